What follows belongs to an exercise in optimizing a design on an open flow for small area and a short achievable clock period; a production flow would make more cautious choices. RTL that was checked went through simulation tests only; none was proved equivalent to the original. Runs are listed by start time; runs that overlapped did not see each other's results, and the first one shown may already differ from the original design. Some runs may be left out. An edit can pass the tests and still lose a function that they never use. No functional check of the RTL was part of runs 5, 6, 16, 17, 19, 22 and 23. Power and IR drop assume default switching activity.

--- design/flow/design.v ---
`timescale 1ns / 1ps
module FIFO(clk, rst, wr_en, rd_en, buf_in, buf_out, buf_empty, buf_full, fifo_counter);
input clk, rst, wr_en, rd_en;
input [7:0] buf_in;
output [7:0] buf_out;
output buf_empty, buf_full;
output [6:0] fifo_counter;
reg [7:0] buf_out;
reg buf_empty, buf_full;
reg [6:0] fifo_counter;
reg [5:0] rd_ptr, wr_ptr;
reg [7:0] buf_mem[63:0];
always@ (fifo_counter) begin
    buf_empty = (fifo_counter == 0);  
    buf_full = (fifo_counter == 64);  
end
always @(posedge clk or posedge rst) begin
    if( rst )  
        fifo_counter <= 0;
    else if((!buf_full && wr_en) && (!buf_empty && rd_en))  
        fifo_counter <= fifo_counter;
    else if (!buf_full && wr_en)  
        fifo_counter <= fifo_counter + 1;
    else if (!buf_empty && rd_en)  
        fifo_counter <= fifo_counter - 1;
    else  
        fifo_counter <= fifo_counter;
end
always @(posedge clk or posedge rst) begin
    if (rst)  
        buf_out <= 0;
    else begin
        if (rd_en && !buf_empty)
            buf_out <= buf_mem[rd_ptr];
        else  
            buf_out <= buf_out;
    end
end
always @(posedge clk) begin
    if (!buf_full && wr_en)
        buf_mem[wr_ptr] <= buf_in;
    else
        buf_mem[wr_ptr] <= buf_mem[wr_ptr];
end
always @(posedge clk or posedge rst) begin
    if(rst) begin
        wr_ptr <= 0;
        rd_ptr <= 0;
    end
    else begin
        if (!buf_full && wr_en)  
            wr_ptr <= wr_ptr + 1;
        else  
            wr_ptr <= wr_ptr;
        if (!buf_empty && rd_en)  
            rd_ptr <= rd_ptr + 1;
        else  
            rd_ptr <= rd_ptr;               
    end
end
endmodule
--- design/flow/run.sh ---
#!/bin/bash
# synth_recipe.tcl (not shown) runs the flow's synth.tcl, then flattens the netlist and writes it again
# the make line also repeats each setting of config.mk as NAME=value (left out here)
make -C /OpenROAD-flow-scripts/flow DESIGN_CONFIG=/design/flow/config.mk WORK_HOME=/design/flow/orfs CLKGATE_MAP_FILE= SYNTH_SCRIPT=/design/flow/synth_recipe.tcl finish
--- design/flow/config.mk ---
export PLATFORM = sky130hd
export DESIGN_NAME = FIFO
export DESIGN_NICKNAME = FIFO
export VERILOG_FILES = /design/flow/design.v
export SDC_FILE = /design/flow/constraint.sdc
export NUM_CORES = 4
export LEC_CHECK = 0
export CAP_MARGIN = 20
export CORE_MARGIN = 2
export CORE_UTILIZATION = 40
export SLEW_MARGIN = 20
--- design/flow/constraint.sdc ---
create_clock -name core_clock -period 5.0 [get_ports {clk}]
set_input_delay 1.0000 -clock core_clock [delete_from_list [all_inputs] [get_ports {clk}]]
set_output_delay 1.0000 -clock core_clock [all_outputs]
set_load 0.01 [all_outputs]
==> results.txt, run 1 <==
Ports=29; Layout area overhead=12.7%; Slowest-stage cell, CP=clkdlybuf4s50_1; synth top area cells=edfxtp_1 72%, mux4_2 8.7%, mux2i_1 4.1%; chip width=235 um; Worst Path Required=4000 ps; die area=0.0553 mm2; Avg Vias per Cell=5.62; hold_buf cts=0; Seq/Total Area, Yosys=75.1%; clock-pin slew on the worst setup and hold paths=60 ps; overall via count from detail_route=10589; Fill cells=4386; Min Clock Period, post-route=3710 ps; leakage power=7.74 nW; met2 WL=24.1 mm; Post-synth top flop=edfxtp_1; total of max-cap violations=0; Buf+Inv Stages, Crit Path=1; GPL Wtd Cong=0.778; vias in the first global route=10965; CP top delay family=simple AND/OR/NAND/NOR gates; Resized Gates After CTS=0; root buffer cell=clkbuf_16; layout cells sized above 1=19.1%; port bufs=28; All-Layer GR Usage=17.8%; RR Startpoint=fifo_counter[0]; Power, Total=0.0130 W; final setup violation count=0; period utilisation layout=74.2%; FF/Latch Area=0.0161 mm2; Ant. Diodes=0; Placeable Area=0.0527 mm2; first-pass GRT wire length=72.9 mm; fmax=270 MHz; Synth async-reset ratio=5.01%; CTS Buf Count=54; top routing layer used=met4; # rows=84; final hold vios=0; Util after Layout=45.8%; Detail Route Antenna Nets=0; clock skew=19.9 ps; area share of the largest cell type after synthesis=71.9%; DRC=0; Synth area leader=edfxtp_1; DR pass1 iterations=5; Die Height=235 um; synthesized area per cell=19.2 um2; initial antenna violation count=0; CP Capture Type=output port; hpwl dp=29.1 mm; outcome=finished clean; Clock Sinks=539; multi-input gate area in the final layout=0.00499 mm2; pin count of the biggest net entering global routing=65; hold path startpoint=wr_ptr[2]; CTS tree=yes; Routed met1 length=20.9 mm; number of synthesized register bits=539; CP startpoint=fifo_counter[0]; starting DRC count in detailed routing=1077; H-tree levels=2; Gate Count Post-Synth=1111; pwr dens=540 mW/mm2; clock latency (worst-skew pair)=600 ps; Avg WL per Cell=26.2 um; library cells used by synthesis=55; HP Class=reg2reg; WP data arrival=2710 ps; Post-synth EDFFs=512; count of pins over their slew limit=0; gr ovfl total=0; Initial Util=40.6%; met3 wire len=2.67 mm; clk buf depth=3; Worst path max stage delay=650 ps; Startpoint Class=flip-flop; CP Max Fanout=5; Synth Warn #=1; Setup Crit Path Kind=reg2out; critical path, cell by cell=or4_4, nor4_1, clkdlybuf4s50_1; unrepaired setup endpoints after global routing=false; Worst-Margin Slew=940 ps; max_slew headroom=37.3%; # Post-CTS Setup Buffers=0; nets=1173; post-synthesis cell area=0.0214 mm2; worst vdd rail ir drop=0.000288 V; Total Negative Setup Slacks=0 ps; Routed WL=49.3 mm
placed cells by master (no fill, tap or decap), drive strengths merged, types with 10 or more instances in the layout:
master         instances
edfxtp               512
mux2i                 87
nor2                  84
mux4                  83
clkbuf                64
nand2                 37
mux2                  32
dfrtp                 27
buf                   25
o211ai                22
clkinv                21
clkdlybuf4s50         20
o22ai                 15
xnor2                 14
a211o                 13
nand3                 12
inv                   12
a21oi                 10
area by class of cell:
| cell class | instances | area share [%] |
|---|---|---|
| multi-input combinational | 501 | 20.7 |
| tap | 688 | 3.57 |
| clock inverter | 35 | 1.38 |
| sequential | 539 | 66.6 |
| timing repair buffer | 45 | 1.65 |
| inverter | 11 | 0.171 |
| clock buffer | 64 | 5.85 |
cells by family (layout without fill, tap and decap cells):
group | count (synthesis) | in the layout | share of synthesized area, %
AOI/OAI and AO/OA | 114 | 114 | 4.23
xor gates and xnor gates | 16 | 16 | 0.726
adders and majority gates | 9 | 9 | 0.562
buffers and inverters | 71 | 155 | 1.55
DFF | 539 | 539 | 75.1
muxes | 202 | 202 | 14.5
and+or+nand+nor | 160 | 160 | 3.33
state kept, by name, summed over array words and instances (netlist names):
register / flops
fifo_counter: 7
buf_mem: 512
wr_ptr: 6
buf_out: 8
rd_ptr: 6
per-stage QoR:
stage          setup WS [ps]  hold WS (ps)  area, um2  instances
4_1_cts                 1250           547      24100       1883
2_1_floorplan           2040           480      21400       1111
5_1_grt                 1190           574      24100       1883
3_5_place_dp            1080           532      22400       1784
6_report                1290           546      24100       1883
3_3_place_gp            1200           517      22400       1784
cells in the mapped netlist (10+ instances only):
| cell | number |
|---|---|
| edfxtp_1 | 512 |
| mux2i_1 | 87 |
| nor2_1 | 84 |
| mux4_2 | 83 |
| nand2_1 | 37 |
| mux2_2 | 32 |
| dfrtp_1 | 27 |
| buf_2 | 22 |
| o211ai_1 | 22 |
| clkbuf_1 | 19 |
| o22ai_1 | 15 |
| a211o_1 | 13 |
| nand3_1 | 12 |
| xnor2_1 | 12 |
| a21oi_1 | 10 |
| buf_1 | 10 |
| inv_1 | 10 |
final timing paths:
check	endpoint	slack (ps)	cells past startpoint
worst min register to register	wr_ptr[2]	550	1
worst min-delay path	wr_ptr[2]	550	1
worst max register to register	fifo_counter[5]	1770	9
max in group asynchronous	rd_ptr[1]	3880	3
min in group asynchronous	fifo_counter[1]	780	3
worst max-delay path	buf_full	1290	3
power breakdown:
part           leakage, nW  switching (W)  internal (W)
Clock                0.822        0.00169       0.00232
Sequential            4.92       0.000398       0.00521
Combinational         1.99        0.00186       0.00153
metal layers:
metal / up-vias / GRT usage [%]
met2: 353 / 29.1
met3: 98 / 3.24
met5: - / 0
li1: 4594 / -
met1: 5544 / 24.0
met4: 0 / 6.35
==> run 2, diff against run 1 <==
==> design/flow/design.v (replaced) <==
`timescale 1ns / 1ps
module FIFO(clk, rst, wr_en, rd_en, buf_in, buf_out, buf_empty, buf_full, fifo_counter);
input clk, rst, wr_en, rd_en;
input [7:0] buf_in;
output [7:0] buf_out;
output buf_empty, buf_full;
output [6:0] fifo_counter;
reg [7:0] buf_out;
reg buf_empty, buf_full;
reg [6:0] fifo_counter;
reg [7:0] mem [0:63];
wire do_wr = wr_en & ~buf_full;
wire do_rd = rd_en & ~buf_empty;
integer i;
always @(posedge clk) begin
    if (do_wr) begin
        mem[0] <= buf_in;
        for (i = 1; i < 64; i = i + 1)
            mem[i] <= mem[i-1];
    end
end
wire [7:0] rsel [0:63];
genvar g;
generate
    for (g = 0; g < 64; g = g + 1) begin : rs
        assign rsel[g] = mem[(g + 63) % 64];
    end
endgenerate
wire [7:0] rdata = rsel[fifo_counter[5:0]];
always @(posedge clk or posedge rst) begin
    if (rst)
        buf_out <= 8'd0;
    else if (do_rd)
        buf_out <= rdata;
end
wire inc = do_wr & ~do_rd;
wire dec = do_rd & ~do_wr;
always @(posedge clk or posedge rst) begin
    if (rst) begin
        fifo_counter <= 7'd0;
        buf_empty <= 1'b1;
        buf_full <= 1'b0;
    end else begin
        if (inc) begin
            fifo_counter <= fifo_counter + 7'd1;
            buf_empty <= 1'b0;
            buf_full <= (fifo_counter == 7'd63);
        end else if (dec) begin
            fifo_counter <= fifo_counter - 7'd1;
            buf_empty <= (fifo_counter == 7'd1);
            buf_full <= 1'b0;
        end
    end
end
endmodule
==> run 2 against run 1 <==
Still clean. Synthesized cell count rose by 5.3%. Core utilization rose by 0.92 points. Final area fell by 3.4%. Critical endpoint is now buf_out[2].
==> results.txt, run 2 <==
Placeable Area=0.0499 mm2; Clock Sinks=529; period utilisation layout=73.9%; clk buf depth=3; library cells used by synthesis=68; Synth async-reset ratio=3.21%; number of synthesized register bits=529; pwr dens=538 mW/mm2; die area=0.0520 mm2; Routed WL=66.9 mm; clock skew=13.2 ps; Seq/Total Area, Yosys=78.7%; GPL Wtd Cong=0.943; unrepaired setup endpoints after global routing=false; port bufs=28; Flop pwr share=44.8%; combinational fraction of design power=21.3%; Resized Gates After CTS=0; hpwl dp=43.1 mm; CP Max Fanout=37; commonest non-fill, non-tap cell in the layout=edfxtp_1; overall via count from detail_route=12906; NetSw=0.00393 W; clock latency (worst-skew pair)=600 ps; All-Layer GR Usage=25.2%; initial antenna violation count=0; Setup Crit Path Kind=reg2reg; most frequent cells in the layout=512 x edfxtp_1, 158 x a22oi_1, 57 x clkbuf_16; Synth area leader=edfxtp_1; Die Height=228 um; root buffer cell=clkbuf_16; DRC=0; Clock Power Share=33.9%; nets=1270; # rows=82; synth top area cells=edfxtp_1 77%, a22oi_1 5.9%, dfrtp_1 2.0%; chip width=228 um; flop2flop setup slack=1300 ps; RR Startpoint=fifo_counter[4]; total of max-cap violations=0; Layout area overhead=16.0%; vias in the first global route=12039; Hold EP=mem[19][1]; Worst Path Required=5520 ps; Synth Warn #=2; Post-synth top flop=edfxtp_1; count of pins over their slew limit=0; Avg WL per Cell=33.9 um; DR pass1 iterations=6; RR Endpoint=buf_out[2]; hold_buf cts=0; pre-CTS setup slack=1510 ps; Slowest-stage cell, CP=and3_1; Worst path max stage delay=940 ps; final setup margin=1300 ps; Min Clock Period, post-route=3700 ps; Post-synth EDFFs=512; first-pass GRT wire length=92.6 mm; Largest Register=mem; max reg flops=512; clock-pin slew on the worst setup and hold paths=70 ps; Int Power=0.00860 W; gr ovfl total=0; worst vdd rail ir drop=0.000256 V; CTS Buf Count=54; H-tree levels=2; Fill cells=4277; post-synthesis cell area=0.0201 mm2; dpl cells=1867; CP Capture Type=flip-flop; hold path startpoint=mem[18][1]; area share of the largest cell type after synthesis=76.6%; biggest registers after layout=mem: 512 flops, buf_out: 8 flops, fifo_counter: 7 flops; CTS tree=yes; top cells by count, synth=512 x edfxtp_1, 158 x a22oi_1, 63 x nor2_1; top-count cell post-synth=edfxtp_1; hold-critical path depth=0; HP Class=reg2reg; critical path, cell by cell=buf_4, nor2b_1, and3_1, a22oi_1, nand2_1, nor3_1, and4_1, o221ai_1; pin count of the biggest net entering global routing=158; Gate Count Post-Synth=1170; Initial Util=40.3%; cells on worst reg2reg path=8; layout cells sized above 1=12.6%; synthesized area per cell=17.2 um2; WP data arrival=4210 ps; non-filler instance count after layout=1970; Worst-Margin Slew=1240 ps; Sw Share=31.4%; # Post-CTS Setup Buffers=0; Avg Vias per Cell=6.55; final setup violation count=0; fmax=271 MHz; Startpoint Class=flip-flop; leakage power=7.84 nW; starting DRC count in detailed routing=2609; outcome=finished clean; max_slew headroom=17.0%; final hold vios=0; Ports=29; Detail Route Antenna Nets=0
[run 2: cell count changes after synthesis, moves of 11 or more]
cell and delta:
mux2i_1 -73, a22oi_1 +152, mux4_2 -83, nand4_1 +28
and3_1 +13, a32oi_1 +42, a22o_1 +15, nor2_1 -21
nor3_1 +11, nand2_1 +13, o211ai_1 -21, mux2_2 -31
dfrtp_1 -11, a211o_1 -13
[run 2: cells by family after synthesis]
family / Yosys count / share of synthesized area (%)
buffers and inverters: 61 / 1.48
adder cells (fa/ha/maj): 6 / 0.374
AO/OA/AOI/OAI: 296 / 11.6
AND/OR/NAND/NOR: 255 / 6.74
multiplexers: 16 / 0.810
flip-flops: 529 / 78.7
XOR/XNOR: 7 / 0.305
[run 2: worst max path at each step]
stage / start / to / slack [ps] / cells after the start
6_report: fifo_counter[4] / buf_out[2] / 1300 / 8
5_1_grt: fifo_counter[0] / buf_out[5] / 1230 / 10
4_1_cts: fifo_counter[0] / buf_out[5] / 1480 / 10
3_5_place_dp: fifo_counter[0] / buf_out[5] / 1510 / 10
3_3_place_gp: fifo_counter[0] / buf_out[2] / 1430 / 10
2_1_floorplan: wr_en / fifo_counter[6] / -5140 / 8
[run 2: worst max-delay path, delay by kind of cell, from the launching register on]
family	cells	cell delay [ps]
buffers and inverters	1	440
AND/OR/NAND/NOR	5	2120
AO/OA/AOI/OAI	2	400
flip-flops	1	640
[run 2: metrics by stage]
step | utilization [%] | hold WS [ps] | TNS, ps | power [W] | cell area [um2]
2_1_floorplan | - | 417 | -2141240 | 0.00707 | 20100
3_3_place_gp | 42.9 | 424 | 0 | 0.00821 | 21400
3_5_place_dp | 42.9 | 430 | 0 | 0.00822 | 21400
4_1_cts | 46.7 | 433 | 0 | 0.0124 | 23300
5_1_grt | 46.7 | 439 | 0 | 0.0128 | 23300
6_report | 46.7 | 444 | 0 | 0.0125 | 23300
[run 2: area by class of cell]
type / count / area, um2 / area share, %
multi-input combinational: 580 / 4020 / 17.3
timing repair buffer: 78 / 721 / 3.10
inverter: 9 / 33.8 / 0.145
antenna: 1 / 2.50 / 0.0107
tap: 672 / 841 / 3.61
clock inverter: 36 / 402 / 1.73
sequential: 529 / 15800 / 67.9
clock buffer: 65 / 1460 / 6.26
[run 2: per-layer routing]
metal  GRT usage (%)  vias up  share of wire, %
met5               0        -                 0
met4            13.2        0               6.6
met3            8.18      275                14
met2            35.9     1113                42
met1            34.6     6453                38
li1                -     5065                 -
[run 2: power by group through the flow]
stage                     registers, W  logic (W)  clock network, W
after global placement         0.00568    0.00253                 0
final                          0.00561    0.00267           0.00424
after global routing           0.00564    0.00272           0.00445
after detailed placement       0.00568    0.00254                 0
after CTS                      0.00560    0.00255           0.00429
after floorplan                0.00554    0.00154                 0
==> run 3, diff against run 2 <==
--- a/design/flow/config.mk
+++ b/design/flow/config.mk
@@ -6,6 +6,10 @@
 export NUM_CORES = 4
 export LEC_CHECK = 0
+export ABC_CLOCK_PERIOD_IN_PS = 2000
 export CAP_MARGIN = 20
 export CORE_MARGIN = 2
-export CORE_UTILIZATION = 40
+export CORE_UTILIZATION = 60
+export CTS_BUF_LIST = sky130_fd_sc_hd__clkbuf_8 sky130_fd_sc_hd__clkbuf_16
+export CTS_CLUSTER_SIZE = 40
+export SETUP_SLACK_MARGIN = 3.0
 export SLEW_MARGIN = 20
==> run 3 against run 2 <==
Still clean on timing, DRC and antenna. Critical path type unchanged. Critical endpoint is now buf_out[6]. Register-to-register slack better by 640 ps. Power increased by 15%. Highest routed layer is now met5. Final area rose by 12%. Maximum frequency is 21% higher. Synthesized cell count unchanged. Critical path depth up 2. Core utilization increased by 33 points.
==> results.txt, run 3 <==
critical path, cell by cell=buf_12, buf_2, buf_4, nor2_2, buf_6, a32o_1, nor4_2, or4b_4, nor4_4, o221ai_1; final hold vios=0; Power, Total=0.0145 W; Largest Register=mem; HP Class=reg2reg; Post-synth EDFFs=512; leakage power=9.23 nW; Worst Path Required=5470 ps; CP Capture Type=flip-flop; hold-critical path depth=0; library cells used by synthesis=68; top cells by count, synth=512 x edfxtp_1, 158 x a22oi_1, 63 x nor2_1; pin count of the biggest net entering global routing=56; synthesized area per cell=17.2 um2; Post-synth top flop=edfxtp_1; gr ovfl total=0; Detail Route Antenna Nets=0; Layout area overhead=29.4%; Startpoint Class=flip-flop; NetSw=0.00497 W; Worst-Margin Slew=1080 ps; All-Layer GR Usage=41.9%; Sw Share=34.4%; cells on worst reg2reg path=10; die area=0.0349 mm2; biggest registers after layout=mem: 512 flops, buf_out: 8 flops, fifo_counter: 7 flops; most frequent cells in the layout=512 x edfxtp_1, 171 x buf_4, 131 x a22oi_1; max_slew headroom=28.0%; total of max-cap violations=0; chip width=187 um; clock-pin slew on the worst setup and hold paths=70 ps; Fill cells=1759; Total Negative Setup Slacks=0 ps; Die Height=187 um; starting DRC count in detailed routing=3112; layout cells sized above 1=34.6%; non-filler instance count after layout=1935; top-count cell post-synth=edfxtp_1; clk buf depth=3; RR Startpoint=fifo_counter[2]; port bufs=28; clock skew=33.9 ps; Slowest-stage cell, CP=or4b_4; multi-input gate area in the final layout=0.00503 mm2; WP data arrival=3530 ps; period utilisation layout=61.1%; first-pass GRT wire length=101 mm; Hold EP=mem[36][0]; Placeable Area=0.0327 mm2; Int Power=0.00948 W; area share of the largest cell type after synthesis=76.6%; CP top delay family=simple AND/OR/NAND/NOR gates; max reg flops=512; Seq/Total Area, Yosys=78.7%; post-synthesis cell area=0.0201 mm2; Buf+Inv Stages, Crit Path=4; clock latency (worst-skew pair)=610 ps; dpl cells=1629; FF/Latch Area=0.0158 mm2; hold_buf cts=0; CP Max Fanout=8; Setup Crit Path Kind=reg2reg; Ports=29; Synth Warn #=2; DRC=0; flop2flop setup slack=1940 ps; RR Endpoint=buf_out[6]; combinational fraction of design power=35.3%; unrepaired setup endpoints after global routing=true; Synth area leader=edfxtp_1; hpwl dp=41.2 mm; CTS Buf Count=51; Avg Vias per Cell=7.64; count of pins over their slew limit=0; vias in the first global route=13318; number of synthesized register bits=529; outcome=finished clean; hold path startpoint=mem[35][0]; DR pass1 iterations=10; Clock Power Share=26.3%; Initial Util=61.4%; Synth async-reset ratio=3.21%; # rows=66; Placed Area=0.0212 mm2; commonest non-fill, non-tap cell in the layout=edfxtp_1; pwr dens=557 mW/mm2; worst vdd rail ir drop=0.000360 V; CTS tree=yes; overall via count from detail_route=14787; GPL Wtd Cong=0.948; Avg WL per Cell=39.9 um; Min Clock Period, post-route=3060 ps; root buffer cell=clkbuf_16; final setup violation count=0; fin area=0.0260 mm2; H-tree levels=2; Clock Sinks=529; Gate Count Post-Synth=1170; initial antenna violation count=2; Routed WL=77.2 mm; synth top area cells=edfxtp_1 77%, a22oi_1 5.9%, dfrtp_1 2.0%; fmax=327 MHz; Worst path max stage delay=520 ps; Flop pwr share=38.4%; nets=1469
run 3: cell count changes in the layout (fill, tap and decap cells not counted), moves of 19 or more:
cell,change
nor2_1,-32
buf_6,+38
buf_12,+21
clkdlybuf4s50_1,-19
a22oi_1,-27
buf_4,+127
a22oi_2,+27
nor2_4,+35
run 3: power groups by stage:
stage | clock [W] | sequential [W] | combinational [W]
after floorplan | 0 | 0.00555 | 0.00169
after global placement | 0 | 0.00567 | 0.00265
after detailed placement | 0 | 0.00567 | 0.00266
after CTS | 0.00378 | 0.00552 | 0.00419
after global routing | 0.00397 | 0.00555 | 0.00506
final | 0.00380 | 0.00554 | 0.00511
run 3: worst max path at each step:
stage	slack (ps)	to	from	cells past startpoint
floorplan	-5140	fifo_counter[6]	wr_en	8
global placement	1270	buf_out[5]	fifo_counter[3]	9
detailed placement	1170	buf_out[2]	fifo_counter[1]	10
CTS	2300	buf_out[4]	fifo_counter[5]	10
global route	1910	buf_out[3]	fifo_counter[0]	10
finish	1940	buf_out[6]	fifo_counter[2]	10
run 3: per-stage QoR:
step                hold WS (ps)  worst slack (ps)  util, %
floorplan                    417             -5140        -
global route                 449              1910     79.4
global placement             429              1270     64.8
CTS                          439              2300     76.6
finish                       419              1940     79.4
detailed placement           433              1170     64.8
run 3: area by class of cell:
type                    count  area share, %
inverters                   9          0.207
flip-flops and latches    529           60.9
clock buffers              53           5.11
well taps                 442           2.13
clock inverters            39           1.07
multi-input cells         580           19.4
repair buffers            280           11.2
diodes                      3         0.0289
run 3: routing by layer:
metal  vias to the layer above  global-route usage (%)  wire (um)
met1                      7126                    56.7      25200
met3                       506                    17.7      14300
met4                         4                    26.4       6580
met5                         -                    3.02         99
met2                      1664                    55.9      31000
li1                       5487                       -          -
run 3: cells by family (layout without fill, tap and decap cells):
logic type,Yosys count,count (layout),synth area share [%]
other cells,0,3,0
flops,529,529,78.7
xor+xnor,7,7,0.305
compound gates,296,296,11.6
mux,16,16,0.810
fa+ha+maj,6,6,0.374
simple gates,255,255,6.74
buf+inv,61,381,1.48
run 3: what timing repair did:
action | in CTS | in global routing
endpoints found under the setup margin | 541 | 296
cloned | 8 | 0
buffers inserted | 139 | 64
gates resized for setup | 265 | 84
pin swaps | 54 | 59
==> run 4, diff against run 3 <==
--- a/design/flow/config.mk
+++ b/design/flow/config.mk
@@ -10,6 +10,4 @@
 export CORE_MARGIN = 2
 export CORE_UTILIZATION = 60
-export CTS_BUF_LIST = sky130_fd_sc_hd__clkbuf_8 sky130_fd_sc_hd__clkbuf_16
-export CTS_CLUSTER_SIZE = 40
 export SETUP_SLACK_MARGIN = 3.0
 export SLEW_MARGIN = 20
==> run 4 against run 3 <==
Still clean on timing, DRC and antenna. Wire length fell by 2.2%. Power decreased by 0.88%. Core utilization decreased by 1.1 points. Hold slack better by 7.6 ps. Via count shrank 0.24%. First-iteration DRC count rose by 7.4%. Sequential power is essentially flat. Largest power group unchanged. Highest routed layer unchanged.
==> results.txt, run 4 <==
outcome=finished clean; M3 GR Usage=17.8%; gr ovfl total=0; CP Max Fanout=8; CTS tree=yes; root buffer cell=clkbuf_16; most frequent cells in the layout=512 x edfxtp_1, 161 x buf_4, 134 x a22oi_1; Gate Count Post-Synth=1170; CTS Buf Count=51; hold_buf cts=0; met1 GRT Util=56.7%; nets=1449; top cells by count, synth=512 x edfxtp_1, 158 x a22oi_1, 63 x nor2_1; CP Capture Type=flip-flop; max_slew headroom=33.2%; fin area=0.0256 mm2; hpwl dp=41.2 mm; Synth Warn #=2; Routed WL=75.5 mm; top-count cell post-synth=edfxtp_1; H-tree levels=2; Avg WL per Cell=39.4 um; clk buf depth=3; period utilisation layout=58.4%; Startpoint Class=flip-flop; NetSw=0.00487 W; synth top area cells=edfxtp_1 77%, a22oi_1 5.9%, dfrtp_1 2.0%; Flop pwr share=38.7%; Avg Vias per Cell=7.70; HP Class=reg2reg; Setup Crit Path Kind=reg2reg; Placed Area=0.0212 mm2; WHS=427 ps; worst vdd rail ir drop=0.000356 V; Die Height=187 um; total of max-cap violations=0; vias in the first global route=13272; Clock Power Share=26.2%; clock skew=28.9 ps; DRC=0; clock-pin slew on the worst setup and hold paths=70 ps; unrepaired setup endpoints after global routing=true; port bufs=28; leakage power=9.03 nW; fmax=342 MHz; non-filler instance count after layout=1917; Clock Sinks=529; library cells used by synthesis=68; Largest Register=mem; Ports=29; Post-synth EDFFs=512; max reg flops=512; die area=0.0349 mm2; overall via count from detail_route=14752; chip width=187 um; # rows=66; Util after Layout=78.3%; Post-synth top flop=edfxtp_1; commonest non-fill, non-tap cell in the layout=edfxtp_1; GR peak layer=met1; Sw Share=34.0%; area share of the largest cell type after synthesis=76.6%; WP data arrival=3380 ps; final hold vios=0; synthesized area per cell=17.2 um2; DR pass1 iterations=7; Layout area overhead=27.5%; Synth area leader=edfxtp_1; M2 GR Usage=55.6%; Seq/Total Area, Yosys=78.7%; pin count of the biggest net entering global routing=110; number of synthesized register bits=529; Initial Util=61.4%; Detail Route Antenna Nets=0; pwr dens=560 mW/mm2; GPL Wtd Cong=0.948; All-Layer GR Usage=41.6%; combinational fraction of design power=35.1%; post-synthesis cell area=0.0201 mm2; Min Clock Period, post-route=2920 ps; starting DRC count in detailed routing=3342; clock latency (worst-skew pair)=610 ps; Fill cells=1819; Int Power=0.00946 W; dpl cells=1629; count of pins over their slew limit=0; final setup violation count=0; Worst Path Required=5460 ps; biggest registers after layout=mem: 512 flops, buf_out: 8 flops, fifo_counter: 7 flops; initial antenna violation count=2; first-pass GRT wire length=100 mm; Total Negative Setup Slacks=0 ps; Worst-Margin Slew=1000 ps; Placeable Area=0.0327 mm2; layout cells sized above 1=33.3%; Synth async-reset ratio=3.21%
==> run 4: cell counts after synthesis <==
No cell type changed its count.
==> run 4: path summary, 6_finish.rpt <==
path / slack (ps) / start / endpoint / cells past startpoint
worst max-delay path: 2080 / fifo_counter[1] / buf_out[4] / 10
worst min-delay path: 430 / mem[35][0] / mem[36][0] / 0
worst max register to register: 2080 / fifo_counter[1] / buf_out[4] / 10
worst min register to register: 430 / mem[35][0] / mem[36][0] / 0
max in group asynchronous: 3320 / rst / fifo_counter[4] / 2
min in group asynchronous: 930 / rst / buf_out[5] / 2
==> run 4: per-layer routing <==
metal | up-vias | wire [um]
met5 | - | 12
met4 | 2 | 6590
met3 | 444 | 13000
met2 | 1648 | 30200
met1 | 7215 | 25600
li1 | 5443 | -
==> run 4: per-stage QoR <==
| stage | setup WS, ps | total power, W |
|---|---|---|
| 6_report | 2080 | 0.0143 |
| 3_5_place_dp | 1170 | 0.00833 |
| 2_1_floorplan | -5140 | 0.00724 |
| 4_1_cts | 2290 | 0.0134 |
| 3_3_place_gp | 1270 | 0.00832 |
| 5_1_grt | 2090 | 0.0145 |
==> run 4: cells by family after synthesis <==
family	Yosys count	synth area share [%]
AO/OA/AOI/OAI	296	11.6
XOR/XNOR	7	0.305
adder cells (fa/ha/maj)	6	0.374
buffers and inverters	61	1.48
flip-flops	529	78.7
multiplexers	16	0.810
AND/OR/NAND/NOR	255	6.74
==> run 4: layout make-up <==
| cell class | instances | area [um2] | share of cell area (%) |
|---|---|---|---|
| Antenna cell | 4 | 10.0 | 0.0391 |
| Clock buffer | 65 | 1370 | 5.36 |
| Clock inverter | 28 | 213 | 0.831 |
| Inverter | 9 | 53.8 | 0.210 |
| Multi-Input combinational cell | 580 | 4960 | 19.4 |
| Sequential cell | 529 | 15800 | 61.8 |
| Tap cell | 442 | 553 | 2.16 |
| Timing Repair Buffer | 260 | 2620 | 10.2 |
==> run 4: timing repair <==
item | CTS | global route
gates resized for setup | 243 | 76
pin swaps | 53 | 51
endpoints found under the setup margin | 541 | 32
gates cloned | 4 | 1
buffers inserted | 134 | 52
==> run 4: power groups by stage <==
stage | Sequential, W | Combinational [W] | Clock (W)
finish | 0.00554 | 0.00503 | 0.00376
global route | 0.00555 | 0.00498 | 0.00393
CTS | 0.00552 | 0.00410 | 0.00375
detailed placement | 0.00567 | 0.00266 | 0
global placement | 0.00567 | 0.00265 | 0
floorplan | 0.00555 | 0.00169 | 0
==> run 4: critical path, cell delays in order (launching register included) <==
cell and delay, ps:
dfrtp_2 450, inv_4 70, ha_4 220, nand3_1 310, nor2_2 230, buf_4 240, a22oi_1 180, nand2_1 110
or3_1 430, nor4_4 390, o221ai_2 140
==> run 5, diff against run 4 <==
--- a/design/flow/design.v
+++ b/design/flow/design.v
@@ -10,22 +10,25 @@
 reg [6:0] fifo_counter;
 reg [7:0] mem [0:63];
+reg       pw;         
+reg [7:0] pd;         
+reg [5:0] ridx;       
+reg       hp;         
 wire do_wr = wr_en & ~buf_full;
 wire do_rd = rd_en & ~buf_empty;
+always @(posedge clk) begin
+    pw <= do_wr;
+    pd <= buf_in;
+    ridx <= fifo_counter[5:0] - 6'd1 - {5'd0, do_rd};
+    hp <= do_wr & (buf_empty | (fifo_counter == 7'd1 & do_rd));
+end
 integer i;
 always @(posedge clk) begin
-    if (do_wr) begin
-        mem[0] <= buf_in;
+    if (pw) begin
+        mem[0] <= pd;
         for (i = 1; i < 64; i = i + 1)
             mem[i] <= mem[i-1];
     end
 end
-wire [7:0] rsel [0:63];
-genvar g;
-generate
-    for (g = 0; g < 64; g = g + 1) begin : rs
-        assign rsel[g] = mem[(g + 63) % 64];
-    end
-endgenerate
-wire [7:0] rdata = rsel[fifo_counter[5:0]];
+wire [7:0] rdata = hp ? pd : mem[ridx];
 always @(posedge clk or posedge rst) begin
     if (rst)
==> design/flow/config.mk (replaced) <==
export PLATFORM = sky130hd
export DESIGN_NAME = FIFO
export DESIGN_NICKNAME = FIFO
export VERILOG_FILES = /design/flow/design.v
export SDC_FILE = /design/flow/constraint.sdc
export NUM_CORES = 4
export LEC_CHECK = 0
export ABC_CLOCK_PERIOD_IN_PS = 2200
export CAP_MARGIN = 20
export CORE_MARGIN = 2
export CORE_UTILIZATION = 55
export SETUP_SLACK_MARGIN = 2.8
export SLEW_MARGIN = 20
==> run 5 against run 4 <==
Critical endpoint is now buf_out[5]. Core utilization decreased by 11 points. Count of clock-buffer cells in the layout increased by 6. Power decreased by 0.64%. Critical path depth decreased by 2. Synthesized cell count increased by 8.5%. Synthesized area increased by 4.1%. Still clean. Via count decreased by 3.9%. Non-clock buffer count decreased by 67.
==> results.txt, run 5 <==
adder-cell area share of the yosys netlist=0.359%; RR Endpoint=buf_out[5]; hold-critical path depth=0; commonest non-fill, non-tap cell in the layout=edfxtp_1; fmax=387 MHz; DRC=0; clock latency (worst-skew pair)=610 ps; Compound-Gate Fraction of Synth Area=10.1%; Worst-Margin Slew=1080 ps; number of synthesized register bits=545; max reg flops=512; Detail Route Antenna Nets=0; Hold EP=mem[0][0]; pwr dens=561 mW/mm2; M3 GR Usage=10.7%; top cells by count, synth=512 x edfxtp_1, 75 x a22oi_1, 65 x a32oi_1; leakage power=8.89 nW; Placeable Area=0.0376 mm2; Min Clock Period, post-route=2590 ps; Synth async-reset ratio=3.12%; simple-gate portion of the synthesized area=8.29%; Post-synth EDFFs=512; count of pins over their slew limit=0; Clock Sinks=545; Total Negative Setup Slacks=0 ps; Worst Path Required=5470 ps; Post-Synth XOR/XNOR Area=0.461%; initial antenna violation count=1; unrepaired setup endpoints after global routing=true; CP Capture Type=flip-flop; # rows=71; flop2flop setup slack=2410 ps; total of max-cap violations=0; H-tree levels=2; layout cells sized above 1=26.4%; hold path startpoint=pd[0]; Avg Vias per Cell=7.12; nets=1452; Power, Total=0.0142 W; Largest Register=mem; starting DRC count in detailed routing=2164; Avg WL per Cell=35.6 um; hpwl dp=43.3 mm; first-pass GRT wire length=97.7 mm; final setup violation count=0; Synth area leader=edfxtp_1; CTS Buf Count=54; met1 GRT Util=49.0%; GPL Wtd Cong=0.939; post-synthesis mux area share=1.67%; outcome=finished clean; final hold vios=0; top-count cell post-synth=edfxtp_1; most frequent cells in the layout=512 x edfxtp_1, 122 x buf_4, 71 x a22oi_1; gr ovfl total=0; port bufs=28; worst vdd rail ir drop=0.000329 V; die area=0.0396 mm2; Slowest-stage cell, CP=or4_4; Ports=29; period utilisation layout=51.7%; clk buf depth=3; clock-pin slew on the worst setup and hold paths=60 ps; CTS tree=yes; Worst path max stage delay=500 ps; GR peak layer=met2; HP Class=reg2reg; chip width=199 um; RR Startpoint=ridx[0]; max_slew headroom=27.4%; Gate Count Post-Synth=1270; overall via count from detail_route=14170; M2 GR Usage=52.8%; Initial Util=55.6%; pin count of the biggest net entering global routing=146; cells on worst reg2reg path=8; WP data arrival=3060 ps; root buffer cell=clkbuf_16; area share of the largest cell type after synthesis=73.6%; Routed WL=70.8 mm; Post-synth top flop=edfxtp_1; post-synthesis cell area=0.0209 mm2; DR pass1 iterations=6; critical path, cell by cell=buf_4, and4b_1, buf_6, nand3_1, nand4_1, or4_4, or4_1, o41a_1; All-Layer GR Usage=36.1%; clock skew=22.1 ps; synth top area cells=edfxtp_1 74%, a32oi_1 2.7%, a22oi_1 2.7%; Layout area overhead=21.5%; largest family of logic cells by synthesized area=compound AO/OA/AOI/OAI gates; Synth Warn #=2; Setup Crit Path Kind=reg2reg; CP Max Fanout=5; Die Height=199 um; Seq/Total Area, Yosys=77.2%; Startpoint Class=flip-flop; vias in the first global route=13577; biggest registers after layout=mem: 512 flops, buf_out: 8 flops, pd: 8 flops; synthesized area per cell=16.5 um2; library cells used by synthesis=69
run 5: cell families (layout without fill, tap and decap cells):
kind of cell,Yosys count,in the layout
buffers and inverters,96,303
DFF,545,545
muxes,32,32
and+or+nand+nor,308,309
xor gates and xnor gates,11,11
other,0,1
adders and majority gates,6,6
AOI/OAI and AO/OA,272,272
run 5: worst max-delay path: cells and delay by family (launching register included):
| family | cells | cell delay (ps) |
|---|---|---|
| simple gates | 5 | 1400 |
| compound gates | 1 | 340 |
| buf+inv | 2 | 310 |
| flops | 1 | 380 |
run 5: stage by stage:
| step | utilization (%) | std cells | hold WS [ps] | instance area, um2 | setup WS [ps] |
|---|---|---|---|---|---|
| 2_1_floorplan | - | 1270 | 401 | 21000 | 800 |
| 3_3_place_gp | 58.8 | 1779 | 412 | 22100 | 1400 |
| 3_5_place_dp | 58.8 | 1779 | 421 | 22100 | 1280 |
| 4_1_cts | 66.4 | 1968 | 436 | 25000 | 2480 |
| 5_1_grt | 67.5 | 1989 | 440 | 25400 | 2380 |
| 6_report | 67.5 | 1990 | 433 | 25400 | 2410 |
run 5: metal layers:
layer	vias to the layer above	routed length, um
li1	5583	-
met4	0	4800
met2	1299	30500
met1	6987	25500
met5	-	0
met3	301	10000
run 5: power breakdown:
group          switching (W)  total [W]  internal [W]
registers           0.000334    0.00573       0.00540
clock network        0.00174    0.00417       0.00243
logic                0.00266    0.00433       0.00167
run 5: final cells by class:
class | count | area [um2]
Inverter | 10 | 46.3
Sequential cell | 545 | 16200
Clock inverter | 29 | 307
Fill cell | 2610 | 12200
Tap cell | 511 | 639
Multi-Input combinational cell | 630 | 4920
Timing Repair Buffer | 193 | 1800
Clock buffer | 71 | 1510
Antenna cell | 1 | 2.50
run 5: worst max-delay path by stage:
stage,start,to,slack [ps],cells past startpoint
after floorplan,pw,mem[0][0],800,0
after global placement,rd_en,buf_out[2],1400,8
after detailed placement,rd_en,buf_out[7],1280,8
after CTS,ridx[2],buf_out[5],2480,8
after global routing,ridx[4],buf_out[5],2380,8
final,ridx[0],buf_out[5],2410,8
run 5: repair_timing:
item,in CTS,in global routing
endpoints found under the setup margin,40,14
hold buffers,0,0
buffers inserted,88,20
pin swaps,16,17
cloned,1,1
resized for setup,192,46
==> run 6, diff against run 5 <==
==> design/flow/config.mk (replaced) <==
export PLATFORM = sky130hd
export DESIGN_NAME = FIFO
export DESIGN_NICKNAME = FIFO
export VERILOG_FILES = /design/flow/design.v
export SDC_FILE = /design/flow/constraint.sdc
export NUM_CORES = 4
export LEC_CHECK = 0
export CAP_MARGIN = 20
export CORE_MARGIN = 2
export CORE_UTILIZATION = 50
export SETUP_SLACK_MARGIN = 2.4
export SLEW_MARGIN = 20
==> run 6 against run 5 <==
Die area up 9.8%. Still clean. First-iteration DRC count up 37%. Non-clock buffer count down 47. Sequential cell count unchanged. Critical path depth down 1. Clock skew down 8.9 ps. Core utilization down 7.6 points. Synthesized area unchanged. Clock power down 2%. Hold slack better by 10 ps. Maximum frequency down 2.5%.
==> results.txt, run 6 <==
Hold EP=mem[18][6]; RR Startpoint=ridx[0]; WP data arrival=3170 ps; pin count of the biggest net entering global routing=181; Placed Area=0.0220 mm2; total of max-cap violations=0; root buffer cell=clkbuf_16; Worst-Margin Slew=1200 ps; synth top area cells=edfxtp_1 74%, a32oi_1 2.7%, a22oi_1 2.7%; most frequent cells in the layout=512 x edfxtp_1, 95 x buf_4, 75 x a22oi_1; Worst Path Required=5520 ps; first-pass GRT wire length=98.1 mm; Detail Route Antenna Nets=0; Synth Warn #=2; Initial Util=50.9%; final hold vios=0; Ant. Diodes=0; Placeable Area=0.0410 mm2; Compound-Gate Fraction of Synth Area=10.1%; WHS=444 ps; Power, Total=0.0137 W; clock skew=13.3 ps; overall via count from detail_route=14034; Avg Vias per Cell=7.15; commonest non-fill, non-tap cell in the layout=edfxtp_1; worst vdd rail ir drop=0.000321 V; CTS tree=yes; flop2flop setup slack=2350 ps; non-filler instance count after layout=1963; period utilisation layout=53.1%; All-Layer GR Usage=32.1%; die area=0.0434 mm2; Layout area overhead=17.6%; H-tree levels=2; final setup violation count=0; layout cells sized above 1=19.1%; adder-cell area share of the yosys netlist=0.359%; simple-gate portion of the synthesized area=8.29%; fin area=0.0246 mm2; Post-Synth XOR/XNOR Area=0.461%; # rows=74; hold-critical path depth=0; hold path startpoint=mem[17][6]; cells on worst reg2reg path=7; hpwl dp=43.6 mm; Ports=29; Seq/Total Area, Yosys=77.2%; Largest Register=mem; Fill cells=3052; top cells by count, synth=512 x edfxtp_1, 75 x a22oi_1, 65 x a32oi_1; biggest registers after layout=mem: 512 flops, buf_out: 8 flops, pd: 8 flops; fmax=377 MHz; initial antenna violation count=3; unrepaired setup endpoints after global routing=true; leakage power=8.52 nW; Total Negative Setup Slacks=0 ps; port bufs=28; max reg flops=512; Clock Sinks=545; number of synthesized register bits=545; Die Height=208 um; top-count cell post-synth=edfxtp_1; clock latency (worst-skew pair)=610 ps; area share of the largest cell type after synthesis=73.6%; DR pass1 iterations=9; nets=1406; post-synthesis mux area share=1.67%; CTS Buf Count=53; Gate Count Post-Synth=1270; GPL Wtd Cong=0.989; Min Clock Period, post-route=2650 ps; Routed WL=70.2 mm; outcome=finished clean; vias in the first global route=13328; HP Class=reg2reg; count of pins over their slew limit=0; Synth async-reset ratio=3.12%; CP Capture Type=flip-flop; clock-pin slew on the worst setup and hold paths=60 ps; dpl cells=1793; synthesized area per cell=16.5 um2; gr ovfl total=0; post-synthesis cell area=0.0209 mm2; chip width=208 um; hold_buf cts=0; clk buf depth=3; RR Endpoint=buf_out[4]; DRC=0; library cells used by synthesis=69; Startpoint Class=flip-flop; starting DRC count in detailed routing=2969; Avg WL per Cell=35.8 um; max_slew headroom=20.0%; Synth area leader=edfxtp_1; Post-synth EDFFs=512; pwr dens=558 mW/mm2; Setup Crit Path Kind=reg2reg; largest family of logic cells by synthesized area=compound AO/OA/AOI/OAI gates; Post-synth top flop=edfxtp_1; CP Max Fanout=8
[run 6: cell counts after synthesis]
No cell type changed its count.
[run 6: kinds of logic (layout without fill, tap and decap cells)]
logic type                 after synthesis  in the layout
DFF                                    545            545
and+or+nand+nor                        308            311
AOI/OAI and AO/OA                      272            272
buffers and inverters                   96            254
muxes                                   32             32
xor gates and xnor gates                11             11
adders and majority gates                6              6
[run 6: stage by stage]
| step | util, % | setup WS (ps) |
|---|---|---|
| 6_report | 59.9 | 2350 |
| 5_1_grt | 59.9 | 2380 |
| 4_1_cts | 59.2 | 2390 |
| 3_5_place_dp | 53.6 | 1280 |
| 3_3_place_gp | 53.6 | 1310 |
| 2_1_floorplan | - | 800 |
[run 6: metal layers]
metal	up-vias	routed length (um)	track usage [%]
li1	5485	-	-
met1	6897	25600	44.4
met2	1298	29000	45.1
met3	348	10700	10.7
met4	6	4900	17.1
met5	-	46	0
[run 6: worst max path at each step]
stage             from          to  slack, ps  depth (start not counted)
2_1_floorplan       pw   mem[0][0]        800                          0
3_3_place_gp     rd_en  buf_out[2]       1310                          9
3_5_place_dp     rd_en  buf_out[2]       1280                          9
4_1_cts        ridx[0]  buf_out[6]       2390                          7
5_1_grt        ridx[0]  buf_out[6]       2380                          7
6_report       ridx[0]  buf_out[4]       2350                          7
[run 6: where the power goes]
part,internal [W],switching [W],total (W)
clock network,0.00236,0.00170,0.00407
registers,0.00540,0.000395,0.00580
logic,0.00139,0.00246,0.00385
[run 6: layout make-up]
type                    instances  area (um2)  share of cell area (%)
clock inverters                25         273                    1.11
clock buffers                  73        1470                    6.00
repair buffers                146        1370                    5.56
inverters                      10        41.3                   0.168
flip-flops and latches        545       16200                    65.7
well taps                     532         666                    2.71
multi-input cells             632        4600                    18.7
[run 6: critical path: stages (launching register included)]
cell and delay [ps]:
dfxtp_4 410, buf_12 160, or4b_2 740, nor2_1 700, a22oi_1 200, nand3_1 110, nor3_1 60, a31oi_1 190
[run 6: what timing repair did]
item / CTS / global route
pin swaps: 4 / 5
setup endpoints to repair: 27 / 12
gates resized for setup: 69 / 22
cloned: 2 / 1
buffers inserted: 40 / 29
==> run 7, diff against run 6 <==
--- a/design/flow/design.v
+++ b/design/flow/design.v
@@ -10,25 +10,34 @@
 reg [6:0] fifo_counter;
 reg [7:0] mem [0:63];
-reg       pw;         
-reg [7:0] pd;         
-reg [5:0] ridx;       
-reg       hp;         
 wire do_wr = wr_en & ~buf_full;
 wire do_rd = rd_en & ~buf_empty;
-always @(posedge clk) begin
-    pw <= do_wr;
-    pd <= buf_in;
-    ridx <= fifo_counter[5:0] - 6'd1 - {5'd0, do_rd};
-    hp <= do_wr & (buf_empty | (fifo_counter == 7'd1 & do_rd));
-end
+wire inc = do_wr & ~do_rd;
+wire dec = do_rd & ~do_wr;
 integer i;
 always @(posedge clk) begin
-    if (pw) begin
-        mem[0] <= pd;
+    if (do_wr) begin
+        mem[0] <= buf_in;
         for (i = 1; i < 64; i = i + 1)
             mem[i] <= mem[i-1];
     end
 end
-wire [7:0] rdata = hp ? pd : mem[ridx];
+wire [7:0] sel_lo, sel_hi;
+fifo_dec3 u_dlo (.a(fifo_counter[2:0]), .y(sel_lo));
+fifo_dec3 u_dhi (.a(fifo_counter[5:3]), .y(sel_hi));
+wire [7:0] grp [0:7];
+genvar g;
+generate
+    for (g = 0; g < 8; g = g + 1) begin : gm
+        fifo_mux8 u_m (.sel(sel_lo),
+            .d0(mem[(g*8+0+63)%64]), .d1(mem[(g*8+1+63)%64]), .d2(mem[(g*8+2+63)%64]), .d3(mem[(g*8+3+63)%64]),
+            .d4(mem[(g*8+4+63)%64]), .d5(mem[(g*8+5+63)%64]), .d6(mem[(g*8+6+63)%64]), .d7(mem[(g*8+7+63)%64]),
+            .y(grp[g]));
+    end
+endgenerate
+wire [7:0] rdata;
+fifo_mux8 u_mt (.sel(sel_hi),
+    .d0(grp[0]), .d1(grp[1]), .d2(grp[2]), .d3(grp[3]),
+    .d4(grp[4]), .d5(grp[5]), .d6(grp[6]), .d7(grp[7]),
+    .y(rdata));
 always @(posedge clk or posedge rst) begin
     if (rst)
@@ -37,6 +46,4 @@
         buf_out <= rdata;
 end
-wire inc = do_wr & ~do_rd;
-wire dec = do_rd & ~do_wr;
 always @(posedge clk or posedge rst) begin
     if (rst) begin
@@ -57,2 +64,14 @@
 end
 endmodule
+module fifo_dec3(a, y);
+input [2:0] a;
+output [7:0] y;
+assign y = 8'd1 << a;
+endmodule
+module fifo_mux8(sel, d0, d1, d2, d3, d4, d5, d6, d7, y);
+input [7:0] sel;
+input [7:0] d0, d1, d2, d3, d4, d5, d6, d7;
+output [7:0] y;
+assign y = ({8{sel[0]}} & d0) | ({8{sel[1]}} & d1) | ({8{sel[2]}} & d2) | ({8{sel[3]}} & d3)
+         | ({8{sel[4]}} & d4) | ({8{sel[5]}} & d5) | ({8{sel[6]}} & d6) | ({8{sel[7]}} & d7);
+endmodule
--- a/design/flow/config.mk
+++ b/design/flow/config.mk
@@ -8,5 +8,7 @@
 export CAP_MARGIN = 20
 export CORE_MARGIN = 2
-export CORE_UTILIZATION = 50
-export SETUP_SLACK_MARGIN = 2.4
+export CORE_UTILIZATION = 55
+export SETUP_SLACK_MARGIN = 2.8
 export SLEW_MARGIN = 20
+export SYNTH_HIERARCHICAL = 1
+export SYNTH_MINIMUM_KEEP_SIZE = 0
==> run 7 against run 6 <==
Clock power decreased by 8.4%. Global-route usage decreased by 7.7 points. Clock skew grew 3.6 ps. Die area fell by 14%. Sequential share of layout area increased by 3.1 points. Core utilization rose by 4.8 points. Non-clock buffer count fell by 38. Worst setup slack improved by 360 ps. Critical endpoint is now buf_out[6]. Largest power group unchanged.
==> results.txt, run 7 <==
outcome=finished clean; max reg flops=512; hold-critical path depth=0; Synth area leader=edfxtp_1; fmax=437 MHz; biggest registers after layout=mem: 512 flops, buf_out: 8 flops, fifo_counter: 7 flops; fin area=0.0230 mm2; vias in the first global route=10652; Clock Sinks=529; Ports=29; Placeable Area=0.0355 mm2; CTS tree=yes; worst vdd rail ir drop=0.000400 V; clock latency (worst-skew pair)=580 ps; RR Endpoint=buf_out[6]; Min Clock Period, post-route=2290 ps; Layout area overhead=16.3%; Util after Layout=64.7%; All-Layer GR Usage=24.4%; CP Capture Type=flip-flop; initial antenna violation count=0; Seq/Total Area, Yosys=80.0%; Startpoint Class=flip-flop; Synth async-reset ratio=3.21%; CTS Buf Count=53; H-tree levels=2; top-count cell post-synth=edfxtp_1; WP data arrival=2750 ps; port bufs=28; Avg WL per Cell=28.2 um; Worst-Margin Slew=1150 ps; nets=1136; clk buf depth=3; DRC=0; overall via count from detail_route=10660; flop2flop setup slack=2710 ps; first-pass GRT wire length=68.5 mm; Die Height=193 um; CP Max Fanout=7; Worst Path Required=5460 ps; number of synthesized register bits=529; Synth Warn #=9; # rows=69; cells on worst reg2reg path=9; Post-synth top flop=edfxtp_1; Gate Count Post-Synth=1029; period utilisation layout=45.8%; Post-synth EDFFs=512; top cells by count, synth=512 x edfxtp_1, 261 x a22oi_1, 74 x nand4_1; most frequent cells in the layout=512 x edfxtp_1, 213 x a22oi_1, 75 x a22oi_2; Placed Area=0.0202 mm2; pin count of the biggest net entering global routing=76; starting DRC count in detailed routing=1117; Setup Crit Path Kind=reg2reg; commonest non-fill, non-tap cell in the layout=edfxtp_1; Routed WL=45.7 mm; hold path startpoint=mem[31][1]; hpwl dp=21.1 mm; RR Startpoint=fifo_counter[2]; final setup violation count=0; Avg Vias per Cell=6.58; max_slew headroom=23.0%; count of pins over their slew limit=0; gr ovfl total=0; area share of the largest cell type after synthesis=77.9%; WHS=444 ps; GPL Wtd Cong=0.716; root buffer cell=clkbuf_16; Detail Route Antenna Nets=0; final hold vios=0; Hold EP=mem[32][1]; synth top area cells=edfxtp_1 78%, a22oi_1 9.9%, buf_6 2.6%; Initial Util=55.6%; pwr dens=557 mW/mm2; leakage power=7.59 nW; Largest Register=mem; total of max-cap violations=0; HP Class=reg2reg; Ant. Diodes=0; clock skew=16.8 ps; post-synthesis cell area=0.0197 mm2; die area=0.0374 mm2; synthesized area per cell=19.2 um2; library cells used by synthesis=33; clock-pin slew on the worst setup and hold paths=60 ps; DR pass1 iterations=5; unrepaired setup endpoints after global routing=true; layout cells sized above 1=24.4%; chip width=193 um
-- run 7: cell count changes in the layout (fill, tap and decap cells not counted), moves of 26 or more --
cell / before / now
a22o_1: 26 / 0
and3_1: 30 / 0
a32oi_1: 65 / 0
a22oi_1: 75 / 213
nand3_1: 64 / 1
a22oi_2: 0 / 75
nand4_1: 37 / 74
nand2_1: 35 / 5
buf_4: 95 / 44
-- run 7: worst max-delay path, stage by stage, from the launching register on --
cell	delay (ps)
dfrtp_4	530
buf_6	160
and3b_4	220
buf_12	160
buf_16	150
a22oi_2	120
nand4_1	140
a22oi_2	210
nand4_1	180
mux2_4	300
-- run 7: logic make-up after synthesis --
family / synth area share (%)
simple gates: 3.57
flops: 80.0
buf+inv: 3.51
fa+ha+maj: 0.254
xor+xnor: 0.311
mux: 0.507
compound gates: 11.8
-- run 7: cell type report --
class | instances | area, um2
flip-flops and latches | 529 | 15800
fillers | 2390 | 12500
multi-input cells | 424 | 3660
clock buffers | 82 | 1520
repair buffers | 108 | 1290
well taps | 461 | 577
clock inverters | 12 | 88.8
inverters | 4 | 15.0
-- run 7: where the power goes --
group | leakage (nW) | internal (W) | total, W | switching, W
Sequential | 5.21 | 0.00524 | 0.00546 | 0.000221
Combinational | 1.59 | 0.00148 | 0.00360 | 0.00212
Clock | 0.785 | 0.00213 | 0.00373 | 0.00160
Total | 7.59 | 0.00885 | 0.0128 | 0.00394
-- run 7: worst max-delay path by stage --
| stage | from | end | slack (ps) | depth (start not counted) |
|---|---|---|---|---|
| after CTS | fifo_counter[2] | buf_out[6] | 2680 | 9 |
| final | fifo_counter[2] | buf_out[6] | 2710 | 9 |
| after global routing | fifo_counter[0] | buf_out[6] | 2630 | 9 |
| after global placement | wr_en | mem[15][1] | 1540 | 4 |
| after detailed placement | wr_en | mem[15][1] | 1510 | 4 |
| after floorplan | wr_en | fifo_counter[6] | -5290 | 6 |
-- run 7: layer usage --
metal  global-route usage, %  part of all wire (%)  up-vias
met5                       0                     0        -
met4                    7.18                   2.4        0
met3                    4.79                   7.0       75
met2                    36.0                    46      441
met1                    37.3                    45     5576
li1                        -                     -     4568
-- run 7: Yosys stat by module (local to each module, per instance) --
module | flops+latches | copies in the design
FIFO | 529 | 1
fifo_dec3 | 0 | 2
fifo_mux8 | 0 | 9
-- run 7: timing repair --
item	4_1_cts	5_1_grt
setup buffers	45	1
pin swaps	44	55
gates resized for setup	171	36
hold buffers	0	0
setup endpoints to repair	389	293
cloned	10	2
-- run 7: metrics by stage --
| stage | instances | worst slack, ps | power [W] | TNS (ps) |
|---|---|---|---|---|
| 2_1_floorplan | 1029 | -5290 | 0.00754 | -2141840 |
| 3_3_place_gp | 1468 | 1540 | 0.00830 | 0 |
| 3_5_place_dp | 1468 | 1510 | 0.00832 | 0 |
| 4_1_cts | 1617 | 2680 | 0.0127 | 0 |
| 5_1_grt | 1620 | 2630 | 0.0133 | 0 |
| 6_report | 1620 | 2710 | 0.0128 | 0 |
==> run 8, diff against run 7 <==
--- a/design/flow/config.mk
+++ b/design/flow/config.mk
@@ -9,4 +9,7 @@
 export CORE_MARGIN = 2
 export CORE_UTILIZATION = 55
+export CTS_BUF_LIST = sky130_fd_sc_hd__clkbuf_8
+export CTS_CLUSTER_DIAMETER = 80
+export CTS_CLUSTER_SIZE = 18
 export SETUP_SLACK_MARGIN = 2.8
 export SLEW_MARGIN = 20
==> run 8 against run 7 <==
Still clean on timing, DRC and antenna. Critical path depth fell by 7. Global-route usage hardly changed. First-iteration DRC count rose by 16%. Maximum frequency down 3.7%. Hold slack improved by 3.7 ps. Die area unchanged. Synthesized area unchanged. Power shrank 12%. Via count fell by 1.5%. Critical endpoint is now fifo_counter[2].
==> results.txt, run 8 <==
outcome=finished clean; Placed Area=0.0202 mm2; CTS Buf Count=35; biggest registers after layout=mem: 512 flops, buf_out: 8 flops, fifo_counter: 7 flops; Seq/Total Area, Yosys=80.0%; Initial Util=55.6%; All-Layer GR Usage=24.4%; top-count cell post-synth=edfxtp_1; total of max-cap violations=0; library cells used by synthesis=33; Setup Crit Path Kind=reg2out; hpwl dp=21.1 mm; period utilisation layout=47.5%; Avg WL per Cell=29.3 um; met1 GRT Util=36.9%; Synth async-reset ratio=3.21%; vias in the first global route=10296; Placeable Area=0.0355 mm2; port bufs=28; M3 GR Usage=4.13%; first-pass GRT wire length=67.9 mm; # rows=69; synthesized area per cell=19.2 um2; Slowest-stage cell, CP=dfrtp_4; top cells by count, synth=512 x edfxtp_1, 261 x a22oi_1, 74 x nand4_1; layout cells sized above 1=23.7%; post-synthesis cell area=0.0197 mm2; Post-synth EDFFs=512; CP top delay family=flip-flops; pin count of the biggest net entering global routing=76; RR Endpoint=buf_out[6]; most frequent cells in the layout=512 x edfxtp_1, 206 x a22oi_1, 82 x a22oi_2; Largest Register=mem; starting DRC count in detailed routing=1295; commonest non-fill, non-tap cell in the layout=edfxtp_1; Worst Path Required=4000 ps; pwr dens=507 mW/mm2; CP Capture Type=output port; Clock Sinks=529; clk buf depth=3; worst vdd rail ir drop=0.000334 V; unrepaired setup endpoints after global routing=true; Synth area leader=edfxtp_1; count of pins over their slew limit=0; Die Height=193 um; final setup violation count=0; hold_buf cts=0; Synth Warn #=9; overall via count from detail_route=10500; nets=1127; RR Startpoint=fifo_counter[1]; initial antenna violation count=0; final setup margin=2620 ps; clock skew=25.6 ps; chip width=193 um; Ant. Diodes=0; pre-CTS setup slack=1510 ps; clock latency (worst-skew pair)=590 ps; Worst path max stage delay=530 ps; Fill cells=2463; crit path to=fifo_counter[2]; flop2flop setup slack=2680 ps; Total Negative Setup Slacks=0 ps; root buffer cell=clkbuf_8; HP Class=reg2reg; critical path, cell by cell=buf_6, buf_6; Post-synth top flop=edfxtp_1; max_slew headroom=19.7%; cells on worst reg2reg path=9; clock-pin slew on the worst setup and hold paths=110 ps; Worst path most repeated cell=buf_6; Layout area overhead=12.7%; CTS tree=yes; M2 GR Usage=37.0%; max reg flops=512; WP data arrival=1380 ps; GPL Wtd Cong=0.716; CP Max Fanout=4; fmax=421 MHz; Util after Layout=62.7%; H-tree levels=2; area share of the largest cell type after synthesis=77.9%; CP startpoint=fifo_counter[2]; DRC=0; leakage power=7.29 nW; Avg Vias per Cell=6.58; gr ovfl total=0; synth top area cells=edfxtp_1 78%, a22oi_1 9.9%, buf_6 2.6%; Ports=29; DR pass1 iterations=5; die area=0.0374 mm2; Detail Route Antenna Nets=0; number of synthesized register bits=529; Routed WL=46.8 mm; Gate Count Post-Synth=1029; Buf+Inv Stages, Crit Path=2; final hold vios=0; GR peak layer=met2; fin area=0.0222 mm2; Startpoint Class=flip-flop; Min Clock Period, post-route=2380 ps; WP depth=2; Worst-Margin Slew=1200 ps
## run 8: cell counts after synthesis
Identical to the previous run, type by type.
## run 8: timing repair
| item | in CTS | in global routing |
|---|---|---|
| resized for setup | 175 | 54 |
| pin swaps | 40 | 35 |
| cloned | 11 | 7 |
| setup endpoints to repair | 372 | 333 |
| buffers inserted | 46 | 3 |
## run 8: area by class of cell
cell class	instances	area, um2	area share, %
clock inverters	24	103	0.461
flip-flops and latches	529	15800	71.1
inverters	4	15.0	0.0675
clock buffers	37	509	2.29
well taps	461	577	2.59
multi-input cells	424	3680	16.5
repair buffers	117	1540	6.90
## run 8: modules after synthesis (local to each module, per instance)
| module | times used | area [um2] |
|---|---|---|
| fifo_dec3 | 2 | 65.1 |
| fifo_mux8 | 9 | 379 |
| FIFO | 1 | 16200 |
## run 8: worst reg2reg max path, cell delays in order, from the launching register on
cell,delay (ps)
dfrtp_4,550
buf_6,150
nor3b_4,150
buf_12,170
buf_16,160
a22oi_2,170
nand4_1,150
a22oi_2,210
nand4_1,190
mux2_4,300
## run 8: worst min path at each step
stage | startpoint | endpoint | slack, ps | depth (start not counted)
3_3_place_gp | mem[4][0] | mem[5][0] | 430 | 0
3_5_place_dp | mem[20][7] | mem[21][7] | 430 | 0
4_1_cts | mem[10][2] | mem[11][2] | 450 | 0
2_1_floorplan | mem[9][6] | mem[10][6] | 430 | 0
5_1_grt | mem[2][3] | mem[3][3] | 450 | 0
6_report | mem[2][3] | mem[3][3] | 450 | 0
## run 8: stage by stage
step,instances,hold slack (ps),total power [W]
after CTS,1586,450,0.0111
after floorplan,1029,427,0.00754
after global routing,1596,453,0.0117
final,1596,447,0.0113
after detailed placement,1468,434,0.00832
after global placement,1468,430,0.00830
## run 8: cells by family after synthesis
| logic type | Yosys count | synth area share (%) |
|---|---|---|
| buffers and inverters | 79 | 3.51 |
| XOR/XNOR | 7 | 0.311 |
| AND/OR/NAND/NOR | 107 | 3.57 |
| flip-flops | 529 | 80.0 |
| adder cells (fa/ha/maj) | 4 | 0.254 |
| AO/OA/AOI/OAI | 294 | 11.8 |
| multiplexers | 9 | 0.507 |
## run 8: power breakdown
part           leakage (nW)  internal (W)  switching (W)
sequential             5.21       0.00523       0.000226
combinational          1.68       0.00158        0.00221
clock                 0.395      0.000700        0.00133
total                  7.29       0.00751        0.00377
## run 8: metal layers
| layer | vias to the layer above | part of all wire [%] |
|---|---|---|
| li1 | 4518 | - |
| met1 | 5507 | 45 |
| met2 | 404 | 45 |
| met3 | 71 | 7.4 |
| met4 | 0 | 2.8 |
| met5 | - | 0 |
==> run 9, diff against run 8 <==
--- a/design/flow/design.v
+++ b/design/flow/design.v
@@ -10,4 +10,5 @@
 reg [6:0] fifo_counter;
 reg [7:0] mem [0:63];
+reg [7:0] sel_lo, sel_hi;
 wire do_wr = wr_en & ~buf_full;
 wire do_rd = rd_en & ~buf_empty;
@@ -22,7 +23,15 @@
     end
 end
-wire [7:0] sel_lo, sel_hi;
-fifo_dec3 u_dlo (.a(fifo_counter[2:0]), .y(sel_lo));
-fifo_dec3 u_dhi (.a(fifo_counter[5:3]), .y(sel_hi));
+wire [7:0] lo0, hi0;
+fifo_dec3 u_dlo (.a(fifo_counter[2:0]), .y(lo0));
+fifo_dec3 u_dhi (.a(fifo_counter[5:3]), .y(hi0));
+wire [7:0] lo_up = {lo0[6:0], lo0[7]};
+wire [7:0] lo_dn = {lo0[0], lo0[7:1]};
+wire [7:0] hi_up = lo0[7] ? {hi0[6:0], hi0[7]} : hi0;
+wire [7:0] hi_dn = lo0[0] ? {hi0[0], hi0[7:1]} : hi0;
+always @(posedge clk) begin
+    sel_lo <= inc ? lo_up : dec ? lo_dn : lo0;
+    sel_hi <= inc ? hi_up : dec ? hi_dn : hi0;
+end
 wire [7:0] grp [0:7];
 genvar g;
@@ -35,14 +44,14 @@
     end
 endgenerate
-wire [7:0] rdata;
-fifo_mux8 u_mt (.sel(sel_hi),
+wire [7:0] out_next;
+fifo_mux9 u_mt (.sel(sel_hi & {8{do_rd}}), .hold(~do_rd),
     .d0(grp[0]), .d1(grp[1]), .d2(grp[2]), .d3(grp[3]),
-    .d4(grp[4]), .d5(grp[5]), .d6(grp[6]), .d7(grp[7]),
-    .y(rdata));
+    .d4(grp[4]), .d5(grp[5]), .d6(grp[6]), .d7(grp[7]), .d8(buf_out),
+    .y(out_next));
 always @(posedge clk or posedge rst) begin
     if (rst)
         buf_out <= 8'd0;
-    else if (do_rd)
-        buf_out <= rdata;
+    else
+        buf_out <= out_next;
 end
 always @(posedge clk or posedge rst) begin
@@ -76,2 +85,11 @@
          | ({8{sel[4]}} & d4) | ({8{sel[5]}} & d5) | ({8{sel[6]}} & d6) | ({8{sel[7]}} & d7);
 endmodule
+module fifo_mux9(sel, hold, d0, d1, d2, d3, d4, d5, d6, d7, d8, y);
+input [7:0] sel;
+input hold;
+input [7:0] d0, d1, d2, d3, d4, d5, d6, d7, d8;
+output [7:0] y;
+assign y = ({8{sel[0]}} & d0) | ({8{sel[1]}} & d1) | ({8{sel[2]}} & d2) | ({8{sel[3]}} & d3)
+         | ({8{sel[4]}} & d4) | ({8{sel[5]}} & d5) | ({8{sel[6]}} & d6) | ({8{sel[7]}} & d7)
+         | ({8{hold}} & d8);
+endmodule
--- a/design/flow/config.mk
+++ b/design/flow/config.mk
@@ -9,8 +9,5 @@
 export CORE_MARGIN = 2
 export CORE_UTILIZATION = 55
-export CTS_BUF_LIST = sky130_fd_sc_hd__clkbuf_8
-export CTS_CLUSTER_DIAMETER = 80
-export CTS_CLUSTER_SIZE = 18
-export SETUP_SLACK_MARGIN = 2.8
+export SETUP_SLACK_MARGIN = 2.9
 export SLEW_MARGIN = 20
 export SYNTH_HIERARCHICAL = 1
==> run 9 against run 8 <==
Largest cell class unchanged. Die area is 3.8% higher. Critical endpoint is now buf_empty. Count of clock-buffer cells in the layout is 26 higher. Critical path depth is 1 lower. Power is 13% higher. Wire length is 4.8% lower. Via count is 4.0% higher. Clock power is 91% higher. Global-route usage is 1.3 points lower. Clock skew is 8.8 ps lower. Hold slack worse by 2.9 ps. Worst setup slack better by 140 ps.
==> results.txt, run 9 <==
outcome=finished clean; max reg flops=512; All-Layer GR Usage=23.1%; synthesized area per cell=18.4 um2; Layout area overhead=12.3%; clock latency (worst-skew pair)=600 ps; total of max-cap violations=0; Worst path max stage delay=540 ps; area share of the largest cell type after synthesis=75.0%; fmax=448 MHz; Slowest-stage cell, CP=dfstp_2; Startpoint Class=flip-flop; post-synthesis cell area=0.0205 mm2; Detail Route Antenna Nets=0; Synth async-reset ratio=3.12%; top-count cell post-synth=edfxtp_1; GPL Wtd Cong=0.757; Placeable Area=0.0367 mm2; CP Max Fanout=2; Setup Crit Path Kind=reg2out; Power, Total=0.0127 W; Fill cells=2564; DRC=0; HP Class=reg2reg; pwr dens=553 mW/mm2; initial antenna violation count=0; CP top delay family=flip-flops; nets=1181; top cells by count, synth=512 x edfxtp_1, 240 x a22oi_1, 66 x nand4_1; commonest non-fill, non-tap cell in the layout=edfxtp_1; library cells used by synthesis=39; vias in the first global route=10835; Avg Vias per Cell=6.53; Ports=29; starting DRC count in detailed routing=1187; most frequent cells in the layout=512 x edfxtp_1, 240 x a22oi_1, 66 x nand4_1; max_slew headroom=30.8%; number of synthesized register bits=545; clock skew=16.8 ps; synth top area cells=edfxtp_1 75%, a22oi_1 8.8%, buf_6 2.4%; chip width=197 um; Post-synth EDFFs=512; final hold vios=0; met3 wire len=3.27 mm; DR pass1 iterations=6; die area=0.0389 mm2; clk buf depth=3; unrepaired setup endpoints after global routing=true; final setup violation count=0; H-tree levels=2; WP data arrival=1230 ps; first-pass GRT wire length=67.2 mm; Initial Util=55.9%; multi-input gate area in the final layout=0.00380 mm2; top routing layer used=met4; CP Capture Type=output port; Routed met1 length=19.9 mm; Worst-Margin Slew=1040 ps; Synth area leader=edfxtp_1; CTS tree=yes; CTS Buf Count=53; worst vdd rail ir drop=0.000286 V; layout cells sized above 1=17.8%; Ant. Diodes=0; Synth Warn #=9; Clock Sinks=545; count of pins over their slew limit=0; leakage power=7.61 nW; WHS=444 ps; hpwl dp=22.4 mm; pin count of the biggest net entering global routing=184; root buffer cell=clkbuf_16; Routed WL=44.5 mm; period utilisation layout=44.7%; # rows=70; Worst Path Required=4000 ps; Post-synth top flop=edfxtp_1; Die Height=197 um; clock-pin slew on the worst setup and hold paths=60 ps; port bufs=28; overall via count from detail_route=10922; Buf+Inv Stages, Crit Path=1; Gate Count Post-Synth=1116; FF/Latch Area=0.0161 mm2; Seq/Total Area, Yosys=78.6%; Largest Register=mem; Min Clock Period, post-route=2230 ps; met2 WL=20.3 mm; Avg WL per Cell=26.6 um; critical path, cell by cell=buf_6; gr ovfl total=0
[run 9: cell count changes after synthesis, moves of 9 or more]
cell | previous run | this run
dfxtp_1 | 0 | 16
mux2i_1 | 1 | 17
nand2_1 | 5 | 14
and3_1 | 0 | 10
a22oi_1 | 261 | 240
nand3_1 | 1 | 10
[run 9: metal layers]
layer	vias to the layer above	track usage (%)
li1	4769	-
met1	5638	34.7
met2	443	34.4
met3	72	4.49
met4	0	7.44
met5	-	0
[run 9: cells by family (layout without fill, tap and decap cells)]
family / Yosys count / after routing / share of synthesized area [%]
xor+xnor: 7 / 7 / 0.299
fa+ha+maj: 5 / 5 / 0.305
mux: 17 / 17 / 0.830
compound gates: 319 / 319 / 12.5
flops: 545 / 545 / 78.6
simple gates: 134 / 134 / 3.97
buf+inv: 89 / 178 / 3.54
[run 9: path summary, 6_finish.rpt]
check	startpoint	end	slack (ps)	depth (start not counted)
max in group asynchronous	rst	buf_out[0]	3330	2
worst min register to register	mem[52][5]	mem[53][5]	440	0
worst min-delay path	mem[52][5]	mem[53][5]	440	0
worst max register to register	buf_full	mem[20][5]	2960	5
min in group asynchronous	rst	buf_out[3]	960	2
worst max-delay path	buf_empty	buf_empty	2770	1
[run 9: per-stage QoR]
step | TNS, ps | setup slack [ps] | util [%] | std cells | instance area [um2]
floorplan | -2251090 | -4930 | - | 1116 | 20600
global placement | 0 | 1400 | 57.1 | 1545 | 21000
detailed placement | 0 | 1300 | 57.1 | 1545 | 21000
CTS | 0 | 2740 | 62.3 | 1663 | 22900
global route | 0 | 2730 | 62.8 | 1673 | 23000
finish | 0 | 2770 | 62.8 | 1673 | 23000
[run 9: per-module statistics from Yosys (local to each module, per instance)]
module	flops+latches	copies in the design	area (um2)	cells
FIFO	545	1	16900	667
fifo_dec3	0	2	65.1	8
fifo_mux8	0	8	379	48
fifo_mux9	0	1	423	49
[run 9: cell type report]
class,count,share of cell area [%]
Clock buffer,63,5.92
Clock inverter,33,1.29
Inverter,6,0.130
Multi-Input combinational cell,482,16.5
Sequential cell,545,70.1
Tap cell,468,2.54
Timing Repair Buffer,76,3.54
[run 9: timing repair]
action	in CTS	in global routing
endpoints found under the hold margin	0	0
buffers inserted	22	8
gates resized for setup	114	9
hold buffers	0	0
pin swaps	4	0
endpoints found under the setup margin	562	211
gates cloned	0	2
[run 9: power breakdown]
part	switching (W)	internal [W]
clock network	0.00167	0.00220
registers	0.000423	0.00543
logic	0.00183	0.00119
total	0.00392	0.00882
==> run 10, diff against run 9 <==
--- a/design/flow/config.mk
+++ b/design/flow/config.mk
@@ -9,4 +9,7 @@
 export CORE_MARGIN = 2
 export CORE_UTILIZATION = 55
+export CTS_BUF_LIST = sky130_fd_sc_hd__clkbuf_8
+export CTS_CLUSTER_DIAMETER = 60
+export CTS_CLUSTER_SIZE = 14
 export SETUP_SLACK_MARGIN = 2.9
 export SLEW_MARGIN = 20
==> run 10 against run 9 <==
Final cell count shrank 1.2%. Largest cell class unchanged. Largest power group unchanged. Sequential share of layout area grew 2.7 points. Wire length grew 0.32%. Via count shrank 0.99%. Hold slack gained 3.1 ps. Sequential power is essentially flat.
==> results.txt, run 10 <==
outcome=finished clean; Buf+Inv Stages, Crit Path=1; die area=0.0389 mm2; Avg WL per Cell=27.0 um; library cells used by synthesis=39; Detail Route Antenna Nets=0; pwr dens=502 mW/mm2; Placeable Area=0.0367 mm2; CP top delay family=flip-flops; final setup violation count=0; M2 GR Usage=34.6%; critical path, cell by cell=buf_6; hpwl dp=22.4 mm; final hold vios=0; RR Startpoint=buf_full; Seq/Total Area, Yosys=78.6%; Worst Path Required=4000 ps; pin count of the biggest net entering global routing=93; first-pass GRT wire length=67.1 mm; port bufs=28; hold path startpoint=mem[24][7]; Worst path max stage delay=550 ps; starting DRC count in detailed routing=1142; Largest Register=mem; nets=1170; M3 GR Usage=4.10%; clk buf depth=3; top cells by count, synth=512 x edfxtp_1, 240 x a22oi_1, 66 x nand4_1; Post-synth top flop=edfxtp_1; total of max-cap violations=0; synthesized area per cell=18.4 um2; synth top area cells=edfxtp_1 75%, a22oi_1 8.8%, buf_6 2.4%; Slowest-stage cell, CP=dfstp_2; Layout area overhead=8.17%; CTS tree=yes; WP data arrival=1270 ps; Synth Warn #=9; layout cells sized above 1=16.4%; max reg flops=512; worst vdd rail ir drop=0.000269 V; met1 GRT Util=35.4%; number of synthesized register bits=545; clock-pin slew on the worst setup and hold paths=90 ps; clock skew=22.3 ps; Initial Util=55.9%; post-synthesis cell area=0.0205 mm2; max_slew headroom=30.3%; count of pins over their slew limit=0; HP Class=reg2reg; Gate Count Post-Synth=1116; Startpoint Class=flip-flop; Post-synth EDFFs=512; CP Capture Type=output port; fmax=441 MHz; most frequent cells in the layout=512 x edfxtp_1, 240 x a22oi_1, 66 x nand4_1; CTS Buf Count=45; commonest non-fill, non-tap cell in the layout=edfxtp_1; Setup Crit Path Kind=reg2out; top-count cell post-synth=edfxtp_1; DR pass1 iterations=5; Worst-Margin Slew=1040 ps; area share of the largest cell type after synthesis=75.0%; # rows=70; clock latency (worst-skew pair)=630 ps; Routed WL=44.7 mm; Die Height=197 um; Util after Layout=60.5%; Min Clock Period, post-route=2270 ps; DRC=0; Ant. Diodes=0; Total Negative Setup Slacks=0 ps; GPL Wtd Cong=0.757; CP startpoint=buf_empty; initial antenna violation count=0; Avg Vias per Cell=6.54; chip width=197 um; Synth area leader=edfxtp_1; overall via count from detail_route=10814; H-tree levels=2; All-Layer GR Usage=23.2%; Clock Sinks=545; Ports=29; unrepaired setup endpoints after global routing=true; gr ovfl total=0; root buffer cell=clkbuf_8; CP Max Fanout=2; vias in the first global route=10711; period utilisation layout=45.4%; GR peak layer=met1; leakage power=7.32 nW; Synth async-reset ratio=3.12%
==> run 10: cell counts after synthesis <==
Identical to the previous run, type by type.
==> run 10: path summary, 6_finish.rpt <==
| check | slack (ps) | end | depth (start not counted) |
|---|---|---|---|
| min in group asynchronous | 920 | buf_out[4] | 2 |
| worst max register to register | 2980 | mem[17][2] | 6 |
| max in group asynchronous | 3370 | buf_out[0] | 2 |
| worst min register to register | 450 | mem[25][7] | 0 |
| worst max-delay path | 2730 | buf_empty | 1 |
| worst min-delay path | 450 | mem[25][7] | 0 |
==> run 10: timing repair <==
action | in CTS | in global routing
pin swaps | 0 | 5
buffers inserted | 14 | 10
gates cloned | 2 | 3
hold buffers | 0 | 0
gates resized for setup | 112 | 15
endpoints found under the setup margin | 554 | 480
==> run 10: stage by stage <==
stage                     hold slack, ps  cells  instance area (um2)  total power [W]  worst slack (ps)
final                                447   1653                22200           0.0111              2730
after detailed placement             433   1545                21000          0.00872              1300
after floorplan                      427   1116                20600          0.00788             -4930
after CTS                            444   1640                22000           0.0112              2680
after global placement               428   1545                21000          0.00872              1400
after global routing                 456   1653                22200           0.0117              2680
==> run 10: report_power, final <==
group / total, W / leakage (nW) / switching, W / internal [W]
clock: 0.00232 / 0.503 / 0.00142 / 0.000897
sequential: 0.00584 / 5.34 / 0.000421 / 0.00542
combinational: 0.00298 / 1.48 / 0.00181 / 0.00117
total: 0.0111 / 7.32 / 0.00365 / 0.00749
==> run 10: Yosys stat by module, one instance, submodules excluded <==
module | flops+latches | cells inside | area (um2) | copies in the design
FIFO | 545 | 667 | 16900 | 1
fifo_mux9 | 0 | 49 | 423 | 1
fifo_mux8 | 0 | 48 | 379 | 8
fifo_dec3 | 0 | 8 | 65.1 | 2
==> run 10: cell families (layout without fill, tap and decap cells) <==
kind of cell / after synthesis / count (layout) / share of synthesized area (%)
AO/OA/AOI/OAI: 319 / 319 / 12.5
buffers and inverters: 89 / 158 / 3.54
multiplexers: 17 / 17 / 0.830
flip-flops: 545 / 545 / 78.6
XOR/XNOR: 7 / 7 / 0.299
adder cells (fa/ha/maj): 5 / 5 / 0.305
AND/OR/NAND/NOR: 134 / 134 / 3.97
==> run 10: routing by layer <==
| layer | wire length, um | vias to the layer above | share of wire (%) |
|---|---|---|---|
| li1 | - | 4738 | - |
| met1 | 20200 | 5615 | 45 |
| met2 | 20300 | 393 | 45 |
| met3 | 3250 | 68 | 7.3 |
| met4 | 934 | 0 | 2.1 |
| met5 | 0 | - | 0 |
==> run 10: area by class of cell <==
type,instances,area (um2)
fillers,2691,14500
well taps,468,586
clock inverters,34,159
clock buffers,45,619
repair buffers,73,852
multi-input cells,482,3790
flip-flops and latches,545,16100
inverters,6,30.0
==> run 11, diff against run 10 <==
--- a/design/flow/config.mk
+++ b/design/flow/config.mk
@@ -9,7 +9,7 @@
 export CORE_MARGIN = 2
 export CORE_UTILIZATION = 55
-export CTS_BUF_LIST = sky130_fd_sc_hd__clkbuf_8
-export CTS_CLUSTER_DIAMETER = 60
-export CTS_CLUSTER_SIZE = 14
+export CTS_BUF_LIST = sky130_fd_sc_hd__clkbuf_16
+export CTS_CLUSTER_DIAMETER = 100
+export CTS_CLUSTER_SIZE = 30
 export SETUP_SLACK_MARGIN = 2.9
 export SLEW_MARGIN = 20
==> run 11 against run 10 <==
Still clean. Hold slack improved by 5.7 ps. Wire length about the same. Clock skew increased by 11 ps. Highest routed layer unchanged. Maximum frequency increased by 2.5%. Die area unchanged. Register-to-register slack improved by 30 ps. Combinational power increased by 3%.
==> results.txt, run 11 <==
chip width=197 um; nets=1159; Layout area overhead=8.19%; overall via count from detail_route=10804; Slowest-stage cell, CP=dfstp_2; total of max-cap violations=0; most frequent cells in the layout=512 x edfxtp_1, 240 x a22oi_1, 66 x nand4_1; WHS=453 ps; Gate Count Post-Synth=1116; final setup violation count=0; worst vdd rail ir drop=0.000330 V; CP Capture Type=output port; Worst path max stage delay=560 ps; post-synthesis cell area=0.0205 mm2; critical path, cell by cell=buf_6; DRC=0; Worst Path Required=4000 ps; Compound-Gate Fraction of Synth Area=12.5%; post-synthesis mux area share=0.830%; Clock Sinks=545; CP top delay family=flip-flops; die area=0.0389 mm2; # rows=70; synth top area cells=edfxtp_1 75%, a22oi_1 8.8%, buf_6 2.4%; dpl cells=1545; simple-gate portion of the synthesized area=3.97%; Post-Synth XOR/XNOR Area=0.299%; Initial Util=55.9%; gr ovfl total=0; Routed WL=44.6 mm; Seq/Total Area, Yosys=78.6%; Ports=29; library cells used by synthesis=39; initial antenna violation count=0; CTS Buf Count=22; final hold vios=0; All-Layer GR Usage=22.3%; top-count cell post-synth=edfxtp_1; Avg WL per Cell=27.5 um; starting DRC count in detailed routing=1302; synthesized area per cell=18.4 um2; HP Class=reg2reg; Post-synth EDFFs=512; unrepaired setup endpoints after global routing=true; pin count of the biggest net entering global routing=184; Startpoint Class=flip-flop; non-filler instance count after layout=1626; port bufs=28; pwr dens=500 mW/mm2; Die Height=197 um; Largest Register=mem; Fill cells=2639; clock skew=33.2 ps; number of synthesized register bits=545; count of pins over their slew limit=0; Synth Warn #=9; period utilisation layout=44.3%; max_slew headroom=31.0%; fmax=452 MHz; clk buf depth=3; Detail Route Antenna Nets=0; Ant. Diodes=0; commonest non-fill, non-tap cell in the layout=edfxtp_1; adder-cell area share of the yosys netlist=0.305%; vias in the first global route=10474; H-tree levels=1; clock latency (worst-skew pair)=570 ps; DR pass1 iterations=6; Setup Crit Path Kind=reg2out; Synth area leader=edfxtp_1; Synth async-reset ratio=3.12%; WP data arrival=1210 ps; hpwl dp=22.4 mm; clock-pin slew on the worst setup and hold paths=120 ps; Worst-Margin Slew=1030 ps; max reg flops=512; Placeable Area=0.0367 mm2; hold_buf cts=0; layout cells sized above 1=15.9%; CTS tree=yes; Min Clock Period, post-route=2210 ps; Avg Vias per Cell=6.64; largest family of logic cells by synthesized area=compound AO/OA/AOI/OAI gates; root buffer cell=clkbuf_16; CP Max Fanout=2; outcome=finished clean; leakage power=7.27 nW; first-pass GRT wire length=65.6 mm; area share of the largest cell type after synthesis=75.0%; GPL Wtd Cong=0.757; Post-synth top flop=edfxtp_1; top cells by count, synth=512 x edfxtp_1, 240 x a22oi_1, 66 x nand4_1; Util after Layout=60.5%; Buf+Inv Stages, Crit Path=1
run 11: routing by layer:
layer | global-route usage, % | vias up | share of wire (%)
li1 | - | 4705 | -
met2 | 34.2 | 407 | 47
met5 | 0 | - | 0
met1 | 34.9 | 5652 | 45
met4 | 4.76 | 0 | 1.5
met3 | 2.65 | 40 | 6.7
run 11: cell type report:
| class | count | area [um2] | area share (%) |
|---|---|---|---|
| well taps | 468 | 586 | 2.64 |
| repair buffers | 85 | 957 | 4.31 |
| flip-flops and latches | 545 | 16200 | 72.8 |
| clock inverters | 17 | 90.1 | 0.406 |
| clock buffers | 23 | 576 | 2.59 |
| inverters | 6 | 30.0 | 0.135 |
| multi-input cells | 482 | 3800 | 17.1 |
run 11: path summary, 6_finish.rpt:
| check | slack [ps] | end | startpoint | cells past startpoint |
|---|---|---|---|---|
| max | 2790 | buf_empty | buf_empty | 1 |
| min | 450 | mem[61][5] | mem[60][5] | 0 |
| max reg2reg | 3010 | buf_out[0] | sel_lo[0] | 7 |
| min reg2reg | 450 | mem[61][5] | mem[60][5] | 0 |
| max in group asynchronous | 3300 | fifo_counter[4] | rst | 2 |
| min in group asynchronous | 980 | fifo_counter[2] | rst | 2 |
run 11: metrics by stage:
stage	setup slack (ps)	setup TNS [ps]	power [W]	area, um2
3_3_place_gp	1400	0	0.00872	21000
6_report	2790	0	0.0111	22200
5_1_grt	2730	0	0.0116	22200
2_1_floorplan	-4930	-2251090	0.00788	20600
3_5_place_dp	1300	0	0.00872	21000
4_1_cts	2700	0	0.0110	21800
run 11: modules after synthesis (local to each module, per instance):
| module | area, um2 | cells | flops+latches | copies in the design |
|---|---|---|---|---|
| fifo_mux9 | 423 | 49 | 0 | 1 |
| fifo_mux8 | 379 | 48 | 0 | 8 |
| fifo_dec3 | 65.1 | 8 | 0 | 2 |
| FIFO | 16900 | 667 | 545 | 1 |
run 11: cell families after synthesis:
group | count (synthesis)
muxes | 17
and+or+nand+nor | 134
buffers and inverters | 89
DFF | 545
adders and majority gates | 5
AOI/OAI and AO/OA | 319
xor gates and xnor gates | 7
run 11: what timing repair did:
action | in CTS | in global routing
gates cloned | 0 | 6
pin swaps | 0 | 7
gates resized for setup | 114 | 19
buffers inserted | 19 | 16
endpoints found under the setup margin | 562 | 556
run 11: where the power goes:
group	internal, W	switching (W)	leakage (nW)
Clock	0.000859	0.00133	0.380
Sequential	0.00542	0.000402	5.34
Combinational	0.00121	0.00186	1.55
Total	0.00749	0.00359	7.27
==> run 12, diff against run 11 <==
--- a/design/flow/config.mk
+++ b/design/flow/config.mk
@@ -11,6 +11,6 @@
 export CTS_BUF_LIST = sky130_fd_sc_hd__clkbuf_16
 export CTS_CLUSTER_DIAMETER = 100
-export CTS_CLUSTER_SIZE = 30
-export SETUP_SLACK_MARGIN = 2.9
+export CTS_CLUSTER_SIZE = 24
+export SETUP_SLACK_MARGIN = 3.1
 export SLEW_MARGIN = 20
 export SYNTH_HIERARCHICAL = 1
==> run 12 against run 11 <==
Critical endpoint unchanged. Largest cell class unchanged. Hold slack improved by 1.4 ps. Combinational power is 3% higher. First-iteration DRC count shrank 26%. Count of clock-buffer cells in the layout grew 3. Final area up 1.4%. Clock skew is 9.9 ps lower.
==> results.txt, run 12 <==
hpwl dp=22.4 mm; clk buf depth=3; library cells used by synthesis=39; Slowest-stage cell, CP=dfstp_2; DR pass1 iterations=5; CP top delay family=flip-flops; Synth area leader=edfxtp_1; critical path, cell by cell=buf_6; WHS=455 ps; Initial Util=55.9%; max reg flops=512; worst vdd rail ir drop=0.000344 V; adder-cell area share of the yosys netlist=0.305%; Worst Path Required=4000 ps; hold_buf cts=0; Post-synth top flop=edfxtp_1; Avg Vias per Cell=6.56; Synth async-reset ratio=3.12%; gr ovfl total=0; Seq/Total Area, Yosys=78.6%; post-synthesis cell area=0.0205 mm2; WP depth=1; top cells by count, synth=512 x edfxtp_1, 240 x a22oi_1, 66 x nand4_1; most frequent cells in the layout=512 x edfxtp_1, 239 x a22oi_1, 66 x nand4_1; unrepaired setup endpoints after global routing=true; nets=1173; Post-Synth XOR/XNOR Area=0.299%; commonest non-fill, non-tap cell in the layout=edfxtp_1; HP Class=reg2reg; final hold vios=0; root buffer cell=clkbuf_16; overall via count from detail_route=10779; DRC=0; fmax=451 MHz; synth top area cells=edfxtp_1 75%, a22oi_1 8.8%, buf_6 2.4%; Largest Register=mem; first-pass GRT wire length=66.9 mm; CTS Buf Count=26; Detail Route Antenna Nets=0; Setup Crit Path Kind=reg2out; Avg WL per Cell=27.4 um; Synth Warn #=9; Compound-Gate Fraction of Synth Area=12.5%; outcome=finished clean; Startpoint Class=flip-flop; die area=0.0389 mm2; Ports=29; H-tree levels=1; vias in the first global route=10498; Worst-Margin Slew=662 ps; Placeable Area=0.0367 mm2; layout cells sized above 1=17.2%; post-synthesis mux area share=0.830%; port bufs=28; Worst path max stage delay=550 ps; # rows=70; CP Max Fanout=2; Clock Sinks=545; period utilisation layout=44.3%; clock latency (worst-skew pair)=580 ps; Layout area overhead=9.71%; Total Negative Setup Slacks=0 ps; final setup violation count=0; number of synthesized register bits=545; CTS tree=yes; clock-pin slew on the worst setup and hold paths=100 ps; chip width=197 um; synthesized area per cell=18.4 um2; Ant. Diodes=0; All-Layer GR Usage=23.0%; pin count of the biggest net entering global routing=104; initial antenna violation count=0; Die Height=197 um; total of max-cap violations=0; leakage power=7.42 nW; clock skew=23.3 ps; pre-CTS setup slack=1110 ps; simple-gate portion of the synthesized area=3.97%; area share of the largest cell type after synthesis=75.0%; CP Capture Type=output port; Buf+Inv Stages, Crit Path=1; WP data arrival=1220 ps; Gate Count Post-Synth=1116; Post-synth EDFFs=512; cells on worst reg2reg path=6; top-count cell post-synth=edfxtp_1; count of pins over their slew limit=0; GPL Wtd Cong=0.744; final setup margin=2780 ps; hold-critical path depth=0; starting DRC count in detailed routing=966; largest family of logic cells by synthesized area=compound AO/OA/AOI/OAI gates; Min Clock Period, post-route=2220 ps; max_slew headroom=55.6%; Routed WL=45.1 mm; pwr dens=502 mW/mm2
==> run 12: path summary, 6_finish.rpt <==
path	from	end	slack [ps]
worst max register to register	buf_empty	buf_out[7]	3130
max in group asynchronous	rst	buf_empty	3640
worst min-delay path	mem[40][3]	mem[41][3]	450
min in group asynchronous	rst	buf_out[2]	760
worst min register to register	mem[40][3]	mem[41][3]	450
worst max-delay path	buf_empty	buf_empty	2780
==> run 12: Yosys stat by module, one instance, submodules excluded <==
module | times used | area (um2)
fifo_dec3 | 2 | 65.1
fifo_mux8 | 8 | 379
FIFO | 1 | 16900
fifo_mux9 | 1 | 423
==> run 12: power by group <==
part / internal (W) / switching, W
clock network: 0.000960 / 0.00136
registers: 0.00542 / 0.000403
logic: 0.00129 / 0.00187
total: 0.00767 / 0.00364
==> run 12: cells by family (layout without fill, tap and decap cells) <==
family | after synthesis | after routing
DFF | 545 | 545
AOI/OAI and AO/OA | 319 | 319
and+or+nand+nor | 134 | 134
buffers and inverters | 89 | 149
muxes | 17 | 17
xor gates and xnor gates | 7 | 7
adders and majority gates | 5 | 5
==> run 12: per-stage QoR <==
step / util (%) / power (W) / area (um2) / cells
after floorplan: - / 0.00788 / 20600 / 1116
after CTS: 60.8 / 0.0113 / 22300 / 1633
final: 61.3 / 0.0113 / 22500 / 1644
after global routing: 61.3 / 0.0118 / 22500 / 1644
after global placement: 57.1 / 0.00867 / 20900 / 1547
after detailed placement: 57.1 / 0.00868 / 20900 / 1547
==> run 12: final cells by class <==
cell class / count / area, um2
inverters: 6 / 30.0
flip-flops and latches: 545 / 16200
fillers: 2640 / 14200
clock buffers: 26 / 651
repair buffers: 94 / 1160
multi-input cells: 482 / 3810
repair inverters: 1 / 5.00
well taps: 468 / 586
clock inverters: 22 / 100
==> run 12: repair_timing <==
item | 4_1_cts | 5_1_grt
hold endpoints to repair | 0 | 0
setup buffers | 30 | 10
pin swaps | 4 | 5
resized for setup | 139 | 16
gates cloned | 8 | 0
setup endpoints to repair | 562 | 145
==> run 12: layer usage <==
layer	vias to the layer above	global-route usage (%)	wire, um
li1	4752	-	-
met1	5578	36.0	20400
met2	395	34.9	20300
met3	54	3.00	3340
met4	0	5.12	974
met5	-	0	0
==> run 13, diff against run 12 <==
--- a/design/flow/design.v
+++ b/design/flow/design.v
@@ -7,10 +7,12 @@
 output [6:0] fifo_counter;
 reg [7:0] buf_out;
-reg buf_empty, buf_full;
+reg buf_full;
+reg not_empty;             
+wire buf_empty = ~not_empty;
 reg [6:0] fifo_counter;
 reg [7:0] mem [0:63];
 reg [7:0] sel_lo, sel_hi;
 wire do_wr = wr_en & ~buf_full;
-wire do_rd = rd_en & ~buf_empty;
+wire do_rd = rd_en & not_empty;
 wire inc = do_wr & ~do_rd;
 wire dec = do_rd & ~do_wr;
@@ -58,14 +60,14 @@
     if (rst) begin
         fifo_counter <= 7'd0;
-        buf_empty <= 1'b1;
+        not_empty <= 1'b0;
         buf_full <= 1'b0;
     end else begin
         if (inc) begin
             fifo_counter <= fifo_counter + 7'd1;
-            buf_empty <= 1'b0;
+            not_empty <= 1'b1;
             buf_full <= (fifo_counter == 7'd63);
         end else if (dec) begin
             fifo_counter <= fifo_counter - 7'd1;
-            buf_empty <= (fifo_counter == 7'd1);
+            not_empty <= (fifo_counter != 7'd1);
             buf_full <= 1'b0;
         end
--- a/design/flow/config.mk
+++ b/design/flow/config.mk
@@ -11,6 +11,6 @@
 export CTS_BUF_LIST = sky130_fd_sc_hd__clkbuf_16
 export CTS_CLUSTER_DIAMETER = 100
-export CTS_CLUSTER_SIZE = 24
-export SETUP_SLACK_MARGIN = 3.1
+export CTS_CLUSTER_SIZE = 30
+export SETUP_SLACK_MARGIN = 2.9
 export SLEW_MARGIN = 20
 export SYNTH_HIERARCHICAL = 1
==> run 13 against run 12 <==
Core utilization decreased by 0.82 points. Combinational power decreased by 9.2%. Maximum frequency decreased by 0.22%. Largest cell class unchanged. Power decreased by 2.9%. Clock skew increased by 7.0 ps. Final cell count decreased by 1.7%. Still clean on timing, DRC and antenna. Non-clock buffer count decreased by 14. Largest power group unchanged.
==> results.txt, run 13 <==
count of pins over their slew limit=0; Routed WL=44.0 mm; DRC=0; vias in the first global route=10474; Post-synth top flop=edfxtp_1; top cells by count, synth=512 x edfxtp_1, 240 x a22oi_1, 66 x nand4_1; CP startpoint=buf_full; first-pass GRT wire length=65.7 mm; CTS Buf Count=22; Initial Util=56.0%; area share of the largest cell type after synthesis=75.0%; Placeable Area=0.0366 mm2; total of max-cap violations=0; Startpoint Class=flip-flop; Ant. Diodes=0; WP data arrival=1220 ps; clock-pin slew on the worst setup and hold paths=110 ps; Ports=29; post-synthesis cell area=0.0205 mm2; WHS=427 ps; RR Startpoint=not_empty; Worst-Margin Slew=962 ps; leakage power=7.25 nW; pin count of the biggest net entering global routing=79; chip width=197 um; Min Clock Period, post-route=2220 ps; GPL Wtd Cong=0.741; CP Max Fanout=2; commonest non-fill, non-tap cell in the layout=edfxtp_1; gr ovfl total=0; hold_buf cts=0; pwr dens=496 mW/mm2; synthesized area per cell=18.5 um2; Clock Sinks=545; Worst path max stage delay=420 ps; combinational fraction of design power=26.1%; Seq/Total Area, Yosys=78.7%; Total Negative Setup Slacks=0 ps; die area=0.0388 mm2; Layout area overhead=8.09%; top-count cell post-synth=edfxtp_1; layout cells sized above 1=15.3%; clock skew=30.4 ps; Synth Warn #=9; Util after Layout=60.5%; Avg Vias per Cell=6.69; outcome=finished clean; clk buf depth=3; max reg flops=512; starting DRC count in detailed routing=1225; Worst path most repeated cell=buf_6; initial antenna violation count=0; synth top area cells=edfxtp_1 75%, a22oi_1 8.8%, buf_6 2.3%; DR pass1 iterations=7; Avg WL per Cell=27.3 um; root buffer cell=clkbuf_16; Gate Count Post-Synth=1110; Largest Register=mem; final setup violation count=0; unrepaired setup endpoints after global routing=true; overall via count from detail_route=10807; Sw Share=32.3%; H-tree levels=1; port bufs=28; library cells used by synthesis=38; Worst Path Required=4000 ps; Detail Route Antenna Nets=0; period utilisation layout=44.4%; # rows=70; max_slew headroom=35.8%; Die Height=197 um; fmax=450 MHz; hold path startpoint=mem[60][7]; All-Layer GR Usage=22.5%; Clock Power Share=20.1%; Slowest-stage cell, CP=dfrtp_1; Flop pwr share=53.8%; Synth async-reset ratio=3.12%; Post-synth EDFFs=512; worst vdd rail ir drop=0.000403 V; Fill cells=2695; clock latency (worst-skew pair)=570 ps; HP Class=reg2reg; CP Capture Type=output port; non-filler instance count after layout=1616; most frequent cells in the layout=512 x edfxtp_1, 240 x a22oi_1, 66 x nand4_1; Synth area leader=edfxtp_1; dpl cells=1545; critical path, cell by cell=buf_6, buf_6; final hold vios=0; hpwl dp=22.5 mm; Int Power=0.00744 W; number of synthesized register bits=545; Placed Area=0.0210 mm2; nets=1149; CTS tree=yes; NetSw=0.00354 W; Setup Crit Path Kind=reg2out; fin area=0.0221 mm2
-- run 13: cell types whose count changed after synthesis, moves of 2 or more --
cell / delta
clkbuf_8: +2
clkbuf_1: +5
or4_1: +2
and3_1: +6
nor2_1: -4
a31oi_1: -2
buf_2: -4
and2_1: -7
nand2_1: -3
buf_4: -2
-- run 13: layout make-up --
type                    count  area [um2]  area share [%]
clock buffers              23         576            2.60
flip-flops and latches    545       16200            72.9
repair buffers             80         970            4.38
clock inverters            17        90.1           0.407
inverters                   7        33.8           0.153
well taps                 468         586            2.64
multi-input cells         476        3740            16.9
-- run 13: through the flow --
stage / total power (W) / setup WS, ps
CTS: 0.0110 / 2760
detailed placement: 0.00870 / 1170
finish: 0.0110 / 2780
global route: 0.0114 / 2710
floorplan: 0.00785 / -5360
global placement: 0.00871 / 1180
-- run 13: power groups by stage --
stage / clock, W / sequential (W) / combinational [W]
after global routing: 0.00240 / 0.00595 / 0.00309
after detailed placement: 0 / 0.00606 / 0.00265
after floorplan: 0 / 0.00582 / 0.00204
final: 0.00220 / 0.00591 / 0.00287
after CTS: 0.00226 / 0.00590 / 0.00283
after global placement: 0 / 0.00606 / 0.00264
-- run 13: critical path: cells and delay by family, from the launching register on --
| family | cells | cell delay, ps |
|---|---|---|
| buf+inv | 2 | 240 |
| flops | 1 | 420 |
-- run 13: worst paths after layout --
kind	cells past startpoint	slack [ps]	end
setup / recovery	2	2780	buf_full
hold / removal	0	430	mem[61][7]
setup reg to reg	9	2830	fifo_counter[5]
hold reg to reg	0	430	mem[61][7]
max in group asynchronous	2	3410	buf_out[1]
min in group asynchronous	2	930	fifo_counter[6]
-- run 13: per-module statistics from Yosys, one instance, submodules excluded --
| module | cells | copies in the design |
|---|---|---|
| fifo_dec3 | 8 | 2 |
| fifo_mux8 | 48 | 8 |
| fifo_mux9 | 49 | 1 |
| FIFO | 661 | 1 |
-- run 13: metal layers --
metal / wire (um) / GRT usage [%] / share of wire, %
met3: 3130 / 3.35 / 7.1
met5: 0 / 0 / 0
met2: 19900 / 34.0 / 45
met1: 20300 / 35.6 / 46
met4: 757 / 4.23 / 1.7
-- run 13: logic make-up (layout without fill, tap and decap cells) --
| logic type | count (synthesis) | after routing | share of synthesized area [%] |
|---|---|---|---|
| flip-flops | 545 | 545 | 78.7 |
| AO/OA/AOI/OAI | 319 | 319 | 12.5 |
| AND/OR/NAND/NOR | 128 | 128 | 3.87 |
| buffers and inverters | 89 | 127 | 3.54 |
| multiplexers | 17 | 17 | 0.830 |
| XOR/XNOR | 7 | 7 | 0.299 |
| adder cells (fa/ha/maj) | 5 | 5 | 0.305 |
-- run 13: repair_timing --
action	CTS	global route
gates resized for setup	125	11
cloned	4	2
pin swaps	4	2
setup endpoints to repair	450	320
setup buffers	19	6
==> run 14, diff against run 13 <==
--- a/design/flow/config.mk
+++ b/design/flow/config.mk
@@ -6,4 +6,5 @@
 export NUM_CORES = 4
 export LEC_CHECK = 0
+export ABC_AREA = 1
 export CAP_MARGIN = 20
 export CORE_MARGIN = 2
==> run 14 against run 13 <==
Still clean. Register-to-register slack improved by 280 ps. Wire length rose by 6.5%. Via count rose by 20%. Count of clock-buffer cells in the layout did not move. Hold slack got worse by 11 ps. Sequential share of layout area fell by 3.9 points. Largest cell class unchanged.
==> results.txt, run 14 <==
HP Class=reg2reg; layout cells sized above 1=6.34%; number of synthesized register bits=545; Largest Register=mem; FF/Latch Area=0.0162 mm2; Min Clock Period, post-route=2210 ps; max reg flops=512; RR Startpoint=sel_lo[7]; Startpoint Class=flip-flop; top routing layer used=met5; Synth async-reset ratio=3.12%; # rows=73; Total Negative Setup Slacks=0 ps; area share of the largest cell type after synthesis=70.3%; pre-CTS setup slack=1420 ps; Die Height=203 um; WP data arrival=1210 ps; CTS tree=yes; top-count cell post-synth=nand2_1; Post-synth EDFFs=512; Worst-Margin Slew=1050 ps; commonest non-fill, non-tap cell in the layout=nand2_1; top cells by count, synth=973 x nand2_1, 512 x edfxtp_1, 180 x nor2_1; first-pass GRT wire length=72.2 mm; Setup Crit Path Kind=reg2out; Detail Route Antenna Nets=0; Buf+Inv Stages, Crit Path=1; H-tree levels=1; Placeable Area=0.0395 mm2; Hold EP=mem[21][0]; CP top delay family=flip-flops; final hold vios=0; die area=0.0414 mm2; Clock Sinks=545; hold_buf cts=0; Slowest-stage cell, CP=dfrtp_1; vias in the first global route=12232; outcome=finished clean; hpwl dp=25.4 mm; period utilisation layout=44.2%; CP Max Fanout=2; CTS Buf Count=22; total of max-cap violations=0; fmax=453 MHz; DRC=0; met3 wire len=3.01 mm; library cells used by synthesis=26; CP Capture Type=output port; All-Layer GR Usage=22.9%; Post-synth top flop=edfxtp_1; WHS=415 ps; nets=1931; Worst Path Required=4000 ps; Util after Layout=59.3%; final setup margin=2790 ps; starting DRC count in detailed routing=1396; clock-pin slew on the worst setup and hold paths=120 ps; clk buf depth=3; Synth Warn #=9; max_slew headroom=30.3%; chip width=203 um; Seq/Total Area, Yosys=73.7%; Fill cells=3239; clock skew=37.9 ps; flop2flop setup slack=3110 ps; root buffer cell=clkbuf_16; Routed WL=46.9 mm; hold path startpoint=mem[20][0]; clock latency (worst-skew pair)=570 ps; multi-input gate area in the final layout=0.00492 mm2; pin count of the biggest net entering global routing=134; RR Endpoint=buf_out[0]; Avg Vias per Cell=5.28; post-synthesis cell area=0.0219 mm2; Synth area leader=edfxtp_1; overall via count from detail_route=12916; Gate Count Post-Synth=1904; Avg WL per Cell=19.2 um; synth top area cells=edfxtp_1 70%, nand2_1 17%, nor2_1 3.1%; Ports=29; DR pass1 iterations=5; Ant. Diodes=0; Initial Util=55.4%; GPL Wtd Cong=0.803; synthesized area per cell=11.5 um2; Routed met1 length=22.0 mm; Layout area overhead=6.91%; unrepaired setup endpoints after global routing=true; final setup violation count=0; met2 WL=20.9 mm; Worst path max stage delay=460 ps; critical path, cell by cell=buf_2; initial antenna violation count=2; most frequent cells in the layout=970 x nand2_1, 512 x edfxtp_1, 173 x nor2_1; count of pins over their slew limit=0; gr ovfl total=0; hold-critical path depth=0; port bufs=28; cells on worst reg2reg path=9
## run 14: per-layer routing
layer	vias to the layer above	GRT usage [%]
met2	346	35.2
met3	55	4.04
met1	6265	34.3
li1	6248	-
met4	2	5.87
met5	-	0
## run 14: layout make-up
class,instances,area share (%)
Sequential cell,545,69.1
Inverter,40,0.701
Clock buffer,23,2.46
Clock inverter,10,0.273
Tap cell,525,2.81
Timing Repair Buffer,67,3.64
Multi-Input combinational cell,1238,21.1
## run 14: through the flow
step | std cells | instance area [um2]
6_report | 2448 | 23400
5_1_grt | 2448 | 23400
4_1_cts | 2445 | 23300
3_5_place_dp | 2390 | 22200
3_3_place_gp | 2390 | 22200
2_1_floorplan | 1904 | 21900
## run 14: timing repair
action | 4_1_cts | 5_1_grt
setup endpoints to repair | 562 | 34
buffers inserted | 14 | 3
pin swaps | 2 | 2
cloned | 8 | 0
gates resized for setup | 110 | 13
## run 14: how the worst max path moves through the flow
stage	cells after the start	endpoint	slack, ps	from
after floorplan	9	fifo_counter[6]	-4930	wr_en
after global placement	8	sel_hi[6]	1520	rd_en
after detailed placement	7	sel_hi[2]	1420	rd_en
after CTS	1	buf_out[6]	2780	buf_out[6]
after global routing	1	buf_out[0]	2760	buf_out[0]
final	1	buf_out[0]	2790	buf_out[0]
## run 14: per-module statistics from Yosys, one instance, submodules excluded
module	area, um2	flops+latches	cells inside
fifo_mux9	586	0	137
fifo_mux8	528	0	128
fifo_dec3	56.3	0	15
FIFO	17000	545	713
## run 14: cell families after synthesis
group	synth area share, %
AO/OA/AOI/OAI	1.44
XOR/XNOR	0.200
adder cells (fa/ha/maj)	0.286
buffers and inverters	4.15
flip-flops	73.7
AND/OR/NAND/NOR	20.2
Power of run 14 is not shown: the default activity estimate is doubtful for this run.
==> run 15, diff against run 14 <==
--- a/design/flow/config.mk
+++ b/design/flow/config.mk
@@ -6,12 +6,11 @@
 export NUM_CORES = 4
 export LEC_CHECK = 0
-export ABC_AREA = 1
 export CAP_MARGIN = 20
 export CORE_MARGIN = 2
-export CORE_UTILIZATION = 55
+export CORE_UTILIZATION = 72
 export CTS_BUF_LIST = sky130_fd_sc_hd__clkbuf_16
 export CTS_CLUSTER_DIAMETER = 100
 export CTS_CLUSTER_SIZE = 30
-export SETUP_SLACK_MARGIN = 2.9
+export SETUP_SLACK_MARGIN = 2.85
 export SLEW_MARGIN = 20
 export SYNTH_HIERARCHICAL = 1
==> run 15 against run 14 <==
Sequential share of layout area rose by 4.6 points. Register-to-register slack lost 330 ps. Count of clock-buffer cells in the layout unchanged. Non-clock buffer count is 14 higher. Wire length decreased by 12%. Highest routed layer is now met4.
==> results.txt, run 15 <==
synthesized area per cell=18.5 um2; clk buf depth=3; Ant. Diodes=0; largest family of logic cells by synthesized area=compound AO/OA/AOI/OAI gates; hpwl dp=21.7 mm; clock skew=28.9 ps; period utilisation layout=44.6%; port bufs=28; root buffer cell=clkbuf_16; CP Max Fanout=4; Min Clock Period, post-route=2230 ps; simple-gate portion of the synthesized area=3.87%; Setup Crit Path Kind=in2reg; Placeable Area=0.0279 mm2; Flop pwr share=54.6%; count of pins over their slew limit=0; final setup margin=2770 ps; library cells used by synthesis=38; top-count cell post-synth=edfxtp_1; Die Height=173 um; gr ovfl total=0; top cells by count, synth=512 x edfxtp_1, 240 x a22oi_1, 66 x nand4_1; starting DRC count in detailed routing=1448; Routed WL=41.1 mm; Synth Warn #=9; WP data arrival=2690 ps; FF/Latch Area=0.0162 mm2; post-synthesis mux area share=0.830%; NetSw=0.00344 W; # rows=61; commonest non-fill, non-tap cell in the layout=edfxtp_1; Detail Route Antenna Nets=0; Ports=29; combinational fraction of design power=25.6%; vias in the first global route=10479; Synth async-reset ratio=3.12%; Sw Share=31.7%; initial antenna violation count=0; Startpoint Class=input port; adder-cell area share of the yosys netlist=0.305%; outcome=finished clean; clock latency (worst-skew pair)=560 ps; dpl cells=1454; final hold vios=0; unrepaired setup endpoints after global routing=true; nets=1150; chip width=173 um; DR pass1 iterations=7; CTS Buf Count=22; pre-CTS setup slack=1190 ps; Util after Layout=78.5%; Avg WL per Cell=26.9 um; non-filler instance count after layout=1526; All-Layer GR Usage=27.2%; Total Negative Setup Slacks=0 ps; pwr dens=495 mW/mm2; layout cells sized above 1=15.0%; Worst Path Required=5460 ps; HP Class=reg2reg; Clock Sinks=545; hold_buf cts=0; CTS tree=yes; H-tree levels=1; worst vdd rail ir drop=0.000339 V; leakage power=7.21 nW; Fill cells=1549; clock-pin slew on the worst setup and hold paths=100 ps; Avg Vias per Cell=7.08; number of synthesized register bits=545; Synth area leader=edfxtp_1; Int Power=0.00741 W; die area=0.0298 mm2; Clock Power Share=19.8%; fmax=449 MHz; max_slew headroom=36.8%; first-pass GRT wire length=62.2 mm; final setup violation count=0; overall via count from detail_route=10807; Compound-Gate Fraction of Synth Area=12.5%; Gate Count Post-Synth=1110; Seq/Total Area, Yosys=78.7%; Post-synth top flop=edfxtp_1; multi-input gate area in the final layout=0.00374 mm2; total of max-cap violations=0; Worst-Margin Slew=948 ps; Post-synth EDFFs=512; Initial Util=73.3%; CP Capture Type=flip-flop; Largest Register=mem; Post-Synth XOR/XNOR Area=0.299%; synth top area cells=edfxtp_1 75%, a22oi_1 8.8%, buf_6 2.3%; pin count of the biggest net entering global routing=101; post-synthesis cell area=0.0205 mm2; GPL Wtd Cong=0.797; DRC=0; most frequent cells in the layout=512 x edfxtp_1, 240 x a22oi_1, 66 x nand4_1; area share of the largest cell type after synthesis=75.0%; Layout area overhead=7.03%; max reg flops=512
[run 15: worst paths after layout]
path	start	to	slack, ps	depth (start not counted)
hold reg to reg	mem[60][0]	mem[61][0]	460	0
max in group asynchronous	rst	fifo_counter[5]	3380	2
setup reg to reg	not_empty	fifo_counter[5]	2780	9
setup / recovery	rd_en	fifo_counter[5]	2770	9
hold / removal	mem[60][0]	mem[61][0]	460	0
min in group asynchronous	rst	buf_out[7]	940	2
[run 15: worst max-delay path, stage by stage]
cell and delay, ps:
buf_8 80, and2_4 150, clkinvlp_4 110, ha_4 180
buf_6 110, or4_4 420, or4_4 430, o21ai_2 70
xor2_1 140
[run 15: timing repair]
item | in CTS | in global routing
buffers inserted | 23 | 7
pin swaps | 4 | 3
gates cloned | 1 | 2
endpoints found under the setup margin | 513 | 488
gates resized for setup | 110 | 19
[run 15: logic make-up after synthesis]
group                    after synthesis
adder cells (fa/ha/maj)                5
XOR/XNOR                               7
multiplexers                          17
flip-flops                           545
buffers and inverters                 89
AND/OR/NAND/NOR                      128
AO/OA/AOI/OAI                        319
[run 15: layer usage]
layer  vias up  GRT usage, %  wire length (um)
met1      5503          43.7             17800
met2       536          40.5             18700
met4         0          7.59               982
met5         -             0                 0
li1       4694             -                 -
met3        74          3.32              3590
[run 15: power by group through the flow]
stage | logic, W | registers, W | clock network, W
global placement | 0.00248 | 0.00608 | 0
floorplan | 0.00204 | 0.00582 | 0
finish | 0.00278 | 0.00593 | 0.00215
CTS | 0.00265 | 0.00592 | 0.00219
detailed placement | 0.00251 | 0.00609 | 0
global route | 0.00300 | 0.00597 | 0.00235
[run 15: per-module statistics from Yosys, one instance, submodules excluded]
| module | cells | area [um2] | flops+latches | copies in the design |
|---|---|---|---|---|
| fifo_mux9 | 49 | 423 | 0 | 1 |
| FIFO | 661 | 16900 | 545 | 1 |
| fifo_dec3 | 8 | 65.1 | 0 | 2 |
| fifo_mux8 | 48 | 379 | 0 | 8 |
[run 15: cell type report]
type,count,share of cell area (%)
Clock inverter,16,0.394
Inverter,7,0.154
Clock buffer,23,2.62
Tap cell,378,2.16
Sequential cell,545,73.7
Timing Repair Buffer,81,3.96
Multi-Input combinational cell,476,17.1
[run 15: through the flow]
stage          hold WS, ps  cell area [um2]  total power (W)
2_1_floorplan          427            20600          0.00785
3_3_place_gp           429            20800          0.00856
3_5_place_dp           434            20800          0.00860
4_1_cts                460            21700           0.0108
5_1_grt                467            21900           0.0113
6_report               459            21900           0.0109
==> run 16, diff against run 15 <==
--- a/design/flow/design.v
+++ b/design/flow/design.v
@@ -57,4 +57,7 @@
         buf_out <= out_next;
 end
+wire [6:0] cnt_up, cnt_dn;
+wire full_up, ne_dn;
+fifo_step u_step (.cnt(fifo_counter), .up(cnt_up), .dn(cnt_dn), .full_up(full_up), .ne_dn(ne_dn));
 always @(posedge clk or posedge rst) begin
     if (rst) begin
@@ -64,10 +67,10 @@
     end else begin
         if (inc) begin
-            fifo_counter <= fifo_counter + 7'd1;
+            fifo_counter <= cnt_up;
             not_empty <= 1'b1;
-            buf_full <= (fifo_counter == 7'd63);
+            buf_full <= full_up;
         end else if (dec) begin
-            fifo_counter <= fifo_counter - 7'd1;
-            not_empty <= (fifo_counter != 7'd1);
+            fifo_counter <= cnt_dn;
+            not_empty <= ne_dn;
             buf_full <= 1'b0;
         end
@@ -96,2 +99,11 @@
          | ({8{hold}} & d8);
 endmodule
+module fifo_step(cnt, up, dn, full_up, ne_dn);
+input [6:0] cnt;
+output [6:0] up, dn;
+output full_up, ne_dn;
+assign up = cnt + 7'd1;
+assign dn = cnt - 7'd1;
+assign full_up = (cnt == 7'd63);
+assign ne_dn = (cnt != 7'd1);
+endmodule
--- a/design/flow/config.mk
+++ b/design/flow/config.mk
@@ -8,5 +8,5 @@
 export CAP_MARGIN = 20
 export CORE_MARGIN = 2
-export CORE_UTILIZATION = 72
+export CORE_UTILIZATION = 65
 export CTS_BUF_LIST = sky130_fd_sc_hd__clkbuf_16
 export CTS_CLUSTER_DIAMETER = 100
==> run 16 against run 15 <==
Die area rose by 12%. Sequential share of layout area fell by 0.85 points. First-iteration DRC count fell by 18%. Core utilization fell by 8.0 points. Sequential cell count did not move. Wire length rose by 4.3%. Synthesized cell count rose by 2.6%. Clock skew fell by 6.6 ps. Critical path type is now reg2out.
==> results.txt, run 16 <==
hpwl dp=22.1 mm; Post-synth EDFFs=512; HP Class=reg2reg; Worst-Margin Slew=1070 ps; Setup Crit Path Kind=reg2out; critical path, cell by cell=buf_6; pin count of the biggest net entering global routing=74; M2 GR Usage=39.7%; final setup violation count=0; CTS tree=yes; GPL Wtd Cong=0.740; Slowest-stage cell, CP=dfrtp_1; clock latency (worst-skew pair)=560 ps; Ports=29; vias in the first global route=10744; chip width=182 um; hold path startpoint=mem[2][1]; synthesized area per cell=18.2 um2; Fill cells=1996; outcome=finished clean; root buffer cell=clkbuf_16; RR Startpoint=sel_lo[7]; Layout area overhead=7.13%; Avg WL per Cell=27.3 um; Die Height=182 um; Gate Count Post-Synth=1139; port bufs=28; most frequent cells in the layout=512 x edfxtp_1, 240 x a22oi_1, 64 x nand4_1; layout cells sized above 1=13.6%; M3 GR Usage=3.55%; WP data arrival=1170 ps; leakage power=7.34 nW; worst vdd rail ir drop=0.000361 V; DR pass1 iterations=5; met1 GRT Util=40.2%; Seq/Total Area, Yosys=77.9%; pwr dens=490 mW/mm2; synth top area cells=edfxtp_1 74%, a22oi_1 8.7%, buf_6 2.5%; nets=1173; clock-pin slew on the worst setup and hold paths=110 ps; All-Layer GR Usage=25.9%; CP startpoint=buf_out[0]; Synth area leader=edfxtp_1; commonest non-fill, non-tap cell in the layout=edfxtp_1; area share of the largest cell type after synthesis=74.3%; # rows=65; top-count cell post-synth=edfxtp_1; number of synthesized register bits=545; final hold vios=0; post-synthesis cell area=0.0207 mm2; Placeable Area=0.0315 mm2; Clock Sinks=545; fmax=461 MHz; Min Clock Period, post-route=2170 ps; count of pins over their slew limit=0; CTS Buf Count=22; Ant. Diodes=0; CP Max Fanout=2; library cells used by synthesis=39; first-pass GRT wire length=65.4 mm; Power, Total=0.0109 W; Worst path max stage delay=460 ps; GR peak layer=met1; Initial Util=65.8%; CP top delay family=flip-flops; Avg Vias per Cell=6.93; Synth async-reset ratio=3.12%; H-tree levels=1; hold_buf cts=0; DRC=0; period utilisation layout=43.4%; clk buf depth=3; max_slew headroom=28.5%; overall via count from detail_route=10900; die area=0.0333 mm2; gr ovfl total=0; CP Capture Type=output port; top cells by count, synth=512 x edfxtp_1, 240 x a22oi_1, 64 x nand4_1; Detail Route Antenna Nets=0; clock skew=22.3 ps; Buf+Inv Stages, Crit Path=1; Worst Path Required=4000 ps; Largest Register=mem; Post-synth top flop=edfxtp_1; unrepaired setup endpoints after global routing=true; Routed WL=42.9 mm; total of max-cap violations=0; starting DRC count in detailed routing=1185; max reg flops=512; Startpoint Class=flip-flop; initial antenna violation count=0; Synth Warn #=9; Total Negative Setup Slacks=0 ps
-- run 16: changes by cell type in the layout (fill, tap and decap cells not counted), sizes merged, moves of 2 or more --
| cell | before | now |
|---|---|---|
| nand4 | 66 | 64 |
| o21ai | 10 | 17 |
| xnor2 | 2 | 4 |
| buf | 69 | 61 |
| clkbuf | 26 | 23 |
| mux2i | 17 | 23 |
| bufbuf | 0 | 5 |
| a21oi | 11 | 9 |
| nand2 | 11 | 21 |
| nor3 | 3 | 5 |
| ha | 5 | 7 |
-- run 16: kinds of logic (layout without fill, tap and decap cells) --
logic type	Yosys count	after routing	synth area share (%)
AOI/OAI and AO/OA	322	322	12.4
DFF	545	545	77.9
buffers and inverters	93	124	3.75
xor gates and xnor gates	9	9	0.381
and+or+nand+nor	140	140	4.05
muxes	23	23	1.11
adders and majority gates	7	7	0.423
-- run 16: routing by layer --
layer,up-vias,part of all wire (%),routed length [um]
met4,0,2.4,1010
met3,57,7.2,3100
met5,-,0,0
li1,4763,-,-
met2,453,46,19700
met1,5627,44,19000
-- run 16: report_power, final --
group / switching (W) / internal, W
sequential: 0.000466 / 0.00539
clock: 0.00132 / 0.000911
combinational: 0.00167 / 0.00112
total: 0.00345 / 0.00743
-- run 16: final cells by class --
type,instances,area (um2),area share (%)
clock buffer,23,576,2.59
clock inverter,17,116,0.525
inverter,7,33.8,0.152
multi-input combinational,501,3850,17.4
sequential,545,16200,72.8
tap,402,503,2.27
timing repair buffer,77,952,4.29
-- run 16: path summary, 6_finish.rpt --
check / endpoint / slack, ps / cells after the start
setup / recovery: buf_out[0] / 2830 / 1
hold / removal: mem[3][1] / 440 / 0
setup reg to reg: buf_out[2] / 2900 / 6
hold reg to reg: mem[3][1] / 440 / 0
max in group asynchronous: fifo_counter[5] / 3390 / 2
min in group asynchronous: buf_out[3] / 950 / 2
-- run 16: stage by stage --
step           setup WS, ps  hold slack (ps)  cells  instance area [um2]  util, %
5_1_grt                2800              443   1572                22200     70.5
4_1_cts                2810              439   1569                22100     70.3
3_5_place_dp           1320              433   1502                21000     66.6
6_report               2830              440   1572                22200     70.5
3_3_place_gp           1400              429   1502                21000     66.6
2_1_floorplan         -4770              427   1139                20700        -
-- run 16: timing repair --
| action | in CTS | in global routing |
|---|---|---|
| gates cloned | 10 | 0 |
| resized for setup | 108 | 6 |
| setup buffers | 17 | 3 |
| setup endpoints to repair | 420 | 25 |
-- run 16: per-module statistics from Yosys (local to each module, per instance) --
module     flops+latches  cell area (um2)  times used  cells
FIFO                 545            16900           1    656
fifo_dec3              0             65.1           2      8
fifo_mux9              0              423           1     49
fifo_mux8              0              379           8     48
fifo_step              0              231           1     34
==> run 17, diff against run 16 <==
--- a/design/flow/config.mk
+++ b/design/flow/config.mk
@@ -8,5 +8,5 @@
 export CAP_MARGIN = 20
 export CORE_MARGIN = 2
-export CORE_UTILIZATION = 65
+export CORE_UTILIZATION = 60
 export CTS_BUF_LIST = sky130_fd_sc_hd__clkbuf_16
 export CTS_CLUSTER_DIAMETER = 100
==> run 17 against run 16 <==
Still clean. Critical endpoint is now buf_out[2]. Power decreased by 0.12%. Critical path depth unchanged. Combinational power increased by 2%. Sequential share of layout area increased by 0.32 points. First-iteration DRC count decreased by 0.17%. Worst setup slack got worse by 27 ps. Count of clock-buffer cells in the layout unchanged. Final cell count increased by 3.2%. Clock skew increased by 7.9 ps. Largest cell class unchanged.
==> results.txt, run 17 <==
post-synthesis cell area=0.0207 mm2; Clock Sinks=545; # rows=68; hpwl dp=22.6 mm; synth top area cells=edfxtp_1 74%, a22oi_1 8.7%, buf_6 2.5%; Setup Crit Path Kind=reg2out; root buffer cell=clkbuf_16; max reg flops=512; first-pass GRT wire length=65.0 mm; Worst Path Required=4000 ps; Post-synth top flop=edfxtp_1; CP startpoint=buf_out[2]; final hold vios=0; All-Layer GR Usage=23.9%; HP Class=reg2reg; initial antenna violation count=0; CP Capture Type=output port; critical path, cell by cell=buf_6; WP data arrival=1200 ps; Initial Util=60.4%; clock skew=30.2 ps; pre-CTS setup slack=1380 ps; port bufs=28; library cells used by synthesis=39; clock-pin slew on the worst setup and hold paths=120 ps; Routed WL=42.9 mm; GPL Wtd Cong=0.732; period utilisation layout=43.9%; Worst-Margin Slew=963 ps; Largest Register=mem; count of pins over their slew limit=0; synthesized area per cell=18.2 um2; Slowest-stage cell, CP=dfrtp_2; Die Height=190 um; flop2flop setup slack=2920 ps; commonest non-fill, non-tap cell in the layout=edfxtp_1; DRC=0; hold_buf cts=0; Post-synth EDFFs=512; outcome=finished clean; pwr dens=492 mW/mm2; Gate Count Post-Synth=1139; starting DRC count in detailed routing=1183; Total Negative Setup Slacks=0 ps; Ports=29; Util after Layout=64.4%; clk buf depth=3; Avg WL per Cell=26.5 um; Synth Warn #=9; WP depth=1; Avg Vias per Cell=6.57; Ant. Diodes=0; vias in the first global route=10500; RR Startpoint=sel_lo[6]; leakage power=7.25 nW; Placeable Area=0.0343 mm2; worst vdd rail ir drop=0.000392 V; Layout area overhead=6.62%; RR Endpoint=buf_out[2]; top cells by count, synth=512 x edfxtp_1, 240 x a22oi_1, 64 x nand4_1; fmax=455 MHz; DR pass1 iterations=5; H-tree levels=1; final setup margin=2800 ps; area share of the largest cell type after synthesis=74.3%; Fill cells=2384; nets=1172; CP top delay family=flip-flops; Detail Route Antenna Nets=0; Min Clock Period, post-route=2200 ps; most frequent cells in the layout=512 x edfxtp_1, 240 x a22oi_1, 64 x nand4_1; Startpoint Class=flip-flop; Seq/Total Area, Yosys=77.9%; cells on worst reg2reg path=6; overall via count from detail_route=10669; Synth area leader=edfxtp_1; die area=0.0360 mm2; clock latency (worst-skew pair)=570 ps; CP Max Fanout=2; CTS Buf Count=22; final setup violation count=0; Worst path max stage delay=480 ps; gr ovfl total=0; CTS tree=yes; chip width=190 um; Synth async-reset ratio=3.12%; unrepaired setup endpoints after global routing=true; layout cells sized above 1=13.8%; total of max-cap violations=0; pin count of the biggest net entering global routing=94; number of synthesized register bits=545; top-count cell post-synth=edfxtp_1; Buf+Inv Stages, Crit Path=1; max_slew headroom=35.7%; crit path to=buf_out[2]
[run 17: worst min path at each step]
stage / start / to / cells past startpoint
finish: mem[58][6] / mem[59][6] / 0
global route: mem[60][6] / mem[61][6] / 0
detailed placement: mem[9][3] / mem[10][3] / 0
global placement: mem[35][4] / mem[36][4] / 0
CTS: mem[58][6] / mem[59][6] / 0
floorplan: mem[9][6] / mem[10][6] / 0
[run 17: final cells by class]
cell class                 instances  area [um2]  area share, %
multi-input combinational        501        3840           17.4
timing repair buffer              76         825           3.73
inverter                           7        33.8          0.153
clock buffer                      23         576           2.61
clock inverter                    16        86.3          0.391
sequential                       545       16100           73.1
tap                              455         569           2.58
[run 17: cells by family (layout without fill, tap and decap cells)]
| logic type | Yosys count | after routing | share of synthesized area, % |
|---|---|---|---|
| buffers and inverters | 93 | 122 | 3.75 |
| and+or+nand+nor | 140 | 140 | 4.05 |
| muxes | 23 | 23 | 1.11 |
| DFF | 545 | 545 | 77.9 |
| AOI/OAI and AO/OA | 322 | 322 | 12.4 |
| adders and majority gates | 7 | 7 | 0.423 |
| xor gates and xnor gates | 9 | 9 | 0.381 |
[run 17: metrics by stage]
stage | instance area [um2] | power, W | std cells | hold WS, ps
finish | 22100 | 0.0109 | 1623 | 426
global route | 22100 | 0.0113 | 1623 | 432
CTS | 22000 | 0.0109 | 1618 | 429
detailed placement | 21100 | 0.00865 | 1556 | 433
global placement | 21100 | 0.00866 | 1556 | 429
floorplan | 20700 | 0.00785 | 1139 | 427
[run 17: per-module statistics from Yosys, one instance, submodules excluded]
module     cells  flops+latches
fifo_step     34              0
fifo_mux8     48              0
fifo_mux9     49              0
FIFO         656            545
fifo_dec3      8              0
[run 17: repair_timing]
| action | 4_1_cts | 5_1_grt |
|---|---|---|
| setup buffers | 20 | 4 |
| gates cloned | 3 | 1 |
| setup endpoints to repair | 550 | 323 |
| gates resized for setup | 105 | 5 |
[run 17: report_power, final]
group	internal [W]	total [W]	switching, W
clock network	0.000858	0.00219	0.00133
logic	0.00113	0.00285	0.00172
registers	0.00539	0.00582	0.000431
total	0.00738	0.0109	0.00348
[run 17: per-layer routing]
metal / vias to the layer above / share of wire [%] / track usage (%)
met2: 326 / 46 / 36.2
met3: 42 / 6.0 / 3.39
met1: 5549 / 46 / 37.6
met5: - / 0 / 0
li1: 4752 / - / -
met4: 0 / 1.9 / 5.01
==> run 18, diff against run 17 <==
--- a/design/flow/design.v
+++ b/design/flow/design.v
@@ -57,7 +57,4 @@
         buf_out <= out_next;
 end
-wire [6:0] cnt_up, cnt_dn;
-wire full_up, ne_dn;
-fifo_step u_step (.cnt(fifo_counter), .up(cnt_up), .dn(cnt_dn), .full_up(full_up), .ne_dn(ne_dn));
 always @(posedge clk or posedge rst) begin
     if (rst) begin
@@ -67,10 +64,10 @@
     end else begin
         if (inc) begin
-            fifo_counter <= cnt_up;
+            fifo_counter <= fifo_counter + 7'd1;
             not_empty <= 1'b1;
-            buf_full <= full_up;
+            buf_full <= (fifo_counter == 7'd63);
         end else if (dec) begin
-            fifo_counter <= cnt_dn;
-            not_empty <= ne_dn;
+            fifo_counter <= fifo_counter - 7'd1;
+            not_empty <= (fifo_counter != 7'd1);
             buf_full <= 1'b0;
         end
@@ -99,11 +96,2 @@
          | ({8{hold}} & d8);
 endmodule
-module fifo_step(cnt, up, dn, full_up, ne_dn);
-input [6:0] cnt;
-output [6:0] up, dn;
-output full_up, ne_dn;
-assign up = cnt + 7'd1;
-assign dn = cnt - 7'd1;
-assign full_up = (cnt == 7'd63);
-assign ne_dn = (cnt != 7'd1);
-endmodule
--- a/design/flow/config.mk
+++ b/design/flow/config.mk
@@ -8,5 +8,5 @@
 export CAP_MARGIN = 20
 export CORE_MARGIN = 2
-export CORE_UTILIZATION = 60
+export CORE_UTILIZATION = 65
 export CTS_BUF_LIST = sky130_fd_sc_hd__clkbuf_16
 export CTS_CLUSTER_DIAMETER = 100
==> run 18 against run 17 <==
Worst setup slack improved by 17 ps. Global-route usage is 1.7 points higher. Power barely moved. Die area shrank 8.5%. Still clean on timing, DRC and antenna. Sequential power grew 2%. Maximum frequency rose by 0.78%. Final area shrank 1.2%. Via count increased by 1.3%. Critical endpoint is now buf_out[5]. Critical path depth did not move. Highest routed layer unchanged.
==> results.txt, run 18 <==
Fill cells=1985; Worst-Margin Slew=984 ps; commonest non-fill, non-tap cell in the layout=edfxtp_1; most frequent cells in the layout=512 x edfxtp_1, 240 x a22oi_1, 66 x nand4_1; flop2flop setup slack=2920 ps; clock-pin slew on the worst setup and hold paths=120 ps; All-Layer GR Usage=25.6%; total of max-cap violations=0; die area=0.0330 mm2; hold path startpoint=mem[5][7]; largest family of logic cells by synthesized area=compound AO/OA/AOI/OAI gates; Synth Warn #=9; starting DRC count in detailed routing=1354; max reg flops=512; gr ovfl total=0; leakage power=7.14 nW; GPL Wtd Cong=0.755; CTS Buf Count=22; fmax=459 MHz; top-count cell post-synth=edfxtp_1; Routed WL=42.7 mm; Buf+Inv Stages, Crit Path=1; CP Max Fanout=2; RR Startpoint=not_empty; Slowest-stage cell, CP=dfrtp_1; H-tree levels=1; layout cells sized above 1=14.6%; Detail Route Antenna Nets=0; cells on worst reg2reg path=8; Initial Util=65.4%; vias in the first global route=10331; port bufs=28; Post-synth top flop=edfxtp_1; area share of the largest cell type after synthesis=75.0%; Synth area leader=edfxtp_1; number of synthesized register bits=545; Clock Sinks=545; synthesized area per cell=18.5 um2; FF/Latch Area=0.0162 mm2; CP Capture Type=output port; unrepaired setup endpoints after global routing=true; # rows=65; WP depth=1; Placed Area=0.0209 mm2; Util after Layout=69.6%; Ant. Diodes=0; RR Endpoint=fifo_counter[5]; Post-synth EDFFs=512; synth top area cells=edfxtp_1 75%, a22oi_1 8.8%, buf_6 2.3%; chip width=182 um; Largest Register=mem; final hold vios=0; pin count of the biggest net entering global routing=197; CP top delay family=flip-flops; count of pins over their slew limit=0; Worst path max stage delay=450 ps; WP data arrival=1180 ps; CTS tree=yes; multi-input gate area in the final layout=0.00373 mm2; Setup Crit Path Kind=reg2out; fin area=0.0218 mm2; post-synthesis mux area share=0.830%; pwr dens=498 mW/mm2; Die Height=182 um; Gate Count Post-Synth=1110; clock skew=33.8 ps; Post-Synth XOR/XNOR Area=0.299%; Min Clock Period, post-route=2180 ps; post-synthesis cell area=0.0205 mm2; Avg WL per Cell=27.6 um; HP Class=reg2reg; outcome=finished clean; Avg Vias per Cell=7.00; simple-gate portion of the synthesized area=3.87%; DRC=0; Total Negative Setup Slacks=0 ps; critical path, cell by cell=buf_2; DR pass1 iterations=5; library cells used by synthesis=38; Hold EP=mem[6][7]; clock latency (worst-skew pair)=560 ps; hpwl dp=23.0 mm; Compound-Gate Fraction of Synth Area=12.5%; initial antenna violation count=0; adder-cell area share of the yosys netlist=0.305%; root buffer cell=clkbuf_16; Ports=29; Placeable Area=0.0313 mm2; Synth async-reset ratio=3.12%; worst vdd rail ir drop=0.000400 V; clk buf depth=3; hold-critical path depth=0; Seq/Total Area, Yosys=78.7%; nets=1146; overall via count from detail_route=10811; Startpoint Class=flip-flop; first-pass GRT wire length=63.6 mm; Layout area overhead=6.43%; final setup violation count=0; period utilisation layout=43.6%; Worst Path Required=4000 ps; top cells by count, synth=512 x edfxtp_1, 240 x a22oi_1, 66 x nand4_1; max_slew headroom=34.3%
[run 18: per-layer routing]
layer | GRT usage, % | part of all wire, %
met4 | 4.23 | 1.6
met2 | 37.4 | 45
met5 | 0 | 0
met1 | 41.3 | 44
met3 | 4.97 | 9.2
[run 18: Yosys stat by module, one instance, submodules excluded]
module | area (um2) | cells inside | flip-flops and latches
FIFO | 16900 | 661 | 545
fifo_dec3 | 65.1 | 8 | 0
fifo_mux8 | 379 | 48 | 0
fifo_mux9 | 423 | 49 | 0
[run 18: kinds of logic after synthesis]
| group | count (synthesis) |
|---|---|
| xor gates and xnor gates | 7 |
| adders and majority gates | 5 |
| buffers and inverters | 89 |
| and+or+nand+nor | 128 |
| AOI/OAI and AO/OA | 319 |
| DFF | 545 |
| muxes | 17 |
[run 18: power breakdown]
group,internal [W],switching [W],total [W]
Clock,0.000855,0.00130,0.00216
Combinational,0.00112,0.00165,0.00276
Sequential,0.00541,0.000529,0.00594
Total,0.00738,0.00348,0.0109
[run 18: worst max-delay path by stage]
| stage | slack [ps] | endpoint | startpoint |
|---|---|---|---|
| after floorplan | -5360 | fifo_counter[5] | wr_en |
| after global placement | 1250 | fifo_counter[5] | rd_en |
| after detailed placement | 1180 | fifo_counter[5] | rd_en |
| after CTS | 2740 | fifo_counter[5] | wr_en |
| after global routing | 2800 | buf_out[3] | buf_out[3] |
| final | 2820 | buf_out[5] | buf_out[5] |
[run 18: final cells by class]
type | instances | share of cell area (%)
timing repair buffer | 77 | 3.36
clock buffer | 23 | 2.64
tap | 402 | 2.31
sequential | 545 | 74.1
inverter | 7 | 0.155
multi-input combinational | 476 | 17.1
clock inverter | 14 | 0.361
[run 18: repair_timing]
item	4_1_cts	5_1_grt
buffers inserted	19	5
hold buffers	0	0
pin swaps	2	5
cloned	0	2
endpoints found under the setup margin	561	293
gates resized for setup	92	20
[run 18: metrics by stage]
step / power (W) / worst slack (ps) / std cells / hold WS (ps)
after floorplan: 0.00785 / -5360 / 1110 / 427
after global placement: 0.00865 / 1250 / 1481 / 428
after detailed placement: 0.00867 / 1180 / 1481 / 434
after CTS: 0.0108 / 2740 / 1537 / 429
after global routing: 0.0113 / 2800 / 1544 / 426
final: 0.0109 / 2820 / 1544 / 424
==> run 19, diff against run 18 <==
==> design/flow/design.v (replaced) <==
`timescale 1ns / 1ps
module FIFO(clk, rst, wr_en, rd_en, buf_in, buf_out, buf_empty, buf_full, fifo_counter);
input clk, rst, wr_en, rd_en;
input [7:0] buf_in;
output [7:0] buf_out;
output buf_empty, buf_full;
output [6:0] fifo_counter;
reg [7:0] buf_out;
reg buf_full;
reg not_empty;             
wire buf_empty = ~not_empty;
reg [6:0] fifo_counter;
reg [7:0] mem_n [0:63];    
reg [7:0] sel_lo_n, sel_hi_n;
wire do_wr = wr_en & ~buf_full;
wire do_rd = rd_en & not_empty;
wire inc = do_wr & ~do_rd;
wire dec = do_rd & ~do_wr;
integer i;
always @(posedge clk) begin
    if (do_wr) begin
        mem_n[0] <= ~buf_in;
        for (i = 1; i < 64; i = i + 1)
            mem_n[i] <= mem_n[i-1];
    end
end
wire [7:0] lo0, hi0;
fifo_dec3 u_dlo (.a(fifo_counter[2:0]), .y(lo0));
fifo_dec3 u_dhi (.a(fifo_counter[5:3]), .y(hi0));
wire [7:0] lo_up = {lo0[6:0], lo0[7]};
wire [7:0] lo_dn = {lo0[0], lo0[7:1]};
wire [7:0] hi_up = lo0[7] ? {hi0[6:0], hi0[7]} : hi0;
wire [7:0] hi_dn = lo0[0] ? {hi0[0], hi0[7:1]} : hi0;
always @(posedge clk) begin
    sel_lo_n <= ~(inc ? lo_up : dec ? lo_dn : lo0);
    sel_hi_n <= ~(inc ? hi_up : dec ? hi_dn : hi0);
end
wire [7:0] grp_n [0:7];
genvar g;
generate
    for (g = 0; g < 8; g = g + 1) begin : gm
        fifo_mux8n u_m (.s_n(sel_lo_n),
            .d0(mem_n[(g*8+0+63)%64]), .d1(mem_n[(g*8+1+63)%64]), .d2(mem_n[(g*8+2+63)%64]), .d3(mem_n[(g*8+3+63)%64]),
            .d4(mem_n[(g*8+4+63)%64]), .d5(mem_n[(g*8+5+63)%64]), .d6(mem_n[(g*8+6+63)%64]), .d7(mem_n[(g*8+7+63)%64]),
            .y_n(grp_n[g]));
    end
endgenerate
wire [7:0] s2_n = sel_hi_n | {8{~do_rd}};
wire [7:0] out_next;
fifo_mux8h u_mt (.s_n(s2_n), .hold_n(do_rd), .q(buf_out),
    .d0(grp_n[0]), .d1(grp_n[1]), .d2(grp_n[2]), .d3(grp_n[3]),
    .d4(grp_n[4]), .d5(grp_n[5]), .d6(grp_n[6]), .d7(grp_n[7]),
    .y(out_next));
always @(posedge clk or posedge rst) begin
    if (rst)
        buf_out <= 8'd0;
    else
        buf_out <= out_next;
end
wire [6:0] cnt_up, cnt_dn;
wire full_up, ne_dn;
fifo_step u_step (.cnt(fifo_counter), .up(cnt_up), .dn(cnt_dn), .full_up(full_up), .ne_dn(ne_dn));
always @(posedge clk or posedge rst) begin
    if (rst) begin
        fifo_counter <= 7'd0;
        not_empty <= 1'b0;
        buf_full <= 1'b0;
    end else begin
        if (inc) begin
            fifo_counter <= cnt_up;
            not_empty <= 1'b1;
            buf_full <= full_up;
        end else if (dec) begin
            fifo_counter <= cnt_dn;
            not_empty <= ne_dn;
            buf_full <= 1'b0;
        end
    end
end
endmodule
module fifo_dec3(a, y);
input [2:0] a;
output [7:0] y;
assign y = 8'd1 << a;
endmodule
module fifo_oai22(a_n, b_n, c_n, d_n, y);
input [7:0] a_n, b_n, c_n, d_n;
output [7:0] y;
assign y = ~((a_n | b_n) & (c_n | d_n));
endmodule
module fifo_mux8n(s_n, d0, d1, d2, d3, d4, d5, d6, d7, y_n);
input [7:0] s_n;
input [7:0] d0, d1, d2, d3, d4, d5, d6, d7;
output [7:0] y_n;
wire [7:0] p0, p1, p2, p3;
fifo_oai22 u0 (.a_n({8{s_n[0]}}), .b_n(d0), .c_n({8{s_n[1]}}), .d_n(d1), .y(p0));
fifo_oai22 u1 (.a_n({8{s_n[2]}}), .b_n(d2), .c_n({8{s_n[3]}}), .d_n(d3), .y(p1));
fifo_oai22 u2 (.a_n({8{s_n[4]}}), .b_n(d4), .c_n({8{s_n[5]}}), .d_n(d5), .y(p2));
fifo_oai22 u3 (.a_n({8{s_n[6]}}), .b_n(d6), .c_n({8{s_n[7]}}), .d_n(d7), .y(p3));
assign y_n = ~(p0 | p1 | p2 | p3);
endmodule
module fifo_mux8h(s_n, hold_n, q, d0, d1, d2, d3, d4, d5, d6, d7, y);
input [7:0] s_n;
input hold_n;
input [7:0] q;
input [7:0] d0, d1, d2, d3, d4, d5, d6, d7;
output [7:0] y;
wire [7:0] p0, p1, p2, p3;
fifo_oai22 u0 (.a_n({8{s_n[0]}}), .b_n(d0), .c_n({8{s_n[1]}}), .d_n(d1), .y(p0));
fifo_oai22 u1 (.a_n({8{s_n[2]}}), .b_n(d2), .c_n({8{s_n[3]}}), .d_n(d3), .y(p1));
fifo_oai22 u2 (.a_n({8{s_n[4]}}), .b_n(d4), .c_n({8{s_n[5]}}), .d_n(d5), .y(p2));
fifo_oai22 u3 (.a_n({8{s_n[6]}}), .b_n(d6), .c_n({8{s_n[7]}}), .d_n(d7), .y(p3));
assign y = p0 | p1 | p2 | p3 | ({8{~hold_n}} & q);
endmodule
module fifo_step(cnt, up, dn, full_up, ne_dn);
input [6:0] cnt;
output [6:0] up, dn;
output full_up, ne_dn;
assign up = cnt + 7'd1;
assign dn = cnt - 7'd1;
assign full_up = (cnt == 7'd63);
assign ne_dn = (cnt != 7'd1);
endmodule
==> run 19 against run 18 <==
Critical path depth is the same. Combinational power rose by 18%. Wire length fell by 0.35%. First-iteration DRC count shrank 11%. Die area shrank 2.4%. Final cell count increased by 3.1%. Maximum frequency increased by 1.3%. Critical endpoint is now buf_out[0].
==> results.txt, run 19 <==
layout cells sized above 1=18.1%; Ant. Diodes=0; M3 GR Usage=3.84%; Buf+Inv Stages, Crit Path=1; number of synthesized register bits=545; Flop pwr share=51.4%; pwr dens=504 mW/mm2; clock-pin slew on the worst setup and hold paths=110 ps; Slowest-stage cell, CP=dfrtp_1; pin count of the biggest net entering global routing=97; synthesized area per cell=18.4 um2; CP Capture Type=output port; largest family of logic cells by synthesized area=compound AO/OA/AOI/OAI gates; Clock Sinks=545; met1 GRT Util=42.8%; post-synthesis mux area share=1.60%; Post-synth EDFFs=512; hpwl dp=21.5 mm; Setup Crit Path Kind=reg2out; cells on worst reg2reg path=6; Post-Synth XOR/XNOR Area=0.394%; Largest Register=mem_n; Initial Util=65.7%; WP data arrival=1150 ps; DR pass1 iterations=5; All-Layer GR Usage=26.6%; flop2flop setup slack=2930 ps; Worst path max stage delay=440 ps; Synth async-reset ratio=3.12%; count of pins over their slew limit=0; GR peak layer=met1; critical path, cell by cell=buf_6; total of max-cap violations=0; final hold vios=0; starting DRC count in detailed routing=1207; Startpoint Class=flip-flop; vias in the first global route=10596; Worst-Margin Slew=676 ps; adder-cell area share of the yosys netlist=0.438%; M2 GR Usage=39.3%; gr ovfl total=0; chip width=179 um; hold path startpoint=mem_n[19][4]; port bufs=28; commonest non-fill, non-tap cell in the layout=edfxtp_1; simple-gate portion of the synthesized area=6.13%; initial antenna violation count=0; library cells used by synthesis=32; Layout area overhead=10.3%; CTS tree=yes; Synth area leader=edfxtp_1; Detail Route Antenna Nets=0; hold-critical path depth=0; DRC=0; Seq/Total Area, Yosys=80.6%; combinational fraction of design power=29.2%; fin area=0.0221 mm2; post-synthesis cell area=0.0200 mm2; WP depth=1; Sw Share=31.8%; Worst Path Required=4000 ps; nets=1203; Min Clock Period, post-route=2150 ps; CP top delay family=flip-flops; Clock Power Share=19.5%; Avg WL per Cell=26.7 um; top-count cell post-synth=edfxtp_1; Placeable Area=0.0304 mm2; die area=0.0322 mm2; max_slew headroom=54.6%; HP Class=reg2reg; Placed Area=0.0209 mm2; synth top area cells=edfxtp_1 77%, o22ai_1 9.0%, nor4_2 4.0%; outcome=finished clean; period utilisation layout=43.0%; Post-synth top flop=edfxtp_1; CP Max Fanout=2; CTS Buf Count=22; Ports=29; # rows=64; fmax=465 MHz; GPL Wtd Cong=0.753; unrepaired setup endpoints after global routing=true; top cells by count, synth=512 x edfxtp_1, 288 x o22ai_1, 64 x nor4_2; clock skew=28.0 ps; H-tree levels=1; Gate Count Post-Synth=1089; Compound-Gate Fraction of Synth Area=10.0%; Int Power=0.00759 W; Die Height=179 um; RR Startpoint=sel_lo_n[7]; root buffer cell=clkbuf_16; most frequent cells in the layout=512 x edfxtp_1, 288 x o22ai_1, 64 x nor4_2; Synth Warn #=9; overall via count from detail_route=10993; Util after Layout=72.5%; area share of the largest cell type after synthesis=76.9%; clk buf depth=3; leakage power=7.26 nW; Avg Vias per Cell=6.91; NetSw=0.00354 W; final setup violation count=0; Routed WL=42.5 mm; WHS=435 ps; CP startpoint=buf_out[0]; first-pass GRT wire length=63.8 mm; worst vdd rail ir drop=0.000511 V; max reg flops=512; clock latency (worst-skew pair)=560 ps
run 19: changes by cell type in the layout (fill, tap and decap cells not counted), moves of 9 or more:
cell     change
o22ai_1    +288
a22oi_1    -240
nand4_1     -66
nor4_2      +64
a22oi_2     -24
and3_1      -16
inv_1       +15
a22o_1       -9
buf_4        -9
nand2_1      +9
nor2_1       +9
nor4_1       +9
run 19: power by group through the flow:
stage | clock, W | combinational (W) | sequential [W]
detailed placement | 0 | 0.00283 | 0.00596
CTS | 0.00221 | 0.00316 | 0.00572
global route | 0.00234 | 0.00346 | 0.00576
floorplan | 0 | 0.00171 | 0.00603
finish | 0.00217 | 0.00325 | 0.00572
global placement | 0 | 0.00279 | 0.00596
run 19: kinds of logic after synthesis:
logic type,count (synthesis)
AOI/OAI and AO/OA,322
adders and majority gates,7
muxes,31
DFF,545
and+or+nand+nor,140
xor gates and xnor gates,9
buffers and inverters,35
run 19: final timing paths:
check | to
max in group asynchronous | fifo_counter[2]
hold / removal | mem_n[20][4]
setup reg to reg | buf_out[3]
min in group asynchronous | buf_out[3]
hold reg to reg | mem_n[20][4]
setup / recovery | buf_out[0]
run 19: metrics by stage:
stage	setup WS, ps	TNS, ps	instances	total power [W]
after floorplan	-4770	-2260120	1089	0.00773
after global placement	1570	0	1520	0.00875
after detailed placement	1530	0	1520	0.00879
after CTS	2760	0	1584	0.0111
after global routing	2820	0	1592	0.0116
final	2850	0	1592	0.0111
run 19: worst register-to-register path: cells and delay by family (launching register included):
family          cells  cell delay [ps]
simple gates        2              560
flops               1              540
compound gates      3              480
buf+inv             1              380
run 19: layer usage:
layer | up-vias | part of all wire (%)
met5 | - | 0
met4 | 0 | 1.9
met3 | 46 | 7.5
met2 | 454 | 46
met1 | 5687 | 45
li1 | 4806 | -
run 19: cell type report:
type / count / area, um2
well taps: 396 / 495
fillers: 1924 / 8370
multi-input cells: 509 / 3770
inverters: 23 / 93.8
clock inverters: 13 / 75.1
flip-flops and latches: 545 / 16100
clock buffers: 23 / 576
repair buffers: 83 / 903
run 19: per-module statistics from Yosys (local to each module, per instance):
module      cells inside  copies in the design
FIFO                 663                     1
fifo_dec3              8                     2
fifo_mux8h            24                     1
fifo_mux8n             8                     8
fifo_oai22             8                    36
fifo_step             34                     1
run 19: what timing repair did:
| action | 4_1_cts | 5_1_grt |
|---|---|---|
| gates resized for setup | 103 | 20 |
| endpoints found under the setup margin | 552 | 164 |
| pin swaps | 0 | 3 |
| cloned | 3 | 0 |
| hold buffers | 0 | 0 |
| setup buffers | 25 | 7 |
==> run 20, diff against run 19 <==
==> design/flow/design.v: back to that of run 13 <==
--- a/design/flow/config.mk
+++ b/design/flow/config.mk
@@ -16,2 +16,3 @@
 export SYNTH_HIERARCHICAL = 1
 export SYNTH_MINIMUM_KEEP_SIZE = 0
+export TNS_END_PERCENT = 10
==> run 20 against run 19 <==
Final area shrank 1.4%. Synthesized cell count grew 1.9%. Critical path type is now reg2reg. Worst setup slack lost 18 ps. Sequential share of layout area grew 1.1 points. Sequential power grew 3.8%. Largest power group unchanged. Critical endpoint is now mem[33][3]. Largest cell class unchanged. Highest routed layer unchanged. Maximum frequency shrank 0.84%. Via count shrank 2.1%. Sequential cell count is the same.
==> results.txt, run 20 <==
Total Negative Setup Slacks=0 ps; Detail Route Antenna Nets=0; WP data arrival=2360 ps; Buf+Inv Stages, Crit Path=5; final hold vios=0; CP Capture Type=flip-flop; Worst Path Required=5190 ps; clock-pin slew on the worst setup and hold paths=110 ps; Die Height=182 um; DR pass1 iterations=5; library cells used by synthesis=38; Worst path max stage delay=510 ps; post-synthesis cell area=0.0205 mm2; Min Clock Period, post-route=2170 ps; number of synthesized register bits=545; WHS=422 ps; Fill cells=1996; RR Endpoint=mem[33][3]; layout cells sized above 1=14.4%; nets=1143; vias in the first global route=10331; Synth area leader=edfxtp_1; All-Layer GR Usage=25.6%; Clock Sinks=545; pwr dens=498 mW/mm2; cells on worst reg2reg path=6; worst vdd rail ir drop=0.000401 V; clock latency (worst-skew pair)=560 ps; Synth async-reset ratio=3.12%; max_slew headroom=35.1%; Gate Count Post-Synth=1110; outcome=finished clean; fmax=461 MHz; Post-synth top flop=edfxtp_1; Synth Warn #=9; Post-synth EDFFs=512; Seq/Total Area, Yosys=78.7%; unrepaired setup endpoints after global routing=true; non-filler instance count after layout=1541; H-tree levels=1; Worst path most repeated cell=buf_4; first-pass GRT wire length=63.6 mm; commonest non-fill, non-tap cell in the layout=edfxtp_1; port bufs=28; Layout area overhead=6.11%; Slowest-stage cell, CP=buf_16; final setup violation count=0; Ant. Diodes=0; Avg WL per Cell=27.6 um; fin area=0.0217 mm2; count of pins over their slew limit=0; Setup Crit Path Kind=reg2reg; Initial Util=65.4%; Startpoint Class=flip-flop; synthesized area per cell=18.5 um2; # rows=65; CTS tree=yes; GPL Wtd Cong=0.755; synth top area cells=edfxtp_1 75%, a22oi_1 8.8%, buf_6 2.3%; dpl cells=1481; critical path, cell by cell=buf_4, nand2b_4, clkinvlp_4, buf_4, buf_4, buf_16; area share of the largest cell type after synthesis=75.0%; Hold EP=mem[6][7]; root buffer cell=clkbuf_16; HP Class=reg2reg; Largest Register=mem; gr ovfl total=0; hold path startpoint=mem[5][7]; clk buf depth=3; Placeable Area=0.0313 mm2; die area=0.0330 mm2; Placed Area=0.0209 mm2; overall via count from detail_route=10763; hpwl dp=23.0 mm; flop2flop setup slack=2830 ps; hold_buf cts=0; total of max-cap violations=0; most frequent cells in the layout=512 x edfxtp_1, 240 x a22oi_1, 66 x nand4_1; Routed WL=42.6 mm; top cells by count, synth=512 x edfxtp_1, 240 x a22oi_1, 66 x nand4_1; period utilisation layout=43.4%; Avg Vias per Cell=6.98; Worst-Margin Slew=973 ps; CP top delay family=buffers and inverters; CTS Buf Count=22; initial antenna violation count=0; CP Max Fanout=161; clock skew=33.3 ps; chip width=182 um; max reg flops=512; DRC=0; leakage power=7.11 nW; RR Startpoint=buf_full; starting DRC count in detailed routing=1260; pin count of the biggest net entering global routing=197; hold-critical path depth=0; top-count cell post-synth=edfxtp_1; Ports=29
run 20: per-stage QoR:
stage                     power, W  util [%]  setup slack (ps)
after detailed placement   0.00867      66.7              1180
final                       0.0108      69.4              2830
after floorplan            0.00785         -             -5360
after CTS                   0.0108      69.1              2740
after global placement     0.00865      66.7              1250
after global routing        0.0113      69.4              2800
run 20: worst register-to-register path: cells and delay by family, from the launching register on:
| kind | cells | cell delay [ps] |
|---|---|---|
| buffers and inverters | 5 | 1090 |
| flip-flops | 1 | 390 |
| AND/OR/NAND/NOR | 1 | 150 |
run 20: final cells by class:
type,count,area (um2),share of cell area (%)
Inverter,7,33.8,0.155
Clock buffer,23,576,2.65
Tap cell,402,503,2.31
Multi-Input combinational cell,476,3730,17.1
Clock inverter,14,78.8,0.363
Timing Repair Buffer,74,668,3.07
Sequential cell,545,16200,74.3
run 20: where the power goes:
| part | switching, W | internal, W | total (W) |
|---|---|---|---|
| sequential | 0.000524 | 0.00541 | 0.00594 |
| combinational | 0.00164 | 0.00109 | 0.00272 |
| clock | 0.00131 | 0.000856 | 0.00216 |
run 20: per-layer routing:
layer  up-vias  wire (um)  track usage [%]
met5         -          0                0
met2       478      19200             37.4
li1       4666          -                -
met4         0        648             4.23
met1      5586      19100             41.3
met3        33       3690             4.97
run 20: worst max-delay path by stage:
stage	from	to	slack, ps	cells past startpoint
2_1_floorplan	wr_en	fifo_counter[5]	-5360	7
3_3_place_gp	rd_en	fifo_counter[5]	1250	8
3_5_place_dp	rd_en	fifo_counter[5]	1180	8
4_1_cts	wr_en	fifo_counter[5]	2740	8
5_1_grt	buf_out[3]	buf_out[3]	2800	1
6_report	buf_full	mem[33][3]	2830	6
run 20: cell families after synthesis:
family / synth area share (%)
AOI/OAI and AO/OA: 12.5
muxes: 0.830
xor gates and xnor gates: 0.299
adders and majority gates: 0.305
buffers and inverters: 3.54
and+or+nand+nor: 3.87
DFF: 78.7
run 20: repair_timing:
| item | 4_1_cts | 5_1_grt |
|---|---|---|
| gates resized for setup | 92 | 16 |
| setup endpoints to repair | 561 | 293 |
| cloned | 0 | 1 |
| hold endpoints to repair | 0 | 0 |
| pin swaps | 2 | 5 |
| buffers inserted | 19 | 3 |
run 20: per-module statistics from Yosys, one instance, submodules excluded:
| module | cells | times used | flip-flops and latches |
|---|---|---|---|
| fifo_mux8 | 48 | 8 | 0 |
| FIFO | 661 | 1 | 545 |
| fifo_dec3 | 8 | 2 | 0 |
| fifo_mux9 | 49 | 1 | 0 |
==> run 21, diff against run 20 <==
--- a/design/flow/config.mk
+++ b/design/flow/config.mk
@@ -12,5 +12,5 @@
 export CTS_CLUSTER_DIAMETER = 100
 export CTS_CLUSTER_SIZE = 30
-export SETUP_SLACK_MARGIN = 2.85
+export SETUP_SLACK_MARGIN = 3.0
 export SLEW_MARGIN = 20
 export SYNTH_HIERARCHICAL = 1
==> run 21 against run 20 <==
Die area did not move. Register-to-register slack improved by 80 ps. Sequential cell count did not move. Synthesized cell count did not move. Sequential share of layout area fell by 0.87 points. Non-clock buffer count rose by 14. Wire length rose by 3.7%. Largest cell class unchanged. Final area rose by 1.2%. Core utilization rose by 0.85 points. Power rose by 2.1%. Largest power group unchanged. Clock skew rose by 0.81 ps. Global-route usage rose by 0.17 points.
==> results.txt, run 21 <==
final hold vios=0; hold_buf cts=0; period utilisation layout=43.6%; Synth async-reset ratio=3.12%; overall via count from detail_route=10950; cells on worst reg2reg path=8; gr ovfl total=0; fmax=459 MHz; leakage power=7.23 nW; library cells used by synthesis=38; outcome=finished clean; Ant. Diodes=0; Avg Vias per Cell=7.04; GPL Wtd Cong=0.755; area share of the largest cell type after synthesis=75.0%; Detail Route Antenna Nets=0; CTS Buf Count=22; root buffer cell=clkbuf_16; commonest non-fill, non-tap cell in the layout=edfxtp_1; HP Class=reg2reg; H-tree levels=1; All-Layer GR Usage=25.7%; Setup Crit Path Kind=reg2out; CP startpoint=buf_out[5]; synth top area cells=edfxtp_1 75%, a22oi_1 8.8%, buf_6 2.3%; hold path startpoint=mem[5][7]; flop2flop setup slack=2910 ps; Worst-Margin Slew=930 ps; Clock Sinks=545; synthesized area per cell=18.5 um2; Gate Count Post-Synth=1110; final setup violation count=0; pre-CTS setup slack=1180 ps; pin count of the biggest net entering global routing=162; RR Endpoint=fifo_counter[5]; DR pass1 iterations=5; count of pins over their slew limit=0; RR Startpoint=not_empty; WP data arrival=1180 ps; max_slew headroom=37.9%; Die Height=182 um; clock latency (worst-skew pair)=560 ps; CP Capture Type=output port; Placeable Area=0.0313 mm2; total of max-cap violations=0; die area=0.0330 mm2; top cells by count, synth=512 x edfxtp_1, 240 x a22oi_1, 66 x nand4_1; # rows=65; unrepaired setup endpoints after global routing=true; worst vdd rail ir drop=0.000362 V; clock-pin slew on the worst setup and hold paths=120 ps; clk buf depth=3; chip width=182 um; Buf+Inv Stages, Crit Path=1; CP top delay family=flip-flops; hold-critical path depth=0; Ports=29; vias in the first global route=10389; Seq/Total Area, Yosys=78.7%; CP Max Fanout=2; post-synthesis cell area=0.0205 mm2; pwr dens=502 mW/mm2; Synth area leader=edfxtp_1; first-pass GRT wire length=64.0 mm; starting DRC count in detailed routing=1453; Fill cells=1949; initial antenna violation count=0; DRC=0; Layout area overhead=7.41%; Power, Total=0.0111 W; Post-synth top flop=edfxtp_1; critical path, cell by cell=buf_2; layout cells sized above 1=15.8%; Min Clock Period, post-route=2180 ps; Initial Util=65.4%; Largest Register=mem; hpwl dp=23.0 mm; clock skew=34.1 ps; Worst Path Required=4000 ps; Routed WL=44.2 mm; number of synthesized register bits=545; nets=1157; Hold EP=mem[6][7]; final setup margin=2820 ps; Total Negative Setup Slacks=0 ps; max reg flops=512; top-count cell post-synth=edfxtp_1; Synth Warn #=9; Post-synth EDFFs=512; Startpoint Class=flip-flop; Worst path max stage delay=450 ps; CTS tree=yes; port bufs=28; most frequent cells in the layout=512 x edfxtp_1, 240 x a22oi_1, 66 x nand4_1; Avg WL per Cell=28.4 um; Slowest-stage cell, CP=dfrtp_1
[run 21: metrics by stage]
step	utilization, %	hold slack [ps]	cell area [um2]	instances
after CTS	69.4	429	21700	1539
after global routing	70.3	426	22000	1555
after global placement	66.7	428	20900	1481
after floorplan	-	427	20600	1110
after detailed placement	66.7	434	20900	1481
final	70.3	424	22000	1555
[run 21: power by group]
group	internal (W)	switching, W
clock network	0.000855	0.00130
logic	0.00122	0.00185
registers	0.00542	0.000411
total	0.00749	0.00357
[run 21: metal layers]
layer | vias to the layer above | track usage [%] | share of wire (%)
li1 | 4698 | - | -
met1 | 5745 | 41.4 | 44
met2 | 473 | 37.6 | 45
met3 | 34 | 5.15 | 8.8
met4 | 0 | 4.68 | 1.6
met5 | - | 0 | 0
[run 21: how the worst max path moves through the flow]
stage / end / slack, ps / cells after the start
5_1_grt: buf_empty / 2800 / 2
3_5_place_dp: fifo_counter[5] / 1180 / 8
3_3_place_gp: fifo_counter[5] / 1250 / 8
4_1_cts: buf_out[5] / 2800 / 1
2_1_floorplan: fifo_counter[5] / -5360 / 7
6_report: buf_out[5] / 2820 / 1
[run 21: cells by family after synthesis]
group	Yosys count	share of synthesized area, %
compound gates	319	12.5
xor+xnor	7	0.299
fa+ha+maj	5	0.305
buf+inv	89	3.54
flops	545	78.7
mux	17	0.830
simple gates	128	3.87
[run 21: what timing repair did]
item                                    CTS  global route
endpoints found under the setup margin  561           344
gates resized for setup                 103            19
pin swaps                                 3             7
gates cloned                              1             1
setup buffers                            20            15
[run 21: Yosys stat by module, one instance, submodules excluded]
module / times used / cell area (um2) / flops+latches
FIFO: 1 / 16900 / 545
fifo_mux8: 8 / 379 / 0
fifo_mux9: 1 / 423 / 0
fifo_dec3: 2 / 65.1 / 0
[run 21: final cells by class]
type | count | area (um2) | share of cell area [%]
clock buffer | 23 | 576 | 2.62
sequential | 545 | 16200 | 73.4
clock inverter | 14 | 78.8 | 0.358
tap | 402 | 503 | 2.29
multi-input combinational | 476 | 3730 | 17.0
inverter | 7 | 33.8 | 0.154
timing repair buffer | 88 | 921 | 4.18
==> run 22, diff against run 21 <==
--- a/design/flow/design.v
+++ b/design/flow/design.v
@@ -12,5 +12,5 @@
 reg [6:0] fifo_counter;
 reg [7:0] mem [0:63];
-reg [7:0] sel_lo, sel_hi;
+reg [7:0] sel_lo;
 wire do_wr = wr_en & ~buf_full;
 wire do_rd = rd_en & not_empty;
@@ -25,14 +25,11 @@
     end
 end
-wire [7:0] lo0, hi0;
+wire [7:0] lo0, sel_hi;
 fifo_dec3 u_dlo (.a(fifo_counter[2:0]), .y(lo0));
-fifo_dec3 u_dhi (.a(fifo_counter[5:3]), .y(hi0));
+fifo_dec3 u_dhi (.a(fifo_counter[5:3]), .y(sel_hi));
 wire [7:0] lo_up = {lo0[6:0], lo0[7]};
 wire [7:0] lo_dn = {lo0[0], lo0[7:1]};
-wire [7:0] hi_up = lo0[7] ? {hi0[6:0], hi0[7]} : hi0;
-wire [7:0] hi_dn = lo0[0] ? {hi0[0], hi0[7:1]} : hi0;
 always @(posedge clk) begin
     sel_lo <= inc ? lo_up : dec ? lo_dn : lo0;
-    sel_hi <= inc ? hi_up : dec ? hi_dn : hi0;
 end
 wire [7:0] grp [0:7];
--- a/design/flow/config.mk
+++ b/design/flow/config.mk
@@ -12,7 +12,6 @@
 export CTS_CLUSTER_DIAMETER = 100
 export CTS_CLUSTER_SIZE = 30
-export SETUP_SLACK_MARGIN = 3.0
+export SETUP_SLACK_MARGIN = 2.85
 export SLEW_MARGIN = 20
 export SYNTH_HIERARCHICAL = 1
 export SYNTH_MINIMUM_KEEP_SIZE = 0
-export TNS_END_PERCENT = 10
==> run 22 against run 21 <==
Still clean on timing, DRC and antenna. Clock skew is 20 ps lower. Final area is 2.5% lower. Register-to-register slack worse by 100 ps. Sequential power is 2% lower. Non-clock buffer count is 11 lower. Critical path type unchanged.
==> results.txt, run 22 <==
outcome=finished clean; leakage power=7.04 nW; max reg flops=512; CTS Buf Count=21; dpl cells=1426; DRC=0; flop2flop setup slack=2810 ps; Synth area leader=edfxtp_1; Total Negative Setup Slacks=0 ps; CP Capture Type=output port; Slowest-stage cell, CP=dfrtp_2; CTS tree=yes; synth top area cells=edfxtp_1 77%, a22oi_1 9.0%, buf_6 2.4%; Min Clock Period, post-route=2210 ps; Avg Vias per Cell=7.01; Synth Warn #=9; first-pass GRT wire length=63.2 mm; Avg WL per Cell=27.8 um; worst vdd rail ir drop=0.000343 V; overall via count from detail_route=10488; Routed WL=41.7 mm; WP data arrival=1210 ps; Initial Util=65.8%; commonest non-fill, non-tap cell in the layout=edfxtp_1; CP Max Fanout=2; Die Height=180 um; Ports=29; fin area=0.0215 mm2; root buffer cell=clkbuf_16; RR Endpoint=fifo_counter[5]; Detail Route Antenna Nets=0; nets=1104; non-filler instance count after layout=1497; count of pins over their slew limit=0; initial antenna violation count=0; clock latency (worst-skew pair)=550 ps; hold-critical path depth=0; Setup Crit Path Kind=reg2out; clk buf depth=3; # rows=64; Layout area overhead=6.96%; CP top delay family=flip-flops; Placeable Area=0.0305 mm2; top cells by count, synth=512 x edfxtp_1, 240 x a22oi_1, 66 x nand4_1; max_slew headroom=31.2%; unrepaired setup endpoints after global routing=true; GPL Wtd Cong=0.731; hold path startpoint=mem[48][3]; gr ovfl total=0; pin count of the biggest net entering global routing=94; biggest registers after layout=mem: 512 flops, buf_out: 8 flops, sel_lo: 8 flops; port bufs=28; H-tree levels=1; number of synthesized register bits=537; Worst path max stage delay=450 ps; Power, Total=0.0105 W; Largest Register=mem; Worst-Margin Slew=1030 ps; library cells used by synthesis=37; die area=0.0323 mm2; Hold EP=mem[49][3]; WP depth=2; Placed Area=0.0204 mm2; critical path, cell by cell=inv_4, buf_6; Clock Sinks=537; period utilisation layout=44.1%; chip width=180 um; hpwl dp=21.5 mm; fmax=453 MHz; Startpoint Class=flip-flop; Post-synth top flop=edfxtp_1; vias in the first global route=9978; WHS=452 ps; Gate Count Post-Synth=1064; total of max-cap violations=0; Worst Path Required=4000 ps; starting DRC count in detailed routing=1374; clock skew=13.8 ps; hold_buf cts=0; final hold vios=0; Seq/Total Area, Yosys=79.5%; layout cells sized above 1=14.5%; cells on worst reg2reg path=8; Fill cells=1915; Ant. Diodes=0; final setup violation count=0; post-synthesis cell area=0.0201 mm2; top-count cell post-synth=edfxtp_1; RR Startpoint=buf_full; DR pass1 iterations=5; clock-pin slew on the worst setup and hold paths=120 ps; synthesized area per cell=18.9 um2; area share of the largest cell type after synthesis=76.6%; pwr dens=488 mW/mm2; Synth async-reset ratio=3.17%; HP Class=reg2reg; Post-synth EDFFs=512; most frequent cells in the layout=512 x edfxtp_1, 240 x a22oi_1, 66 x nand4_1; All-Layer GR Usage=25.7%; Buf+Inv Stages, Crit Path=2
run 22: cell count changes after synthesis, sizes merged:
cell    before  now
a21oi       11    3
clkbuf      11    7
dfxtp       16    8
and3        18   10
a211oi       8    0
buf         71   70
nand2       11   10
mux2i       17    9
run 22: logic make-up after synthesis:
group	Yosys count	synth area share [%]
flip-flops	537	79.5
AO/OA/AOI/OAI	303	12.3
AND/OR/NAND/NOR	119	3.68
buffers and inverters	84	3.46
multiplexers	9	0.449
XOR/XNOR	7	0.306
adder cells (fa/ha/maj)	5	0.312
run 22: power by group:
group | switching [W] | leakage, nW | internal [W]
sequential | 0.000373 | 5.27 | 0.00532
clock | 0.00125 | 0.343 | 0.000779
combinational | 0.00169 | 1.43 | 0.00105
run 22: layout make-up:
cell class,count,area (um2),share of cell area [%]
sequential,537,16000,74.5
inverter,7,36.3,0.169
timing repair buffer,77,906,4.22
clock buffer,21,526,2.45
clock inverter,16,61.3,0.286
tap,396,495,2.31
multi-input combinational,443,3450,16.1
run 22: repair_timing:
action | 4_1_cts | 5_1_grt
resized for setup | 118 | 10
gates cloned | 5 | 2
setup buffers | 20 | 7
setup endpoints to repair | 546 | 139
pin swaps | 3 | 2
run 22: Yosys stat by module, one instance, submodules excluded:
| module | cells | flip-flops and latches |
|---|---|---|
| FIFO | 615 | 537 |
| fifo_dec3 | 8 | 0 |
| fifo_mux8 | 48 | 0 |
| fifo_mux9 | 49 | 0 |
run 22: routing by layer:
layer	GRT usage [%]	share of wire, %	wire (um)	vias to the layer above
li1	-	-	-	4519
met1	42.0	44	18300	5413
met2	37.9	46	19000	516
met3	4.27	9.3	3890	40
met4	3.80	1.2	506	0
met5	0	0	0	-
run 22: worst max path at each step:
stage          startpoint  slack, ps               to
2_1_floorplan       wr_en      -5440  fifo_counter[5]
3_3_place_gp        rd_en       1110  fifo_counter[5]
3_5_place_dp        rd_en       1080  fifo_counter[5]
4_1_cts          buf_full       2790  fifo_counter[5]
5_1_grt          buf_full       2760  fifo_counter[5]
6_report        not_empty       2790        buf_empty
run 22: metrics by stage:
stage	utilization [%]	setup WS (ps)
final	70.3	2790
after floorplan	-	-5440
after global placement	66.8	1110
after detailed placement	66.8	1080
after global routing	70.3	2760
after CTS	69.9	2790
==> run 23, diff against run 22 <==
--- a/design/flow/config.mk
+++ b/design/flow/config.mk
@@ -11,5 +11,5 @@
 export CTS_BUF_LIST = sky130_fd_sc_hd__clkbuf_16
 export CTS_CLUSTER_DIAMETER = 100
-export CTS_CLUSTER_SIZE = 30
+export CTS_CLUSTER_SIZE = 20
 export SETUP_SLACK_MARGIN = 2.85
 export SLEW_MARGIN = 20
==> run 23 against run 22 <==
Via count up 0.17%. Sequential cell count unchanged. Global-route usage up 0.12 points. Critical path type is now in2reg. Critical endpoint is now fifo_counter[5].
==> results.txt, run 23 <==
worst vdd rail ir drop=0.000373 V; Synth Warn #=9; clock skew=18.3 ps; Setup Crit Path Kind=in2reg; post-synthesis cell area=0.0201 mm2; root buffer cell=clkbuf_16; Seq/Total Area, Yosys=79.5%; top-count cell post-synth=edfxtp_1; WHS=442 ps; Placeable Area=0.0305 mm2; Worst path max stage delay=440 ps; period utilisation layout=44.8%; Avg Vias per Cell=6.96; max_slew headroom=29.1%; most frequent cells in the layout=512 x edfxtp_1, 240 x a22oi_1, 66 x nand4_1; die area=0.0323 mm2; pwr dens=503 mW/mm2; Worst Path Required=5510 ps; Worst-Margin Slew=1060 ps; hold_buf cts=0; Layout area overhead=8.22%; Util after Layout=71.2%; initial antenna violation count=0; commonest non-fill, non-tap cell in the layout=edfxtp_1; GPL Wtd Cong=0.731; clk buf depth=3; Min Clock Period, post-route=2240 ps; All-Layer GR Usage=25.8%; Gate Count Post-Synth=1064; Post-synth top flop=edfxtp_1; CP Max Fanout=2; final hold vios=0; leakage power=7.18 nW; biggest registers after layout=mem: 512 flops, buf_out: 8 flops, sel_lo: 8 flops; Die Height=180 um; Detail Route Antenna Nets=0; critical path, cell by cell=dlygate4sd2_1, nand2b_4, clkinvlp_4, ha_4, or4_1, or4_1, o21ai_2, xor2_1; CP Capture Type=flip-flop; Initial Util=65.8%; first-pass GRT wire length=63.7 mm; # rows=64; starting DRC count in detailed routing=1375; WP data arrival=2750 ps; Slowest-stage cell, CP=or4_1; Worst path most repeated cell=or4_1; vias in the first global route=10218; synth top area cells=edfxtp_1 77%, a22oi_1 9.0%, buf_6 2.4%; clock-pin slew on the worst setup and hold paths=90 ps; CTS tree=yes; area share of the largest cell type after synthesis=76.6%; hpwl dp=21.5 mm; library cells used by synthesis=37; outcome=finished clean; total of max-cap violations=0; Largest Register=mem; DRC=0; Ports=29; unrepaired setup endpoints after global routing=true; HP Class=reg2reg; max reg flops=512; Clock Sinks=537; Startpoint Class=input port; CTS Buf Count=30; DR pass1 iterations=8; flop2flop setup slack=2810 ps; H-tree levels=1; port bufs=28; overall via count from detail_route=10506; Post-synth EDFFs=512; Ant. Diodes=0; number of synthesized register bits=537; synthesized area per cell=18.9 um2; pin count of the biggest net entering global routing=94; Routed WL=41.8 mm; chip width=180 um; clock latency (worst-skew pair)=590 ps; Synth async-reset ratio=3.17%; top cells by count, synth=512 x edfxtp_1, 240 x a22oi_1, 66 x nand4_1; gr ovfl total=0; fmax=447 MHz; final setup violation count=0; nets=1110; layout cells sized above 1=14.8%; Synth area leader=edfxtp_1; Avg WL per Cell=27.7 um; count of pins over their slew limit=0
[run 23: cell types whose count changed in the layout (fill, tap and decap cells not counted), sizes merged]
| cell | delta |
|---|---|
| buf | -4 |
| clkbuf | +10 |
| dlygate4sd2 | +1 |
| inv | +6 |
[run 23: repair_timing]
action | CTS | global route
setup endpoints to repair | 510 | 138
resized for setup | 116 | 7
gates cloned | 5 | 2
pin swaps | 1 | 0
buffers inserted | 20 | 4
[run 23: power breakdown]
group          total [W]  internal [W]  switching (W)  leakage [nW]
registers        0.00569       0.00532       0.000375          5.27
logic            0.00274       0.00105        0.00169          1.41
clock network    0.00248       0.00112        0.00136         0.498
total             0.0109       0.00749        0.00343          7.18
[run 23: Yosys stat by module, one instance, submodules excluded]
module	cells inside	area, um2	copies in the design	flip-flops and latches
fifo_mux9	49	423	1	0
fifo_mux8	48	379	8	0
FIFO	615	16500	1	537
fifo_dec3	8	65.1	2	0
[run 23: final cells by class]
type	count	area [um2]
clock inverters	22	83.8
clock buffers	31	776
fillers	1870	8790
well taps	396	495
repair buffers	74	880
multi-input cells	443	3450
flip-flops and latches	537	16000
inverters	7	36.3
[run 23: kinds of logic (layout without fill, tap and decap cells)]
kind of cell | Yosys count | count (layout) | synth area share, %
simple gates | 119 | 119 | 3.68
mux | 9 | 9 | 0.449
xor+xnor | 7 | 7 | 0.306
compound gates | 303 | 303 | 12.3
flops | 537 | 537 | 79.5
buf+inv | 84 | 134 | 3.46
fa+ha+maj | 5 | 5 | 0.312
[run 23: final timing paths]
kind | from | to | cells after the start
worst max-delay path | wr_en | fifo_counter[5] | 8
worst min-delay path | mem[21][2] | mem[22][2] | 0
max in group asynchronous | rst | buf_out[5] | 2
worst min register to register | mem[21][2] | mem[22][2] | 0
min in group asynchronous | rst | buf_out[3] | 2
worst max register to register | buf_full | mem[60][0] | 7
[run 23: worst max-delay path, delay by kind of cell]
family | cells | cell delay, ps
AND/OR/NAND/NOR | 3 | 960
buffers and inverters | 2 | 390
adder cells (fa/ha/maj) | 1 | 170
XOR/XNOR | 1 | 150
AO/OA/AOI/OAI | 1 | 90
[run 23: metrics by stage]
step           area [um2]  setup TNS (ps)  total power, W  setup WS [ps]  cells
2_1_floorplan       20100        -2214370         0.00761          -5440   1064
3_3_place_gp        20400               0         0.00834           1110   1426
3_5_place_dp        20400               0         0.00836           1080   1426
4_1_cts             21600               0          0.0109           2760   1504
5_1_grt             21700               0          0.0114           2730   1510
6_report            21700               0          0.0109           2760   1510
[run 23: layer usage]
metal	wire length (um)	part of all wire [%]	global-route usage [%]
met1	18000	43	40.8
met4	566	1.4	4.68
met3	4010	9.6	5.27
met5	0	0	0
met2	19200	46	38.4
==> run 24, diff against run 23 <==
--- a/design/flow/design.v
+++ b/design/flow/design.v
@@ -54,4 +54,8 @@
         buf_out <= out_next;
 end
+wire [6:0] all1, all0;
+wire full_up, ne_dn;
+fifo_cnt_pre u_pre (.cnt(fifo_counter), .all1(all1), .all0(all0), .full_up(full_up), .ne_dn(ne_dn));
+wire [6:0] tgl = ({7{inc}} & all1) | ({7{dec}} & all0);
 always @(posedge clk or posedge rst) begin
     if (rst) begin
@@ -60,11 +64,10 @@
         buf_full <= 1'b0;
     end else begin
+        fifo_counter <= fifo_counter ^ tgl;
         if (inc) begin
-            fifo_counter <= fifo_counter + 7'd1;
             not_empty <= 1'b1;
-            buf_full <= (fifo_counter == 7'd63);
+            buf_full <= full_up;
         end else if (dec) begin
-            fifo_counter <= fifo_counter - 7'd1;
-            not_empty <= (fifo_counter != 7'd1);
+            not_empty <= ne_dn;
             buf_full <= 1'b0;
         end
@@ -93,2 +96,18 @@
          | ({8{hold}} & d8);
 endmodule
+module fifo_cnt_pre(cnt, all1, all0, full_up, ne_dn);
+input [6:0] cnt;
+output [6:0] all1, all0;
+output full_up, ne_dn;
+genvar k;
+assign all1[0] = 1'b1;
+assign all0[0] = 1'b1;
+generate
+    for (k = 1; k < 7; k = k + 1) begin : pre
+        assign all1[k] = &cnt[k-1:0];
+        assign all0[k] = ~|cnt[k-1:0];
+    end
+endgenerate
+assign full_up = (cnt == 7'd63);
+assign ne_dn = (cnt != 7'd1);
+endmodule
--- a/design/flow/config.mk
+++ b/design/flow/config.mk
@@ -11,5 +11,5 @@
 export CTS_BUF_LIST = sky130_fd_sc_hd__clkbuf_16
 export CTS_CLUSTER_DIAMETER = 100
-export CTS_CLUSTER_SIZE = 20
+export CTS_CLUSTER_SIZE = 30
 export SETUP_SLACK_MARGIN = 2.85
 export SLEW_MARGIN = 20
==> run 24 against run 23 <==
Largest power group unchanged. Clock power down 18%. Critical endpoint is now mem[0][6]. Still clean on timing, DRC and antenna. Die area up 0.23%. Hold slack better by 11 ps. Maximum frequency up 3.5%. Critical path depth down 3.
==> results.txt, run 24 <==
outcome=finished clean; post-synthesis cell area=0.0201 mm2; max_slew headroom=37.1%; CP Max Fanout=88; leakage power=6.94 nW; Gate Count Post-Synth=1071; synthesized area per cell=18.8 um2; fmax=462 MHz; commonest non-fill, non-tap cell in the layout=edfxtp_1; top-count cell post-synth=edfxtp_1; DRC=0; Min Clock Period, post-route=2160 ps; GPL Wtd Cong=0.758; Startpoint Class=input port; Clock Sinks=537; pre-CTS setup slack=1350 ps; starting DRC count in detailed routing=1258; first-pass GRT wire length=62.5 mm; Fill cells=1925; clock latency (worst-skew pair)=550 ps; overall via count from detail_route=10393; initial antenna violation count=1; Routed WL=41.5 mm; Worst path max stage delay=500 ps; Worst Path Required=5190 ps; layout cells sized above 1=13.6%; max reg flops=512; HP Class=reg2reg; WP data arrival=2350 ps; Initial Util=65.9%; cells on worst reg2reg path=6; Slowest-stage cell, CP=clkdlybuf4s50_1; pin count of the biggest net entering global routing=91; Largest Register=mem; critical path, cell by cell=clkdlybuf4s50_1, nand2b_4, clkinvlp_4, buf_12, buf_16; nets=1101; Synth area leader=edfxtp_1; Avg WL per Cell=27.8 um; # rows=64; H-tree levels=1; clock-pin slew on the worst setup and hold paths=110 ps; final hold vios=0; gr ovfl total=0; Layout area overhead=5.98%; crit path to=mem[0][6]; final setup margin=2840 ps; count of pins over their slew limit=0; CP Capture Type=flip-flop; library cells used by synthesis=34; vias in the first global route=9996; Ports=29; CP startpoint=wr_en; total of max-cap violations=0; Worst-Margin Slew=942 ps; Synth Warn #=9; Util after Layout=69.9%; Avg Vias per Cell=6.94; number of synthesized register bits=537; period utilisation layout=43.3%; flop2flop setup slack=2960 ps; area share of the largest cell type after synthesis=76.4%; Post-synth EDFFs=512; Synth async-reset ratio=3.17%; All-Layer GR Usage=25.5%; CTS tree=yes; top cells by count, synth=512 x edfxtp_1, 245 x a22oi_1, 65 x nand4_1; die area=0.0324 mm2; worst vdd rail ir drop=0.000331 V; most frequent cells in the layout=512 x edfxtp_1, 245 x a22oi_1, 65 x nand4_1; RR Endpoint=buf_out[0]; dpl cells=1431; Seq/Total Area, Yosys=79.4%; clk buf depth=3; Total Negative Setup Slacks=0 ps; Setup Crit Path Kind=in2reg; final setup violation count=0; hpwl dp=22.0 mm; Die Height=180 um; Detail Route Antenna Nets=0; clock skew=20.7 ps; root buffer cell=clkbuf_16; chip width=180 um; pwr dens=493 mW/mm2; synth top area cells=edfxtp_1 76%, a22oi_1 9.1%, buf_6 2.5%; Placeable Area=0.0305 mm2; biggest registers after layout=mem: 512 flops, buf_out: 8 flops, sel_lo: 8 flops; unrepaired setup endpoints after global routing=true; DR pass1 iterations=6; CTS Buf Count=21; port bufs=28; non-filler instance count after layout=1497; Post-synth top flop=edfxtp_1; RR Startpoint=sel_lo[0]
-- run 24: changes by cell type after synthesis, moves of 3 or more --
| cell | before | now |
|---|---|---|
| xnor2_1 | 2 | 7 |
| a22oi_1 | 240 | 245 |
| clkbuf_1 | 6 | 3 |
| xor2_1 | 5 | 0 |
| buf_4 | 8 | 12 |
| nor3_1 | 3 | 6 |
-- run 24: worst min-delay path by stage --
stage / cells past startpoint / endpoint / slack [ps] / from
floorplan: 0 / mem[10][6] / 430 / mem[9][6]
detailed placement: 0 / mem[23][2] / 430 / mem[22][2]
global placement: 0 / mem[49][2] / 430 / mem[48][2]
global route: 0 / mem[21][7] / 470 / mem[20][7]
finish: 0 / mem[39][2] / 450 / mem[38][2]
CTS: 0 / mem[44][2] / 460 / mem[43][2]
-- run 24: cells by family after synthesis --
family,Yosys count,synth area share [%]
DFF,537,79.4
AOI/OAI and AO/OA,305,12.4
and+or+nand+nor,123,3.76
buffers and inverters,87,3.62
muxes,8,0.398
xor gates and xnor gates,7,0.305
adders and majority gates,3,0.187
other,1,0.0186
-- run 24: critical path, delay by kind of cell --
family | cells | cell delay, ps
buffers and inverters | 4 | 1140
and+or+nand+nor | 1 | 80
-- run 24: timing repair --
action	CTS	global route
gates cloned	2	0
gates resized for setup	106	7
buffers inserted	24	2
hold buffers	0	0
endpoints found under the setup margin	541	247
-- run 24: power breakdown --
part / total [W] / internal [W] / switching, W
Sequential: 0.00577 / 0.00531 / 0.000457
Combinational: 0.00270 / 0.00103 / 0.00168
Clock: 0.00203 / 0.000781 / 0.00125
Total: 0.0105 / 0.00712 / 0.00338
-- run 24: cell type report --
| cell class | instances | area, um2 | area share (%) |
|---|---|---|---|
| flip-flops and latches | 537 | 16000 | 75.0 |
| multi-input cells | 448 | 3450 | 16.2 |
| repair buffers | 72 | 759 | 3.56 |
| clock buffers | 21 | 526 | 2.47 |
| well taps | 396 | 495 | 2.32 |
| clock inverters | 16 | 61.3 | 0.288 |
| inverters | 6 | 30.0 | 0.141 |
| diodes | 1 | 2.50 | 0.0117 |
-- run 24: layer usage --
layer | vias up | track usage [%] | part of all wire (%)
met3 | 41 | 3.32 | 7.7
met2 | 445 | 37.5 | 45
met5 | - | 0 | 0
li1 | 4507 | - | -
met1 | 5400 | 41.8 | 45
met4 | 0 | 5.04 | 1.6
-- run 24: per-stage QoR --
stage / hold slack (ps) / power (W) / instance area, um2
floorplan: 427 / 0.00761 / 20100
global placement: 428 / 0.00840 / 20400
finish: 453 / 0.0105 / 21300
CTS: 456 / 0.0105 / 21300
detailed placement: 434 / 0.00844 / 20400
global route: 468 / 0.0109 / 21300
-- run 24: modules after synthesis (local to each module, per instance) --
module / times used / flops+latches / cells inside
fifo_cnt_pre: 1 / 0 / 20
fifo_mux9: 1 / 0 / 49
FIFO: 1 / 537 / 602
fifo_mux8: 8 / 0 / 48
fifo_dec3: 2 / 0 / 8
==> run 25, diff against run 24 <==
--- a/design/flow/config.mk
+++ b/design/flow/config.mk
@@ -11,5 +11,5 @@
 export CTS_BUF_LIST = sky130_fd_sc_hd__clkbuf_16
 export CTS_CLUSTER_DIAMETER = 100
-export CTS_CLUSTER_SIZE = 30
+export CTS_CLUSTER_SIZE = 26
 export SETUP_SLACK_MARGIN = 2.85
 export SLEW_MARGIN = 20
==> run 25 against run 24 <==
Maximum frequency is 0.76% lower. Sequential share of layout area is 0.66 points lower. Sequential cell count unchanged. Final cell count is 0.67% higher. Final area increased by 0.89%. Die area is the same. Core utilization up 0.62 points. Count of clock-buffer cells in the layout up 4. Critical path depth decreased by 4. Combinational power hardly changed. Via count is 0.90% higher. Critical path type is now reg2out. Highest routed layer unchanged.
==> results.txt, run 25 <==
post-synthesis cell area=0.0201 mm2; Avg Vias per Cell=6.96; overall via count from detail_route=10487; CP Capture Type=output port; Die Height=180 um; critical path, cell by cell=buf_6; Fill cells=1904; Worst Path Required=4000 ps; Gate Count Post-Synth=1071; Synth Warn #=9; HP Class=reg2reg; clock latency (worst-skew pair)=560 ps; leakage power=7.04 nW; pwr dens=498 mW/mm2; Buf+Inv Stages, Crit Path=1; unrepaired setup endpoints after global routing=true; CTS Buf Count=24; root buffer cell=clkbuf_16; DR pass1 iterations=5; area share of the largest cell type after synthesis=76.4%; Layout area overhead=6.93%; pin count of the biggest net entering global routing=91; Synth async-reset ratio=3.17%; total of max-cap violations=0; Compound-Gate Fraction of Synth Area=12.4%; Min Clock Period, post-route=2180 ps; max reg flops=512; fin area=0.0215 mm2; top-count cell post-synth=edfxtp_1; Worst path max stage delay=470 ps; Hold EP=mem[41][3]; Clock Sinks=537; Setup Crit Path Kind=reg2out; worst vdd rail ir drop=0.000351 V; count of pins over their slew limit=0; starting DRC count in detailed routing=1411; outcome=finished clean; DRC=0; Post-synth top flop=edfxtp_1; RR Startpoint=sel_lo[0]; hold path startpoint=mem[40][3]; WP data arrival=1180 ps; top cells by count, synth=512 x edfxtp_1, 245 x a22oi_1, 65 x nand4_1; clk buf depth=3; Initial Util=65.9%; hold-critical path depth=0; vias in the first global route=10069; simple-gate portion of the synthesized area=3.76%; adder-cell area share of the yosys netlist=0.187%; pre-CTS setup slack=1350 ps; Detail Route Antenna Nets=0; Startpoint Class=flip-flop; Post-Synth XOR/XNOR Area=0.305%; synthesized area per cell=18.8 um2; initial antenna violation count=1; flop2flop setup slack=2930 ps; chip width=180 um; hold_buf cts=0; clock skew=12.4 ps; Worst-Margin Slew=895 ps; post-synthesis mux area share=0.398%; synth top area cells=edfxtp_1 76%, a22oi_1 9.1%, buf_6 2.5%; CP top delay family=flip-flops; All-Layer GR Usage=25.6%; RR Endpoint=buf_out[0]; commonest non-fill, non-tap cell in the layout=edfxtp_1; Seq/Total Area, Yosys=79.4%; Largest Register=mem; die area=0.0324 mm2; cells on worst reg2reg path=6; library cells used by synthesis=34; most frequent cells in the layout=512 x edfxtp_1, 245 x a22oi_1, 65 x nand4_1; Post-synth EDFFs=512; Avg WL per Cell=28.0 um; hpwl dp=22.0 mm; Ports=29; max_slew headroom=40.2%; period utilisation layout=43.6%; Placed Area=0.0204 mm2; Slowest-stage cell, CP=dfrtp_2; largest family of logic cells by synthesized area=compound AO/OA/AOI/OAI gates; clock-pin slew on the worst setup and hold paths=110 ps; number of synthesized register bits=537; GPL Wtd Cong=0.758; gr ovfl total=0; first-pass GRT wire length=62.9 mm; final hold vios=0; CTS tree=yes; # rows=64; layout cells sized above 1=14.3%; Routed WL=42.2 mm; final setup margin=2820 ps; fmax=459 MHz; port bufs=28; nets=1109; Placeable Area=0.0305 mm2; H-tree levels=1; CP Max Fanout=2; final setup violation count=0; Synth area leader=edfxtp_1; biggest registers after layout=mem: 512 flops, buf_out: 8 flops, sel_lo: 8 flops
==> run 25: area by class of cell <==
cell class | count | area (um2) | share of cell area, %
antenna | 1 | 2.50 | 0.0116
timing repair buffer | 77 | 840 | 3.90
multi-input combinational | 448 | 3450 | 16.1
inverter | 6 | 30.0 | 0.140
tap | 396 | 495 | 2.30
clock buffer | 25 | 626 | 2.91
clock inverter | 17 | 71.3 | 0.332
sequential | 537 | 16000 | 74.3
==> run 25: kinds of logic (layout without fill, tap and decap cells) <==
group                      after synthesis  after routing
buffers and inverters                   87            125
xor gates and xnor gates                 7              7
DFF                                    537            537
and+or+nand+nor                        123            123
muxes                                    8              8
other                                    1              3
AOI/OAI and AO/OA                      305            305
adders and majority gates                3              3
==> run 25: report_power, final <==
group | switching (W) | internal, W | leakage [nW]
clock | 0.00130 | 0.000918 | 0.399
combinational | 0.00168 | 0.00103 | 1.36
sequential | 0.000458 | 0.00531 | 5.28
total | 0.00345 | 0.00727 | 7.04
==> run 25: worst reg2reg max path: stages (launching register included) <==
cell and delay, ps:
dfxtp_4 540, buf_6 330, a22oi_1 250, nand4_1 200, a22o_1 290, a221oi_2 220
nand3_1 110
==> run 25: through the flow <==
stage | setup TNS (ps) | std cells | util, % | hold slack, ps | power [W]
after floorplan | -2216310 | 1072 | - | 427 | 0.00761
after global placement | 0 | 1431 | 66.8 | 428 | 0.00840
after detailed placement | 0 | 1431 | 66.8 | 434 | 0.00844
after CTS | 0 | 1500 | 70.1 | 451 | 0.0107
after global routing | 0 | 1507 | 70.5 | 458 | 0.0111
final | 0 | 1507 | 70.5 | 452 | 0.0107
==> run 25: metal layers <==
| metal | vias up | global-route usage, % | routed length [um] |
|---|---|---|---|
| met1 | 5423 | 41.7 | 18700 |
| met2 | 475 | 37.5 | 19100 |
| li1 | 4539 | - | - |
| met3 | 50 | 3.63 | 3500 |
| met5 | - | 0.148 | 0 |
| met4 | 0 | 5.69 | 840 |
==> run 25: worst max-delay path by stage <==
stage,start,endpoint,cells past startpoint
global route,buf_out[1],buf_out[1],1
floorplan,wr_en,fifo_counter[4],7
CTS,fifo_counter[0],fifo_counter[0],1
global placement,rd_en,fifo_counter[0],6
detailed placement,rd_en,fifo_counter[0],6
finish,buf_out[1],buf_out[1],1
==> run 25: what timing repair did <==
action / in CTS / in global routing
gates resized for setup: 107 / 6
endpoints found under the setup margin: 541 / 253
gates cloned: 2 / 3
pin swaps: 0 / 0
buffers inserted: 25 / 3
==> run 25: per-module statistics from Yosys, one instance, submodules excluded <==
module	times used	cells inside	flops+latches
fifo_mux9	1	49	0
fifo_dec3	2	8	0
FIFO	1	602	537
fifo_mux8	8	48	0
fifo_cnt_pre	1	20	0
==> run 26, diff against run 25 <==
--- a/design/flow/design.v
+++ b/design/flow/design.v
@@ -10,5 +10,6 @@
 reg not_empty;             
 wire buf_empty = ~not_empty;
-reg [6:0] fifo_counter;
+reg [5:0] cnt_lo;           
+wire [6:0] fifo_counter = {buf_full, cnt_lo};
 reg [7:0] mem [0:63];
 reg [7:0] sel_lo;
@@ -54,15 +55,15 @@
         buf_out <= out_next;
 end
-wire [6:0] all1, all0;
+wire [5:0] all1, all0;
 wire full_up, ne_dn;
-fifo_cnt_pre u_pre (.cnt(fifo_counter), .all1(all1), .all0(all0), .full_up(full_up), .ne_dn(ne_dn));
-wire [6:0] tgl = ({7{inc}} & all1) | ({7{dec}} & all0);
+fifo_cnt_pre u_pre (.cnt(cnt_lo), .all1(all1), .all0(all0), .full_up(full_up), .ne_dn(ne_dn));
+wire [5:0] tgl = ({6{inc}} & all1) | ({6{dec}} & all0);
 always @(posedge clk or posedge rst) begin
     if (rst) begin
-        fifo_counter <= 7'd0;
+        cnt_lo <= 6'd0;
         not_empty <= 1'b0;
         buf_full <= 1'b0;
     end else begin
-        fifo_counter <= fifo_counter ^ tgl;
+        cnt_lo <= cnt_lo ^ tgl;
         if (inc) begin
             not_empty <= 1'b1;
@@ -97,6 +98,6 @@
 endmodule
 module fifo_cnt_pre(cnt, all1, all0, full_up, ne_dn);
-input [6:0] cnt;
-output [6:0] all1, all0;
+input [5:0] cnt;
+output [5:0] all1, all0;
 output full_up, ne_dn;
 genvar k;
@@ -104,10 +105,10 @@
 assign all0[0] = 1'b1;
 generate
-    for (k = 1; k < 7; k = k + 1) begin : pre
+    for (k = 1; k < 6; k = k + 1) begin : pre
         assign all1[k] = &cnt[k-1:0];
         assign all0[k] = ~|cnt[k-1:0];
     end
 endgenerate
-assign full_up = (cnt == 7'd63);
-assign ne_dn = (cnt != 7'd1);
+assign full_up = &cnt;
+assign ne_dn = (cnt != 6'd1);
 endmodule
--- a/design/flow/config.mk
+++ b/design/flow/config.mk
@@ -11,5 +11,5 @@
 export CTS_BUF_LIST = sky130_fd_sc_hd__clkbuf_16
 export CTS_CLUSTER_DIAMETER = 100
-export CTS_CLUSTER_SIZE = 26
+export CTS_CLUSTER_SIZE = 30
 export SETUP_SLACK_MARGIN = 2.85
 export SLEW_MARGIN = 20
==> run 26 against run 25 <==
Power is 2.2% lower. Worst setup slack got worse by 13 ps. Die area is 0.32% lower. Hold slack better by 0.75 ps. Non-clock buffer count fell by 12. Maximum frequency decreased by 0.58%. Largest cell class unchanged. Highest routed layer unchanged.
==> results.txt, run 26 <==
Post-synth top flop=edfxtp_1; number of synthesized register bits=536; GPL Wtd Cong=0.730; # rows=64; CTS tree=yes; DRC=0; Ports=29; leakage power=6.92 nW; synthesized area per cell=18.8 um2; count of pins over their slew limit=0; area share of the largest cell type after synthesis=76.7%; Avg Vias per Cell=6.98; root buffer cell=clkbuf_16; Synth Warn #=9; library cells used by synthesis=36; clock skew=16.6 ps; commonest non-fill, non-tap cell in the layout=edfxtp_1; clk buf depth=3; HP Class=reg2reg; CP Capture Type=output port; Worst-Margin Slew=922 ps; Largest Register=mem; final setup violation count=0; Worst Path Required=4000 ps; period utilisation layout=43.9%; gr ovfl total=0; Min Clock Period, post-route=2190 ps; clock latency (worst-skew pair)=560 ps; clock-pin slew on the worst setup and hold paths=110 ps; first-pass GRT wire length=62.5 mm; Fill cells=1924; CP Max Fanout=3; unrepaired setup endpoints after global routing=true; port bufs=28; WP data arrival=1190 ps; top cells by count, synth=512 x edfxtp_1, 244 x a22oi_1, 64 x nand4_1; outcome=finished clean; fmax=456 MHz; max reg flops=512; Gate Count Post-Synth=1064; CTS Buf Count=21; Avg WL per Cell=27.7 um; starting DRC count in detailed routing=1436; pwr dens=492 mW/mm2; Clock Sinks=536; hold_buf cts=0; Synth area leader=edfxtp_1; Routed WL=41.0 mm; total of max-cap violations=0; overall via count from detail_route=10340; Startpoint Class=flip-flop; Setup Crit Path Kind=reg2out; final hold vios=0; most frequent cells in the layout=512 x edfxtp_1, 244 x a22oi_1, 64 x nand4_1; synth top area cells=edfxtp_1 77%, a22oi_1 9.1%, buf_6 2.4%; layout cells sized above 1=13.3%; Synth async-reset ratio=2.99%; nets=1088; worst vdd rail ir drop=0.000398 V; pin count of the biggest net entering global routing=75; H-tree levels=1; chip width=180 um; post-synthesis cell area=0.0200 mm2; Power, Total=0.0105 W; biggest registers after layout=mem: 512 flops, buf_out: 8 flops, sel_lo: 8 flops; All-Layer GR Usage=25.3%; Post-synth EDFFs=512; Placeable Area=0.0305 mm2; Detail Route Antenna Nets=0; Initial Util=65.7%; initial antenna violation count=0; die area=0.0323 mm2; hpwl dp=20.7 mm; Layout area overhead=6.20%; top-count cell post-synth=edfxtp_1; DR pass1 iterations=6; max_slew headroom=38.5%; Die Height=180 um; Seq/Total Area, Yosys=79.5%; vias in the first global route=10040; Ant. Diodes=0; Util after Layout=69.8%
run 26: cell families after synthesis:
group           Yosys count  share of synthesized area [%]
buf+inv                  86                           3.58
simple gates            120                           3.71
flops                   536                           79.5
compound gates          304                           12.4
other cells               1                         0.0187
mux                       8                          0.399
fa+ha+maj                 3                          0.187
xor+xnor                  6                          0.262
run 26: metrics by stage:
step	hold WS (ps)	area (um2)	setup TNS, ps	instances	setup slack [ps]
floorplan	427	20100	-2212640	1065	-4830
global placement	429	20400	0	1423	1440
detailed placement	433	20400	0	1423	1410
CTS	456	21200	0	1479	2790
global route	467	21300	0	1481	2770
finish	453	21300	0	1481	2810
run 26: final cells by class:
cell class	count	area (um2)	share of cell area (%)
Timing Repair Buffer	65	774	3.64
Sequential cell	536	16000	75.0
Clock buffer	21	526	2.47
Tap cell	396	495	2.33
Multi-Input combinational cell	443	3420	16.1
Timing Repair inverter	1	5.00	0.0235
Inverter	5	26.3	0.123
Clock inverter	14	78.8	0.370
run 26: worst max-delay path, cell delays in order, from the launching register on:
cell and delay (ps):
dfrtp_1 410, buf_6 130, buf_6 110
run 26: report_power, final:
part,switching [W],total (W),internal [W]
logic,0.00160,0.00261,0.00102
clock network,0.00126,0.00209,0.000829
registers,0.000473,0.00578,0.00531
run 26: timing repair:
action | CTS | global route
gates resized for setup | 97 | 8
setup endpoints to repair | 533 | 70
buffers inserted | 14 | 2
pin swaps | 0 | 0
cloned | 7 | 0
run 26: modules after synthesis, one instance, submodules excluded:
module / copies in the design / flops+latches
FIFO: 1 / 536
fifo_mux9: 1 / 0
fifo_mux8: 8 / 0
fifo_cnt_pre: 1 / 0
fifo_dec3: 2 / 0
run 26: worst paths after layout:
check                          start    endpoint  slack, ps  cells past startpoint
min in group asynchronous        rst  buf_out[3]        950                      2
setup / recovery            buf_full    buf_full       2810                      2
hold / removal             mem[3][7]   mem[4][7]        450                      0
max in group asynchronous        rst   cnt_lo[1]       3430                      2
setup reg to reg           sel_lo[2]  buf_out[1]       2960                      5
hold reg to reg            mem[3][7]   mem[4][7]        450                      0
run 26: per-layer routing:
metal,vias up,share of wire (%),GRT usage [%]
li1,4479,-,-
met1,5377,45,40.8
met2,435,47,38.5
met3,49,6.9,3.12
met4,0,1.5,4.26
met5,-,0,0
==> run 27, diff against run 26 <==
==> design/flow/flow/run.sh (new file) <==
#!/bin/bash
# The standard layout, except that the input and output ports are
# buffered with buf_2 cells rather than the delay-cell buffer buffer_ports
# picks by default. make's full output goes to standard.log here; each ORFS
# step keeps its own log under orfs/logs/.
set -euo pipefail
bash standard.sh 'BUFFER_PORTS_ARGS=-buffer_cell sky130_fd_sc_hd__buf_2' finish > standard.log 2>&1
==> design/flow/standard.sh (new file) <==
#!/bin/bash
# synth_recipe.tcl (not shown) runs the flow's synth.tcl, then flattens the netlist and writes it again
# the make line also repeats each setting of config.mk as NAME=value (left out here)
make -C /OpenROAD-flow-scripts/flow DESIGN_CONFIG=/design/flow/config.mk WORK_HOME=/design/flow/orfs CLKGATE_MAP_FILE= SYNTH_SCRIPT=/design/flow/synth_recipe.tcl "${@:-finish}"
removed: design/flow/run.sh
==> run 27 against run 26 <==
Still clean on timing, DRC and antenna. Core utilization down 0.48 points. Sequential cell count is the same. Maximum frequency increased by 3.0%. Hold slack better by 3.0 ps. Power about the same. Final cell count grew 0.20%. Sequential share of layout area increased by 0.54 points. Critical endpoint is now buf_out[5].
==> results.txt, run 27 <==
outcome=finished clean; clock-pin slew on the worst setup and hold paths=110 ps; Synth area leader=edfxtp_1; root buffer cell=clkbuf_16; top cells by count, synth=512 x edfxtp_1, 244 x a22oi_1, 64 x nand4_1; worst vdd rail ir drop=0.000540 V; Gate Count Post-Synth=1064; clock latency (worst-skew pair)=550 ps; synth top area cells=edfxtp_1 77%, a22oi_1 9.1%, buf_6 2.4%; CTS Buf Count=21; non-filler instance count after layout=1484; Seq/Total Area, Yosys=79.5%; starting DRC count in detailed routing=1280; Post-synth EDFFs=512; critical path, cell by cell=buf_2; chip width=180 um; biggest registers after layout=mem: 512 flops, buf_out: 8 flops, sel_lo: 8 flops; DR pass1 iterations=5; Worst path max stage delay=430 ps; library cells used by synthesis=36; Ports=29; Startpoint Class=flip-flop; area share of the largest cell type after synthesis=76.7%; H-tree levels=1; Ant. Diodes=0; max_slew headroom=35.8%; WP data arrival=1130 ps; vias in the first global route=10086; max reg flops=512; synthesized area per cell=18.8 um2; first-pass GRT wire length=62.1 mm; leakage power=6.89 nW; CP Max Fanout=2; Setup Crit Path Kind=reg2out; final hold vios=0; Worst Path Required=4000 ps; Buf+Inv Stages, Crit Path=1; dpl cells=1424; Avg WL per Cell=28.0 um; clk buf depth=3; pwr dens=495 mW/mm2; # rows=64; most frequent cells in the layout=512 x edfxtp_1, 244 x a22oi_1, 64 x nand4_1; Worst-Margin Slew=963 ps; GPL Wtd Cong=0.738; hpwl dp=21.2 mm; Avg Vias per Cell=6.97; clock skew=12.5 ps; All-Layer GR Usage=25.1%; pin count of the biggest net entering global routing=101; period utilisation layout=42.6%; die area=0.0323 mm2; HP Class=reg2reg; Die Height=180 um; Post-synth top flop=edfxtp_1; Largest Register=mem; CP top delay family=flip-flops; DRC=0; Layout area overhead=5.46%; Clock Sinks=536; Placeable Area=0.0305 mm2; total of max-cap violations=0; CP Capture Type=output port; initial antenna violation count=0; nets=1090; count of pins over their slew limit=0; Min Clock Period, post-route=2130 ps; Slowest-stage cell, CP=dfrtp_1; Synth async-reset ratio=2.99%; fmax=470 MHz; top-count cell post-synth=edfxtp_1; Detail Route Antenna Nets=0; unrepaired setup endpoints after global routing=true; gr ovfl total=0; WHS=456 ps; port bufs=28; layout cells sized above 1=14.2%; commonest non-fill, non-tap cell in the layout=edfxtp_1; Initial Util=65.7%; CTS tree=yes; Routed WL=41.5 mm; post-synthesis cell area=0.0200 mm2; Synth Warn #=9; overall via count from detail_route=10349; number of synthesized register bits=536; final setup violation count=0
run 27: cell counts after synthesis:
No cell type changed its count.
run 27: stage by stage:
stage	TNS (ps)	utilization [%]	power (W)	instance area, um2	worst slack (ps)
global placement	0	66.3	0.00827	20200	1850
floorplan	-2212640	-	0.00761	20100	-4830
global route	0	69.3	0.0109	21100	2820
CTS	0	68.9	0.0105	21000	2740
finish	0	69.3	0.0105	21100	2870
detailed placement	0	66.3	0.00831	20200	1820
run 27: worst paths after layout:
path / from / end / slack [ps] / cells after the start
max in group asynchronous: rst / not_empty / 3690 / 2
hold / removal: mem[5][7] / mem[6][7] / 460 / 0
hold reg to reg: mem[5][7] / mem[6][7] / 460 / 0
min in group asynchronous: rst / buf_out[6] / 660 / 2
setup / recovery: buf_out[5] / buf_out[5] / 2870 / 1
setup reg to reg: sel_lo[6] / buf_out[4] / 2920 / 5
run 27: report_power, final:
part / internal (W) / leakage [nW] / total [W] / switching [W]
clock: 0.000830 / 0.347 / 0.00209 / 0.00126
sequential: 0.00531 / 5.27 / 0.00576 / 0.000448
combinational: 0.00102 / 1.27 / 0.00263 / 0.00161
total: 0.00716 / 6.89 / 0.0105 / 0.00332
run 27: repair_timing:
action	4_1_cts	5_1_grt
gates resized for setup	15	9
setup endpoints to repair	425	157
hold buffers	0	0
pin swaps	0	0
setup buffers	12	8
gates cloned	3	1
run 27: cell families after synthesis:
kind of cell,synth area share (%)
fa+ha+maj,0.187
simple gates,3.71
mux,0.399
other cells,0.0187
buf+inv,3.58
compound gates,12.4
flops,79.5
xor+xnor,0.262
run 27: area by class of cell:
| cell class | count | area (um2) |
|---|---|---|
| Fill cell | 1918 | 9370 |
| Timing Repair Buffer | 66 | 619 |
| Inverter | 5 | 26.3 |
| Multi-Input combinational cell | 443 | 3420 |
| Tap cell | 396 | 495 |
| Clock inverter | 15 | 82.6 |
| Clock buffer | 21 | 526 |
| Timing Repair inverter | 2 | 10.0 |
| Sequential cell | 536 | 16000 |
run 27: routing by layer:
layer  vias up  GRT usage, %  wire length (um)
li1       4476             -                 -
met1      5414          40.8             18700
met2       403          36.9             19000
met3        56          3.34              2960
met4         0          5.82               895
met5         -             0                 0
run 27: Yosys stat by module, one instance, submodules excluded:
module | cells | flip-flops and latches
FIFO | 599 | 536
fifo_cnt_pre | 16 | 0
fifo_dec3 | 8 | 0
fifo_mux9 | 49 | 0
fifo_mux8 | 48 | 0

-- separate check: timing with driven ports --
The results above use ideal ports. As a check the final layouts listed here were re-extracted and re-timed, cells and wires unchanged. Step 1 assumes that a clkbuf_16 drives the clock port and a buf_2 every other input. Step 2 adds t to the input delays and takes it off the output delays; t is the mean of the earliest and latest rising clock arrival at the registers after step 1. Input paths then give back, and output paths get back, about the clock's delay inside the block. Three values: ideal, step 1, step 2; two values: the first two.
run	shift t [ns]	setup slack, ns	worst setup path after step 2
run 1	0.648	1.289 / 1.234 / 1.118	input to register
run 2	0.661	1.304 / 1.304 / 1.304	register to register
run 3	0.655	1.943 / 1.943 / 1.943	register to register
run 4	0.653	2.079 / 2.079 / 2.079	register to register
run 5	0.658	2.413 / 2.413 / 2.058	input to register
run 6	0.667	2.346 / 2.346 / 1.914	input to register
run 7	0.627	2.710 / 2.669 / 2.301	input to register
run 8	0.629	2.623 / 2.573 / 2.314	input to register
run 9	0.645	2.766 / 2.713 / 2.325	input to register
run 10	0.669	2.731 / 2.682 / 2.101	input to register
run 11	0.605	2.785 / 2.732 / 2.543	input to register
run 12	0.629	2.784 / 2.728 / 2.546	input to register
run 13	0.611	2.779 / 2.726 / 2.191	input to register
run 14	0.611	2.791 / 2.736 / 2.357	input to register
run 15	0.598	2.771 / 2.777 / 2.179	input to register
run 16	0.607	2.831 / 2.778 / 2.286	input to register
run 17	0.605	2.804 / 2.753 / 2.269	input to register
run 18	0.595	2.821 / 2.769 / 2.286	input to register
run 19	0.600	2.849 / 2.797 / 2.286	input to register
run 20	0.595	2.831 / 2.788 / 2.284	input to register
run 21	0.595	2.821 / 2.768 / 2.275	input to register
run 22	0.597	2.793 / 2.739 / 2.217	input to register
run 23	0.631	2.761 / 2.715 / 2.163	input to register
run 24	0.595	2.836 / 2.785 / 2.271	input to register
run 25	0.611	2.820 / 2.766 / 2.246	input to register
run 26	0.601	2.807 / 2.751 / 2.270	input to register
run 27	0.595	2.870 / 2.817 / 2.404	input to register
After both steps setup and hold are still met in every run listed. For run 10, which loses most, drivers alone change the setup slack by -0.049 ns; drivers and shift together by -0.630 ns.
